Context: an optimization exercise on an open-source flow, tuned for small area. The choices shown serve that exercise and are no tape-out recipe.
RTL that was checked went through simulation tests only; none was proved equivalent to the original.
Runs are listed by start time; runs that overlapped did not see each other's results, and the first one shown may already differ from the original design.
Some runs may be left out. An edit can pass the tests and still lose a function that they never use.
The RTL of runs 4 to 7 and 10 was laid out without a check of its function.

==> flow/design.v <==
module metronome_display(
    input wire clk,            
    input wire reset_n,        
    input wire key_inc_n,      
    input wire key_dec_n,      
    input wire key_mode_n,     
    input wire key_opt_n,      
    output wire beep_n,        
    output wire [3:0] led_n,   
    output wire [3:0] dig,     
    output wire [7:0] seg      
);
    wire [8:0] bpm;
    wire [1:0] beat_position;
    wire running;
    wire [1:0] time_sig;
    wire accent_enable;
    wire visual_only;
    wire [1:0] current_mode;
    wire show_mode;
    metronome metro (
        .clk(clk),
        .reset_n(reset_n),
        .key_inc_n(key_inc_n),
        .key_dec_n(key_dec_n),
        .key_mode_n(key_mode_n),
        .key_opt_n(key_opt_n),
        .beep_n(beep_n),
        .bpm_out(bpm),
        .beat_pos(beat_position),
        .running_out(running),
        .time_sig_out(time_sig),
        .accent_out(accent_enable),
        .visual_out(visual_only),
        .mode_out(current_mode),
        .show_mode_out(show_mode)
    );
    assign led_n[0] = ~(running && beat_position == 2'd0);
    assign led_n[1] = ~(running && beat_position == 2'd1);
    assign led_n[2] = ~(running && beat_position == 2'd2);
    assign led_n[3] = ~(running && beat_position == 2'd3);
    wire [8:0] display_val;
    assign display_val = show_mode ? {7'd0, current_mode} : bpm;
    seg7_display display (
        .clk(clk),
        .rst_n(reset_n),
        .display_value(display_val),
        .show_mode(show_mode),
        .mode_value(current_mode),
        .time_sig(time_sig),
        .accent(accent_enable),
        .visual(visual_only),
        .dig(dig),
        .seg(seg)
    );
endmodule
module metronome(
    input wire clk,
    input wire reset_n,
    input wire key_inc_n,
    input wire key_dec_n,
    input wire key_mode_n,
    input wire key_opt_n,
    output reg beep_n,
    output wire [8:0] bpm_out,
    output reg [1:0] beat_pos,
    output wire running_out,
    output wire [1:0] time_sig_out,
    output wire accent_out,
    output wire visual_out,
    output wire [1:0] mode_out,
    output wire show_mode_out
);
    parameter CLK_FREQ = 500000;       
    parameter MIN_BPM = 30;
    parameter MAX_BPM = 300;
    localparam MODE_RUN = 2'd0;
    localparam MODE_TIME_SIG = 2'd1;
    localparam MODE_ACCENT = 2'd2;
    localparam MODE_VISUAL = 2'd3;
    reg [1:0] current_mode;
    reg [8:0] bpm;
    reg running;
    reg [1:0] time_sig_sel;   
    reg accent_enable;
    reg visual_only;
    assign bpm_out = bpm;
    assign running_out = running;
    assign time_sig_out = time_sig_sel;
    assign accent_out = accent_enable;
    assign visual_out = visual_only;
    assign mode_out = current_mode;
    reg [26:0] mode_timer;
    reg show_mode;
    assign show_mode_out = show_mode;
    reg [31:0] tick_counter;
    reg [31:0] tick_threshold;
    reg [2:0] beats_per_measure;
    always @(*) begin
        case (time_sig_sel)
            2'b00: beats_per_measure = 3'd2;   
            2'b01: beats_per_measure = 3'd3;   
            2'b10: beats_per_measure = 3'd4;   
            2'b11: beats_per_measure = 3'd6;   
        endcase
    end
    reg [2:0] beat_count;
    reg [19:0] buzz_counter;
    reg buzz_active;
    reg accent_beat;
    reg [19:0] key_inc_db;
    reg [19:0] key_dec_db;
    reg [19:0] key_mode_db;
    reg [19:0] key_opt_db;
    reg key_mode_prev;
    reg key_opt_prev;
    wire key_mode_edge = key_mode_prev && !(|key_mode_db[19:10]);
    wire key_opt_edge = key_opt_prev && !(|key_opt_db[19:10]);
    reg [23:0] fast_inc_counter;
    reg fast_mode;
    reg [19:0] pulse_length;
    always @(posedge clk or negedge reset_n) begin
        if (!reset_n) begin
            bpm <= 9'd120;
            running <= 1'b1;
            current_mode <= MODE_RUN;
            time_sig_sel <= 2'b10;
            accent_enable <= 1'b1;
            visual_only <= 1'b0;
            tick_counter <= 0;
            tick_threshold <= CLK_FREQ * 60 / 120;
            beep_n <= 1;
            buzz_counter <= 0;
            buzz_active <= 0;
            beat_count <= 0;
            beat_pos <= 0;
            key_inc_db <= 20'hFFFFF;
            key_dec_db <= 20'hFFFFF;
            key_mode_db <= 20'hFFFFF;
            key_opt_db <= 20'hFFFFF;
            key_mode_prev <= 1;
            key_opt_prev <= 1;
            fast_mode <= 0;
            fast_inc_counter <= 0;
            show_mode <= 1'b0;
            mode_timer <= 27'd0;
            accent_beat <= 1'b0;
        end else begin
            key_inc_db <= {key_inc_db[18:0], key_inc_n};
            key_dec_db <= {key_dec_db[18:0], key_dec_n};
            key_mode_db <= {key_mode_db[18:0], key_mode_n};
            key_opt_db <= {key_opt_db[18:0], key_opt_n};
            key_mode_prev <= |key_mode_db[19:10];
            key_opt_prev <= |key_opt_db[19:10];
            if (key_mode_edge) begin
                if (current_mode == MODE_VISUAL)
                    current_mode <= MODE_RUN;
                else
                    current_mode <= current_mode + 1'b1;
                show_mode <= 1'b1;
                mode_timer <= CLK_FREQ * 2;
            end
            if (show_mode) begin
                if (mode_timer > 0)
                    mode_timer <= mode_timer - 1'b1;
                else
                    show_mode <= 1'b0;
            end
            if (key_opt_edge) begin
                case (current_mode)
                    MODE_RUN: begin
                        running <= ~running;
                        if (~running) begin
                            beat_count <= 0;
                            beat_pos <= 0;
                            tick_counter <= 0;
                        end
                    end
                    MODE_TIME_SIG: begin
                        time_sig_sel <= time_sig_sel + 1'b1;
                    end
                    MODE_ACCENT: begin
                        accent_enable <= ~accent_enable;
                    end
                    MODE_VISUAL: begin
                        visual_only <= ~visual_only;
                    end
                endcase
            end
            if (&key_inc_db == 0 || &key_dec_db == 0) begin
                fast_inc_counter <= fast_inc_counter + 1'b1;
                if (fast_inc_counter > CLK_FREQ * 5)  
                    fast_mode <= 1;
            end else begin
                fast_inc_counter <= 0;
                fast_mode <= 0;
            end
            if (&key_inc_db == 0 && bpm < MAX_BPM) begin
                if (fast_inc_counter == 0 || (fast_mode && (tick_counter[16:0] == 0)))
                    bpm <= (bpm < MAX_BPM - 5 && fast_mode) ? bpm + 5 : bpm + 1'b1;
            end
            if (&key_dec_db == 0 && bpm > MIN_BPM) begin
                if (fast_inc_counter == 0 || (fast_mode && (tick_counter[16:0] == 0)))
                    bpm <= (bpm > MIN_BPM + 5 && fast_mode) ? bpm - 5 : bpm - 1'b1;
            end
            tick_threshold <= CLK_FREQ * 60 / bpm;
            if (running) begin
                if (tick_counter >= tick_threshold) begin
                    tick_counter <= 0;
                    buzz_active <= 1;
                    buzz_counter <= 0;
                    accent_beat <= (beat_count == 0) && accent_enable;
                    beat_pos <= beat_count[1:0];
                    if (beat_count >= beats_per_measure - 1)
                        beat_count <= 0;
                    else
                        beat_count <= beat_count + 1'b1;
                end else begin
                    tick_counter <= tick_counter + 1'b1;
                end
            end
            if (buzz_active) begin
                pulse_length = accent_beat ? CLK_FREQ / 100 : CLK_FREQ / 200;
                if (buzz_counter < pulse_length) begin
                    beep_n <= visual_only ? 1'b1 : 1'b0;   
                    buzz_counter <= buzz_counter + 1'b1;
                end else begin
                    beep_n <= 1;
                    buzz_active <= 0;
                end
            end else begin
                beep_n <= 1;
            end
        end
    end
endmodule
module seg7_display (
    input wire clk,
    input wire rst_n,
    input wire [8:0] display_value,   
    input wire show_mode,             
    input wire [1:0] mode_value,      
    input wire [1:0] time_sig,        
    input wire accent,                
    input wire visual,                
    output reg [3:0] dig,
    output reg [7:0] seg
);
    wire [3:0] digit0, digit1, digit2, digit3;
    assign digit0 = display_value % 10;            
    assign digit1 = (display_value / 10) % 10;     
    assign digit2 = (display_value / 100) % 10;    
    assign digit3 = 4'd0;                          
    reg [9:0] refresh_counter;
    reg [1:0] digit_select;
    always @(posedge clk or negedge rst_n) begin
        if (!rst_n) begin
            refresh_counter <= 0;
            digit_select <= 0;
        end else begin
            refresh_counter <= refresh_counter + 1'b1;
            if (refresh_counter == 0) begin
                digit_select <= digit_select + 1'b1;
            end
        end
    end
    reg [3:0] current_digit;
    reg [7:0] mode_seg;
    always @(*) begin
        if (show_mode) begin
            case (mode_value)
                2'd0: begin  
                    case (digit_select)
                        2'b00: dig = 4'b1110;  
                        2'b01: dig = 4'b1101;  
                        2'b10: dig = 4'b1011;  
                        2'b11: dig = 4'b0111;  
                    endcase
                    current_digit = 4'd10;  
                    if (digit_select == 2'b11)
                        mode_seg = 8'b10001100;  
                    else
                        mode_seg = 8'b11111111;
                end
                2'd1: begin  
                    case (digit_select)
                        2'b00: dig = 4'b1110;  
                        2'b01: dig = 4'b1101;  
                        2'b10: dig = 4'b1011;  
                        2'b11: dig = 4'b0111;  
                    endcase
                    if (digit_select == 2'b11) begin
                        case (time_sig)
                            2'b00: current_digit = 4'd2;  
                            2'b01: current_digit = 4'd3;  
                            2'b10: current_digit = 4'd4;  
                            2'b11: current_digit = 4'd6;  
                        endcase
                    end else begin
                        current_digit = 4'd10;  
                    end
                    mode_seg = 8'b11111111;
                end
                2'd2: begin  
                    case (digit_select)
                        2'b00: dig = 4'b1110;  
                        2'b01: dig = 4'b1101;  
                        2'b10: dig = 4'b1011;  
                        2'b11: dig = 4'b0111;  
                    endcase
                    current_digit = 4'd10;
                    case (digit_select)
                        2'b11: mode_seg = 8'b10001000;  
                        2'b10: mode_seg = 8'b11111111;  
                        2'b01: mode_seg = 8'b11000000;  
                        2'b00: mode_seg = accent ? 8'b11001000 : 8'b10001110;  
                    endcase
                end
                2'd3: begin  
                    case (digit_select)
                        2'b00: dig = 4'b1110;  
                        2'b01: dig = 4'b1101;  
                        2'b10: dig = 4'b1011;  
                        2'b11: dig = 4'b0111;  
                    endcase
                    current_digit = 4'd10;
                    case (digit_select)
                        2'b11: mode_seg = 8'b11000001;  
                        2'b10: mode_seg = 8'b11111111;  
                        2'b01: mode_seg = 8'b11000000;  
                        2'b00: mode_seg = visual ? 8'b11001000 : 8'b10001110;  
                    endcase
                end
            endcase
        end else begin
            case (digit_select)
                2'b00: begin
                    dig = 4'b1110;
                    current_digit = digit0;
                end
                2'b01: begin
                    dig = 4'b1101;
                    current_digit = digit1;
                end
                2'b10: begin
                    dig = 4'b1011;
                    current_digit = digit2;
                end
                2'b11: begin
                    dig = 4'b0111;
                    current_digit = digit3;
                end
            endcase
            mode_seg = 8'b11111111;
        end
    end
    always @(*) begin
        if (show_mode && mode_seg != 8'b11111111) begin
            seg = mode_seg;
        end else begin
            case (current_digit)
                4'd0: seg = 8'b11000000;
                4'd1: seg = 8'b11111001;
                4'd2: seg = 8'b10100100;
                4'd3: seg = 8'b10110000;
                4'd4: seg = 8'b10011001;
                4'd5: seg = 8'b10010010;
                4'd6: seg = 8'b10000010;
                4'd7: seg = 8'b11111000;
                4'd8: seg = 8'b10000000;
                4'd9: seg = 8'b10010000;
                default: seg = 8'b11111111;  
            endcase
        end
    end
endmodule
==> flow/run.sh <==
#!/bin/bash
# synth_recipe.tcl (not shown) runs the flow's synth.tcl, then flattens the netlist and writes it again
# the make line also repeats each setting of config.mk as NAME=value (left out here)
make -C /OpenROAD-flow-scripts/flow DESIGN_CONFIG=/design/flow/config.mk WORK_HOME=/design/flow/orfs CLKGATE_MAP_FILE= SYNTH_SCRIPT=/design/flow/synth_recipe.tcl finish
==> flow/config.mk <==
export PLATFORM = sky130hd
export DESIGN_NAME = metronome_display
export DESIGN_NICKNAME = metronome_display
export VERILOG_FILES = /design/flow/design.v
export SDC_FILE = /design/flow/constraint.sdc
export NUM_CORES = 4
export LEC_CHECK = 0
export CAP_MARGIN = 20
export CORE_MARGIN = 2
export CORE_UTILIZATION = 40
export SLEW_MARGIN = 20
==> flow/constraint.sdc <==
create_clock -name core_clock -period 100.0 [get_ports {clk}]
set_input_delay 20.0000 -clock core_clock [delete_from_list [all_inputs] [get_ports {clk}]]
set_output_delay 20.0000 -clock core_clock [all_outputs]
set_load 0.01 [all_outputs]
==> summary.txt, run 1 <==
ys async rst share 1.00; I/O pin total 23; CTS resizes 0; relative slew slack 0.229; clock latency (worst-skew pair) between 0.6 and 0.7 ns; Final min period about 87 ns; synthesis-stage register bit count 255; DR pass1 iterations 5; Worst Path Max Fanout 36; Most common cell on crit path a21o_1; DR DRC count 0; postcts setup bufs 0; max_cap viols 0; critical path arrival slightly below 90 ns; # rows 110; CTS tree built; # hold bufs at CTS 0; GRT Util Overall 0.210; Synth Instances between 4000 and 5000; max-slew violations 0; max incr delay on CP 0.64 ns; Hold Path Class flop to flop; Post-synth EDFFs 0; top_reg_cell synth dfrtp_1; post-route ant nets 0; Sum Neg Setup Slack 0 ns; Die W slightly above 300 um; H-Tree Depth 1; setup ws final ~13 ns; Layout area overhead 6.84%; GR Overflow Total 0; area of the die ~0.093 sq mm; gpl congestion 0.909; final-report hold violation count 0; CTS clk-pin slew, worst paths approximately 0.070 ns; final setup vio count 0; RSZ-0062 raised after global routing false; mapped cell area ~0.036 sq mm; die height 305 um; cell area after layout ~0.039 sq mm; fmax about 0.012 GHz; Avg Inst Size Synth approximately 7.6 sq um; global-route wire length before repair 168 mm; ANT cells 0; worst slew pin tran between 1 and 1.5 ns; largest net degree at the start of global routing ~130; via total after detailed routing around 35000; CTS Sinks roughly 260; total number of yosys warnings 2; Place WS around 15 ns; post-layout net count 5050; Clock Skew 0.0368 ns; Initial Util 0.403; layout filler cell count 9088; DP Area ~0.038 sq mm; Core ar. 0.0899 sq mm; Clock Tree Buf Depth 3; root buffer cell clkbuf_16; vias in the first global route 32800; Worst Setup End Kind flop; fin crit share 0.866; TritonCTS Buffers 31; antenna violations before repair 0; register area share after synthesis 0.179; Synth cell types 148; Wirelength per Cell between 15 and 20 um; HPWL Detailed 76.9 mm; number of DRC markers in iteration 0 around 2900; layout cells sized above 1 0.0950; Via-to-Cell Ratio slightly below 6; status timing/DRC/antenna clean; Worst path slowest cell or2_1; Startpoint Class flop; PortBufs 21; Crit Path Class flop to flop; CP required around 100 ns; final WL between 100 and 150 mm
sequential cells by signal (all words and copies together), names as in the netlist, 2 cells and up:
signal / flops
metro.beat_pos: 2
metro.buzz_counter: 20
metro.fast_inc_counter: 24
metro.current_mode: 2
metro.time_sig_sel: 2
metro.key_opt_db: 20
display.refresh_counter: 10
metro.beat_count: 3
metro.bpm: 9
display.digit_select: 2
metro.tick_threshold: 32
metro.key_mode_db: 20
metro.key_dec_db: 20
metro.tick_counter: 32
metro.key_inc_db: 20
metro.mode_timer: 27
per-stage QoR:
step	utilization	hold slack, ns	cells
final	0.431	0.345	5912
after global routing	0.431	0.351	5912
after CTS	0.431	0.348	5912
after detailed placement	0.419	0.347	5854
after global placement	0.419	0.346	5854
after floorplan	-	0.345	4755
cell usage in the layout (no fill, tap or decap), drive strengths merged, types with 91 or more instances in the layout:
cell type | synthesis | final
nor2 | 436 | 436
nand2 | 401 | 401
a21oi | 354 | 354
o21ai | 346 | 346
ha | 333 | 333
inv | 220 | 223
nand3 | 194 | 194
xnor2 | 172 | 172
nor3 | 162 | 162
dfrtp | 158 | 158
a21o | 140 | 140
xor2 | 137 | 137
nand2b | 105 | 105
dfstp | 97 | 97
and3 | 91 | 91
per-layer routing:
layer	share of wire	vias up	track usage
li1	-	17700	-
met1	0.49	16500	0.302
met2	0.44	905	0.339
met3	0.048	132	0.0184
met4	0.021	0	0.0493
met5	0	-	0
cell families after synthesis:
group           share of synthesized area
compound gates                      0.280
xor+xnor                           0.0760
fa+ha+maj                           0.115
buf+inv                            0.0393
flops                               0.179
mux                                0.0384
other cells                      0.000207
simple gates                        0.271
critical path: cells and delay by family, from the launching register on:
kind | cells | cell delay, ns
xor+xnor | 1 | 0.15
compound gates | 193 | 42.67
simple gates | 124 | 24.41
flops | 1 | 0.53
mux | 6 | 1.87
buf+inv | 37 | 6.93
fa+ha+maj | 32 | 9.67
cell usage after synthesis, drive strengths merged, types with 57 or more instances:
cell type  count  share of area
a21oi        354          0.050
nor4          63          0.014
nand2b       105          0.018
dfstp         97          0.070
clkbuf        93         0.0096
dfrtp        158           0.11
xor2         137          0.033
a31oi         62          0.011
a21o         140          0.029
mux2          69          0.022
o211ai        57          0.012
nor3         162          0.024
nor2         436          0.046
o21ai        346          0.048
xnor2        172          0.042
or3           59          0.010
o31ai         64          0.015
ha           333           0.11
o21a          81          0.017
nand4         86          0.017
and3          91          0.016
nand3        194          0.028
nand2        401          0.042
inv          220          0.023
and2          73          0.013
mux2i         59          0.017
a211oi        60          0.013
path summary, 6_finish.rpt:
check,slack [ns],cells past startpoint,startpoint,to
hold / removal,0.34,0,metro.key_opt_db[1],metro.key_opt_db[2]
setup reg to reg,13.44,393,metro.bpm[1],metro.tick_threshold[0]
hold reg to reg,0.34,0,metro.key_opt_db[1],metro.key_opt_db[2]
max in group asynchronous,79.20,2,reset_n,metro.bpm[0]
setup / recovery,13.44,393,metro.bpm[1],metro.tick_threshold[0]
min in group asynchronous,19.54,1,reset_n,metro.visual_only
cell type report:
type / count / area, sq um / area share
sequential: 255 / 6500 / 0.168
clock buffer: 45 / 952 / 0.0246
inverter: 222 / 833 / 0.0215
timing repair buffer: 60 / 520 / 0.0134
clock inverter: 13 / 109 / 0.00281
multi-input combinational: 4141 / 28300 / 0.732
tap: 1176 / 1470 / 0.0380
Power of run 1 is not shown: default switching activity piles up to over one toggle a cycle in this logic, so the estimate is an artifact.
==> inputs of run 2 (changes only) <==
==> flow/design.v (replaced) <==
module metronome_display(
    input wire clk,
    input wire reset_n,
    input wire key_inc_n,
    input wire key_dec_n,
    input wire key_mode_n,
    input wire key_opt_n,
    output reg beep_n,
    output wire [3:0] led_n,
    output wire [3:0] dig,
    output reg [7:0] seg
);
    localparam [25:0] S_RST  = 26'h2363CF7;
    localparam [25:0] S_LOAD = 26'h2363C7F;
    localparam [23:0] FIC_F    = 24'hf5c025;   
    localparam [19:0] MT_START = 20'hd4cd1;    
    localparam [19:0] MT_END   = 20'hfffff;
    localparam [12:0] BZ_N     = 13'h020b;     
    localparam [12:0] BZ_A     = 13'h022b;     
    localparam [12:0] BZ_END   = 13'h0357;
    reg [8:0]  bpm;
    reg        running;
    reg [1:0]  mode;
    reg [1:0]  ts;
    reg        acc_en;
    reg        vis;
    reg        show_mode;
    reg [19:0] mt;               
    reg [19:0] tc;
    reg [25:0] s;                
    reg        d_nz, d_neg, d_5;  
    reg [2:0]  beat_count;
    reg [1:0]  beat_pos;
    reg [12:0] bz;               
    reg        bact;
    reg [4:0]  ki, kd;           
    reg [3:0]  mz, oz;           
    reg [3:0]  md, od;           
    reg [23:0] fic;              
    reg        fast;             
    reg [9:0]  rc;
    reg [1:0]  ds;
    integer i;
    wire inc_h = |ki;
    wire dec_h = |kd;
    wire any_h = inc_h | dec_h;
    wire mode_edge = (md == 4'd1);
    wire opt_edge  = (od == 4'd1);
    reg [4:0] ki_m1, kd_m1;
    reg [3:0] mz_p1, oz_p1, md_m1, od_m1;
    reg c0, c1, c2, c3, c4, c5;
    always @(*) begin
        c0 = 1'b1; c1 = 1'b1;
        for (i = 0; i < 5; i = i + 1) begin
            ki_m1[i] = ki[i] ^ c0; c0 = c0 & ~ki[i];
            kd_m1[i] = kd[i] ^ c1; c1 = c1 & ~kd[i];
        end
        c2 = 1'b1; c3 = 1'b1; c4 = 1'b1; c5 = 1'b1;
        for (i = 0; i < 4; i = i + 1) begin
            mz_p1[i] = mz[i] ^ c2; c2 = c2 & mz[i];
            oz_p1[i] = oz[i] ^ c3; c3 = c3 & oz[i];
            md_m1[i] = md[i] ^ c4; c4 = c4 & ~md[i];
            od_m1[i] = od[i] ^ c5; c5 = c5 & ~od[i];
        end
    end
    wire fic_low0 = ~|fic[22:0];
    wire fic_zero = fic_low0 & ~fic[23];
    wire fic_fb   = fic[23] ^ fic[22] ^ fic[21] ^ fic[16] ^ fic_low0;
    wire tcl0   = ~|tc[16:0];
    wire step   = fic_zero | (fast & tcl0);
    wire at_max = (bpm == 9'd300);
    wire at_min = (bpm == 9'd30);
    wire lt295  = ~(bpm[8] & bpm[5] & (bpm[3] | (bpm[2] & bpm[1] & bpm[0])));   
    wire gt35   = bpm[8] | bpm[7] | bpm[6] | (bpm[5] & (bpm[4] | bpm[3] | bpm[2]));   
    wire dec_ok = dec_h & ~at_min & step;
    wire inc_ok = inc_h & ~at_max & step;
    wire big    = fast & (dec_ok ? gt35 : lt295);
    wire [8:0] add = dec_ok ? {6'b111111, ~big, 2'b11} :
                     inc_ok ? {6'd0, big, 1'b0, 1'b1} : 9'd0;
    reg [8:0] bpm_n;
    reg cb;
    always @(*) begin
        cb = 1'b0;
        for (i = 0; i < 9; i = i + 1) begin
            bpm_n[i] = bpm[i] ^ add[i] ^ cb;
            cb = (bpm[i] & add[i]) | (cb & (bpm[i] ^ add[i]));
        end
    end
    wire restart = opt_edge & (mode == 2'd0) & ~running;
    wire beat    = running & ~s[25];
    wire load    = restart | beat;
    reg [19:0] u;         
    reg ct;
    always @(*) begin
        ct = 1'b1;
        for (i = 0; i < 20; i = i + 1) begin
            u[i] = tc[i] ^ ct; ct = ct & tc[i];
        end
    end
    reg [22:0] m;
    reg cm;
    reg [22:0] q4;
    always @(*) begin
        q4 = {1'b0, u, 2'b00} & {23{d_5}};
        cm = 1'b0;
        for (i = 0; i < 23; i = i + 1) begin
            m[i] = (i < 20 ? u[i] : 1'b0) ^ q4[i] ^ cm;
            cm = ((i < 20 ? u[i] : 1'b0) & q4[i]) | (cm & ((i < 20 ? u[i] : 1'b0) ^ q4[i]));
        end
    end
    reg [25:0] sa, mb, xs, xc, s_n;
    reg cs, xb;
    always @(*) begin
        sa = load ? S_LOAD : s;
        for (i = 0; i < 26; i = i + 1)
            mb[i] = ~load & d_nz & ((i < 23 ? m[i] : 1'b0) ^ d_neg);
        for (i = 0; i < 26; i = i + 1) begin
            xb = (i < 9) ? bpm[i] : 1'b0;
            xs[i] = sa[i] ^ mb[i] ^ xb;
            xc[i] = (sa[i] & mb[i]) | (xb & (sa[i] ^ mb[i]));
        end
        cs = ~load & d_nz & d_neg;
        for (i = 0; i < 26; i = i + 1) begin
            xb = (i > 0) ? xc[i-1] : 1'b0;
            s_n[i] = xs[i] ^ xb ^ cs;
            cs = (xs[i] & xb) | (cs & (xs[i] ^ xb));
        end
    end
    wire last_beat = (ts == 2'd0) ? (beat_count != 3'd0) :
                     (ts == 2'd1) ? beat_count[1] :
                     (ts == 2'd2) ? (beat_count[1] & beat_count[0]) | beat_count[2] :
                                    (beat_count[2] & beat_count[0]);
    wire [2:0] bc_inc = {beat_count[2] | (beat_count[1] & beat_count[0]),
                         beat_count[1] ^ beat_count[0], ~beat_count[0]};
    wire [19:0] mt_step = {mt[18:0], mt[19] ^ mt[16]};
    wire [12:0] bz_step = {bz[11:0], bz[12] ^ bz[3] ^ bz[2] ^ bz[0]};
    wire rc_low0 = ~|rc[8:0];
    wire rc_zero = rc_low0 & ~rc[9];
    wire [9:0]  rc_step = {rc[8:0], rc[9] ^ rc[6] ^ rc_low0};
    always @(posedge clk or negedge reset_n) begin
        if (!reset_n) begin
            bpm <= 9'd120;
            running <= 1'b1;
            mode <= 2'd0;
            ts <= 2'b10;
            acc_en <= 1'b1;
            vis <= 1'b0;
            show_mode <= 1'b0;
            tc <= 20'd0;
            s <= S_RST;
            d_nz <= 1'b0; d_neg <= 1'b0; d_5 <= 1'b0;
            beat_count <= 3'd0;
            beat_pos <= 2'd0;
            bact <= 1'b0;
            beep_n <= 1'b1;
            ki <= 5'd0; kd <= 5'd0;
            mz <= 4'd0; oz <= 4'd0;
            md <= 4'd0; od <= 4'd0;
            rc <= 10'd0;
            ds <= 2'd0;
        end else begin
            ki <= !key_inc_n ? 5'd20 : inc_h ? ki_m1 : 5'd0;
            kd <= !key_dec_n ? 5'd20 : dec_h ? kd_m1 : 5'd0;
            mz <= key_mode_n ? 4'd0 : (mz == 4'd10) ? mz : mz_p1;
            oz <= key_opt_n  ? 4'd0 : (oz == 4'd10) ? oz : oz_p1;
            md <= (!key_mode_n && mz == 4'd9) ? 4'd11 : (md != 4'd0) ? md_m1 : 4'd0;
            od <= (!key_opt_n  && oz == 4'd9) ? 4'd11 : (od != 4'd0) ? od_m1 : 4'd0;
            if (mode_edge) begin
                mode <= mode + 2'd1;
                show_mode <= 1'b1;
            end
            if (show_mode && mt == MT_END)
                show_mode <= 1'b0;
            if (opt_edge) begin
                case (mode)
                    2'd0: running <= ~running;
                    2'd1: ts <= ts + 2'd1;
                    2'd2: acc_en <= ~acc_en;
                    2'd3: vis <= ~vis;
                endcase
            end
            bpm <= bpm_n;
            d_nz <= dec_ok | inc_ok;
            d_neg <= dec_ok;
            d_5 <= big;
            s <= s_n;
            if (load)
                tc <= 20'd0;
            else if (running)
                tc <= u;
            if (restart) begin
                beat_count <= 3'd0;
                beat_pos <= 2'd0;
            end
            if (beat) begin
                beat_pos <= beat_count[1:0];
                beat_count <= last_beat ? 3'd0 : bc_inc;
            end
            if (bact && bz != BZ_END)
                beep_n <= vis;
            else
                beep_n <= 1'b1;
            if (beat)
                bact <= 1'b1;
            else if (bz == BZ_END)
                bact <= 1'b0;
            rc <= rc_step;
            if (rc_zero)
                ds <= ds + 2'd1;
        end
    end
    always @(posedge clk) begin
        fic  <= any_h ? {fic[22:0], fic_fb} : 24'd0;
        fast <= any_h & (fast | (fic == FIC_F));
        mt <= (mode_edge && !show_mode) ? MT_START : mt_step;
        bz <= beat ? ((beat_count == 3'd0 && acc_en) ? BZ_A : BZ_N) : bz_step;
    end
    assign led_n[0] = ~(running && beat_pos == 2'd0);
    assign led_n[1] = ~(running && beat_pos == 2'd1);
    assign led_n[2] = ~(running && beat_pos == 2'd2);
    assign led_n[3] = ~(running && beat_pos == 2'd3);
    assign dig = ~(4'b0001 << ds);
    function [3:0] add3;
        input [3:0] x;
        case (x)
            4'd5: add3 = 4'd8;
            4'd6: add3 = 4'd9;
            4'd7: add3 = 4'd10;
            4'd8: add3 = 4'd11;
            4'd9: add3 = 4'd12;
            default: add3 = x;
        endcase
    endfunction
    reg [20:0] dd;
    always @(*) begin
        dd = {12'd0, bpm};
        for (i = 0; i < 9; i = i + 1) begin
            dd[12:9]  = add3(dd[12:9]);
            dd[16:13] = add3(dd[16:13]);
            dd[20:17] = add3(dd[20:17]);
            dd = dd << 1;
        end
    end
    wire [3:0] d0 = dd[12:9];
    wire [3:0] d1 = dd[16:13];
    wire [3:0] d2 = dd[20:17];
    reg [3:0] cd;
    always @(*) begin
        case (ds)
            2'd0: cd = d0;
            2'd1: cd = d1;
            2'd2: cd = d2;
            default: cd = 4'd0;
        endcase
    end
    function [7:0] dec7;
        input [3:0] v;
        case (v)
            4'd0: dec7 = 8'b11000000;
            4'd1: dec7 = 8'b11111001;
            4'd2: dec7 = 8'b10100100;
            4'd3: dec7 = 8'b10110000;
            4'd4: dec7 = 8'b10011001;
            4'd5: dec7 = 8'b10010010;
            4'd6: dec7 = 8'b10000010;
            4'd7: dec7 = 8'b11111000;
            4'd8: dec7 = 8'b10000000;
            4'd9: dec7 = 8'b10010000;
            default: dec7 = 8'b11111111;
        endcase
    endfunction
    wire [3:0] tsd = (ts == 2'd0) ? 4'd2 : (ts == 2'd1) ? 4'd3 :
                     (ts == 2'd2) ? 4'd4 : 4'd6;
    always @(*) begin
        if (!show_mode)
            seg = dec7(cd);
        else case (mode)
            2'd0: seg = (ds == 2'd3) ? 8'b10001100 : 8'b11111111;
            2'd1: seg = (ds == 2'd3) ? dec7(tsd) : 8'b11111111;
            2'd2: seg = (ds == 2'd3) ? 8'b10001000 : (ds == 2'd2) ? 8'b11111111 :
                        (ds == 2'd1) ? 8'b11000000 : (acc_en ? 8'b11001000 : 8'b10001110);
            default: seg = (ds == 2'd3) ? 8'b11000001 : (ds == 2'd2) ? 8'b11111111 :
                        (ds == 2'd1) ? 8'b11000000 : (vis ? 8'b11001000 : 8'b10001110);
        endcase
    end
endmodule
==> summary.txt, run 2 <==
status timing/DRC/antenna clean (unchanged); CTS Sinks 169 (was 255); area of the die 0.0268 sq mm (was 0.0931 sq mm); Layout area overhead 10.6% (was 6.84%); number of flip-flops in the largest register 26; leading cell type in the layout, fill and taps excluded inv_1 (was nor2_1); GRT Util Overall 0.157 (was 0.210); I/O pin total 23 (unchanged); Synth Instances 1006 (was 4754); Clock Skew 0.0108 ns (was 0.0368 ns); max incr delay on CP 0.82 ns (was 0.64 ns); top_reg_cell synth dfrtp_1 (unchanged); Core ar. 0.0251 sq mm (was 0.0899 sq mm); Post-synth EDFFs 0 (unchanged); Worst Setup End Kind output port (was flop); CTS resizes 0 (unchanged); Via-to-Cell Ratio 5.07 (was 5.96); Hold Path Class flop to flop (unchanged); Worst path slowest cell dfrtp_1 (was or2_1); relative slew slack 0.415 (was 0.229); DR DRC count 0 (unchanged); TritonCTS Buffers 17 (was 31); Crit Path Class flop to output port (was flop to flop); HPWL Detailed 13.5 mm (was 76.9 mm); Startpoint Class flop (unchanged); top cell type's share of synthesized area 0.213 (was 0.115); die height 164 um (was 305 um); Wirelength per Cell 14.2 um (was 17.1 um); Initial Util 0.406 (was 0.403); Final min period 25.09 ns (was 86.56 ns); CP Cell Sequence and4bb_2 > a211oi_1 > a31oi_1 > nor3_2 > a22o_4 > mux2_4 > or3_4 > and2_4 > ha_1 > nor2b_1 > a221oi_1 > o31ai_1 > clkdlybuf4s50_1; max_cap viols 0 (unchanged); layout filler cell count 2358 (was 9088); most frequent cell after synthesis inv_1 (was nor2_1); via total after detailed routing 6862 (was 35200); Die W 164 um (was 305 um); CTS tree built (unchanged); Biggest register s; worst slew pin tran 0.877 ns (was 1.14 ns); vias in the first global route 6855 (was 32800); biggest regs s (26), fic (24) (was metro.tick_counter (32), metro.tick_threshold (32), metro.mode_timer (27)); mapped cell area 0.0102 sq mm (was 0.0363 sq mm); layout cells sized above 1 0.0929 (was 0.0950); CTS clk-pin slew, worst paths 0.07 ns (about the same); ys async rst share 0.657 (was 1.00); number of DRC markers in iteration 0 420 (was 2879); post-route ant nets 0 (unchanged); clock latency (worst-skew pair) 0.43 ns (was 0.61 ns); global-route wire length before repair 33.7 mm (was 168 mm); hold path depth 0 (unchanged); Hold Startpoint rc[4] (was metro.key_opt_db[1]); Worst Path Max Fanout 22 (was 36); DR pass1 iterations 4 (was 5); antenna violations before repair 0 (unchanged); Yosys top cell by area dfrtp_1 (was ha_1); post-layout net count 1151 (was 5050); final-report hold violation count 0 (unchanged); Hold Path End rc[5] (was metro.key_opt_db[2]); Sum Neg Setup Slack 0 ns (unchanged); register area share after synthesis 0.389 (was 0.179); worst r2r dst s[25] (was metro.tick_threshold[0]); Clock Tree Buf Depth 2 (was 3); fin crit share 0.251 (was 0.866); RSZ-0062 raised after global routing false (unchanged); Avg Inst Size Synth 10.1 sq um (was 7.63 sq um); # hold bufs at CTS 0 (unchanged); synthesis-stage register bit count 169 (was 255); root buffer cell clkbuf_16 (unchanged); fmax 0.0399 GHz (was 0.0116 GHz); postcts setup bufs 0 (unchanged); RR Startpoint tc[0] (was metro.bpm[1]); Worst R2R Path Depth 32 (was 393); ANT cells 0 (unchanged); final setup vio count 0 (unchanged); max-slew violations 0 (unchanged); largest net degree at the start of global routing 68 (was 131); critical path arrival 5.09 ns (was 87.06 ns); gpl congestion 0.849 (was 0.909); CP required 80.00 ns (was 100.49 ns); FF-to-FF setup slack 88.46 ns (was 13.44 ns); # rows 58 (was 110); PortBufs 21 (unchanged); final core utilization 0.450 (was 0.431); total number of yosys warnings 1 (was 2); H-Tree Depth 4 (was 1); top cells by area, synth dfrtp_1 (21%), dfxtp_1 (11%), fa_1 (11%) (was ha_1 (11%), dfrtp_1 (11%), dfstp_2 (7.0%)); final WL 19.3 mm (was 101 mm); Commonest cells post-synth inv_1 (105), dfrtp_1 (87), ha_1 (78) (was nor2_1 (429), nand2_1 (399), a21oi_1 (349)); Synth cell types 84 (was 148); GR Overflow Total 0 (unchanged); commonest cells after routing, fill and taps aside inv_1 (105), dfrtp_1 (87), ha_1 (78), nor2_1 (67), and2_1 (61) (was nor2_1 (429), nand2_1 (398), a21oi_1 (349), ha_1 (333), o21ai_0 (317))
[run 2: cell count changes after synthesis, sizes merged, moves of 88 or more]
cell	change
and3	-88
nand3	-174
ha	-255
xor2	-124
xnor2	-135
o21ai	-312
nor2	-369
nand2	-347
nor3	-148
a21o	-135
inv	-114
a21oi	-335
[run 2: layer usage]
layer  track usage  vias to the layer above  part of all wire
li1              -                     3397                 -
met4        0.0566                        0             0.017
met5             0                        -                 0
met2         0.248                       81              0.46
met1         0.218                     3357              0.50
met3        0.0265                       27             0.026
[run 2: critical path: cells and delay by family (launching register included)]
family,cells,cell delay (ns)
AO/OA/AOI/OAI,5,1.03
adder cells (fa/ha/maj),1,0.29
multiplexers,1,0.29
flip-flops,1,0.82
buffers and inverters,1,0.57
AND/OR/NAND/NOR,5,1.66
[run 2: cells by family after synthesis]
group           count (synthesis)  synth area share
other cells                     1          0.000367
buf+inv                       149            0.0576
simple gates                  339             0.184
xor+xnor                       50            0.0429
flops                         169             0.389
compound gates                154             0.109
fa+ha+maj                     136             0.208
mux                             8           0.00883
[run 2: area by class of cell]
class / instances / area [sq um] / area share
Timing Repair Buffer: 26 / 245 / 0.0217
Inverter: 108 / 407 / 0.0360
Sequential cell: 169 / 3970 / 0.352
Clock inverter: 14 / 161 / 0.0143
Tap cell: 330 / 413 / 0.0366
Multi-Input combinational cell: 688 / 5670 / 0.502
Clock buffer: 18 / 429 / 0.0380
[run 2: worst max path at each step]
stage | start | endpoint | slack [ns]
2_1_floorplan | bpm[6] | seg[3] | 76.66
3_3_place_gp | bpm[7] | seg[3] | 75.45
3_5_place_dp | bpm[7] | seg[3] | 75.40
4_1_cts | bpm[7] | seg[3] | 74.92
5_1_grt | bpm[7] | seg[3] | 74.62
6_report | bpm[7] | seg[3] | 74.91
[run 2: stage by stage]
step / std cells / area [sq um] / hold slack (ns) / worst slack (ns)
floorplan: 1006 / 10200 / 0.354 / 76.66
global placement: 1321 / 10700 / 0.364 / 75.45
detailed placement: 1321 / 10700 / 0.364 / 75.40
CTS: 1353 / 11300 / 0.380 / 74.92
global route: 1353 / 11300 / 0.396 / 74.62
finish: 1353 / 11300 / 0.378 / 74.91
Power of run 2 is not shown: the default activity estimate is doubtful for this run.
==> inputs of run 3 (changes only) <==
--- a/flow/design.v
+++ b/flow/design.v
@@ -19,5 +19,7 @@
     localparam [12:0] BZ_A     = 13'h022b;     
     localparam [12:0] BZ_END   = 13'h0357;
-    reg [8:0]  bpm;
+    reg [1:0]  bh;               
+    reg [3:0]  bt;               
+    reg [3:0]  bo;               
     reg        running;
     reg [1:0]  mode;
@@ -69,20 +71,42 @@
     wire tcl0   = ~|tc[16:0];
     wire step   = fic_zero | (fast & tcl0);
-    wire at_max = (bpm == 9'd300);
-    wire at_min = (bpm == 9'd30);
-    wire lt295  = ~(bpm[8] & bpm[5] & (bpm[3] | (bpm[2] & bpm[1] & bpm[0])));   
-    wire gt35   = bpm[8] | bpm[7] | bpm[6] | (bpm[5] & (bpm[4] | bpm[3] | bpm[2]));   
+    wire at_max = bh[1] & bh[0];
+    wire at_min = (bh == 2'd0) & (bt == 4'd3) & (bo == 4'd0);
+    wire o_ge5  = bo[3] | (bo[2] & (bo[1] | bo[0]));
+    wire lt295  = ~((bh == 2'd2) & (bt == 4'd9) & o_ge5);
+    wire gt35   = ~((bh == 2'd0) & (bt == 4'd3) & ~(bo[3] | (bo[2] & bo[1])));
     wire dec_ok = dec_h & ~at_min & step;
     wire inc_ok = inc_h & ~at_max & step;
     wire big    = fast & (dec_ok ? gt35 : lt295);
-    wire [8:0] add = dec_ok ? {6'b111111, ~big, 2'b11} :
-                     inc_ok ? {6'd0, big, 1'b0, 1'b1} : 9'd0;
-    reg [8:0] bpm_n;
-    reg cb;
+    reg [3:0] bo_n, bt_n;
+    reg [1:0] bh_n;
+    reg oc, tc_c;    
     always @(*) begin
-        cb = 1'b0;
-        for (i = 0; i < 9; i = i + 1) begin
-            bpm_n[i] = bpm[i] ^ add[i] ^ cb;
-            cb = (bpm[i] & add[i]) | (cb & (bpm[i] ^ add[i]));
+        bo_n = bo; bt_n = bt; bh_n = bh; oc = 1'b0; tc_c = 1'b0;
+        if (big) begin
+            bo_n = o_ge5 ? bo - 4'd5 : bo + 4'd5;
+            oc = dec_ok ? ~o_ge5 : o_ge5;
+        end else if (dec_ok) begin
+            bo_n = (bo == 4'd0) ? 4'd9 : bo - 4'd1;
+            oc = (bo == 4'd0);
+        end else begin
+            bo_n = (bo == 4'd9) ? 4'd0 : bo + 4'd1;
+            oc = (bo == 4'd9);
+        end
+        if (dec_ok) begin
+            if (oc) begin
+                bt_n = (bt == 4'd0) ? 4'd9 : bt - 4'd1;
+                tc_c = (bt == 4'd0);
+            end
+            if (tc_c) bh_n = bh - 2'd1;
+        end else begin
+            if (oc) begin
+                bt_n = (bt == 4'd9) ? 4'd0 : bt + 4'd1;
+                tc_c = (bt == 4'd9);
+            end
+            if (tc_c) bh_n = bh + 2'd1;
+        end
+        if (!(dec_ok | inc_ok)) begin
+            bo_n = bo; bt_n = bt; bh_n = bh;
         end
     end
@@ -98,33 +122,212 @@
         end
     end
-    reg [22:0] m;
-    reg cm;
-    reg [22:0] q4;
-    always @(*) begin
-        q4 = {1'b0, u, 2'b00} & {23{d_5}};
-        cm = 1'b0;
-        for (i = 0; i < 23; i = i + 1) begin
-            m[i] = (i < 20 ? u[i] : 1'b0) ^ q4[i] ^ cm;
-            cm = ((i < 20 ? u[i] : 1'b0) & q4[i]) | (cm & ((i < 20 ? u[i] : 1'b0) ^ q4[i]));
-        end
-    end
-    reg [25:0] sa, mb, xs, xc, s_n;
-    reg cs, xb;
-    always @(*) begin
-        sa = load ? S_LOAD : s;
-        for (i = 0; i < 26; i = i + 1)
-            mb[i] = ~load & d_nz & ((i < 23 ? m[i] : 1'b0) ^ d_neg);
-        for (i = 0; i < 26; i = i + 1) begin
-            xb = (i < 9) ? bpm[i] : 1'b0;
-            xs[i] = sa[i] ^ mb[i] ^ xb;
-            xc[i] = (sa[i] & mb[i]) | (xb & (sa[i] ^ mb[i]));
-        end
-        cs = ~load & d_nz & d_neg;
-        for (i = 0; i < 26; i = i + 1) begin
-            xb = (i > 0) ? xc[i-1] : 1'b0;
-            s_n[i] = xs[i] ^ xb ^ cs;
-            cs = (xs[i] & xb) | (cs & (xs[i] ^ xb));
-        end
-    end
+    wire nzg   = d_nz & ~load;
+    wire d5g   = d_5 & ~load;
+    wire cneg  = nzg & d_neg;
+    wire cneg5 = d5g & d_neg;
+    wire cneg1 = nzg & d_neg & ~d5g;
+    wire h6 = bh[1] ^ bh[0];
+    wire h7 = bh[1] & ~bh[0];
+    wire h8 = bh[1] & bh[0];
+    wire [25:0] sa = load ? S_LOAD : s;
+    wire [19:0] ra = {20{nzg}} & (u ^ {20{d_neg}});
+    wire [19:0] rb = {20{d5g}} & (u ^ {20{d_neg}});
+    wire [25:0] s_n;
+    wire ca0_s = sa[0] ^ ra[0] ^ cneg;
+    wire ca0_c = (sa[0] & ra[0]) | (cneg & (sa[0] ^ ra[0]));
+    wire ca1_s = bo[0] ^ ca0_s;
+    wire ca1_c = bo[0] & ca0_s;
+    assign s_n[0] = ca1_s;
+    wire ca2_s = sa[1] ^ ra[1] ^ bo[1];
+    wire ca2_c = (sa[1] & ra[1]) | (bo[1] & (sa[1] ^ ra[1]));
+    wire ca3_s = bt[0] ^ ca0_c ^ ca1_c;
+    wire ca3_c = (bt[0] & ca0_c) | (ca1_c & (bt[0] ^ ca0_c));
+    wire ca4_s = ca2_s ^ ca3_s;
+    wire ca4_c = ca2_s & ca3_s;
+    assign s_n[1] = ca4_s;
+    wire ca5_s = sa[2] ^ ra[2] ^ rb[0];
+    wire ca5_c = (sa[2] & ra[2]) | (rb[0] & (sa[2] ^ ra[2]));
+    wire ca6_s = cneg5 ^ bo[2] ^ bt[1];
+    wire ca6_c = (cneg5 & bo[2]) | (bt[1] & (cneg5 ^ bo[2]));
+    wire ca7_s = bh[0] ^ ca2_c ^ ca3_c;
+    wire ca7_c = (bh[0] & ca2_c) | (ca3_c & (bh[0] ^ ca2_c));
+    wire ca8_s = ca4_c ^ ca5_s ^ ca6_s;
+    wire ca8_c = (ca4_c & ca5_s) | (ca6_s & (ca4_c ^ ca5_s));
+    wire ca9_s = ca7_s ^ ca8_s;
+    wire ca9_c = ca7_s & ca8_s;
+    assign s_n[2] = ca9_s;
+    wire ca10_s = sa[3] ^ ra[3] ^ rb[1];
+    wire ca10_c = (sa[3] & ra[3]) | (rb[1] & (sa[3] ^ ra[3]));
+    wire ca11_s = bo[3] ^ bt[0] ^ bt[2];
+    wire ca11_c = (bo[3] & bt[0]) | (bt[2] & (bo[3] ^ bt[0]));
+    wire ca12_s = bh[1] ^ ca5_c ^ ca6_c;
+    wire ca12_c = (bh[1] & ca5_c) | (ca6_c & (bh[1] ^ ca5_c));
+    wire ca13_s = ca7_c ^ ca8_c ^ ca9_c;
+    wire ca13_c = (ca7_c & ca8_c) | (ca9_c & (ca7_c ^ ca8_c));
+    wire ca14_s = ca10_s ^ ca11_s ^ ca12_s;
+    wire ca14_c = (ca10_s & ca11_s) | (ca12_s & (ca10_s ^ ca11_s));
+    wire ca15_s = ca13_s ^ ca14_s;
+    wire ca15_c = ca13_s & ca14_s;
+    assign s_n[3] = ca15_s;
+    wire ca16_s = sa[4] ^ ra[4] ^ rb[2];
+    wire ca16_c = (sa[4] & ra[4]) | (rb[2] & (sa[4] ^ ra[4]));
+    wire ca17_s = bt[1] ^ bt[3] ^ ca10_c;
+    wire ca17_c = (bt[1] & bt[3]) | (ca10_c & (bt[1] ^ bt[3]));
+    wire ca18_s = ca11_c ^ ca12_c ^ ca13_c;
+    wire ca18_c = (ca11_c & ca12_c) | (ca13_c & (ca11_c ^ ca12_c));
+    wire ca19_s = ca14_c ^ ca15_c ^ ca16_s;
+    wire ca19_c = (ca14_c & ca15_c) | (ca16_s & (ca14_c ^ ca15_c));
+    wire ca20_s = ca17_s ^ ca18_s ^ ca19_s;
+    wire ca20_c = (ca17_s & ca18_s) | (ca19_s & (ca17_s ^ ca18_s));
+    assign s_n[4] = ca20_s;
+    wire ca21_s = sa[5] ^ ra[5] ^ rb[3];
+    wire ca21_c = (sa[5] & ra[5]) | (rb[3] & (sa[5] ^ ra[5]));
+    wire ca22_s = bh[0] ^ bt[2] ^ ca16_c;
+    wire ca22_c = (bh[0] & bt[2]) | (ca16_c & (bh[0] ^ bt[2]));
+    wire ca23_s = ca17_c ^ ca18_c ^ ca19_c;
+    wire ca23_c = (ca17_c & ca18_c) | (ca19_c & (ca17_c ^ ca18_c));
+    wire ca24_s = ca20_c ^ ca21_s ^ ca22_s;
+    wire ca24_c = (ca20_c & ca21_s) | (ca22_s & (ca20_c ^ ca21_s));
+    wire ca25_s = ca23_s ^ ca24_s;
+    wire ca25_c = ca23_s & ca24_s;
+    assign s_n[5] = ca25_s;
+    wire ca26_s = sa[6] ^ ra[6] ^ rb[4];
+    wire ca26_c = (sa[6] & ra[6]) | (rb[4] & (sa[6] ^ ra[6]));
+    wire ca27_s = h6 ^ bt[3] ^ ca21_c;
+    wire ca27_c = (h6 & bt[3]) | (ca21_c & (h6 ^ bt[3]));
+    wire ca28_s = ca22_c ^ ca23_c ^ ca24_c;
+    wire ca28_c = (ca22_c & ca23_c) | (ca24_c & (ca22_c ^ ca23_c));
+    wire ca29_s = ca25_c ^ ca26_s ^ ca27_s;
+    wire ca29_c = (ca25_c & ca26_s) | (ca27_s & (ca25_c ^ ca26_s));
+    wire ca30_s = ca28_s ^ ca29_s;
+    wire ca30_c = ca28_s & ca29_s;
+    assign s_n[6] = ca30_s;
+    wire ca31_s = sa[7] ^ ra[7] ^ rb[5];
+    wire ca31_c = (sa[7] & ra[7]) | (rb[5] & (sa[7] ^ ra[7]));
+    wire ca32_s = h7 ^ ca26_c ^ ca27_c;
+    wire ca32_c = (h7 & ca26_c) | (ca27_c & (h7 ^ ca26_c));
+    wire ca33_s = ca28_c ^ ca29_c ^ ca30_c;
+    wire ca33_c = (ca28_c & ca29_c) | (ca30_c & (ca28_c ^ ca29_c));
+    wire ca34_s = ca31_s ^ ca32_s ^ ca33_s;
+    wire ca34_c = (ca31_s & ca32_s) | (ca33_s & (ca31_s ^ ca32_s));
+    assign s_n[7] = ca34_s;
+    wire ca35_s = sa[8] ^ ra[8] ^ rb[6];
+    wire ca35_c = (sa[8] & ra[8]) | (rb[6] & (sa[8] ^ ra[8]));
+    wire ca36_s = h8 ^ ca31_c ^ ca32_c;
+    wire ca36_c = (h8 & ca31_c) | (ca32_c & (h8 ^ ca31_c));
+    wire ca37_s = ca33_c ^ ca34_c ^ ca35_s;
+    wire ca37_c = (ca33_c & ca34_c) | (ca35_s & (ca33_c ^ ca34_c));
+    wire ca38_s = ca36_s ^ ca37_s;
+    wire ca38_c = ca36_s & ca37_s;
+    assign s_n[8] = ca38_s;
+    wire ca39_s = sa[9] ^ ra[9] ^ rb[7];
+    wire ca39_c = (sa[9] & ra[9]) | (rb[7] & (sa[9] ^ ra[9]));
+    wire ca40_s = ca35_c ^ ca36_c ^ ca37_c;
+    wire ca40_c = (ca35_c & ca36_c) | (ca37_c & (ca35_c ^ ca36_c));
+    wire ca41_s = ca38_c ^ ca39_s ^ ca40_s;
+    wire ca41_c = (ca38_c & ca39_s) | (ca40_s & (ca38_c ^ ca39_s));
+    assign s_n[9] = ca41_s;
+    wire ca42_s = sa[10] ^ ra[10] ^ rb[8];
+    wire ca42_c = (sa[10] & ra[10]) | (rb[8] & (sa[10] ^ ra[10]));
+    wire ca43_s = ca39_c ^ ca40_c ^ ca41_c;
+    wire ca43_c = (ca39_c & ca40_c) | (ca41_c & (ca39_c ^ ca40_c));
+    wire ca44_s = ca42_s ^ ca43_s;
+    wire ca44_c = ca42_s & ca43_s;
+    assign s_n[10] = ca44_s;
+    wire ca45_s = sa[11] ^ ra[11] ^ rb[9];
+    wire ca45_c = (sa[11] & ra[11]) | (rb[9] & (sa[11] ^ ra[11]));
+    wire ca46_s = ca42_c ^ ca43_c ^ ca44_c;
+    wire ca46_c = (ca42_c & ca43_c) | (ca44_c & (ca42_c ^ ca43_c));
+    wire ca47_s = ca45_s ^ ca46_s;
+    wire ca47_c = ca45_s & ca46_s;
+    assign s_n[11] = ca47_s;
+    wire ca48_s = sa[12] ^ ra[12] ^ rb[10];
+    wire ca48_c = (sa[12] & ra[12]) | (rb[10] & (sa[12] ^ ra[12]));
+    wire ca49_s = ca45_c ^ ca46_c ^ ca47_c;
+    wire ca49_c = (ca45_c & ca46_c) | (ca47_c & (ca45_c ^ ca46_c));
+    wire ca50_s = ca48_s ^ ca49_s;
+    wire ca50_c = ca48_s & ca49_s;
+    assign s_n[12] = ca50_s;
+    wire ca51_s = sa[13] ^ ra[13] ^ rb[11];
+    wire ca51_c = (sa[13] & ra[13]) | (rb[11] & (sa[13] ^ ra[13]));
+    wire ca52_s = ca48_c ^ ca49_c ^ ca50_c;
+    wire ca52_c = (ca48_c & ca49_c) | (ca50_c & (ca48_c ^ ca49_c));
+    wire ca53_s = ca51_s ^ ca52_s;
+    wire ca53_c = ca51_s & ca52_s;
+    assign s_n[13] = ca53_s;
+    wire ca54_s = sa[14] ^ ra[14] ^ rb[12];
+    wire ca54_c = (sa[14] & ra[14]) | (rb[12] & (sa[14] ^ ra[14]));
+    wire ca55_s = ca51_c ^ ca52_c ^ ca53_c;
+    wire ca55_c = (ca51_c & ca52_c) | (ca53_c & (ca51_c ^ ca52_c));
+    wire ca56_s = ca54_s ^ ca55_s;
+    wire ca56_c = ca54_s & ca55_s;
+    assign s_n[14] = ca56_s;
+    wire ca57_s = sa[15] ^ ra[15] ^ rb[13];
+    wire ca57_c = (sa[15] & ra[15]) | (rb[13] & (sa[15] ^ ra[15]));
+    wire ca58_s = ca54_c ^ ca55_c ^ ca56_c;
+    wire ca58_c = (ca54_c & ca55_c) | (ca56_c & (ca54_c ^ ca55_c));
+    wire ca59_s = ca57_s ^ ca58_s;
+    wire ca59_c = ca57_s & ca58_s;
+    assign s_n[15] = ca59_s;
+    wire ca60_s = sa[16] ^ ra[16] ^ rb[14];
+    wire ca60_c = (sa[16] & ra[16]) | (rb[14] & (sa[16] ^ ra[16]));
+    wire ca61_s = ca57_c ^ ca58_c ^ ca59_c;
+    wire ca61_c = (ca57_c & ca58_c) | (ca59_c & (ca57_c ^ ca58_c));
+    wire ca62_s = ca60_s ^ ca61_s;
+    wire ca62_c = ca60_s & ca61_s;
+    assign s_n[16] = ca62_s;
+    wire ca63_s = sa[17] ^ ra[17] ^ rb[15];
+    wire ca63_c = (sa[17] & ra[17]) | (rb[15] & (sa[17] ^ ra[17]));
+    wire ca64_s = ca60_c ^ ca61_c ^ ca62_c;
+    wire ca64_c = (ca60_c & ca61_c) | (ca62_c & (ca60_c ^ ca61_c));
+    wire ca65_s = ca63_s ^ ca64_s;
+    wire ca65_c = ca63_s & ca64_s;
+    assign s_n[17] = ca65_s;
+    wire ca66_s = sa[18] ^ ra[18] ^ rb[16];
+    wire ca66_c = (sa[18] & ra[18]) | (rb[16] & (sa[18] ^ ra[18]));
+    wire ca67_s = ca63_c ^ ca64_c ^ ca65_c;
+    wire ca67_c = (ca63_c & ca64_c) | (ca65_c & (ca63_c ^ ca64_c));
+    wire ca68_s = ca66_s ^ ca67_s;
+    wire ca68_c = ca66_s & ca67_s;
+    assign s_n[18] = ca68_s;
+    wire ca69_s = sa[19] ^ ra[19] ^ rb[17];
+    wire ca69_c = (sa[19] & ra[19]) | (rb[17] & (sa[19] ^ ra[19]));
+    wire ca70_s = ca66_c ^ ca67_c ^ ca68_c;
+    wire ca70_c = (ca66_c & ca67_c) | (ca68_c & (ca66_c ^ ca67_c));
+    wire ca71_s = ca69_s ^ ca70_s;
+    wire ca71_c = ca69_s & ca70_s;
+    assign s_n[19] = ca71_s;
+    wire ca72_s = sa[20] ^ rb[18] ^ cneg;
+    wire ca72_c = (sa[20] & rb[18]) | (cneg & (sa[20] ^ rb[18]));
+    wire ca73_s = ca69_c ^ ca70_c ^ ca71_c;
+    wire ca73_c = (ca69_c & ca70_c) | (ca71_c & (ca69_c ^ ca70_c));
+    wire ca74_s = ca72_s ^ ca73_s;
+    wire ca74_c = ca72_s & ca73_s;
+    assign s_n[20] = ca74_s;
+    wire ca75_s = sa[21] ^ rb[19] ^ cneg;
+    wire ca75_c = (sa[21] & rb[19]) | (cneg & (sa[21] ^ rb[19]));
+    wire ca76_s = ca72_c ^ ca73_c ^ ca74_c;
+    wire ca76_c = (ca72_c & ca73_c) | (ca74_c & (ca72_c ^ ca73_c));
+    wire ca77_s = ca75_s ^ ca76_s;
+    wire ca77_c = ca75_s & ca76_s;
+    assign s_n[21] = ca77_s;
+    wire ca78_s = sa[22] ^ cneg1 ^ ca75_c;
+    wire ca78_c = (sa[22] & cneg1) | (ca75_c & (sa[22] ^ cneg1));
+    wire ca79_s = ca76_c ^ ca77_c ^ ca78_s;
+    wire ca79_c = (ca76_c & ca77_c) | (ca78_s & (ca76_c ^ ca77_c));
+    assign s_n[22] = ca79_s;
+    wire ca80_s = sa[23] ^ cneg ^ ca78_c;
+    wire ca80_c = (sa[23] & cneg) | (ca78_c & (sa[23] ^ cneg));
+    wire ca81_s = ca79_c ^ ca80_s;
+    wire ca81_c = ca79_c & ca80_s;
+    assign s_n[23] = ca81_s;
+    wire ca82_s = sa[24] ^ cneg ^ ca80_c;
+    wire ca82_c = (sa[24] & cneg) | (ca80_c & (sa[24] ^ cneg));
+    wire ca83_s = ca81_c ^ ca82_s;
+    wire ca83_c = ca81_c & ca82_s;
+    assign s_n[24] = ca83_s;
+    wire ca84_s = sa[25] ^ cneg ^ ca82_c;
+    wire ca85_s = ca83_c ^ ca84_s;
+    assign s_n[25] = ca85_s;
     wire last_beat = (ts == 2'd0) ? (beat_count != 3'd0) :
                      (ts == 2'd1) ? beat_count[1] :
@@ -140,5 +343,5 @@
     always @(posedge clk or negedge reset_n) begin
         if (!reset_n) begin
-            bpm <= 9'd120;
+            bh <= 2'd1; bt <= 4'd2; bo <= 4'd0;
             running <= 1'b1;
             mode <= 2'd0;
@@ -180,8 +383,8 @@
                 endcase
             end
-            bpm <= bpm_n;
+            bh <= bh_n; bt <= bt_n; bo <= bo_n;
             d_nz <= dec_ok | inc_ok;
             d_neg <= dec_ok;
-            d_5 <= big;
+            d_5 <= big & (dec_ok | inc_ok);
             s <= s_n;
             if (load)
@@ -221,28 +424,7 @@
     assign led_n[3] = ~(running && beat_pos == 2'd3);
     assign dig = ~(4'b0001 << ds);
-    function [3:0] add3;
-        input [3:0] x;
-        case (x)
-            4'd5: add3 = 4'd8;
-            4'd6: add3 = 4'd9;
-            4'd7: add3 = 4'd10;
-            4'd8: add3 = 4'd11;
-            4'd9: add3 = 4'd12;
-            default: add3 = x;
-        endcase
-    endfunction
-    reg [20:0] dd;
-    always @(*) begin
-        dd = {12'd0, bpm};
-        for (i = 0; i < 9; i = i + 1) begin
-            dd[12:9]  = add3(dd[12:9]);
-            dd[16:13] = add3(dd[16:13]);
-            dd[20:17] = add3(dd[20:17]);
-            dd = dd << 1;
-        end
-    end
-    wire [3:0] d0 = dd[12:9];
-    wire [3:0] d1 = dd[16:13];
-    wire [3:0] d2 = dd[20:17];
+    wire [3:0] d0 = bo;
+    wire [3:0] d1 = bt;
+    wire [3:0] d2 = {2'b00, bh};
     reg [3:0] cd;
     always @(*) begin
==> summary.txt, run 3 <==
synthesis-stage register bit count 170 (was 169); die height 162 um (was 164 um); # rows 57 (was 58); layout filler cell count 2339 (was 2358); DR DRC count 0 (unchanged); global-route wire length before repair 32.4 mm (was 33.7 mm); antenna violations before repair 0 (unchanged); I/O pin total 23 (unchanged); Worst path slowest cell a22oi_1 (was dfrtp_1); Commonest cells post-synth inv_1 (120), dfrtp_1 (90), ha_1 (84) (was inv_1 (105), dfrtp_1 (87), ha_1 (78)); metal3 WL 399 um (was 502 um); Worst Path Max Fanout 7 (was 22); Avg Inst Size Synth 10.3 sq um (was 10.1 sq um); fmax 0.0428 GHz (was 0.0399 GHz); # hold bufs at CTS 0 (unchanged); WP buf/inv 2 (was 1); HPWL Detailed 13.2 mm (was 13.5 mm); H-Tree Depth 4 (unchanged); max-slew violations 0 (unchanged); register area share after synthesis 0.401 (was 0.389); GRT Util Overall 0.153 (was 0.157); top cell type's share of synthesized area 0.226 (was 0.213); highest routed layer met4 (unchanged); Synth Instances 967 (was 1006); post-layout net count 1132 (was 1151); CTS resizes 0 (unchanged); largest net degree at the start of global routing 58 (was 68); RSZ-0062 raised after global routing false (unchanged); post-route ant nets 0 (unchanged); layout cells sized above 1 0.0949 (was 0.0929); worst slew pin tran 0.755 ns (was 0.877 ns); Routed met1 length 9.20 mm (was 9.57 mm); Sum Neg Setup Slack 0 ns (unchanged); final setup vio count 0 (unchanged); Sequential cell area 0.00399 sq mm (was 0.00397 sq mm); CTS Sinks 170 (was 169); CTS clk-pin slew, worst paths 0.08 ns (was 0.07 ns); Wirelength per Cell 14.0 um (was 14.2 um); PortBufs 21 (unchanged); Clock Tree Buf Depth 2 (unchanged); Biggest register s (unchanged); root buffer cell clkbuf_16 (unchanged); top_reg_cell synth dfrtp_1 (unchanged); fin crit share 0.234 (was 0.251); commonest cells after routing, fill and taps aside inv_1 (120), dfrtp_1 (90), ha_1 (84), nand2_1 (72), fa_1 (64) (was inv_1 (105), dfrtp_1 (87), ha_1 (78), nor2_1 (67), and2_1 (61)); final-report hold violation count 0 (unchanged); Layout area overhead 11.1% (was 10.6%); gpl congestion 0.841 (was 0.849); number of flip-flops in the largest register 26 (unchanged); number of DRC markers in iteration 0 315 (was 420); total number of yosys warnings 1 (unchanged); ys async rst share 0.659 (was 0.657); Die W 162 um (was 164 um); vias in the first global route 6570 (was 6855); worst r2r dst s[25] (unchanged); Hold Path End rc[8] (was rc[5]); Crit Path Class flop to output port (unchanged); CP Cell Sequence inv_1 > ha_1 > a22oi_1 > nor2_1 > o21ai_0 > nand2b_1 > a311oi_1 > a21oi_1 > clkdlybuf4s50_1 (was and4bb_2 > a211oi_1 > a31oi_1 > nor3_2 > a22o_4 > mux2_4 > or3_4 > and2_4 > ha_1 > nor2b_1 > a221oi_1 > o31ai_1 > clkdlybuf4s50_1); Post-synth EDFFs 0 (unchanged); RR Startpoint mode[0] (was tc[0]); Startpoint Class flop (unchanged); clock latency (worst-skew pair) 0.43 ns (about the same); FF-to-FF setup slack 80.56 ns (was 88.46 ns); max_cap viols 0 (unchanged); postcts setup bufs 0 (unchanged); Core ar. 0.0244 sq mm (was 0.0251 sq mm); CP required 80.00 ns (about the same); final WL 18.5 mm (was 19.3 mm); GR Overflow Total 0 (unchanged); critical path arrival 3.38 ns (was 5.09 ns); via total after detailed routing 6363 (was 6862); leading cell type in the layout, fill and taps excluded inv_1 (unchanged); final core utilization 0.453 (was 0.450); Synth cell types 64 (was 84); biggest regs s (26), fic (24) (unchanged); hold path depth 0 (unchanged); Worst Setup End Kind output port (unchanged); Hold Startpoint rc[7] (was rc[4]); ANT cells 0 (unchanged); CP delay by family, top compound AO/OA/AOI/OAI gates (was simple AND/OR/NAND/NOR gates); Final min period 23.38 ns (was 25.09 ns); relative slew slack 0.497 (was 0.415); CTS tree built (unchanged); Initial Util 0.408 (was 0.406); mapped cell area 0.00996 sq mm (was 0.0102 sq mm); detailed route wirelength on metal2 8.68 mm (was 8.86 mm); DR pass1 iterations 6 (was 4); Multi-input gate area 0.00537 sq mm (was 0.00567 sq mm); Clock Skew 0.0182 ns (was 0.0108 ns); most frequent cell after synthesis inv_1 (unchanged); Worst R2R Path Depth 94 (was 32); area of the die 0.0262 sq mm (was 0.0268 sq mm); Hold Path Class flop to flop (unchanged); Via-to-Cell Ratio 4.84 (was 5.07); status timing/DRC/antenna clean (unchanged); TritonCTS Buffers 17 (unchanged); top cells by area, synth dfrtp_1 (23%), fa_1 (13%), dfxtp_1 (12%) (was dfrtp_1 (21%), dfxtp_1 (11%), fa_1 (11%)); Yosys top cell by area dfrtp_1 (unchanged); max incr delay on CP 0.60 ns (was 0.82 ns)
==> run 3: per-stage QoR <==
stage	hold WS [ns]	cell area, sq um	worst slack, ns	std cells
2_1_floorplan	0.354	9960	77.88	967
6_report	0.376	11100	76.62	1315
3_3_place_gp	0.360	10500	77.25	1283
5_1_grt	0.393	11100	76.35	1315
3_5_place_dp	0.367	10500	77.11	1283
4_1_cts	0.379	11100	76.63	1315
==> run 3: kinds of logic after synthesis <==
group                    share of synthesized area
flip-flops                                   0.401
adder cells (fa/ha/maj)                      0.234
multiplexers                                0.0139
buffers and inverters                       0.0602
other                                     0.000377
AND/OR/NAND/NOR                              0.158
AO/OA/AOI/OAI                               0.0876
XOR/XNOR                                    0.0449
==> run 3: area by class of cell <==
cell class,instances,share of cell area
multi-input combinational,641,0.485
sequential,170,0.361
inverter,121,0.0415
clock buffer,17,0.0385
tap,324,0.0367
timing repair buffer,27,0.0229
clock inverter,15,0.0141
==> run 3: layer usage <==
metal,global-route usage,vias up
met5,0,-
met1,0.218,3103
met3,0.0283,14
met2,0.241,56
met4,0.0398,0
li1,-,3190
==> run 3: how the worst max path moves through the flow <==
stage / slack, ns / cells past startpoint / endpoint / from
2_1_floorplan: 77.88 / 10 / seg[3] / ds[1]
3_3_place_gp: 77.25 / 9 / seg[5] / ds[1]
3_5_place_dp: 77.11 / 9 / seg[5] / ds[1]
4_1_cts: 76.63 / 9 / seg[5] / ds[1]
5_1_grt: 76.35 / 11 / seg[6] / ds[1]
6_report: 76.62 / 9 / seg[5] / ds[1]
==> run 3: worst reg2reg max path, delay by kind of cell, from the launching register on <==
family / cells / cell delay, ns
fa+ha+maj: 47 / 14.63
flops: 1 / 0.40
buf+inv: 41 / 2.56
simple gates: 3 / 1.27
compound gates: 1 / 0.17
xor+xnor: 2 / 0.36
Power of run 3 is not shown: the default activity estimate is doubtful for this run.
==> inputs of run 4 (changes only) <==
--- a/flow/design.v
+++ b/flow/design.v
@@ -29,5 +29,6 @@
     reg        show_mode;
     reg [19:0] mt;               
-    reg [19:0] tc;
+    reg        fresh;            
+    reg [19:0] tc;               
     reg [25:0] s;                
     reg        d_nz, d_neg, d_5;  
@@ -44,6 +45,6 @@
     reg [1:0]  ds;
     integer i;
-    wire inc_h = |ki;
-    wire dec_h = |kd;
+    wire inc_h = |ki & ~fresh;
+    wire dec_h = |kd & ~fresh;
     wire any_h = inc_h | dec_h;
     wire mode_edge = (md == 4'd1);
@@ -112,5 +113,5 @@
     end
     wire restart = opt_edge & (mode == 2'd0) & ~running;
-    wire beat    = running & ~s[25];
+    wire beat    = running & ~s[25] & ~fresh;
     wire load    = restart | beat;
     reg [19:0] u;         
@@ -130,5 +131,5 @@
     wire h7 = bh[1] & ~bh[0];
     wire h8 = bh[1] & bh[0];
-    wire [25:0] sa = load ? S_LOAD : s;
+    wire [25:0] sa = fresh ? S_RST : load ? S_LOAD : s;
     wire [19:0] ra = {20{nzg}} & (u ^ {20{d_neg}});
     wire [19:0] rb = {20{d5g}} & (u ^ {20{d_neg}});
@@ -350,6 +351,5 @@
             vis <= 1'b0;
             show_mode <= 1'b0;
-            tc <= 20'd0;
-            s <= S_RST;
+            fresh <= 1'b1;
             d_nz <= 1'b0; d_neg <= 1'b0; d_5 <= 1'b0;
             beat_count <= 3'd0;
@@ -357,5 +357,4 @@
             bact <= 1'b0;
             beep_n <= 1'b1;
-            ki <= 5'd0; kd <= 5'd0;
             mz <= 4'd0; oz <= 4'd0;
             md <= 4'd0; od <= 4'd0;
@@ -363,6 +362,5 @@
             ds <= 2'd0;
         end else begin
-            ki <= !key_inc_n ? 5'd20 : inc_h ? ki_m1 : 5'd0;
-            kd <= !key_dec_n ? 5'd20 : dec_h ? kd_m1 : 5'd0;
+            fresh <= 1'b0;
             mz <= key_mode_n ? 4'd0 : (mz == 4'd10) ? mz : mz_p1;
             oz <= key_opt_n  ? 4'd0 : (oz == 4'd10) ? oz : oz_p1;
@@ -387,9 +385,4 @@
             d_neg <= dec_ok;
             d_5 <= big & (dec_ok | inc_ok);
-            s <= s_n;
-            if (load)
-                tc <= 20'd0;
-            else if (running)
-                tc <= u;
             if (restart) begin
                 beat_count <= 3'd0;
@@ -414,4 +407,11 @@
     end
     always @(posedge clk) begin
+        ki <= !key_inc_n ? 5'd20 : inc_h ? ki_m1 : 5'd0;
+        kd <= !key_dec_n ? 5'd20 : dec_h ? kd_m1 : 5'd0;
+        s <= s_n;
+        if (load | fresh)
+            tc <= {19'd0, fresh};
+        else if (running)
+            tc <= u;
         fic  <= any_h ? {fic[22:0], fic_fb} : 24'd0;
         fast <= any_h & (fast | (fic == FIC_F));
--- a/flow/config.mk
+++ b/flow/config.mk
@@ -8,4 +8,4 @@
 export CAP_MARGIN = 20
 export CORE_MARGIN = 2
-export CORE_UTILIZATION = 40
+export CORE_UTILIZATION = 70
 export SLEW_MARGIN = 20
==> summary.txt, run 4 <==
most frequent cell after synthesis inv_1 (unchanged); Via-to-Cell Ratio 5.67 (was 4.84); Crit Path Class flop to output port (unchanged); max-slew violations 0 (unchanged); RSZ-0062 raised after global routing false (unchanged); Biggest register s (unchanged); Die W 123 um (was 162 um); CTS Sinks 171 (was 170); Hold Startpoint rc[0] (was rc[7]); commonest cells after routing, fill and taps aside inv_1 (116), dfxtp_1 (113), nand2_1 (92), ha_1 (84), nor2_1 (80) (was inv_1 (120), dfrtp_1 (90), ha_1 (84), nand2_1 (72), fa_1 (64)); final WL 19.5 mm (was 18.5 mm); Synth Instances 999 (was 967); CTS clk-pin slew, worst paths 0.06 ns (was 0.08 ns); synthesis-stage register bit count 171 (was 170); total number of yosys warnings 1 (unchanged); Wirelength per Cell 16.3 um (was 14.0 um); worst slew pin tran 0.868 ns (was 0.755 ns); Sum Neg Setup Slack 0 ns (unchanged); top cell type's share of synthesized area 0.230 (was 0.226); biggest regs s (26), fic (24) (unchanged); Startpoint Class flop (unchanged); leading cell type in the layout, fill and taps excluded inv_1 (unchanged); TritonCTS Buffers 17 (unchanged); number of DRC markers in iteration 0 420 (was 315); Initial Util 0.714 (was 0.408); top cells by area, synth dfxtp_1 (23%), fa_1 (13%), dfrtp_1 (13%) (was dfrtp_1 (23%), fa_1 (13%), dfxtp_1 (12%)); root buffer cell clkbuf_16 (unchanged); number of flip-flops in the largest register 26 (unchanged); H-Tree Depth 4 (unchanged); die height 123 um (was 162 um); Worst Path Max Fanout 7 (unchanged); ys async rst share 0.333 (was 0.659); Yosys top cell by area dfxtp_1 (was dfrtp_1); Worst R2R Path Depth 93 (was 94); area of the die 0.0150 sq mm (was 0.0262 sq mm); gpl congestion 0.893 (was 0.841); vias in the first global route 7057 (was 6570); Post-synth EDFFs 1 (was 0); final setup vio count 0 (unchanged); DR DRC count 0 (unchanged); layout cells sized above 1 0.0716 (was 0.0949); max_cap viols 0 (unchanged); antenna violations before repair 0 (unchanged); Hold Path Class flop to flop (unchanged); final-report hold violation count 0 (unchanged); postcts setup bufs 0 (unchanged); # hold bufs at CTS 0 (unchanged); ANT cells 0 (unchanged); clock latency (worst-skew pair) 0.43 ns (about the same); Layout area overhead 8.71% (was 11.1%); post-layout net count 1161 (was 1132); status timing/DRC/antenna clean (unchanged); final core utilization 0.776 (was 0.453); # rows 43 (was 57); CTS resizes 0 (unchanged); hold path depth 0 (unchanged); Core ar. 0.0138 sq mm (was 0.0244 sq mm); critical path arrival 3.45 ns (was 3.38 ns); Hold Path End rc[1] (was rc[8]); Avg Inst Size Synth 9.84 sq um (was 10.3 sq um); largest net degree at the start of global routing 58 (unchanged); DR pass1 iterations 4 (was 6); GRT Util Overall 0.282 (was 0.153); CP required 80.00 ns (about the same); register area share after synthesis 0.379 (was 0.401); relative slew slack 0.421 (was 0.497); PortBufs 21 (unchanged); first element of the critical path ds[1] (unchanged); Worst Setup End Kind output port (unchanged); GR Overflow Total 0 (unchanged); Commonest cells post-synth inv_1 (116), dfxtp_1 (113), nand2_1 (92) (was inv_1 (120), dfrtp_1 (90), ha_1 (84)); RR Startpoint running (was mode[0]); Final min period 23.45 ns (was 23.38 ns); FF-to-FF setup slack 80.14 ns (was 80.56 ns); Clock Tree Buf Depth 2 (unchanged); post-route ant nets 0 (unchanged); Synth cell types 62 (was 64); Clock Skew 0.00944 ns (was 0.0182 ns); global-route wire length before repair 32.8 mm (was 32.4 mm); CTS tree built (unchanged); via total after detailed routing 6796 (was 6363); top_reg_cell synth dfxtp_1 (was dfrtp_1); mapped cell area 0.00983 sq mm (was 0.00996 sq mm); worst r2r dst s[25] (unchanged); fin crit share 0.234 (about the same); HPWL Detailed 14.0 mm (was 13.2 mm); fmax 0.0426 GHz (was 0.0428 GHz); I/O pin total 23 (unchanged)
## run 4: worst max-delay path by stage
stage | slack, ns | depth (start not counted) | endpoint
CTS | 76.57 | 10 | seg[4]
global route | 76.26 | 10 | seg[4]
global placement | 77.11 | 10 | seg[4]
finish | 76.55 | 10 | seg[4]
detailed placement | 77.04 | 10 | seg[4]
floorplan | 77.79 | 9 | seg[4]
## run 4: final cells by class
class | count | area [sq um]
Sequential cell | 171 | 3730
Timing Repair Buffer | 26 | 243
Inverter | 117 | 439
Clock buffer | 21 | 462
Tap cell | 180 | 225
Fill cell | 900 | 3090
Multi-Input combinational cell | 674 | 5510
Clock inverter | 10 | 81.3
## run 4: metal layers
metal / up-vias / wire length [um] / GRT usage
met3: 42 / 635 / 0.0520
met2: 125 / 10000 / 0.487
li1: 3268 / - / -
met5: - / 0 / 0
met4: 0 / 494 / 0.117
met1: 3361 / 8420 / 0.348
## run 4: critical path, stage by stage (launching register included)
cell	delay, ns
dfrtp_1	0.43
inv_1	0.13
ha_1	0.29
a222oi_1	0.63
nor2_1	0.16
ha_1	0.24
nand2_1	0.06
nand2_1	0.06
a221o_1	0.29
o21ai_0	0.16
clkdlybuf4s50_1	0.56
## run 4: kinds of logic (layout without fill, tap and decap cells)
kind of cell | Yosys count | count (layout) | synth area share
DFF | 171 | 171 | 0.379
other | 2 | 2 | 0.000764
muxes | 22 | 22 | 0.0229
buffers and inverters | 154 | 174 | 0.0607
xor gates and xnor gates | 52 | 52 | 0.0463
adders and majority gates | 148 | 148 | 0.237
and+or+nand+nor | 343 | 343 | 0.177
AOI/OAI and AO/OA | 107 | 107 | 0.0756
## run 4: metrics by stage
stage	instance area, sq um	setup WS, ns	instances	hold slack, ns
floorplan	9830	77.79	999	0.354
global placement	10100	77.11	1168	0.360
detailed placement	10100	77.04	1168	0.368
CTS	10700	76.57	1199	0.386
global route	10700	76.26	1199	0.399
finish	10700	76.55	1199	0.383
Power of run 4 is not shown: the default activity estimate is doubtful for this run.
==> inputs of run 5 (changes only) <==
--- a/flow/config.mk
+++ b/flow/config.mk
@@ -9,3 +9,5 @@
 export CORE_MARGIN = 2
 export CORE_UTILIZATION = 70
+export CTS_BUF_LIST = sky130_fd_sc_hd__clkbuf_8
+export CTS_CLUSTER_SIZE = 50
 export SLEW_MARGIN = 20
==> summary.txt, run 5 <==
status timing/DRC/antenna clean (unchanged); post-synthesis adder-cell area fraction 0.237 (unchanged); Post-synth EDFFs 1 (unchanged); # hold bufs at CTS 0 (unchanged); max incr delay on CP 0.62 ns (was 0.63 ns); post-layout net count 1161 (unchanged); TritonCTS Buffers 17 (unchanged); max_cap viols 0 (unchanged); Clock Tree Buf Depth 2 (unchanged); layout cells sized above 1 0.0716 (unchanged); commonest cells after routing, fill and taps aside inv_1 (119), dfxtp_1 (113), nand2_1 (92), ha_1 (84), nor2_1 (80) (was inv_1 (116), dfxtp_1 (113), nand2_1 (92), ha_1 (84), nor2_1 (80)); final core utilization 0.762 (was 0.776); GR Overflow Total 0 (unchanged); Die W 123 um (unchanged); number of flip-flops in the largest register 26 (unchanged); Post-Synth Simple-Gate Area 0.177 (unchanged); Yosys top cell by area dfxtp_1 (unchanged); top_reg_cell synth dfxtp_1 (unchanged); multiplexer share of the synthesized area 0.0229 (unchanged); final WL 19.1 mm (was 19.5 mm); CP required 80.00 ns (about the same); synthesis-stage register bit count 171 (unchanged); CTS resizes 0 (unchanged); gpl congestion 0.893 (unchanged); RSZ-0062 raised after global routing false (unchanged); non-filler cells, final 1199 (unchanged); ys async rst share 0.333 (unchanged); # rows 43 (unchanged); DR pass1 iterations 5 (was 4); compound-cell area share of the yosys netlist 0.0756 (unchanged); Worst path slowest cell a222oi_1 (unchanged); Startpoint Class flop (unchanged); fmax 0.0426 GHz (about the same); Clock Skew 0.0123 ns (was 0.00944 ns); mapped cell area 0.00983 sq mm (unchanged); biggest regs s (26), fic (24) (unchanged); HPWL Detailed 14.0 mm (unchanged); worst slew pin tran 0.830 ns (was 0.868 ns); final setup vio count 0 (unchanged); total number of yosys warnings 1 (unchanged); final-report hold violation count 0 (unchanged); most frequent cell after synthesis inv_1 (unchanged); CTS Sinks 171 (unchanged); Core ar. 0.0138 sq mm (unchanged); via total after detailed routing 6790 (was 6796); CTS tree built (unchanged); top cells by area, synth dfxtp_1 (23%), fa_1 (13%), dfrtp_1 (13%) (unchanged); Most Crowded Layer GR met2 (unchanged); clock latency (worst-skew pair) 0.46 ns (was 0.43 ns); fin crit share 0.235 (was 0.234); GRT Util Overall 0.278 (was 0.282); H-Tree Depth 4 (unchanged); Commonest cells post-synth inv_1 (116), dfxtp_1 (113), nand2_1 (92) (unchanged); top cell type's share of synthesized area 0.230 (unchanged); postcts setup bufs 0 (unchanged); ANT cells 0 (unchanged); met1 Usage GRT 0.342 (was 0.348); Worst Path Max Fanout 7 (unchanged); max-slew violations 0 (unchanged); PortBufs 21 (unchanged); Synth cell types 62 (unchanged); Final min period 23.45 ns (about the same); Biggest register s (unchanged); DR DRC count 0 (unchanged); Initial Util 0.714 (unchanged); relative slew slack 0.447 (was 0.421); Wirelength per Cell 15.9 um (was 16.3 um); Sum Neg Setup Slack 0 ns (unchanged); Post-Synth XOR/XNOR Area 0.0463 (unchanged); CTS clk-pin slew, worst paths 0.09 ns (was 0.06 ns); DP Cell Count 1168 (unchanged); M2 GR Usage 0.480 (was 0.487); Avg Inst Size Synth 9.84 sq um (unchanged); Layout area overhead 6.81% (was 8.71%); I/O pin total 23 (unchanged); root buffer cell clkbuf_8 (was clkbuf_16); global-route wire length before repair 32.5 mm (was 32.8 mm); register area share after synthesis 0.379 (unchanged); number of DRC markers in iteration 0 442 (was 420); critical path arrival 3.45 ns (about the same); vias in the first global route 7109 (was 7057); Crit Path Class flop to output port (unchanged); CP Cell Sequence inv_1 > ha_1 > a222oi_1 > nor2_1 > ha_1 > nand2_1 > nand2_1 > a221o_1 > o21ai_0 > clkdlybuf4s50_1 (unchanged); area of the die 0.0150 sq mm (unchanged); Synth Instances 999 (unchanged); Worst Setup End Kind output port (unchanged); GRT met3 Usage 0.0562 (was 0.0520); Via-to-Cell Ratio 5.66 (was 5.67); largest family of logic cells by synthesized area adder cells (unchanged); largest net degree at the start of global routing 58 (unchanged); Hold Path Class flop to flop (unchanged); die height 123 um (unchanged); antenna violations before repair 0 (unchanged); leading cell type in the layout, fill and taps excluded inv_1 (unchanged); post-route ant nets 0 (unchanged)
[run 5: cell counts after synthesis]
No cell type changed its count.
[run 5: critical path: cells and delay by family, from the launching register on]
family          cells  cell delay [ns]
simple gates        3             0.27
compound gates      3             1.08
fa+ha+maj           2             0.53
buf+inv             2             0.70
flops               1             0.43
[run 5: logic make-up (layout without fill, tap and decap cells)]
family | Yosys count | in the layout
compound gates | 107 | 107
fa+ha+maj | 148 | 148
simple gates | 343 | 343
flops | 171 | 171
other cells | 2 | 2
buf+inv | 154 | 174
mux | 22 | 22
xor+xnor | 52 | 52
[run 5: area by class of cell]
| type | count | area [sq um] |
|---|---|---|
| clock inverter | 14 | 123 |
| multi-input combinational | 674 | 5510 |
| clock buffer | 17 | 234 |
| fill | 928 | 3270 |
| tap | 180 | 225 |
| timing repair buffer | 26 | 243 |
| sequential | 171 | 3730 |
| inverter | 117 | 439 |
[run 5: per-stage QoR]
step	instance area (sq um)	setup slack, ns	hold WS [ns]
after floorplan	9830	77.79	0.354
after global placement	10100	77.11	0.360
after detailed placement	10100	77.04	0.368
after CTS	10500	76.53	0.391
after global routing	10500	76.20	0.405
final	10500	76.55	0.389
[run 5: layer usage]
| layer | vias to the layer above | part of all wire | wire length, um |
|---|---|---|---|
| met5 | - | 0 | 0 |
| met4 | 0 | 0.022 | 427 |
| met3 | 34 | 0.033 | 631 |
| met2 | 138 | 0.51 | 9840 |
| met1 | 3348 | 0.43 | 8220 |
| li1 | 3270 | - | - |
[run 5: worst paths after layout]
path | startpoint | endpoint | slack (ns) | cells past startpoint
worst min-delay path | rc[0] | rc[1] | 0.39 | 0
min in group asynchronous | reset_n | bact | 19.67 | 2
worst max register to register | running | s[25] | 80.20 | 93
worst max-delay path | ds[1] | seg[4] | 76.55 | 10
max in group asynchronous | reset_n | od[3] | 79.82 | 2
worst min register to register | rc[0] | rc[1] | 0.39 | 0
Power of run 5 is not shown: the default activity estimate is doubtful for this run.
==> inputs of run 6 (changes only) <==
--- a/flow/design.v
+++ b/flow/design.v
@@ -45,26 +45,39 @@
     reg [1:0]  ds;
     integer i;
-    wire inc_h = |ki & ~fresh;
-    wire dec_h = |kd & ~fresh;
+    wire inc_h = |ki;
+    wire dec_h = |kd;
     wire any_h = inc_h | dec_h;
-    wire mode_edge = (md == 4'd1);
-    wire opt_edge  = (od == 4'd1);
-    reg [4:0] ki_m1, kd_m1;
-    reg [3:0] mz_p1, oz_p1, md_m1, od_m1;
-    reg c0, c1, c2, c3, c4, c5;
-    always @(*) begin
-        c0 = 1'b1; c1 = 1'b1;
-        for (i = 0; i < 5; i = i + 1) begin
-            ki_m1[i] = ki[i] ^ c0; c0 = c0 & ~ki[i];
-            kd_m1[i] = kd[i] ^ c1; c1 = c1 & ~kd[i];
-        end
-        c2 = 1'b1; c3 = 1'b1; c4 = 1'b1; c5 = 1'b1;
-        for (i = 0; i < 4; i = i + 1) begin
-            mz_p1[i] = mz[i] ^ c2; c2 = c2 & mz[i];
-            oz_p1[i] = oz[i] ^ c3; c3 = c3 & oz[i];
-            md_m1[i] = md[i] ^ c4; c4 = c4 & ~md[i];
-            od_m1[i] = od[i] ^ c5; c5 = c5 & ~od[i];
-        end
-    end
+    wire mode_edge = ~md[3] & ~md[2] & ~md[1] & md[0];
+    wire opt_edge  = ~od[3] & ~od[2] & ~od[1] & od[0];
+    wire [4:0] ki_n;
+    assign ki_n[0] = (key_inc_n & ki[1] & ~ki[0]) | (key_inc_n & ki[2] & ~ki[0]) | (key_inc_n & ki[3] & ~ki[0]) | (key_inc_n & ki[4] & ~ki[0]);
+    assign ki_n[1] = (key_inc_n & ki[1] & ki[0]) | (key_inc_n & ki[2] & ~ki[1] & ~ki[0]) | (key_inc_n & ki[3] & ~ki[1] & ~ki[0]) | (key_inc_n & ki[4] & ~ki[1] & ~ki[0]);
+    assign ki_n[2] = (~key_inc_n) | (ki[2] & ki[0]) | (ki[3] & ~ki[2] & ~ki[1] & ~ki[0]) | (ki[4] & ~ki[2] & ~ki[1] & ~ki[0]) | (ki[2] & ki[1]);
+    assign ki_n[3] = (key_inc_n & ki[3] & ki[0]) | (key_inc_n & ki[4] & ~ki[2] & ~ki[1] & ~ki[0]) | (key_inc_n & ki[3] & ki[1]) | (key_inc_n & ki[3] & ki[2]);
+    assign ki_n[4] = (~key_inc_n) | (ki[4] & ki[0]) | (ki[4] & ki[1]) | (ki[4] & ki[2]);
+    wire [4:0] kd_n;
+    assign kd_n[0] = (key_dec_n & kd[1] & ~kd[0]) | (key_dec_n & kd[2] & ~kd[0]) | (key_dec_n & kd[3] & ~kd[0]) | (key_dec_n & kd[4] & ~kd[0]);
+    assign kd_n[1] = (key_dec_n & kd[1] & kd[0]) | (key_dec_n & kd[2] & ~kd[1] & ~kd[0]) | (key_dec_n & kd[3] & ~kd[1] & ~kd[0]) | (key_dec_n & kd[4] & ~kd[1] & ~kd[0]);
+    assign kd_n[2] = (~key_dec_n) | (kd[2] & kd[0]) | (kd[3] & ~kd[2] & ~kd[1] & ~kd[0]) | (kd[4] & ~kd[2] & ~kd[1] & ~kd[0]) | (kd[2] & kd[1]);
+    assign kd_n[3] = (key_dec_n & kd[3] & kd[0]) | (key_dec_n & kd[4] & ~kd[2] & ~kd[1] & ~kd[0]) | (key_dec_n & kd[3] & kd[1]) | (key_dec_n & kd[3] & kd[2]);
+    assign kd_n[4] = (~key_dec_n) | (kd[4] & kd[0]) | (kd[4] & kd[1]) | (kd[4] & kd[2]);
+    wire [3:0] mz_n, md_n;
+    assign mz_n[0] = (~key_mode_n & ~mz[1] & ~mz[0]) | (~key_mode_n & ~mz[3] & ~mz[0]);
+    assign mz_n[1] = (~key_mode_n & ~mz[1] & mz[0]) | (~key_mode_n & mz[1] & ~mz[0]);
+    assign mz_n[2] = (~key_mode_n & ~mz[2] & mz[1] & mz[0]) | (~key_mode_n & mz[2] & ~mz[1]) | (~key_mode_n & mz[2] & ~mz[0]);
+    assign mz_n[3] = (~key_mode_n & mz[3]) | (~key_mode_n & mz[2] & mz[1] & mz[0]);
+    assign md_n[0] = (md[1] & ~md[0]) | (md[2] & ~md[0]) | (md[3] & ~md[0]) | (~key_mode_n & mz[3] & mz[0]);
+    assign md_n[1] = (md[1] & md[0]) | (md[2] & ~md[1] & ~md[0]) | (md[3] & ~md[1] & ~md[0]) | (~key_mode_n & mz[3] & mz[0]);
+    assign md_n[2] = (~mz[3] & md[2] & md[0]) | (~mz[0] & md[2] & md[0]) | (~mz[0] & md[2] & md[1]) | (~mz[0] & md[3] & ~md[1] & ~md[0]) | (key_mode_n & md[2] & md[0]) | (key_mode_n & md[3] & ~md[1] & ~md[0]) | (~mz[3] & md[3] & ~md[1] & ~md[0]) | (key_mode_n & md[2] & md[1]) | (~mz[3] & md[2] & md[1]);
+    assign md_n[3] = (md[3] & md[0]) | (md[3] & md[1]) | (~key_mode_n & mz[3] & mz[0]);
+    wire [3:0] oz_n, od_n;
+    assign oz_n[0] = (~key_opt_n & ~oz[1] & ~oz[0]) | (~key_opt_n & ~oz[3] & ~oz[0]);
+    assign oz_n[1] = (~key_opt_n & ~oz[1] & oz[0]) | (~key_opt_n & oz[1] & ~oz[0]);
+    assign oz_n[2] = (~key_opt_n & ~oz[2] & oz[1] & oz[0]) | (~key_opt_n & oz[2] & ~oz[1]) | (~key_opt_n & oz[2] & ~oz[0]);
+    assign oz_n[3] = (~key_opt_n & oz[3]) | (~key_opt_n & oz[2] & oz[1] & oz[0]);
+    assign od_n[0] = (od[1] & ~od[0]) | (od[2] & ~od[0]) | (od[3] & ~od[0]) | (~key_opt_n & oz[3] & oz[0]);
+    assign od_n[1] = (od[1] & od[0]) | (od[2] & ~od[1] & ~od[0]) | (od[3] & ~od[1] & ~od[0]) | (~key_opt_n & oz[3] & oz[0]);
+    assign od_n[2] = (~oz[3] & od[2] & od[0]) | (~oz[0] & od[2] & od[0]) | (~oz[0] & od[2] & od[1]) | (~oz[0] & od[3] & ~od[1] & ~od[0]) | (key_opt_n & od[2] & od[0]) | (key_opt_n & od[3] & ~od[1] & ~od[0]) | (~oz[3] & od[3] & ~od[1] & ~od[0]) | (key_opt_n & od[2] & od[1]) | (~oz[3] & od[2] & od[1]);
+    assign od_n[3] = (od[3] & od[0]) | (od[3] & od[1]) | (~key_opt_n & oz[3] & oz[0]);
     wire fic_low0 = ~|fic[22:0];
     wire fic_zero = fic_low0 & ~fic[23];
@@ -80,36 +93,20 @@
     wire inc_ok = inc_h & ~at_max & step;
     wire big    = fast & (dec_ok ? gt35 : lt295);
-    reg [3:0] bo_n, bt_n;
-    reg [1:0] bh_n;
-    reg oc, tc_c;    
-    always @(*) begin
-        bo_n = bo; bt_n = bt; bh_n = bh; oc = 1'b0; tc_c = 1'b0;
-        if (big) begin
-            bo_n = o_ge5 ? bo - 4'd5 : bo + 4'd5;
-            oc = dec_ok ? ~o_ge5 : o_ge5;
-        end else if (dec_ok) begin
-            bo_n = (bo == 4'd0) ? 4'd9 : bo - 4'd1;
-            oc = (bo == 4'd0);
-        end else begin
-            bo_n = (bo == 4'd9) ? 4'd0 : bo + 4'd1;
-            oc = (bo == 4'd9);
-        end
-        if (dec_ok) begin
-            if (oc) begin
-                bt_n = (bt == 4'd0) ? 4'd9 : bt - 4'd1;
-                tc_c = (bt == 4'd0);
-            end
-            if (tc_c) bh_n = bh - 2'd1;
-        end else begin
-            if (oc) begin
-                bt_n = (bt == 4'd9) ? 4'd0 : bt + 4'd1;
-                tc_c = (bt == 4'd9);
-            end
-            if (tc_c) bh_n = bh + 2'd1;
-        end
-        if (!(dec_ok | inc_ok)) begin
-            bo_n = bo; bt_n = bt; bh_n = bh;
-        end
-    end
+    wire bcd_en = dec_ok | inc_ok;
+    wire [3:0] bo_n, bt_n;
+    wire [1:0] bh_n;
+    wire oc, tcy;
+    assign bo_n[0] = (~bcd_en & bo[0]) | (bcd_en & ~bo[0]);
+    assign bo_n[1] = (~bcd_en & bo[1]) | (~big & ~dec_ok & bo[1] & ~bo[0]) | (big & bo[2] & bo[1] & bo[0]) | (bcd_en & big & bo[3] & ~bo[0]) | (bcd_en & big & ~bo[3] & ~bo[2] & ~bo[1] & bo[0]) | (big & ~bo[2] & bo[1] & ~bo[0]) | (~big & dec_ok & bo[1] & bo[0]) | (bcd_en & dec_ok & bo[3] & ~bo[0]) | (bcd_en & ~big & dec_ok & bo[2] & ~bo[1] & ~bo[0]) | (bcd_en & ~big & ~dec_ok & ~bo[3] & ~bo[1] & bo[0]);
+    assign bo_n[2] = (~bcd_en & bo[2]) | (bcd_en & ~big & ~dec_ok & ~bo[2] & bo[1] & bo[0]) | (bcd_en & ~big & dec_ok & bo[3] & ~bo[0]) | (bcd_en & big & ~bo[2] & ~bo[1] & bo[0]) | (bcd_en & big & ~bo[3] & ~bo[2] & ~bo[0]) | (~big & ~dec_ok & bo[2] & ~bo[0]) | (~big & dec_ok & bo[2] & bo[1]) | (~big & bo[2] & ~bo[1] & bo[0]);
+    assign bo_n[3] = (~big & dec_ok & bo[3] & bo[0]) | (bcd_en & big & ~bo[2] & bo[1] & bo[0]) | (bcd_en & big & bo[2] & ~bo[1] & ~bo[0]) | (bcd_en & ~big & ~dec_ok & bo[2] & bo[1] & bo[0]) | (~bcd_en & bo[3]) | (~big & ~dec_ok & bo[3] & ~bo[0]) | (bcd_en & ~big & dec_ok & ~bo[3] & ~bo[2] & ~bo[1] & ~bo[0]);
+    assign oc = (bcd_en & big & ~dec_ok & bo[2] & bo[0]) | (bcd_en & big & ~dec_ok & bo[2] & bo[1]) | (bcd_en & big & ~dec_ok & bo[3]) | (bcd_en & ~dec_ok & bo[3] & bo[0]) | (bcd_en & dec_ok & ~bo[3] & ~bo[2] & ~bo[1] & ~bo[0]) | (bcd_en & big & dec_ok & ~bo[3] & ~bo[2]) | (bcd_en & big & dec_ok & ~bo[3] & ~bo[1] & ~bo[0]);
+    assign bt_n[0] = (~oc & bt[0]) | (oc & ~bt[0]);
+    assign bt_n[1] = (oc & ~dec_ok & ~bt[3] & ~bt[1] & bt[0]) | (~oc & bt[1]) | (~dec_ok & bt[1] & ~bt[0]) | (oc & dec_ok & bt[3] & ~bt[0]) | (dec_ok & bt[1] & bt[0]) | (oc & dec_ok & bt[2] & ~bt[1] & ~bt[0]);
+    assign bt_n[2] = (oc & ~dec_ok & ~bt[2] & bt[1] & bt[0]) | (~oc & bt[2]) | (oc & dec_ok & bt[3] & ~bt[0]) | (~dec_ok & bt[2] & ~bt[0]) | (dec_ok & bt[2] & bt[1]) | (bt[2] & ~bt[1] & bt[0]);
+    assign bt_n[3] = (oc & ~dec_ok & bt[2] & bt[1] & bt[0]) | (~oc & bt[3]) | (~dec_ok & bt[3] & ~bt[0]) | (oc & dec_ok & ~bt[3] & ~bt[2] & ~bt[1] & ~bt[0]) | (dec_ok & bt[3] & bt[0]);
+    assign tcy = (oc & dec_ok & ~bt[3] & ~bt[2] & ~bt[1] & ~bt[0]) | (oc & ~dec_ok & bt[3] & bt[0]);
+    assign bh_n[0] = (~tcy & bh[0]) | (tcy & ~bh[0]);
+    assign bh_n[1] = (~tcy & bh[1]) | (tcy & ~dec_ok & ~bh[1] & bh[0]) | (~dec_ok & bh[1] & ~bh[0]) | (tcy & dec_ok & ~bh[1] & ~bh[0]) | (dec_ok & bh[1] & bh[0]);
     wire restart = opt_edge & (mode == 2'd0) & ~running;
     wire beat    = running & ~s[25] & ~fresh;
@@ -118,5 +115,5 @@
     reg ct;
     always @(*) begin
-        ct = 1'b1;
+        ct = running;
         for (i = 0; i < 20; i = i + 1) begin
             u[i] = tc[i] ^ ct; ct = ct & tc[i];
@@ -357,4 +354,5 @@
             bact <= 1'b0;
             beep_n <= 1'b1;
+            ki <= 5'd0; kd <= 5'd0;
             mz <= 4'd0; oz <= 4'd0;
             md <= 4'd0; od <= 4'd0;
@@ -363,8 +361,7 @@
         end else begin
             fresh <= 1'b0;
-            mz <= key_mode_n ? 4'd0 : (mz == 4'd10) ? mz : mz_p1;
-            oz <= key_opt_n  ? 4'd0 : (oz == 4'd10) ? oz : oz_p1;
-            md <= (!key_mode_n && mz == 4'd9) ? 4'd11 : (md != 4'd0) ? md_m1 : 4'd0;
-            od <= (!key_opt_n  && oz == 4'd9) ? 4'd11 : (od != 4'd0) ? od_m1 : 4'd0;
+            ki <= ki_n; kd <= kd_n;
+            mz <= mz_n; oz <= oz_n;
+            md <= md_n; od <= od_n;
             if (mode_edge) begin
                 mode <= mode + 2'd1;
@@ -407,10 +404,8 @@
     end
     always @(posedge clk) begin
-        ki <= !key_inc_n ? 5'd20 : inc_h ? ki_m1 : 5'd0;
-        kd <= !key_dec_n ? 5'd20 : dec_h ? kd_m1 : 5'd0;
         s <= s_n;
         if (load | fresh)
             tc <= {19'd0, fresh};
-        else if (running)
+        else
             tc <= u;
         fic  <= any_h ? {fic[22:0], fic_fb} : 24'd0;
--- a/flow/config.mk
+++ b/flow/config.mk
@@ -9,5 +9,6 @@
 export CORE_MARGIN = 2
 export CORE_UTILIZATION = 70
-export CTS_BUF_LIST = sky130_fd_sc_hd__clkbuf_8
-export CTS_CLUSTER_SIZE = 50
+export CTS_BUF_LIST = sky130_fd_sc_hd__clkbuf_16
+export CTS_CLUSTER_DIAMETER = 300
+export CTS_CLUSTER_SIZE = 80
 export SLEW_MARGIN = 20
==> summary.txt, run 6 <==
Worst R2R Path Depth 93 (unchanged); mapped cell area 0.00943 sq mm (was 0.00983 sq mm); Synth cell types 66 (was 62); compound-cell area share of the yosys netlist 0.0811 (was 0.0756); Startpoint Class flop (unchanged); Core ar. 0.0132 sq mm (was 0.0138 sq mm); FF-to-FF setup slack 79.77 ns (was 80.20 ns); vias in the first global route 6920 (was 7109); HPWL Detailed 13.3 mm (was 14.0 mm); post-layout net count 1100 (was 1161); multiplexer share of the synthesized area 0.00770 (was 0.0229); PortBufs 21 (unchanged); Via-to-Cell Ratio 5.72 (was 5.66); worst r2r dst s[25] (unchanged); largest net degree at the start of global routing 68 (was 58); register area share after synthesis 0.400 (was 0.379); Hold Path Class flop to flop (unchanged); CTS clk-pin slew, worst paths 0.07 ns (was 0.09 ns); CTS Sinks 171 (unchanged); fmax 0.0429 GHz (was 0.0426 GHz); Clock Skew 0.0106 ns (was 0.0123 ns); relative slew slack 0.215 (was 0.447); crit path to seg[5] (was seg[4]); Yosys top cell by area dfxtp_1 (unchanged); most frequent cell after synthesis dfxtp_1 (was inv_1); Post-Synth Simple-Gate Area 0.189 (was 0.177); Sum Neg Setup Slack 0 ns (unchanged); global-route wire length before repair 32.3 mm (was 32.5 mm); gpl congestion 0.853 (was 0.893); max-slew violations 0 (unchanged); top cell type's share of synthesized area 0.221 (was 0.230); first element of the critical path ds[0] (was ds[1]); ys async rst share 0.392 (was 0.333); TritonCTS Buffers 17 (unchanged); GRT Util Overall 0.286 (was 0.278); ANT cells 0 (unchanged); Synth Instances 953 (was 999); Post-Synth XOR/XNOR Area 0.0455 (was 0.0463); RR Startpoint od[1] (was running); synthesis-stage register bit count 171 (unchanged); CTS tree built (unchanged); root buffer cell clkbuf_16 (was clkbuf_8); Wirelength per Cell 16.4 um (was 15.9 um); via total after detailed routing 6602 (was 6790); critical path arrival 3.33 ns (was 3.45 ns); largest family of logic cells by synthesized area adder cells (unchanged); number of flip-flops in the largest register 26 (unchanged); final-report hold violation count 0 (unchanged); final WL 18.9 mm (was 19.1 mm); GR Overflow Total 0 (unchanged); area of the die 0.0144 sq mm (was 0.0150 sq mm); total number of yosys warnings 1 (unchanged); top cells by area, synth dfxtp_1 (22%), dfrtp_1 (16%), fa_1 (13%) (was dfxtp_1 (23%), fa_1 (13%), dfrtp_1 (13%)); fin crit share 0.233 (was 0.235); Initial Util 0.715 (was 0.714); Biggest register s (unchanged); CP required 80.00 ns (about the same); top_reg_cell synth dfxtp_1 (unchanged); DR pass1 iterations 5 (unchanged); biggest regs s (26), fic (24) (unchanged); # rows 42 (was 43); Avg Inst Size Synth 9.89 sq um (was 9.84 sq um); Layout area overhead 9.62% (was 6.81%); layout cells sized above 1 0.0695 (was 0.0716); die height 120 um (was 123 um); final setup vio count 0 (unchanged); number of DRC markers in iteration 0 408 (was 442); antenna violations before repair 0 (unchanged); worst slew pin tran 1.16 ns (was 0.830 ns); Commonest cells post-synth dfxtp_1 (104), inv_1 (103), nand2_1 (89) (was inv_1 (116), dfxtp_1 (113), nand2_1 (92)); Clock Tree Buf Depth 2 (unchanged); status timing/DRC/antenna clean (unchanged); max_cap viols 0 (unchanged); post-synthesis adder-cell area fraction 0.221 (was 0.237); RSZ-0062 raised after global routing false (unchanged); I/O pin total 23 (unchanged); Crit Path Class flop to output port (unchanged); post-route ant nets 0 (unchanged); H-Tree Depth 4 (unchanged); Worst Path Max Fanout 6 (was 7); CTS resizes 0 (unchanged); Die W 120 um (was 123 um); Worst Setup End Kind output port (unchanged); Post-synth EDFFs 0 (was 1); Final min period 23.33 ns (was 23.45 ns); DR DRC count 0 (unchanged); clock latency (worst-skew pair) 0.44 ns (was 0.46 ns); postcts setup bufs 0 (unchanged); commonest cells after routing, fill and taps aside inv_1 (104), dfxtp_1 (104), nand2_1 (89), ha_1 (65), fa_1 (63) (was inv_1 (119), dfxtp_1 (113), nand2_1 (92), ha_1 (84), nor2_1 (80)); # hold bufs at CTS 0 (unchanged)
==> run 6: cell types whose count changed after synthesis, moves of 5 or more <==
| cell | before | now |
|---|---|---|
| inv_1 | 116 | 103 |
| nor4_1 | 7 | 12 |
| nor3_1 | 10 | 21 |
| mux2i_1 | 18 | 5 |
| dfxtp_1 | 113 | 104 |
| nor2_1 | 80 | 57 |
| a21boi_0 | 0 | 5 |
| o21ai_0 | 31 | 41 |
| dfrtp_1 | 50 | 60 |
| ha_1 | 84 | 65 |
| clkbuf_1 | 33 | 27 |
| and2_1 | 42 | 60 |
==> run 6: worst min path at each step <==
stage / startpoint / to / slack (ns) / depth (start not counted)
2_1_floorplan: rc[1] / rc[2] / 0.35 / 0
3_3_place_gp: rc[5] / rc[6] / 0.36 / 0
3_5_place_dp: rc[1] / rc[2] / 0.36 / 0
4_1_cts: rc[8] / rc[9] / 0.39 / 0
5_1_grt: rc[8] / rc[9] / 0.39 / 0
6_report: rc[4] / rc[5] / 0.38 / 0
==> run 6: critical path, stage by stage, from the launching register on <==
cell and delay, ns:
dfrtp_1 0.46, inv_1 0.12, ha_1 0.28, a222oi_1 0.47
or2_2 0.24, inv_1 0.07, ha_1 0.21, nor3_1 0.19
nor2_1 0.07, o21ai_0 0.18, o21ai_0 0.11, clkdlybuf4s50_1 0.50
==> run 6: logic make-up (layout without fill, tap and decap cells) <==
family	after synthesis	after routing
muxes	7	7
xor gates and xnor gates	49	49
AOI/OAI and AO/OA	117	117
adders and majority gates	129	129
and+or+nand+nor	344	344
other	2	2
DFF	171	171
buffers and inverters	134	160
==> run 6: metrics by stage <==
step | hold WS (ns) | setup WS [ns] | instance area (sq um) | utilization | std cells
after detailed placement | 0.364 | 77.12 | 9750 | 0.739 | 1123
after CTS | 0.385 | 76.68 | 10300 | 0.783 | 1155
after floorplan | 0.354 | 77.92 | 9430 | - | 953
after global placement | 0.362 | 77.22 | 9750 | 0.739 | 1123
final | 0.385 | 76.67 | 10300 | 0.783 | 1155
after global routing | 0.391 | 76.46 | 10300 | 0.783 | 1155
==> run 6: final cells by class <==
cell class / count / area, sq um
clock buffer: 17 / 425
timing repair buffer: 25 / 235
sequential: 171 / 3770
tap: 176 / 220
clock inverter: 15 / 153
inverter: 103 / 387
multi-input combinational: 648 / 5140
fill: 861 / 2860
==> run 6: routing by layer <==
metal  routed length (um)  GRT usage  vias up
met2                 9690      0.500      144
met1                 8120      0.352     3278
met4                  318      0.102        0
li1                     -          -     3145
met3                  809     0.0570       35
met5                    0          0        -
Power of run 6 is not shown: the default activity estimate is doubtful for this run.
==> inputs of run 7 (changes only) <==
--- a/flow/config.mk
+++ b/flow/config.mk
@@ -9,6 +9,6 @@
 export CORE_MARGIN = 2
 export CORE_UTILIZATION = 70
-export CTS_BUF_LIST = sky130_fd_sc_hd__clkbuf_16
-export CTS_CLUSTER_DIAMETER = 300
-export CTS_CLUSTER_SIZE = 80
+export CTS_BUF_LIST = sky130_fd_sc_hd__clkbuf_8
+export CTS_CLUSTER_DIAMETER = 200
+export CTS_CLUSTER_SIZE = 40
 export SLEW_MARGIN = 20
==> summary.txt, run 7 <==
largest net degree at the start of global routing 68 (unchanged); # rows 42 (unchanged); commonest cells after routing, fill and taps aside inv_1 (104), dfxtp_1 (104), nand2_1 (89), ha_1 (65), fa_1 (63) (unchanged); Avg Inst Size Synth 9.89 sq um (unchanged); FF-to-FF setup slack 80.04 ns (was 79.77 ns); Worst R2R Path Depth 93 (unchanged); fmax 0.0428 GHz (was 0.0429 GHz); ys async rst share 0.392 (unchanged); critical path arrival 3.38 ns (was 3.33 ns); synthesis-stage register bit count 171 (unchanged); postcts setup bufs 0 (unchanged); ANT cells 0 (unchanged); final WL 18.1 mm (was 18.9 mm); final-report hold violation count 0 (unchanged); DR DRC count 0 (unchanged); Worst Path Max Fanout 6 (unchanged); hold path depth 0 (unchanged); status timing/DRC/antenna clean (unchanged); # hold bufs at CTS 0 (unchanged); CTS clk-pin slew, worst paths 0.09 ns (was 0.07 ns); Place WS 77.12 ns (unchanged); top cell type's share of synthesized area 0.221 (unchanged); Sum Neg Setup Slack 0 ns (unchanged); biggest regs s (26), fic (24) (unchanged); relative slew slack 0.290 (was 0.215); number of DRC markers in iteration 0 399 (was 408); DP Area 0.00975 sq mm (unchanged); PortBufs 21 (unchanged); total number of yosys warnings 1 (unchanged); worst slew pin tran 1.05 ns (was 1.16 ns); register area share after synthesis 0.400 (unchanged); CTS tree built (unchanged); Core ar. 0.0132 sq mm (unchanged); RSZ-0062 raised after global routing false (unchanged); GR Overflow Total 0 (unchanged); layout filler cell count 887 (was 861); clock latency (worst-skew pair) 0.47 ns (was 0.44 ns); Biggest register s (unchanged); antenna violations before repair 0 (unchanged); Crit Path Class flop to output port (unchanged); most frequent cell after synthesis dfxtp_1 (unchanged); final setup vio count 0 (unchanged); Die W 120 um (unchanged); TritonCTS Buffers 17 (unchanged); Worst Setup End Kind output port (unchanged); top_reg_cell synth dfxtp_1 (unchanged); Via-to-Cell Ratio 5.65 (was 5.72); fin crit share 0.234 (was 0.233); area of the die 0.0144 sq mm (unchanged); vias in the first global route 6761 (was 6920); cell area after layout 0.0101 sq mm (was 0.0103 sq mm); Initial Util 0.715 (unchanged); CP required 80.00 ns (about the same); CP Cell Sequence inv_1 > ha_1 > a222oi_1 > or2_2 > inv_1 > ha_1 > nor3_1 > nor2_1 > o21ai_0 > o21ai_0 > clkdlybuf4s50_1 (unchanged); layout cells sized above 1 0.0695 (unchanged); setup ws final 76.62 ns (was 76.67 ns); mapped cell area 0.00943 sq mm (unchanged); root buffer cell clkbuf_8 (was clkbuf_16); CTS Sinks 171 (unchanged); max-slew violations 0 (unchanged); Commonest cells post-synth dfxtp_1 (104), inv_1 (103), nand2_1 (89) (unchanged); Synth cell types 66 (unchanged); max_cap viols 0 (unchanged); global-route wire length before repair 31.2 mm (was 32.3 mm); RR Startpoint fresh (was od[1]); Clock Skew 0.0154 ns (was 0.0106 ns); DP Cell Count 1123 (unchanged); Synth Instances 953 (unchanged); via total after detailed routing 6523 (was 6602); max incr delay on CP 0.50 ns (about the same); Wirelength per Cell 15.6 um (was 16.4 um); Hold Startpoint rc[2] (was rc[4]); Yosys top cell by area dfxtp_1 (unchanged); Worst path slowest cell clkdlybuf4s50_1 (unchanged); HPWL Detailed 13.3 mm (unchanged); GRT Util Overall 0.273 (was 0.286); worst r2r dst s[25] (unchanged); die height 120 um (unchanged); Startpoint Class flop (unchanged); Clock Tree Buf Depth 2 (unchanged); Post-synth EDFFs 0 (unchanged); Hold Path End rc[3] (was rc[5]); top cells by area, synth dfxtp_1 (22%), dfrtp_1 (16%), fa_1 (13%) (unchanged); Layout area overhead 7.59% (was 9.62%); post-layout net count 1100 (unchanged); Hold Path Class flop to flop (unchanged); number of flip-flops in the largest register 26 (unchanged); I/O pin total 23 (unchanged); gpl congestion 0.853 (unchanged); non-filler cells, final 1155 (unchanged); post-route ant nets 0 (unchanged); Final min period 23.38 ns (was 23.33 ns); DR pass1 iterations 6 (was 5); H-Tree Depth 4 (unchanged); CTS resizes 0 (unchanged)
run 7: cell counts after synthesis:
No cell type changed its count.
run 7: area by class of cell:
type,instances,area (sq um),area share
multi-input cells,648,5140,0.507
flip-flops and latches,171,3770,0.371
inverters,103,387,0.0381
repair buffers,25,235,0.0232
clock buffers,17,234,0.0231
well taps,176,220,0.0217
clock inverters,15,153,0.0151
run 7: through the flow:
step           hold slack [ns]  utilization
6_report                 0.390        0.769
4_1_cts                  0.392        0.769
5_1_grt                  0.398        0.769
3_3_place_gp             0.362        0.739
2_1_floorplan            0.354            -
3_5_place_dp             0.364        0.739
run 7: routing by layer:
metal	part of all wire	up-vias	track usage	wire length [um]
met3	0.041	36	0.0604	739
met1	0.45	3213	0.347	8140
met5	0	-	0	0
met2	0.49	134	0.467	8870
met4	0.018	0	0.0890	329
li1	-	3140	-	-
run 7: worst max-delay path by stage:
stage | start | endpoint | cells after the start
6_report | ds[1] | seg[5] | 11
5_1_grt | ds[1] | seg[3] | 13
3_3_place_gp | ds[0] | seg[3] | 13
2_1_floorplan | ds[0] | seg[3] | 12
4_1_cts | ds[0] | seg[3] | 13
3_5_place_dp | ds[1] | seg[3] | 13
run 7: worst max-delay path, delay by kind of cell (launching register included):
kind | cells | cell delay (ns)
compound gates | 3 | 0.77
simple gates | 3 | 0.51
fa+ha+maj | 2 | 0.48
flops | 1 | 0.46
buf+inv | 3 | 0.71
run 7: cell families (layout without fill, tap and decap cells):
family	count (synthesis)	in the layout	synth area share
fa+ha+maj	129	129	0.221
simple gates	344	344	0.189
compound gates	117	117	0.0811
flops	171	171	0.400
other cells	2	2	0.000797
xor+xnor	49	49	0.0455
mux	7	7	0.00770
buf+inv	134	160	0.0547
Power of run 7 is not shown: the default activity estimate is doubtful for this run.
==> inputs of run 8 (changes only) <==
--- a/flow/design.v
+++ b/flow/design.v
@@ -431,33 +431,21 @@
         endcase
     end
-    function [7:0] dec7;
-        input [3:0] v;
-        case (v)
-            4'd0: dec7 = 8'b11000000;
-            4'd1: dec7 = 8'b11111001;
-            4'd2: dec7 = 8'b10100100;
-            4'd3: dec7 = 8'b10110000;
-            4'd4: dec7 = 8'b10011001;
-            4'd5: dec7 = 8'b10010010;
-            4'd6: dec7 = 8'b10000010;
-            4'd7: dec7 = 8'b11111000;
-            4'd8: dec7 = 8'b10000000;
-            4'd9: dec7 = 8'b10010000;
-            default: dec7 = 8'b11111111;
-        endcase
-    endfunction
-    wire [3:0] tsd = (ts == 2'd0) ? 4'd2 : (ts == 2'd1) ? 4'd3 :
-                     (ts == 2'd2) ? 4'd4 : 4'd6;
-    always @(*) begin
-        if (!show_mode)
-            seg = dec7(cd);
-        else case (mode)
-            2'd0: seg = (ds == 2'd3) ? 8'b10001100 : 8'b11111111;
-            2'd1: seg = (ds == 2'd3) ? dec7(tsd) : 8'b11111111;
-            2'd2: seg = (ds == 2'd3) ? 8'b10001000 : (ds == 2'd2) ? 8'b11111111 :
-                        (ds == 2'd1) ? 8'b11000000 : (acc_en ? 8'b11001000 : 8'b10001110);
-            default: seg = (ds == 2'd3) ? 8'b11000001 : (ds == 2'd2) ? 8'b11111111 :
-                        (ds == 2'd1) ? 8'b11000000 : (vis ? 8'b11001000 : 8'b10001110);
-        endcase
-    end
+    wire [6:0] dn;
+    wire [7:0] sp;
+    assign dn[0] = (~cd[3] & ~cd[2] & ~cd[1] & cd[0]) | (cd[2] & ~cd[1] & ~cd[0]);
+    assign dn[1] = (cd[2] & ~cd[1] & cd[0]) | (cd[2] & cd[1] & ~cd[0]);
+    assign dn[2] = (~cd[2] & cd[1] & ~cd[0]);
+    assign dn[3] = (~cd[3] & ~cd[2] & ~cd[1] & cd[0]) | (cd[2] & ~cd[1] & ~cd[0]) | (cd[2] & cd[1] & cd[0]);
+    assign dn[4] = (cd[0]) | (cd[2] & ~cd[1]);
+    assign dn[5] = (~cd[3] & ~cd[2] & cd[0]) | (~cd[2] & cd[1]) | (cd[1] & cd[0]);
+    assign dn[6] = (~cd[3] & ~cd[2] & ~cd[1]) | (cd[2] & cd[1] & cd[0]);
+    assign sp[0] = (~mode[1] & ~ds[1]) | (ds[1] & ~ds[0]) | (mode[1] & mode[0] & ds[1]) | (mode[0] & ds[1] & ts[1] & ~ts[0]);
+    assign sp[1] = (~mode[1] & ~ds[1]) | (~mode[1] & mode[0] & ts[1] & ts[0]) | (~mode[0] & ~ds[0] & ~acc_en) | (ds[1] & ~ds[0]) | (mode[0] & ~ds[0] & ~vis);
+    assign sp[2] = (~mode[1] & ~mode[0]) | (~mode[1] & ~ds[1]) | (~mode[0] & ~ds[0] & ~acc_en) | (ds[1] & ~ds[0]) | (mode[0] & ~ds[0] & ~vis) | (~mode[1] & ~ts[1] & ~ts[0]);
+    assign sp[3] = (~mode[1] & ~ds[1]) | (~ds[0]) | (~mode[0] & ds[1]) | (~mode[1] & ts[1] & ~ts[0]);
+    assign sp[4] = (~mode[1] & ~ds[1]) | (ds[1] & ~ds[0]) | (~mode[1] & mode[0] & ~ts[1] & ts[0]) | (~mode[1] & mode[0] & ts[1] & ~ts[0]);
+    assign sp[5] = (~mode[1] & ~ds[1]) | (ds[1] & ~ds[0]) | (~mode[1] & mode[0] & ~ts[1]);
+    assign sp[6] = (~ds[1] & ds[0]) | (ds[1] & ~ds[0]) | (~mode[1] & ~ds[1]) | (mode[1] & mode[0] & vis) | (mode[1] & mode[0] & ds[0]) | (~mode[0] & ~ds[1] & acc_en);
+    assign sp[7] = 1'b1;
+    always @(*) seg = show_mode ? sp : {1'b1, dn};
 endmodule
--- a/flow/config.mk
+++ b/flow/config.mk
@@ -10,5 +10,3 @@
 export CORE_UTILIZATION = 70
 export CTS_BUF_LIST = sky130_fd_sc_hd__clkbuf_8
-export CTS_CLUSTER_DIAMETER = 200
-export CTS_CLUSTER_SIZE = 40
 export SLEW_MARGIN = 20
==> summary.txt, run 8 <==
PortBufs 21 (unchanged); layout filler cell count 846 (was 887); # hold bufs at CTS 0 (unchanged); top cells by area, synth dfxtp_1 (23%), dfrtp_1 (16%), fa_1 (14%) (was dfxtp_1 (22%), dfrtp_1 (16%), fa_1 (13%)); Hold Path End rc[8] (was rc[3]); CP required 80.00 ns (about the same); CTS clk-pin slew, worst paths 0.10 ns (was 0.09 ns); max incr delay on CP 0.86 ns (was 0.50 ns); vias in the first global route 6513 (was 6761); fmax 0.0425 GHz (was 0.0428 GHz); CTS resizes 0 (unchanged); max_cap viols 0 (unchanged); max-slew violations 0 (unchanged); relative slew slack 0.378 (was 0.290); biggest regs s (26), fic (24) (unchanged); DR pass1 iterations 6 (unchanged); ANT cells 0 (unchanged); Yosys top cell by area dfxtp_1 (unchanged); Die W 119 um (was 120 um); die height 119 um (was 120 um); antenna violations before repair 0 (unchanged); final setup vio count 0 (unchanged); gpl congestion 0.895 (was 0.853); Synth cell types 68 (was 66); Initial Util 0.724 (was 0.715); CP Cell Sequence inv_1 > ha_1 > a222oi_1 > nand2_1 > o21ai_0 > nand2_1 > a21oi_1 > nor2_1 > a31oi_1 > clkdlybuf4s50_1 (was inv_1 > ha_1 > a222oi_1 > or2_2 > inv_1 > ha_1 > nor3_1 > nor2_1 > o21ai_0 > o21ai_0 > clkdlybuf4s50_1); H-Tree Depth 4 (unchanged); number of flip-flops in the largest register 26 (unchanged); clock latency (worst-skew pair) 0.47 ns (about the same); worst slew pin tran 0.933 ns (was 1.05 ns); top_reg_cell synth dfxtp_1 (unchanged); CTS Sinks 171 (unchanged); critical path arrival 3.52 ns (was 3.38 ns); via total after detailed routing 6364 (was 6523); GRT Util Overall 0.273 (about the same); root buffer cell clkbuf_8 (unchanged); I/O pin total 23 (unchanged); ys async rst share 0.392 (unchanged); Via-to-Cell Ratio 5.68 (was 5.65); most frequent cell after synthesis dfxtp_1 (unchanged); Worst R2R Path Depth 93 (unchanged); layout cells sized above 1 0.0802 (was 0.0695); post-layout net count 1062 (was 1100); Core ar. 0.0128 sq mm (was 0.0132 sq mm); Commonest cells post-synth dfxtp_1 (104), inv_1 (101), nand2_1 (85) (was dfxtp_1 (104), inv_1 (103), nand2_1 (89)); Worst path slowest cell a222oi_1 (was clkdlybuf4s50_1); RSZ-0062 raised after global routing false (unchanged); Clock Tree Buf Depth 2 (unchanged); synthesis-stage register bit count 171 (unchanged); top cell type's share of synthesized area 0.225 (was 0.221); Crit Path Class flop to output port (unchanged); Biggest register s (unchanged); fin crit share 0.235 (was 0.234); Wirelength per Cell 15.9 um (was 15.6 um); CTS tree built (unchanged); final-report hold violation count 0 (unchanged); Worst Setup End Kind output port (unchanged); register area share after synthesis 0.407 (was 0.400); final core utilization 0.782 (was 0.769); # rows 41 (was 42); DP Area 0.00956 sq mm (was 0.00975 sq mm); global-route wire length before repair 30.8 mm (was 31.2 mm); TritonCTS Buffers 17 (unchanged); RR Startpoint fresh (unchanged); DR DRC count 0 (unchanged); postcts setup bufs 0 (unchanged); Avg Inst Size Synth 10.1 sq um (was 9.89 sq um); area of the die 0.0141 sq mm (was 0.0144 sq mm); HPWL Detailed 13.0 mm (was 13.3 mm); final WL 17.8 mm (was 18.1 mm); FF-to-FF setup slack 80.05 ns (was 80.04 ns); hold path depth 0 (unchanged); Most common cell on crit path nand2_1; leading cell type in the layout, fill and taps excluded dfxtp_1; mapped cell area 0.00925 sq mm (was 0.00943 sq mm); commonest cells after routing, fill and taps aside dfxtp_1 (104), inv_1 (101), nand2_1 (85), fa_1 (63), dfrtp_1 (60) (was inv_1 (104), dfxtp_1 (104), nand2_1 (89), ha_1 (65), fa_1 (63)); Worst Path Max Fanout 9 (was 6); Clock Skew 0.0157 ns (was 0.0154 ns); status timing/DRC/antenna clean (unchanged); cell area after layout 0.00998 sq mm (was 0.0101 sq mm); largest net degree at the start of global routing 68 (unchanged); GR Overflow Total 0 (unchanged); worst r2r dst s[25] (unchanged); Sum Neg Setup Slack 0 ns (unchanged); Final min period 23.52 ns (was 23.38 ns); Post-synth EDFFs 0 (unchanged); Synth Instances 920 (was 953); Hold Startpoint rc[7] (was rc[2]); number of DRC markers in iteration 0 485 (was 399); Hold Path Class flop to flop (unchanged); Startpoint Class flop (unchanged); post-route ant nets 0 (unchanged); Layout area overhead 7.97% (was 7.59%); total number of yosys warnings 1 (unchanged)
run 8: cell type report:
class                   instances  area, sq um  area share
clock buffers                  17          234      0.0234
flip-flops and latches        171         3770       0.377
inverters                     102          385      0.0386
clock inverters                15          168      0.0168
multi-input cells             615         4960       0.497
well taps                     172          215      0.0216
repair buffers                 28          255      0.0256
run 8: stage by stage:
| stage | hold WS, ns | cells | setup WS [ns] |
|---|---|---|---|
| 2_1_floorplan | 0.354 | 920 | 77.87 |
| 3_3_place_gp | 0.362 | 1086 | 77.20 |
| 3_5_place_dp | 0.370 | 1086 | 77.04 |
| 4_1_cts | 0.397 | 1118 | 76.50 |
| 5_1_grt | 0.405 | 1120 | 76.30 |
| 6_report | 0.394 | 1120 | 76.48 |
run 8: layer usage:
layer  GRT usage  routed length [um]  vias to the layer above
met5           0                   0                        -
met4      0.0885                 297                        0
met3      0.0589                 704                       32
met2       0.457                8870                      161
met1       0.355                7910                     3125
li1            -                   -                     3046
run 8: how the worst max path moves through the flow:
| stage | from | end | slack, ns | cells after the start |
|---|---|---|---|---|
| floorplan | ds[1] | seg[3] | 77.87 | 9 |
| global placement | ds[1] | seg[3] | 77.20 | 10 |
| detailed placement | ds[1] | seg[3] | 77.04 | 10 |
| CTS | ds[1] | seg[3] | 76.50 | 10 |
| global route | ds[1] | seg[3] | 76.30 | 10 |
| finish | ds[1] | seg[3] | 76.48 | 10 |
run 8: logic make-up (layout without fill, tap and decap cells):
kind of cell / after synthesis / in the layout / synth area share
adders and majority gates: 121 / 121 / 0.215
AOI/OAI and AO/OA: 116 / 116 / 0.0848
xor gates and xnor gates: 49 / 49 / 0.0464
and+or+nand+nor: 322 / 322 / 0.183
muxes: 5 / 5 / 0.00568
other: 2 / 2 / 0.000812
buffers and inverters: 134 / 162 / 0.0570
DFF: 171 / 171 / 0.407
run 8: critical path: cells and delay by family (launching register included):
family	cells	cell delay (ns)
AO/OA/AOI/OAI	4	1.33
buffers and inverters	2	0.69
flip-flops	1	0.51
adder cells (fa/ha/maj)	1	0.27
AND/OR/NAND/NOR	3	0.27
Power of run 8 is not shown: the default activity estimate is doubtful for this run.
==> inputs of run 9 (changes only) <==
==> flow/flow/run.sh (new file) <==
#!/bin/bash
# The standard layout, with the port buffers made from the smallest buffer cell.
set -euo pipefail
bash standard.sh BUFFER_PORTS_ARGS="-buffer_cell sky130_fd_sc_hd__buf_1" finish > standard.log 2>&1
==> flow/standard.sh (new file) <==
#!/bin/bash
# synth_recipe.tcl (not shown) runs the flow's synth.tcl, then flattens the netlist and writes it again
# the make line also repeats each setting of config.mk as NAME=value (left out here)
make -C /OpenROAD-flow-scripts/flow DESIGN_CONFIG=/design/flow/config.mk WORK_HOME=/design/flow/orfs CLKGATE_MAP_FILE= SYNTH_SCRIPT=/design/flow/synth_recipe.tcl "${@:-finish}"
removed: flow/run.sh
==> summary.txt, run 9 <==
global-route wire length before repair 31.1 mm (was 30.8 mm); biggest regs s (26), fic (24) (unchanged); Clock Tree Buf Depth 2 (unchanged); GR Overflow Total 0 (unchanged); Via-to-Cell Ratio 5.60 (was 5.68); status timing/DRC/antenna clean (unchanged); CP required 80.00 ns (about the same); Startpoint Class flop (unchanged); crit path to seg[3] (unchanged); Commonest cells post-synth dfxtp_1 (104), inv_1 (101), nand2_1 (85) (unchanged); PortBufs 21 (unchanged); total number of yosys warnings 1 (unchanged); ys async rst share 0.392 (unchanged); post-route ant nets 0 (unchanged); number of DRC markers in iteration 0 466 (was 485); DR pass1 iterations 5 (was 6); vias in the first global route 6421 (was 6513); clock latency (worst-skew pair) 0.48 ns (was 0.47 ns); die height 119 um (unchanged); CTS clk-pin slew, worst paths 0.09 ns (was 0.10 ns); synthesis-stage register bit count 171 (unchanged); Sum Neg Setup Slack 0 ns (unchanged); Yosys top cell by area dfxtp_1 (unchanged); Place WS 77.44 ns (was 77.04 ns); mapped cell area 0.00925 sq mm (unchanged); postcts setup bufs 0 (unchanged); setup ws final 76.86 ns (was 76.48 ns); via total after detailed routing 6246 (was 6364); Hold Path Class flop to flop (unchanged); RR Startpoint fresh (unchanged); top_reg_cell synth dfxtp_1 (unchanged); register area share after synthesis 0.407 (unchanged); max incr delay on CP 0.83 ns (was 0.86 ns); Avg Inst Size Synth 10.1 sq um (unchanged); Worst Setup End Kind output port (unchanged); relative slew slack 0.250 (was 0.378); antenna violations before repair 0 (unchanged); DR DRC count 0 (unchanged); CTS Sinks 171 (unchanged); final setup vio count 0 (unchanged); DP Area 0.00942 sq mm (was 0.00956 sq mm); layout cells sized above 1 0.0773 (was 0.0802); Post-synth EDFFs 0 (unchanged); Worst path slowest cell a222oi_1 (unchanged); HPWL Detailed 13.4 mm (was 13.0 mm); H-Tree Depth 4 (unchanged); final WL 18.0 mm (was 17.8 mm); max-slew violations 0 (unchanged); final-report hold violation count 0 (unchanged); leading cell type in the layout, fill and taps excluded dfxtp_1 (unchanged); cell area after layout 0.00987 sq mm (was 0.00998 sq mm); Initial Util 0.724 (unchanged); Die W 119 um (unchanged); worst r2r dst s[25] (unchanged); # rows 41 (unchanged); final core utilization 0.772 (was 0.782); layout filler cell count 875 (was 846); largest net degree at the start of global routing 68 (unchanged); Clock Skew 0.0101 ns (was 0.0157 ns); TritonCTS Buffers 17 (unchanged); Final min period 23.14 ns (was 23.52 ns); Synth Instances 920 (unchanged); ANT cells 0 (unchanged); RSZ-0062 raised after global routing false (unchanged); hold path depth 0 (unchanged); fmax 0.0432 GHz (was 0.0425 GHz); # hold bufs at CTS 0 (unchanged); CP Cell Sequence inv_1 > ha_1 > a222oi_1 > nand2_1 > o21ai_0 > nand2_1 > a21oi_1 > nor2_1 > a31oi_1 > buf_1 (was inv_1 > ha_1 > a222oi_1 > nand2_1 > o21ai_0 > nand2_1 > a21oi_1 > nor2_1 > a31oi_1 > clkdlybuf4s50_1); Worst Path Max Fanout 9 (unchanged); top cells by area, synth dfxtp_1 (23%), dfrtp_1 (16%), fa_1 (14%) (unchanged); Wirelength per Cell 16.1 um (was 15.9 um); number of flip-flops in the largest register 26 (unchanged); Core ar. 0.0128 sq mm (unchanged); fin crit share 0.231 (was 0.235); I/O pin total 23 (unchanged); CTS tree built (unchanged); root buffer cell clkbuf_8 (unchanged); Most common cell on crit path nand2_1 (unchanged); area of the die 0.0141 sq mm (unchanged); first element of the critical path ds[1] (unchanged); commonest cells after routing, fill and taps aside dfxtp_1 (104), inv_1 (101), nand2_1 (85), fa_1 (63), dfrtp_1 (60) (unchanged); CTS resizes 0 (unchanged); Biggest register s (unchanged); worst slew pin tran 1.11 ns (was 0.933 ns); post-layout net count 1058 (was 1062); most frequent cell after synthesis dfxtp_1 (unchanged); Layout area overhead 6.70% (was 7.97%); Crit Path Class flop to output port (unchanged); GRT Util Overall 0.277 (was 0.273); critical path arrival 3.14 ns (was 3.52 ns); FF-to-FF setup slack 80.06 ns (was 80.05 ns); Worst R2R Path Depth 93 (unchanged); top cell type's share of synthesized area 0.225 (unchanged); Synth cell types 68 (unchanged); max_cap viols 0 (unchanged); gpl congestion 0.889 (was 0.895)
run 9: cell counts after synthesis:
No cell type changed its count.
run 9: cells by family after synthesis:
family,Yosys count,share of synthesized area
mux,5,0.00568
flops,171,0.407
simple gates,322,0.183
buf+inv,134,0.0570
fa+ha+maj,121,0.215
xor+xnor,49,0.0464
compound gates,116,0.0848
other cells,2,0.000812
run 9: per-stage QoR:
stage / std cells / hold WS [ns]
2_1_floorplan: 920 / 0.354
3_3_place_gp: 1084 / 0.359
3_5_place_dp: 1084 / 0.366
4_1_cts: 1116 / 0.395
5_1_grt: 1116 / 0.401
6_report: 1116 / 0.392
run 9: worst max-delay path: cells and delay by family (launching register included):
kind                       cells  cell delay [ns]
DFF                            1             0.51
buffers and inverters          2             0.31
adders and majority gates      1             0.26
AOI/OAI and AO/OA              4             1.32
and+or+nand+nor                3             0.27
run 9: layout make-up:
type	count	area, sq um	share of cell area
well taps	172	215	0.0218
repair buffers	24	103	0.0104
inverters	102	385	0.0391
multi-input cells	615	4960	0.503
clock buffers	17	234	0.0237
clock inverters	15	200	0.0203
flip-flops and latches	171	3770	0.382
run 9: worst min-delay path by stage:
stage           from  slack, ns    end
4_1_cts        rc[1]       0.40  rc[2]
6_report       rc[7]       0.39  rc[8]
2_1_floorplan  rc[1]       0.35  rc[2]
3_5_place_dp   rc[2]       0.37  rc[3]
5_1_grt        rc[4]       0.40  rc[5]
3_3_place_gp   rc[4]       0.36  rc[5]
run 9: layer usage:
metal,GRT usage,part of all wire,wire length (um)
met1,0.359,0.45,8030
met2,0.474,0.51,9170
met3,0.0522,0.028,505
met4,0.0833,0.016,291
met5,0,0,0
Power of run 9 is not shown: the default activity estimate is doubtful for this run.
==> inputs of run 10 (changes only) <==
--- a/flow/design.v
+++ b/flow/design.v
@@ -48,36 +48,22 @@
     wire dec_h = |kd;
     wire any_h = inc_h | dec_h;
-    wire mode_edge = ~md[3] & ~md[2] & ~md[1] & md[0];
-    wire opt_edge  = ~od[3] & ~od[2] & ~od[1] & od[0];
-    wire [4:0] ki_n;
-    assign ki_n[0] = (key_inc_n & ki[1] & ~ki[0]) | (key_inc_n & ki[2] & ~ki[0]) | (key_inc_n & ki[3] & ~ki[0]) | (key_inc_n & ki[4] & ~ki[0]);
-    assign ki_n[1] = (key_inc_n & ki[1] & ki[0]) | (key_inc_n & ki[2] & ~ki[1] & ~ki[0]) | (key_inc_n & ki[3] & ~ki[1] & ~ki[0]) | (key_inc_n & ki[4] & ~ki[1] & ~ki[0]);
-    assign ki_n[2] = (~key_inc_n) | (ki[2] & ki[0]) | (ki[3] & ~ki[2] & ~ki[1] & ~ki[0]) | (ki[4] & ~ki[2] & ~ki[1] & ~ki[0]) | (ki[2] & ki[1]);
-    assign ki_n[3] = (key_inc_n & ki[3] & ki[0]) | (key_inc_n & ki[4] & ~ki[2] & ~ki[1] & ~ki[0]) | (key_inc_n & ki[3] & ki[1]) | (key_inc_n & ki[3] & ki[2]);
-    assign ki_n[4] = (~key_inc_n) | (ki[4] & ki[0]) | (ki[4] & ki[1]) | (ki[4] & ki[2]);
-    wire [4:0] kd_n;
-    assign kd_n[0] = (key_dec_n & kd[1] & ~kd[0]) | (key_dec_n & kd[2] & ~kd[0]) | (key_dec_n & kd[3] & ~kd[0]) | (key_dec_n & kd[4] & ~kd[0]);
-    assign kd_n[1] = (key_dec_n & kd[1] & kd[0]) | (key_dec_n & kd[2] & ~kd[1] & ~kd[0]) | (key_dec_n & kd[3] & ~kd[1] & ~kd[0]) | (key_dec_n & kd[4] & ~kd[1] & ~kd[0]);
-    assign kd_n[2] = (~key_dec_n) | (kd[2] & kd[0]) | (kd[3] & ~kd[2] & ~kd[1] & ~kd[0]) | (kd[4] & ~kd[2] & ~kd[1] & ~kd[0]) | (kd[2] & kd[1]);
-    assign kd_n[3] = (key_dec_n & kd[3] & kd[0]) | (key_dec_n & kd[4] & ~kd[2] & ~kd[1] & ~kd[0]) | (key_dec_n & kd[3] & kd[1]) | (key_dec_n & kd[3] & kd[2]);
-    assign kd_n[4] = (~key_dec_n) | (kd[4] & kd[0]) | (kd[4] & kd[1]) | (kd[4] & kd[2]);
-    wire [3:0] mz_n, md_n;
-    assign mz_n[0] = (~key_mode_n & ~mz[1] & ~mz[0]) | (~key_mode_n & ~mz[3] & ~mz[0]);
-    assign mz_n[1] = (~key_mode_n & ~mz[1] & mz[0]) | (~key_mode_n & mz[1] & ~mz[0]);
-    assign mz_n[2] = (~key_mode_n & ~mz[2] & mz[1] & mz[0]) | (~key_mode_n & mz[2] & ~mz[1]) | (~key_mode_n & mz[2] & ~mz[0]);
-    assign mz_n[3] = (~key_mode_n & mz[3]) | (~key_mode_n & mz[2] & mz[1] & mz[0]);
-    assign md_n[0] = (md[1] & ~md[0]) | (md[2] & ~md[0]) | (md[3] & ~md[0]) | (~key_mode_n & mz[3] & mz[0]);
-    assign md_n[1] = (md[1] & md[0]) | (md[2] & ~md[1] & ~md[0]) | (md[3] & ~md[1] & ~md[0]) | (~key_mode_n & mz[3] & mz[0]);
-    assign md_n[2] = (~mz[3] & md[2] & md[0]) | (~mz[0] & md[2] & md[0]) | (~mz[0] & md[2] & md[1]) | (~mz[0] & md[3] & ~md[1] & ~md[0]) | (key_mode_n & md[2] & md[0]) | (key_mode_n & md[3] & ~md[1] & ~md[0]) | (~mz[3] & md[3] & ~md[1] & ~md[0]) | (key_mode_n & md[2] & md[1]) | (~mz[3] & md[2] & md[1]);
-    assign md_n[3] = (md[3] & md[0]) | (md[3] & md[1]) | (~key_mode_n & mz[3] & mz[0]);
-    wire [3:0] oz_n, od_n;
-    assign oz_n[0] = (~key_opt_n & ~oz[1] & ~oz[0]) | (~key_opt_n & ~oz[3] & ~oz[0]);
-    assign oz_n[1] = (~key_opt_n & ~oz[1] & oz[0]) | (~key_opt_n & oz[1] & ~oz[0]);
-    assign oz_n[2] = (~key_opt_n & ~oz[2] & oz[1] & oz[0]) | (~key_opt_n & oz[2] & ~oz[1]) | (~key_opt_n & oz[2] & ~oz[0]);
-    assign oz_n[3] = (~key_opt_n & oz[3]) | (~key_opt_n & oz[2] & oz[1] & oz[0]);
-    assign od_n[0] = (od[1] & ~od[0]) | (od[2] & ~od[0]) | (od[3] & ~od[0]) | (~key_opt_n & oz[3] & oz[0]);
-    assign od_n[1] = (od[1] & od[0]) | (od[2] & ~od[1] & ~od[0]) | (od[3] & ~od[1] & ~od[0]) | (~key_opt_n & oz[3] & oz[0]);
-    assign od_n[2] = (~oz[3] & od[2] & od[0]) | (~oz[0] & od[2] & od[0]) | (~oz[0] & od[2] & od[1]) | (~oz[0] & od[3] & ~od[1] & ~od[0]) | (key_opt_n & od[2] & od[0]) | (key_opt_n & od[3] & ~od[1] & ~od[0]) | (~oz[3] & od[3] & ~od[1] & ~od[0]) | (key_opt_n & od[2] & od[1]) | (~oz[3] & od[2] & od[1]);
-    assign od_n[3] = (od[3] & od[0]) | (od[3] & od[1]) | (~key_opt_n & oz[3] & oz[0]);
+    wire mode_edge = (md == 4'b1000);
+    wire opt_edge  = (od == 4'b1000);
+    function kf_fb;
+        input [4:0] q;
+        kf_fb = (q[3] & ~q[0] & ~q[4]) | (q[0] & q[4]);
+    endfunction
+    function m_fb;
+        input [3:0] q;
+        m_fb = (~q[3] & (q[1] ^ q[2])) | (q[1] & q[2] & q[3]);
+    endfunction
+    wire [4:0] ki_n = key_inc_n ? {ki[3:0], kf_fb(ki)} : 5'b00001;
+    wire [4:0] kd_n = key_dec_n ? {kd[3:0], kf_fb(kd)} : 5'b00001;
+    wire [3:0] mz_n = key_mode_n ? 4'b1110 : {mz[2:0], m_fb(mz)};
+    wire [3:0] oz_n = key_opt_n  ? 4'b1110 : {oz[2:0], m_fb(oz)};
+    wire m_ev = ~key_mode_n & (mz == 4'b1100);
+    wire o_ev = ~key_opt_n  & (oz == 4'b1100);
+    wire [3:0] md_n = m_ev ? 4'b1110 : {md[2:0], m_fb(md)};
+    wire [3:0] od_n = o_ev ? 4'b1110 : {od[2:0], m_fb(od)};
     wire fic_low0 = ~|fic[22:0];
     wire fic_zero = fic_low0 & ~fic[23];
@@ -355,5 +341,5 @@
             beep_n <= 1'b1;
             ki <= 5'd0; kd <= 5'd0;
-            mz <= 4'd0; oz <= 4'd0;
+            mz <= 4'b1110; oz <= 4'b1110;
             md <= 4'd0; od <= 4'd0;
             rc <= 10'd0;
==> summary.txt, run 10 <==
status timing/DRC/antenna clean (unchanged); final setup vio count 0 (unchanged); CTS clk-pin slew, worst paths 0.09 ns (about the same); fin crit share 0.229 (was 0.231); Startpoint Class flop (unchanged); global-route wire length before repair 29.7 mm (was 31.1 mm); CP required 80.00 ns (about the same); biggest regs s (26), fic (24) (unchanged); layout cells sized above 1 0.0904 (was 0.0773); max_cap viols 0 (unchanged); postcts setup bufs 0 (unchanged); register area share after synthesis 0.414 (was 0.407); largest family of logic cells by synthesized area adder cells (unchanged); worst slew pin tran 0.981 ns (was 1.11 ns); Sum Neg Setup Slack 0 ns (unchanged); Post-Synth XOR/XNOR Area 0.0442 (was 0.0464); RSZ-0062 raised after global routing false (unchanged); Worst Setup End Kind output port (unchanged); area of the die 0.0139 sq mm (was 0.0141 sq mm); total number of yosys warnings 1 (unchanged); Initial Util 0.719 (was 0.724); multiplexer share of the synthesized area 0.00810 (was 0.00568); leading cell type in the layout, fill and taps excluded dfxtp_1 (unchanged); root buffer cell clkbuf_8 (unchanged); Via-to-Cell Ratio 5.57 (was 5.60); final-report hold violation count 0 (unchanged); Hold Path Class flop to flop (unchanged); Yosys top cell by area dfxtp_1 (unchanged); Post-Synth Simple-Gate Area 0.193 (was 0.183); HPWL Detailed 13.0 mm (was 13.4 mm); ys async rst share 0.392 (unchanged); Clock Tree Buf Depth 2 (unchanged); Biggest register s (unchanged); compound-cell area share of the yosys netlist 0.0630 (was 0.0848); max-slew violations 0 (unchanged); GR Overflow Total 0 (unchanged); Post-synth EDFFs 0 (unchanged); CTS Sinks 171 (unchanged); top cell type's share of synthesized area 0.229 (was 0.225); GRT Util Overall 0.265 (was 0.277); gpl congestion 0.971 (was 0.889); DP Area 0.00933 sq mm (was 0.00942 sq mm); top_reg_cell synth dfxtp_1 (unchanged); # rows 41 (unchanged); commonest cells after routing, fill and taps aside dfxtp_1 (104), inv_1 (102), nand2_1 (86), fa_1 (63), ha_1 (62) (was dfxtp_1 (104), inv_1 (101), nand2_1 (85), fa_1 (63), dfrtp_1 (60)); PortBufs 21 (unchanged); Worst Path Max Fanout 8 (was 9); number of flip-flops in the largest register 26 (unchanged); H-Tree Depth 4 (unchanged); Synth Instances 899 (was 920); vias in the first global route 6265 (was 6421); Die W 118 um (was 119 um); Clock Skew 0.0147 ns (was 0.0101 ns); synthesis-stage register bit count 171 (unchanged); DR pass1 iterations 6 (was 5); Final min period 22.86 ns (was 23.14 ns); top cells by area, synth dfxtp_1 (23%), dfrtp_1 (15%), fa_1 (14%) (was dfxtp_1 (23%), dfrtp_1 (16%), fa_1 (14%)); DR DRC count 0 (unchanged); cell area after layout 0.00969 sq mm (was 0.00987 sq mm); Synth cell types 58 (was 68); Layout area overhead 6.32% (was 6.70%); I/O pin total 23 (unchanged); clock latency (worst-skew pair) 0.46 ns (was 0.48 ns); via total after detailed routing 6134 (was 6246); Core ar. 0.0127 sq mm (was 0.0128 sq mm); mapped cell area 0.00911 sq mm (was 0.00925 sq mm); Crit Path Class flop to output port (unchanged); fmax 0.0437 GHz (was 0.0432 GHz); final WL 17.1 mm (was 18.0 mm); largest net degree at the start of global routing 68 (unchanged); CTS resizes 0 (unchanged); post-layout net count 1047 (was 1058); TritonCTS Buffers 17 (unchanged); CTS tree built (unchanged); number of DRC markers in iteration 0 501 (was 466); Avg Inst Size Synth 10.1 sq um (about the same); most frequent cell after synthesis dfxtp_1 (unchanged); post-route ant nets 0 (unchanged); critical path arrival 2.86 ns (was 3.14 ns); # hold bufs at CTS 0 (unchanged); post-synthesis adder-cell area fraction 0.224 (was 0.215); Commonest cells post-synth dfxtp_1 (104), inv_1 (100), nand2_1 (86) (was dfxtp_1 (104), inv_1 (101), nand2_1 (85)); die height 118 um (was 119 um); Wirelength per Cell 15.6 um (was 16.1 um); ANT cells 0 (unchanged); antenna violations before repair 0 (unchanged); relative slew slack 0.337 (was 0.250)
run 10: cell count changes after synthesis, sizes merged, moves of 4 or more:
cell	previous run	this run
a21boi	5	0
nor2	57	51
nor2b	15	38
dfstp	7	13
a21oi	24	19
buf	9	1
and2	60	54
or2	12	24
o21ai	32	24
dfrtp	60	54
nand2b	12	7
a31oi	12	3
ha	58	62
o22ai	0	4
run 10: stage by stage:
step                      hold WS [ns]  instances  utilization  worst slack (ns)
after floorplan                  0.354        899            -             78.08
after global placement           0.361       1069        0.736             77.82
after detailed placement         0.361       1069        0.736             77.64
after CTS                        0.386       1101        0.764             77.13
after global routing             0.405       1101        0.764             76.88
final                            0.385       1101        0.764             77.14
run 10: final timing paths:
check	startpoint	endpoint	slack (ns)	depth (start not counted)
setup / recovery	ds[0]	seg[4]	77.14	6
hold / removal	rc[7]	rc[8]	0.38	0
setup reg to reg	od[1]	s[25]	80.53	94
hold reg to reg	rc[7]	rc[8]	0.38	0
max in group asynchronous	reset_n	d_neg	79.75	2
min in group asynchronous	reset_n	ki[1]	19.72	2
run 10: critical path, stage by stage, from the launching register on:
cell	delay [ns]
dfrtp_1	0.50
inv_1	0.11
ha_1	0.28
a222oi_1	0.84
o21ai_0	0.27
a22o_1	0.29
buf_1	0.12
run 10: cell type report:
| cell class | instances | area, sq um |
|---|---|---|
| multi-input cells | 601 | 4860 |
| flip-flops and latches | 171 | 3770 |
| fillers | 862 | 2980 |
| inverters | 100 | 375 |
| clock buffers | 17 | 234 |
| well taps | 172 | 215 |
| clock inverters | 15 | 119 |
| repair buffers | 25 | 110 |
run 10: per-layer routing:
layer | up-vias | GRT usage | routed length [um]
met1 | 3043 | 0.357 | 7650
met3 | 19 | 0.0601 | 802
li1 | 2940 | - | -
met4 | 0 | 0.0587 | 163
met2 | 132 | 0.442 | 8520
met5 | - | 0 | 0
run 10: cell families (layout without fill, tap and decap cells):
logic type | count (synthesis) | count (layout)
mux | 7 | 7
fa+ha+maj | 125 | 125
flops | 171 | 171
other cells | 2 | 2
buf+inv | 127 | 157
simple gates | 335 | 335
xor+xnor | 46 | 46
compound gates | 86 | 86
Power of run 10 is not shown: the default activity estimate is doubtful for this run.
==> inputs of run 11 (changes only) <==
==> flow/design.v (replaced) <==
module metronome_display(
    input wire clk,
    input wire reset_n,
    input wire key_inc_n,
    input wire key_dec_n,
    input wire key_mode_n,
    input wire key_opt_n,
    output reg beep_n,
    output wire [3:0] led_n,
    output wire [3:0] dig,
    output reg [7:0] seg
);
    localparam [25:0] S_RST  = 26'h2363CF7;
    localparam [25:0] S_LOAD = 26'h2363C7F;
    localparam [23:0] FIC_F    = 24'hf5c025;   
    localparam [19:0] MT_START = 20'hd4cd1;    
    localparam [19:0] MT_END   = 20'hfffff;
    localparam [12:0] BZ_N     = 13'h020b;     
    localparam [12:0] BZ_A     = 13'h022b;     
    localparam [12:0] BZ_END   = 13'h0357;
    localparam [23:0] FIC_M    = 24'hffd772;
    localparam [19:0] MT_M     = 20'hffffe;
    localparam [12:0] BZ_M     = 13'h1fed;
    reg [1:0]  bh;               
    reg [3:0]  bt;               
    reg        bq;               
    reg [2:0]  br;               
    reg        running;
    reg [1:0]  mode;
    reg [1:0]  ts;
    reg        acc_en;
    reg        vis;
    reg        show_mode;
    reg [19:0] mt;               
    reg        fresh;            
    reg [19:0] tc;               
    reg [25:0] s;                
    reg        d_nz, d_neg, d_5;  
    reg [2:0]  beat_count;
    reg [1:0]  beat_pos;
    reg [12:0] bz;               
    reg        bact;
    reg [4:0]  ki, kd;           
    reg [3:0]  mz, oz;           
    reg [3:0]  md, od;           
    reg [23:0] fic;              
    reg        fast;             
    reg [9:0]  rc;
    reg [1:0]  ds;
    integer i;
    wire inc_h = |ki;
    wire dec_h = |kd;
    wire any_h = inc_h | dec_h;
    wire mode_edge = (md == 4'b1000);
    wire opt_edge  = (od == 4'b1000);
    function kf_fb;
        input [4:0] q;
        kf_fb = (q[3] & ~q[0] & ~q[4]) | (q[0] & q[4]);
    endfunction
    function m_fb;
        input [3:0] q;
        m_fb = (~q[3] & (q[1] ^ q[2])) | (q[1] & q[2] & q[3]);
    endfunction
    wire [4:0] ki_n = key_inc_n ? {ki[3:0], kf_fb(ki)} : 5'b00001;
    wire [4:0] kd_n = key_dec_n ? {kd[3:0], kf_fb(kd)} : 5'b00001;
    wire [3:0] mz_n = key_mode_n ? 4'b1110 : {mz[2:0], m_fb(mz)};
    wire [3:0] oz_n = key_opt_n  ? 4'b1110 : {oz[2:0], m_fb(oz)};
    wire m_ev = ~key_mode_n & (mz == 4'b1100);
    wire o_ev = ~key_opt_n  & (oz == 4'b1100);
    wire [3:0] md_n = m_ev ? 4'b1110 : {md[2:0], m_fb(md)};
    wire [3:0] od_n = o_ev ? 4'b1110 : {od[2:0], m_fb(od)};
    wire fic_low0 = ~|fic[22:0];
    wire fic_zero = fic_low0 & ~fic[23];
    wire fic_fb   = fic[23] ^ fic[22] ^ fic[21] ^ fic[16] ^ fic_low0;
    wire tcl0   = ~|tc[16:0];
    wire step   = fic_zero | (fast & tcl0);
    wire at_max = bh[1] & bh[0];
    wire at_min = (bh == 2'd0) & (bt == 4'd3) & ~bq & (br == 3'd0);
    wire lt295  = ~((bh == 2'd2) & (bt == 4'd9) & bq);
    wire gt35   = ~((bh == 2'd0) & (bt == 4'd3) & (~bq | (br == 3'd0)));
    wire dec_ok = dec_h & ~at_min & step;
    wire inc_ok = inc_h & ~at_max & step;
    wire big    = fast & (dec_ok ? gt35 : lt295);
    wire bcd_en = dec_ok | inc_ok;
    wire bq_n, oc, tcy;
    wire [2:0] br_n;
    wire [3:0] bt_n;
    wire [1:0] bh_n;
    wire [3:0] d0;       
    assign bq_n = (~bcd_en & bq) | (bcd_en & ~dec_ok & ~bq & br[2]) | (bcd_en & big & ~bq) | (~big & ~dec_ok & bq & ~br[2]) | (bcd_en & dec_ok & ~bq & ~br[2] & ~br[1] & ~br[0]) | (~big & bq & br[0]) | (~big & bq & br[1]) | (~big & dec_ok & bq & br[2]);
    assign br_n[0] = (~bcd_en & br[0]) | (bcd_en & ~big & ~dec_ok & ~br[2] & ~br[0]) | (big & br[0]) | (bcd_en & ~big & br[1] & ~br[0]) | (bcd_en & ~big & dec_ok & br[2]);
    assign br_n[1] = (~bcd_en & br[1]) | (bcd_en & ~big & ~dec_ok & ~br[1] & br[0]) | (~dec_ok & br[1] & ~br[0]) | (big & br[1]) | (dec_ok & br[1] & br[0]) | (bcd_en & ~big & dec_ok & br[2]);
    assign br_n[2] = (bcd_en & ~big & ~dec_ok & br[1] & br[0]) | (big & br[2]) | (~bcd_en & br[2]) | (bcd_en & ~big & dec_ok & ~br[2] & ~br[1] & ~br[0]);
    assign oc = (bcd_en & big & ~dec_ok & bq) | (bcd_en & ~dec_ok & bq & br[2]) | (bcd_en & dec_ok & ~bq & ~br[2] & ~br[1] & ~br[0]) | (bcd_en & big & dec_ok & ~bq);
    assign bt_n[0] = (~oc & bt[0]) | (oc & ~bt[0]);
    assign bt_n[1] = (oc & ~dec_ok & ~bt[3] & ~bt[1] & bt[0]) | (~oc & bt[1]) | (~dec_ok & bt[1] & ~bt[0]) | (oc & dec_ok & bt[3] & ~bt[0]) | (dec_ok & bt[1] & bt[0]) | (oc & dec_ok & bt[2] & ~bt[1] & ~bt[0]);
    assign bt_n[2] = (oc & ~dec_ok & ~bt[2] & bt[1] & bt[0]) | (~oc & bt[2]) | (oc & dec_ok & bt[3] & ~bt[0]) | (~dec_ok & bt[2] & ~bt[1]) | (bt[2] & bt[1] & ~bt[0]) | (dec_ok & bt[2] & bt[0]);
    assign bt_n[3] = (oc & ~dec_ok & bt[2] & bt[1] & bt[0]) | (~oc & bt[3]) | (~dec_ok & bt[3] & ~bt[0]) | (oc & dec_ok & ~bt[3] & ~bt[2] & ~bt[1] & ~bt[0]) | (dec_ok & bt[3] & bt[0]);
    assign tcy = (oc & dec_ok & ~bt[3] & ~bt[2] & ~bt[1] & ~bt[0]) | (oc & ~dec_ok & bt[3] & bt[0]);
    assign bh_n[0] = (~tcy & bh[0]) | (tcy & ~bh[0]);
    assign bh_n[1] = (~tcy & bh[1]) | (tcy & ~dec_ok & ~bh[1] & bh[0]) | (~dec_ok & bh[1] & ~bh[0]) | (tcy & dec_ok & ~bh[1] & ~bh[0]) | (dec_ok & bh[1] & bh[0]);
    assign d0[0] = (~bq & br[0]) | (bq & ~br[0]);
    assign d0[1] = (br[1] & ~br[0]) | (bq & ~br[1] & br[0]) | (~bq & br[1]);
    assign d0[2] = (~bq & br[2]) | (bq & ~br[2] & ~br[0]) | (bq & ~br[1] & br[0]);
    assign d0[3] = (bq & br[1] & br[0]) | (bq & br[2]);
    wire restart = opt_edge & (mode == 2'd0) & ~running;
    wire beat    = running & ~s[25] & ~fresh;
    wire load    = restart | beat;
    reg [19:0] u;         
    reg ct;
    always @(*) begin
        ct = running;
        for (i = 0; i < 20; i = i + 1) begin
            u[i] = tc[i] ^ ct; ct = ct & tc[i];
        end
    end
    wire nzg   = d_nz & ~load;
    wire d5g   = d_5 & ~load;
    wire cneg  = nzg & d_neg;
    wire cneg5 = d5g & d_neg;
    wire cneg1 = nzg & d_neg & ~d5g;
    wire h6 = bh[1] ^ bh[0];
    wire h7 = bh[1] & ~bh[0];
    wire h8 = bh[1] & bh[0];
    wire [25:0] sa = fresh ? S_RST : load ? S_LOAD : s;
    wire [19:0] ra = {20{nzg}} & (u ^ {20{d_neg}});
    wire [19:0] rb = {20{d5g}} & (u ^ {20{d_neg}});
    wire [25:0] s_n;
    wire ca0_s = sa[0] ^ ra[0] ^ cneg;
    wire ca0_c = (sa[0] & ra[0]) | (cneg & (sa[0] ^ ra[0]));
    wire ca1_s = br[0] ^ bq ^ ca0_s;
    wire ca1_c = (br[0] & bq) | (ca0_s & (br[0] ^ bq));
    assign s_n[0] = ca1_s;
    wire ca2_s = sa[1] ^ ra[1] ^ br[1];
    wire ca2_c = (sa[1] & ra[1]) | (br[1] & (sa[1] ^ ra[1]));
    wire ca3_s = bt[0] ^ ca0_c ^ ca1_c;
    wire ca3_c = (bt[0] & ca0_c) | (ca1_c & (bt[0] ^ ca0_c));
    wire ca4_s = ca2_s ^ ca3_s;
    wire ca4_c = ca2_s & ca3_s;
    assign s_n[1] = ca4_s;
    wire ca5_s = sa[2] ^ ra[2] ^ rb[0];
    wire ca5_c = (sa[2] & ra[2]) | (rb[0] & (sa[2] ^ ra[2]));
    wire ca6_s = cneg5 ^ br[2] ^ bq;
    wire ca6_c = (cneg5 & br[2]) | (bq & (cneg5 ^ br[2]));
    wire ca7_s = bt[1] ^ bh[0] ^ ca2_c;
    wire ca7_c = (bt[1] & bh[0]) | (ca2_c & (bt[1] ^ bh[0]));
    wire ca8_s = ca3_c ^ ca4_c ^ ca5_s;
    wire ca8_c = (ca3_c & ca4_c) | (ca5_s & (ca3_c ^ ca4_c));
    wire ca9_s = ca6_s ^ ca7_s ^ ca8_s;
    wire ca9_c = (ca6_s & ca7_s) | (ca8_s & (ca6_s ^ ca7_s));
    assign s_n[2] = ca9_s;
    wire ca10_s = sa[3] ^ ra[3] ^ rb[1];
    wire ca10_c = (sa[3] & ra[3]) | (rb[1] & (sa[3] ^ ra[3]));
    wire ca11_s = bt[0] ^ bt[2] ^ bh[1];
    wire ca11_c = (bt[0] & bt[2]) | (bh[1] & (bt[0] ^ bt[2]));
    wire ca12_s = ca5_c ^ ca6_c ^ ca7_c;
    wire ca12_c = (ca5_c & ca6_c) | (ca7_c & (ca5_c ^ ca6_c));
    wire ca13_s = ca8_c ^ ca9_c ^ ca10_s;
    wire ca13_c = (ca8_c & ca9_c) | (ca10_s & (ca8_c ^ ca9_c));
    wire ca14_s = ca11_s ^ ca12_s ^ ca13_s;
    wire ca14_c = (ca11_s & ca12_s) | (ca13_s & (ca11_s ^ ca12_s));
    assign s_n[3] = ca14_s;
    wire ca15_s = sa[4] ^ ra[4] ^ rb[2];
    wire ca15_c = (sa[4] & ra[4]) | (rb[2] & (sa[4] ^ ra[4]));
    wire ca16_s = bt[1] ^ bt[3] ^ ca10_c;
    wire ca16_c = (bt[1] & bt[3]) | (ca10_c & (bt[1] ^ bt[3]));
    wire ca17_s = ca11_c ^ ca12_c ^ ca13_c;
    wire ca17_c = (ca11_c & ca12_c) | (ca13_c & (ca11_c ^ ca12_c));
    wire ca18_s = ca14_c ^ ca15_s ^ ca16_s;
    wire ca18_c = (ca14_c & ca15_s) | (ca16_s & (ca14_c ^ ca15_s));
    wire ca19_s = ca17_s ^ ca18_s;
    wire ca19_c = ca17_s & ca18_s;
    assign s_n[4] = ca19_s;
    wire ca20_s = sa[5] ^ ra[5] ^ rb[3];
    wire ca20_c = (sa[5] & ra[5]) | (rb[3] & (sa[5] ^ ra[5]));
    wire ca21_s = bh[0] ^ bt[2] ^ ca15_c;
    wire ca21_c = (bh[0] & bt[2]) | (ca15_c & (bh[0] ^ bt[2]));
    wire ca22_s = ca16_c ^ ca17_c ^ ca18_c;
    wire ca22_c = (ca16_c & ca17_c) | (ca18_c & (ca16_c ^ ca17_c));
    wire ca23_s = ca19_c ^ ca20_s ^ ca21_s;
    wire ca23_c = (ca19_c & ca20_s) | (ca21_s & (ca19_c ^ ca20_s));
    wire ca24_s = ca22_s ^ ca23_s;
    wire ca24_c = ca22_s & ca23_s;
    assign s_n[5] = ca24_s;
    wire ca25_s = sa[6] ^ ra[6] ^ rb[4];
    wire ca25_c = (sa[6] & ra[6]) | (rb[4] & (sa[6] ^ ra[6]));
    wire ca26_s = h6 ^ bt[3] ^ ca20_c;
    wire ca26_c = (h6 & bt[3]) | (ca20_c & (h6 ^ bt[3]));
    wire ca27_s = ca21_c ^ ca22_c ^ ca23_c;
    wire ca27_c = (ca21_c & ca22_c) | (ca23_c & (ca21_c ^ ca22_c));
    wire ca28_s = ca24_c ^ ca25_s ^ ca26_s;
    wire ca28_c = (ca24_c & ca25_s) | (ca26_s & (ca24_c ^ ca25_s));
    wire ca29_s = ca27_s ^ ca28_s;
    wire ca29_c = ca27_s & ca28_s;
    assign s_n[6] = ca29_s;
    wire ca30_s = sa[7] ^ ra[7] ^ rb[5];
    wire ca30_c = (sa[7] & ra[7]) | (rb[5] & (sa[7] ^ ra[7]));
    wire ca31_s = h7 ^ ca25_c ^ ca26_c;
    wire ca31_c = (h7 & ca25_c) | (ca26_c & (h7 ^ ca25_c));
    wire ca32_s = ca27_c ^ ca28_c ^ ca29_c;
    wire ca32_c = (ca27_c & ca28_c) | (ca29_c & (ca27_c ^ ca28_c));
    wire ca33_s = ca30_s ^ ca31_s ^ ca32_s;
    wire ca33_c = (ca30_s & ca31_s) | (ca32_s & (ca30_s ^ ca31_s));
    assign s_n[7] = ca33_s;
    wire ca34_s = sa[8] ^ ra[8] ^ rb[6];
    wire ca34_c = (sa[8] & ra[8]) | (rb[6] & (sa[8] ^ ra[8]));
    wire ca35_s = h8 ^ ca30_c ^ ca31_c;
    wire ca35_c = (h8 & ca30_c) | (ca31_c & (h8 ^ ca30_c));
    wire ca36_s = ca32_c ^ ca33_c ^ ca34_s;
    wire ca36_c = (ca32_c & ca33_c) | (ca34_s & (ca32_c ^ ca33_c));
    wire ca37_s = ca35_s ^ ca36_s;
    wire ca37_c = ca35_s & ca36_s;
    assign s_n[8] = ca37_s;
    wire ca38_s = sa[9] ^ ra[9] ^ rb[7];
    wire ca38_c = (sa[9] & ra[9]) | (rb[7] & (sa[9] ^ ra[9]));
    wire ca39_s = ca34_c ^ ca35_c ^ ca36_c;
    wire ca39_c = (ca34_c & ca35_c) | (ca36_c & (ca34_c ^ ca35_c));
    wire ca40_s = ca37_c ^ ca38_s ^ ca39_s;
    wire ca40_c = (ca37_c & ca38_s) | (ca39_s & (ca37_c ^ ca38_s));
    assign s_n[9] = ca40_s;
    wire ca41_s = sa[10] ^ ra[10] ^ rb[8];
    wire ca41_c = (sa[10] & ra[10]) | (rb[8] & (sa[10] ^ ra[10]));
    wire ca42_s = ca38_c ^ ca39_c ^ ca40_c;
    wire ca42_c = (ca38_c & ca39_c) | (ca40_c & (ca38_c ^ ca39_c));
    wire ca43_s = ca41_s ^ ca42_s;
    wire ca43_c = ca41_s & ca42_s;
    assign s_n[10] = ca43_s;
    wire ca44_s = sa[11] ^ ra[11] ^ rb[9];
    wire ca44_c = (sa[11] & ra[11]) | (rb[9] & (sa[11] ^ ra[11]));
    wire ca45_s = ca41_c ^ ca42_c ^ ca43_c;
    wire ca45_c = (ca41_c & ca42_c) | (ca43_c & (ca41_c ^ ca42_c));
    wire ca46_s = ca44_s ^ ca45_s;
    wire ca46_c = ca44_s & ca45_s;
    assign s_n[11] = ca46_s;
    wire ca47_s = sa[12] ^ ra[12] ^ rb[10];
    wire ca47_c = (sa[12] & ra[12]) | (rb[10] & (sa[12] ^ ra[12]));
    wire ca48_s = ca44_c ^ ca45_c ^ ca46_c;
    wire ca48_c = (ca44_c & ca45_c) | (ca46_c & (ca44_c ^ ca45_c));
    wire ca49_s = ca47_s ^ ca48_s;
    wire ca49_c = ca47_s & ca48_s;
    assign s_n[12] = ca49_s;
    wire ca50_s = sa[13] ^ ra[13] ^ rb[11];
    wire ca50_c = (sa[13] & ra[13]) | (rb[11] & (sa[13] ^ ra[13]));
    wire ca51_s = ca47_c ^ ca48_c ^ ca49_c;
    wire ca51_c = (ca47_c & ca48_c) | (ca49_c & (ca47_c ^ ca48_c));
    wire ca52_s = ca50_s ^ ca51_s;
    wire ca52_c = ca50_s & ca51_s;
    assign s_n[13] = ca52_s;
    wire ca53_s = sa[14] ^ ra[14] ^ rb[12];
    wire ca53_c = (sa[14] & ra[14]) | (rb[12] & (sa[14] ^ ra[14]));
    wire ca54_s = ca50_c ^ ca51_c ^ ca52_c;
    wire ca54_c = (ca50_c & ca51_c) | (ca52_c & (ca50_c ^ ca51_c));
    wire ca55_s = ca53_s ^ ca54_s;
    wire ca55_c = ca53_s & ca54_s;
    assign s_n[14] = ca55_s;
    wire ca56_s = sa[15] ^ ra[15] ^ rb[13];
    wire ca56_c = (sa[15] & ra[15]) | (rb[13] & (sa[15] ^ ra[15]));
    wire ca57_s = ca53_c ^ ca54_c ^ ca55_c;
    wire ca57_c = (ca53_c & ca54_c) | (ca55_c & (ca53_c ^ ca54_c));
    wire ca58_s = ca56_s ^ ca57_s;
    wire ca58_c = ca56_s & ca57_s;
    assign s_n[15] = ca58_s;
    wire ca59_s = sa[16] ^ ra[16] ^ rb[14];
    wire ca59_c = (sa[16] & ra[16]) | (rb[14] & (sa[16] ^ ra[16]));
    wire ca60_s = ca56_c ^ ca57_c ^ ca58_c;
    wire ca60_c = (ca56_c & ca57_c) | (ca58_c & (ca56_c ^ ca57_c));
    wire ca61_s = ca59_s ^ ca60_s;
    wire ca61_c = ca59_s & ca60_s;
    assign s_n[16] = ca61_s;
    wire ca62_s = sa[17] ^ ra[17] ^ rb[15];
    wire ca62_c = (sa[17] & ra[17]) | (rb[15] & (sa[17] ^ ra[17]));
    wire ca63_s = ca59_c ^ ca60_c ^ ca61_c;
    wire ca63_c = (ca59_c & ca60_c) | (ca61_c & (ca59_c ^ ca60_c));
    wire ca64_s = ca62_s ^ ca63_s;
    wire ca64_c = ca62_s & ca63_s;
    assign s_n[17] = ca64_s;
    wire ca65_s = sa[18] ^ ra[18] ^ rb[16];
    wire ca65_c = (sa[18] & ra[18]) | (rb[16] & (sa[18] ^ ra[18]));
    wire ca66_s = ca62_c ^ ca63_c ^ ca64_c;
    wire ca66_c = (ca62_c & ca63_c) | (ca64_c & (ca62_c ^ ca63_c));
    wire ca67_s = ca65_s ^ ca66_s;
    wire ca67_c = ca65_s & ca66_s;
    assign s_n[18] = ca67_s;
    wire ca68_s = sa[19] ^ ra[19] ^ rb[17];
    wire ca68_c = (sa[19] & ra[19]) | (rb[17] & (sa[19] ^ ra[19]));
    wire ca69_s = ca65_c ^ ca66_c ^ ca67_c;
    wire ca69_c = (ca65_c & ca66_c) | (ca67_c & (ca65_c ^ ca66_c));
    wire ca70_s = ca68_s ^ ca69_s;
    wire ca70_c = ca68_s & ca69_s;
    assign s_n[19] = ca70_s;
    wire ca71_s = sa[20] ^ rb[18] ^ cneg;
    wire ca71_c = (sa[20] & rb[18]) | (cneg & (sa[20] ^ rb[18]));
    wire ca72_s = ca68_c ^ ca69_c ^ ca70_c;
    wire ca72_c = (ca68_c & ca69_c) | (ca70_c & (ca68_c ^ ca69_c));
    wire ca73_s = ca71_s ^ ca72_s;
    wire ca73_c = ca71_s & ca72_s;
    assign s_n[20] = ca73_s;
    wire ca74_s = sa[21] ^ rb[19] ^ cneg;
    wire ca74_c = (sa[21] & rb[19]) | (cneg & (sa[21] ^ rb[19]));
    wire ca75_s = ca71_c ^ ca72_c ^ ca73_c;
    wire ca75_c = (ca71_c & ca72_c) | (ca73_c & (ca71_c ^ ca72_c));
    wire ca76_s = ca74_s ^ ca75_s;
    wire ca76_c = ca74_s & ca75_s;
    assign s_n[21] = ca76_s;
    wire ca77_s = sa[22] ^ cneg1 ^ ca74_c;
    wire ca77_c = (sa[22] & cneg1) | (ca74_c & (sa[22] ^ cneg1));
    wire ca78_s = ca75_c ^ ca76_c ^ ca77_s;
    wire ca78_c = (ca75_c & ca76_c) | (ca77_s & (ca75_c ^ ca76_c));
    assign s_n[22] = ca78_s;
    wire ca79_s = sa[23] ^ cneg ^ ca77_c;
    wire ca79_c = (sa[23] & cneg) | (ca77_c & (sa[23] ^ cneg));
    wire ca80_s = ca78_c ^ ca79_s;
    wire ca80_c = ca78_c & ca79_s;
    assign s_n[23] = ca80_s;
    wire ca81_s = sa[24] ^ cneg ^ ca79_c;
    wire ca81_c = (sa[24] & cneg) | (ca79_c & (sa[24] ^ cneg));
    wire ca82_s = ca80_c ^ ca81_s;
    wire ca82_c = ca80_c & ca81_s;
    assign s_n[24] = ca82_s;
    wire ca83_s = sa[25] ^ cneg ^ ca81_c;
    wire ca84_s = ca82_c ^ ca83_s;
    assign s_n[25] = ca84_s;
    wire last_beat = (ts == 2'd0) ? (beat_count != 3'd0) :
                     (ts == 2'd1) ? beat_count[1] :
                     (ts == 2'd2) ? (beat_count[1] & beat_count[0]) | beat_count[2] :
                                    (beat_count[2] & beat_count[0]);
    wire [2:0] bc_inc = {beat_count[2] | (beat_count[1] & beat_count[0]),
                         beat_count[1] ^ beat_count[0], ~beat_count[0]};
    wire [19:0] mt_step = {mt[18:0], mt[19] ^ mt[16]};
    wire [12:0] bz_step = {bz[11:0], bz[12] ^ bz[3] ^ bz[2] ^ bz[0]};
    wire rc_low0 = ~|rc[8:0];
    wire rc_zero = rc_low0 & ~rc[9];
    wire [9:0]  rc_step = {rc[8:0], rc[9] ^ rc[6] ^ rc_low0};
    always @(posedge clk or negedge reset_n) begin
        if (!reset_n) begin
            bh <= 2'd1; bt <= 4'd2; bq <= 1'b0; br <= 3'd0;
            running <= 1'b1;
            mode <= 2'd0;
            ts <= 2'b10;
            acc_en <= 1'b1;
            vis <= 1'b0;
            show_mode <= 1'b0;
            fresh <= 1'b1;
            d_nz <= 1'b0; d_neg <= 1'b0; d_5 <= 1'b0;
            beat_count <= 3'd0;
            beat_pos <= 2'd0;
            bact <= 1'b0;
            beep_n <= 1'b1;
            ki <= 5'd0; kd <= 5'd0;
            mz <= 4'b1110; oz <= 4'b1110;
            md <= 4'd0; od <= 4'd0;
            rc <= 10'd0;
            ds <= 2'd0;
        end else begin
            fresh <= 1'b0;
            ki <= ki_n; kd <= kd_n;
            mz <= mz_n; oz <= oz_n;
            md <= md_n; od <= od_n;
            if (mode_edge) begin
                mode <= mode + 2'd1;
                show_mode <= 1'b1;
            end
            if (show_mode && (mt & MT_M) == (MT_END & MT_M))
                show_mode <= 1'b0;
            if (opt_edge) begin
                case (mode)
                    2'd0: running <= ~running;
                    2'd1: ts <= ts + 2'd1;
                    2'd2: acc_en <= ~acc_en;
                    2'd3: vis <= ~vis;
                endcase
            end
            bh <= bh_n; bt <= bt_n; bq <= bq_n; br <= br_n;
            d_nz <= dec_ok | inc_ok;
            d_neg <= dec_ok;
            d_5 <= big & (dec_ok | inc_ok);
            if (restart) begin
                beat_count <= 3'd0;
                beat_pos <= 2'd0;
            end
            if (beat) begin
                beat_pos <= beat_count[1:0];
                beat_count <= last_beat ? 3'd0 : bc_inc;
            end
            if (bact && (bz & BZ_M) != (BZ_END & BZ_M))
                beep_n <= vis;
            else
                beep_n <= 1'b1;
            if (beat)
                bact <= 1'b1;
            else if ((bz & BZ_M) == (BZ_END & BZ_M))
                bact <= 1'b0;
            rc <= rc_step;
            if (rc_zero)
                ds <= ds + 2'd1;
        end
    end
    always @(posedge clk) begin
        s <= s_n;
        if (load | fresh)
            tc <= {19'd0, fresh};
        else
            tc <= u;
        fic  <= any_h ? {fic[22:0], fic_fb} : 24'd0;
        fast <= any_h & (fast | ((fic & FIC_M) == (FIC_F & FIC_M)));
        mt <= (mode_edge && !show_mode) ? MT_START : mt_step;
        bz <= beat ? ((beat_count == 3'd0 && acc_en) ? BZ_A : BZ_N) : bz_step;
    end
    assign led_n[0] = ~(running && beat_pos == 2'd0);
    assign led_n[1] = ~(running && beat_pos == 2'd1);
    assign led_n[2] = ~(running && beat_pos == 2'd2);
    assign led_n[3] = ~(running && beat_pos == 2'd3);
    assign dig = ~(4'b0001 << ds);
    wire [3:0] d1 = bt;
    wire [3:0] d2 = {2'b00, bh};
    reg [3:0] cd;
    always @(*) begin
        case (ds)
            2'd0: cd = d0;
            2'd1: cd = d1;
            2'd2: cd = d2;
            default: cd = 4'd0;
        endcase
    end
    wire [6:0] dn;
    wire [7:0] sp;
    assign dn[0] = (~cd[3] & ~cd[2] & ~cd[1] & cd[0]) | (cd[2] & ~cd[1] & ~cd[0]);
    assign dn[1] = (cd[2] & ~cd[1] & cd[0]) | (cd[2] & cd[1] & ~cd[0]);
    assign dn[2] = (~cd[2] & cd[1] & ~cd[0]);
    assign dn[3] = (~cd[3] & ~cd[2] & ~cd[1] & cd[0]) | (cd[2] & ~cd[1] & ~cd[0]) | (cd[2] & cd[1] & cd[0]);
    assign dn[4] = (cd[0]) | (cd[2] & ~cd[1]);
    assign dn[5] = (~cd[3] & ~cd[2] & cd[0]) | (~cd[2] & cd[1]) | (cd[1] & cd[0]);
    assign dn[6] = (~cd[3] & ~cd[2] & ~cd[1]) | (cd[2] & cd[1] & cd[0]);
    assign sp[0] = (~mode[1] & ~ds[1]) | (ds[1] & ~ds[0]) | (mode[1] & mode[0] & ds[1]) | (mode[0] & ds[1] & ts[1] & ~ts[0]);
    assign sp[1] = (~mode[1] & ~ds[1]) | (~mode[1] & mode[0] & ts[1] & ts[0]) | (~mode[0] & ~ds[0] & ~acc_en) | (ds[1] & ~ds[0]) | (mode[0] & ~ds[0] & ~vis);
    assign sp[2] = (~mode[1] & ~mode[0]) | (~mode[1] & ~ds[1]) | (~mode[0] & ~ds[0] & ~acc_en) | (ds[1] & ~ds[0]) | (mode[0] & ~ds[0] & ~vis) | (~mode[1] & ~ts[1] & ~ts[0]);
    assign sp[3] = (~mode[1] & ~ds[1]) | (~ds[0]) | (~mode[0] & ds[1]) | (~mode[1] & ts[1] & ~ts[0]);
    assign sp[4] = (~mode[1] & ~ds[1]) | (ds[1] & ~ds[0]) | (~mode[1] & mode[0] & ~ts[1] & ts[0]) | (~mode[1] & mode[0] & ts[1] & ~ts[0]);
    assign sp[5] = (~mode[1] & ~ds[1]) | (ds[1] & ~ds[0]) | (~mode[1] & mode[0] & ~ts[1]);
    assign sp[6] = (~ds[1] & ds[0]) | (ds[1] & ~ds[0]) | (~mode[1] & ~ds[1]) | (mode[1] & mode[0] & vis) | (mode[1] & mode[0] & ds[0]) | (~mode[0] & ~ds[1] & acc_en);
    assign sp[7] = 1'b1;
    always @(*) seg = show_mode ? sp : {1'b1, dn};
endmodule
==> flow/flow/run.sh (replaced) <==
#!/bin/bash
# The standard layout, with two changes:
#  - the combinational logic of the standard synthesis is re-mapped for area by
#    yosys/ABC (flow/remap.ys, flow/remap.abc); flip-flops, adders and tie cells are
#    left untouched, so the registers keep their names and cells;
#  - the port buffers are made from the smallest buffer cell.
set -euo pipefail
ARGS=(BUFFER_PORTS_ARGS="-buffer_cell sky130_fd_sc_hd__buf_1")
bash standard.sh "${ARGS[@]}" synth > standard_synth.log 2>&1
R=orfs/results/${FLOW_PLATFORM}/metronome_display/base
cp $R/1_2_yosys.v $R/1_2_yosys_standard.v
LIB=$FLOW_HOME/platforms/${FLOW_PLATFORM}/lib/sky130_fd_sc_hd__tt_025C_1v80.lib
sed -e "s#@LIB@#$LIB#g" -e "s#@IN@#$R/1_2_yosys_standard.v#" -e "s#@OUT@#$R/1_2_yosys.v#" \
    -e "s#@ABC@#$PWD/flow/remap.abc#" -e "s#@STAT@#$PWD/remap_stat.txt#" flow/remap.ys > remap.ys
YOSYS=yosys
if [[ -x $FLOW_HOME/../tools/install/yosys/bin/yosys ]]; then YOSYS=$FLOW_HOME/../tools/install/yosys/bin/yosys; fi
$YOSYS -s remap.ys > yosys_remap.log 2>&1
bash standard.sh "${ARGS[@]}" finish > standard_finish.log 2>&1
==> flow/flow/remap.abc (new file) <==
strash
&get -n
&st
&syn2
&dch -f
&nf -R 1000
&put
topo
==> flow/flow/remap.ys (new file) <==
# Re-map the combinational logic of the standard synthesis for area. Flip-flops, full
# and half adders and tie cells are kept as they are (blackboxes), so every register
# keeps its name and cell.
read_liberty -ignore_miss_func @LIB@
read_verilog @IN@
hierarchy -top metronome_display
setattr -mod -set blackbox 1 sky130_fd_sc_hd__df* sky130_fd_sc_hd__fa_* sky130_fd_sc_hd__ha_* sky130_fd_sc_hd__conb_*
flatten
opt_clean -purge
abc -liberty @LIB@ -dont_use sky130_fd_sc_hd__lpflow_bleeder_1 -dont_use sky130_fd_sc_hd__lpflow_clkbufkapwr_1 -dont_use sky130_fd_sc_hd__lpflow_clkbufkapwr_16 -dont_use sky130_fd_sc_hd__lpflow_clkbufkapwr_2 -dont_use sky130_fd_sc_hd__lpflow_clkbufkapwr_4 -dont_use sky130_fd_sc_hd__lpflow_clkbufkapwr_8 -dont_use sky130_fd_sc_hd__lpflow_clkinvkapwr_1 -dont_use sky130_fd_sc_hd__lpflow_clkinvkapwr_16 -dont_use sky130_fd_sc_hd__lpflow_clkinvkapwr_2 -dont_use sky130_fd_sc_hd__lpflow_clkinvkapwr_4 -dont_use sky130_fd_sc_hd__lpflow_clkinvkapwr_8 -dont_use sky130_fd_sc_hd__lpflow_decapkapwr_12 -dont_use sky130_fd_sc_hd__lpflow_decapkapwr_3 -dont_use sky130_fd_sc_hd__lpflow_decapkapwr_4 -dont_use sky130_fd_sc_hd__lpflow_decapkapwr_6 -dont_use sky130_fd_sc_hd__lpflow_decapkapwr_8 -dont_use sky130_fd_sc_hd__lpflow_inputiso0n_1 -dont_use sky130_fd_sc_hd__lpflow_inputiso0p_1 -dont_use sky130_fd_sc_hd__lpflow_inputiso1n_1 -dont_use sky130_fd_sc_hd__lpflow_inputiso1p_1 -dont_use sky130_fd_sc_hd__lpflow_inputisolatch_1 -dont_use sky130_fd_sc_hd__lpflow_isobufsrc_1 -dont_use sky130_fd_sc_hd__lpflow_isobufsrc_16 -dont_use sky130_fd_sc_hd__lpflow_isobufsrc_2 -dont_use sky130_fd_sc_hd__lpflow_isobufsrc_4 -dont_use sky130_fd_sc_hd__lpflow_isobufsrc_8 -dont_use sky130_fd_sc_hd__lpflow_isobufsrckapwr_16 -dont_use sky130_fd_sc_hd__lpflow_lsbuf_lh_hl_isowell_tap_1 -dont_use sky130_fd_sc_hd__lpflow_lsbuf_lh_hl_isowell_tap_2 -dont_use sky130_fd_sc_hd__lpflow_lsbuf_lh_hl_isowell_tap_4 -dont_use sky130_fd_sc_hd__lpflow_lsbuf_lh_isowell_4 -dont_use sky130_fd_sc_hd__lpflow_lsbuf_lh_isowell_tap_1 -dont_use sky130_fd_sc_hd__lpflow_lsbuf_lh_isowell_tap_2 -dont_use sky130_fd_sc_hd__lpflow_lsbuf_lh_isowell_tap_4 -dont_use sky130_fd_sc_hd__probe_p_8 -dont_use sky130_fd_sc_hd__probec_p_8  -script @ABC@
read_liberty -lib -ignore_redef @LIB@
opt_clean -purge
splitnets
hilomap -singleton -hicell sky130_fd_sc_hd__conb_1 HI -locell sky130_fd_sc_hd__conb_1 LO
insbuf -buf sky130_fd_sc_hd__buf_4 A X
opt_clean -purge
check -assert
tee -o @STAT@ stat -liberty @LIB@
write_verilog -noattr -nohex -nodec @OUT@
==> summary.txt, run 11 <==
Initial Util 0.711 (was 0.719); largest net degree at the start of global routing 68 (unchanged); DR pass1 iterations 5 (was 6); CTS tree built (unchanged); # hold bufs at CTS 0 (unchanged); Startpoint Class flop (unchanged); TritonCTS Buffers 17 (unchanged); # rows 41 (unchanged); final WL 16.5 mm (was 17.1 mm); DR DRC count 0 (unchanged); Final min period 23.14 ns (was 22.86 ns); Most common cell on crit path nand2_1; Sum Neg Setup Slack 0 ns (unchanged); root buffer cell clkbuf_8 (unchanged); final-report hold violation count 0 (unchanged); max incr delay on CP 0.47 ns (was 0.84 ns); DP Cell Count 1043 (was 1069); HPWL Detailed 12.2 mm (was 13.0 mm); max_cap viols 0 (unchanged); die height 117 um (was 118 um); Die W 117 um (was 118 um); leading cell type in the layout, fill and taps excluded dfxtp_1 (unchanged); H-Tree Depth 4 (unchanged); post-layout net count 1021 (was 1047); critical path arrival 3.14 ns (was 2.86 ns); number of flip-flops in the largest register 26 (unchanged); final core utilization 0.761 (was 0.764); PortBufs 21 (unchanged); global-route wire length before repair 28.3 mm (was 29.7 mm); gpl congestion 0.857 (was 0.971); Core ar. 0.0125 sq mm (was 0.0127 sq mm); Biggest register s (unchanged); GR Overflow Total 0 (unchanged); Avg Inst Size Synth 10.4 sq um (was 10.1 sq um); total number of yosys warnings 1 (unchanged); Crit Path Class flop to output port (unchanged); fmax 0.0432 GHz (was 0.0437 GHz); Synth Instances 860 (was 899); final setup vio count 0 (unchanged); CTS clk-pin slew, worst paths 0.08 ns (was 0.09 ns); CTS resizes 0 (unchanged); layout cells sized above 1 0.0532 (was 0.0904); CP Cell Sequence clkinv_1 > nand2_1 > nand2_1 > a22o_1 > a22oi_1 > o21ai_0 > a21oi_1 > nor2_1 > a211oi_1 > o32a_1 > buf_1 (was inv_1 > ha_1 > a222oi_1 > o21ai_0 > a22o_1 > buf_1); postcts setup bufs 0 (unchanged); ANT cells 0 (unchanged); mapped cell area 0.00890 sq mm (was 0.00911 sq mm); Via-to-Cell Ratio 5.44 (was 5.57); CTS Sinks 171 (unchanged); Worst Setup End Kind output port (unchanged); GRT Util Overall 0.270 (was 0.265); I/O pin total 23 (unchanged); commonest cells after routing, fill and taps aside dfxtp_1 (104), clkinv_1 (103), nand2_1 (77), and2_0 (66), fa_1 (64) (was dfxtp_1 (104), inv_1 (102), nand2_1 (86), fa_1 (63), ha_1 (62)); antenna violations before repair 0 (unchanged); worst slew pin tran 1.18 ns (was 0.981 ns); post-route ant nets 0 (unchanged); CP required 80.00 ns (about the same); Wirelength per Cell 15.3 um (was 15.6 um); area of the die 0.0136 sq mm (was 0.0139 sq mm); relative slew slack 0.202 (was 0.337); Clock Tree Buf Depth 2 (unchanged); biggest regs s (26), fic (24) (unchanged); layout filler cell count 904 (was 862); Worst Path Max Fanout 7 (was 8); clock latency (worst-skew pair) 0.47 ns (was 0.46 ns); Layout area overhead 7.00% (was 6.32%); Worst path slowest cell dfrtp_1 (was a222oi_1); setup ws final 76.86 ns (was 77.14 ns); non-filler cells, final 1075 (was 1101); Clock Skew 0.0101 ns (was 0.0147 ns); via total after detailed routing 5847 (was 6134); max-slew violations 0 (unchanged); vias in the first global route 6058 (was 6265); Hold Path Class flop to flop (unchanged); status timing/DRC/antenna clean (unchanged); RSZ-0062 raised after global routing false (unchanged); fin crit share 0.231 (was 0.229); number of DRC markers in iteration 0 399 (was 501); Place WS 77.40 ns (was 77.64 ns)
==> run 11: per-stage QoR <==
stage | instance area [sq um] | hold WS [ns]
CTS | 9520 | 0.383
global route | 9520 | 0.394
detailed placement | 9120 | 0.368
finish | 9520 | 0.380
floorplan | 8900 | 0.354
global placement | 9120 | 0.365
==> run 11: worst max-delay path, delay by kind of cell (launching register included) <==
| family | cells | cell delay, ns |
|---|---|---|
| flip-flops | 1 | 0.47 |
| AO/OA/AOI/OAI | 6 | 1.60 |
| buffers and inverters | 2 | 0.35 |
| AND/OR/NAND/NOR | 3 | 0.25 |
==> run 11: final cells by class <==
type,count,area (sq um),area share
clock inverters,14,155,0.0163
flip-flops and latches,171,3770,0.396
clock buffers,18,248,0.0260
multi-input cells,570,4620,0.485
repair buffers,27,125,0.0131
inverters,103,387,0.0406
well taps,172,215,0.0226
==> run 11: routing by layer <==
| metal | part of all wire | track usage | wire length (um) |
|---|---|---|---|
| met1 | 0.45 | 0.356 | 7460 |
| met5 | 0 | 0 | 0 |
| met2 | 0.49 | 0.449 | 8040 |
| met4 | 0.020 | 0.0996 | 333 |
| met3 | 0.038 | 0.0503 | 627 |
==> run 11: worst paths after layout <==
| check | from | to | slack (ns) | depth (start not counted) |
|---|---|---|---|---|
| setup / recovery | br[1] | seg[3] | 76.86 | 11 |
| hold / removal | rc[4] | rc[5] | 0.38 | 0 |
| setup reg to reg | od[1] | s[25] | 79.42 | 93 |
| hold reg to reg | rc[4] | rc[5] | 0.38 | 0 |
| max in group asynchronous | reset_n | kd[2] | 79.73 | 2 |
| min in group asynchronous | reset_n | oz[0] | 19.70 | 2 |
Power of run 11 is not shown: the default activity estimate is doubtful for this run.
==> inputs of run 12 (changes only) <==
--- a/flow/flow/run.sh
+++ b/flow/flow/run.sh
@@ -4,7 +4,10 @@
 #    yosys/ABC (flow/remap.ys, flow/remap.abc); flip-flops, adders and tie cells are
 #    left untouched, so the registers keep their names and cells;
-#  - the port buffers are made from the smallest buffer cell.
+#  - the port buffers are made from the smallest buffer cell;
+#  - clock tree synthesis runs with its standard arguments plus -dont_use_dummy_load
+#    (no dummy load cells for balancing).
 set -euo pipefail
-ARGS=(BUFFER_PORTS_ARGS="-buffer_cell sky130_fd_sc_hd__buf_1")
+ARGS=(BUFFER_PORTS_ARGS="-buffer_cell sky130_fd_sc_hd__buf_1"
+      CTS_ARGS="-sink_clustering_enable -repair_clock_nets -buf_list sky130_fd_sc_hd__clkbuf_8 -dont_use_dummy_load")
 bash standard.sh "${ARGS[@]}" synth > standard_synth.log 2>&1
 R=orfs/results/${FLOW_PLATFORM}/metronome_display/base
==> summary.txt, run 12 <==
status timing/DRC/antenna clean (unchanged); CTS tree built (unchanged); RSZ-0062 raised after global routing false (unchanged); vias in the first global route 5977 (was 6058); critical path arrival 3.10 ns (was 3.14 ns); Startpoint Class flop (unchanged); fmax 0.0433 GHz (was 0.0432 GHz); worst slew pin tran 1.04 ns (was 1.18 ns); number of flip-flops in the largest register 26 (unchanged); Synth Instances 860 (unchanged); HPWL Detailed 12.2 mm (unchanged); TritonCTS Buffers 17 (unchanged); biggest regs s (26), fic (24) (unchanged); largest net degree at the start of global routing 68 (unchanged); antenna violations before repair 0 (unchanged); Clock Tree Buf Depth 2 (unchanged); Hold Path Class flop to flop (unchanged); final WL 16.2 mm (was 16.5 mm); CP required 80.00 ns (about the same); Worst Path Max Fanout 7 (unchanged); Avg Inst Size Synth 10.4 sq um (unchanged); Final min period 23.10 ns (was 23.14 ns); die height 117 um (unchanged); non-filler cells, final 1060 (was 1075); Worst Setup End Kind output port (unchanged); PortBufs 21 (unchanged); root buffer cell clkbuf_8 (unchanged); Clock Skew 0.0222 ns (was 0.0101 ns); Sequential cell area 0.00377 sq mm (unchanged); max_cap viols 0 (unchanged); I/O pin total 23 (unchanged); max-slew violations 0 (unchanged); Biggest register s (unchanged); commonest cells after routing, fill and taps aside dfxtp_1 (104), clkinv_1 (103), nand2_1 (77), and2_0 (66), fa_1 (64) (unchanged); relative slew slack 0.299 (was 0.202); Sum Neg Setup Slack 0 ns (unchanged); Wirelength per Cell 15.3 um (about the same); layout filler cell count 919 (was 904); number of DRC markers in iteration 0 316 (was 399); Crit Path Class flop to output port (unchanged); clock latency (worst-skew pair) 0.46 ns (was 0.47 ns); post-route ant nets 0 (unchanged); GRT Util Overall 0.266 (was 0.270); gpl congestion 0.857 (unchanged); ANT cells 0 (unchanged); DP Cell Count 1043 (unchanged); GR Overflow Total 0 (unchanged); CTS resizes 0 (unchanged); postcts setup bufs 0 (unchanged); fin crit share 0.231 (about the same); Initial Util 0.711 (unchanged); CTS Sinks 171 (unchanged); global-route wire length before repair 27.8 mm (was 28.3 mm); DR pass1 iterations 5 (unchanged); post-layout net count 1021 (unchanged); DP Area 0.00912 sq mm (unchanged); final-report hold violation count 0 (unchanged); final setup vio count 0 (unchanged); leading cell type in the layout, fill and taps excluded dfxtp_1 (unchanged); area of the die 0.0136 sq mm (unchanged); cell area after layout 0.00936 sq mm (was 0.00952 sq mm); final hold slack 0.379 ns (was 0.380 ns); Layout area overhead 5.10% (was 7.00%); DR DRC count 0 (unchanged); mapped cell area 0.00890 sq mm (unchanged); Via-to-Cell Ratio 5.46 (was 5.44); layout cells sized above 1 0.0417 (was 0.0532); Die W 117 um (unchanged); CTS clk-pin slew, worst paths 0.07 ns (was 0.08 ns); # rows 41 (unchanged); # hold bufs at CTS 0 (unchanged); Multi-input gate area 0.00462 sq mm (unchanged); total number of yosys warnings 1 (unchanged); via total after detailed routing 5788 (was 5847); H-Tree Depth 4 (unchanged); Core ar. 0.0125 sq mm (unchanged)
-- run 12: changes by cell type in the layout (fill, tap and decap cells not counted), sizes merged --
| cell | delta |
|---|---|
| clkinv | -3 |
| clkbuf | -1 |
| bufinv | -3 |
| clkinvlp | -1 |
| inv | -7 |
-- run 12: layer usage --
layer	share of wire	up-vias	global-route usage	routed length (um)
met5	0	-	0	0
met3	0.037	26	0.0576	597
met4	0.016	0	0.0847	261
met2	0.49	123	0.442	7980
met1	0.45	2816	0.351	7360
li1	-	2823	-	-
-- run 12: final timing paths --
kind                              start     end  slack [ns]  cells past startpoint
worst min-delay path              rc[4]   rc[5]        0.38                      0
worst max register to register    od[1]   s[25]       79.50                     93
min in group asynchronous       reset_n   oz[0]       19.70                      2
max in group asynchronous       reset_n      bq       79.72                      2
worst max-delay path              br[1]  seg[0]       76.90                     12
worst min register to register    rc[4]   rc[5]        0.38                      0
-- run 12: layout make-up --
type                            count  share of cell area
Tap cell                          172              0.0230
Inverter                          103              0.0413
Clock buffer                       17              0.0250
Timing Repair Buffer               27              0.0134
Sequential cell                   171               0.404
Multi-Input combinational cell    570               0.494
-- run 12: through the flow --
step                      setup WS [ns]  utilization
after floorplan                   77.79            -
after global placement            77.42        0.729
after detailed placement          77.40        0.729
after CTS                         76.89        0.747
after global routing              76.48        0.747
final                             76.90        0.747
-- run 12: critical path, stage by stage, from the launching register on --
cell      delay, ns
dfrtp_1        0.47
clkinv_1       0.20
nand2_1        0.12
nand2_1        0.06
a22o_1         0.25
a22oi_1        0.42
o21ai_0        0.18
a21oi_1        0.25
nor2_1         0.07
a211oi_1       0.26
nor2_1         0.07
a21oi_1        0.14
buf_1          0.17
Power of run 12 is not shown: the default activity estimate is doubtful for this run.
==> inputs of run 13 (changes only) <==
--- a/flow/flow/run.sh
+++ b/flow/flow/run.sh
@@ -1,4 +1,4 @@
 #!/bin/bash
-# The standard layout, with two changes:
+# The standard layout, with three changes:
 #  - the combinational logic of the standard synthesis is re-mapped for area by
 #    yosys/ABC (flow/remap.ys, flow/remap.abc); flip-flops, adders and tie cells are
==> summary.txt, run 13 <==
detailed route wirelength on metal2 7.98 mm (unchanged); CP Cell Sequence clkinv_1 > nand2_1 > nand2_1 > a22o_1 > a22oi_1 > o21ai_0 > a21oi_1 > nor2_1 > a211oi_1 > nor2_1 > a21oi_1 > buf_1 (unchanged); CTS tree built (unchanged); DP Cell Count 1043 (unchanged); Layout area overhead 5.10% (unchanged); final WL 16.2 mm (unchanged); final hold slack 0.379 ns (unchanged); commonest cells after routing, fill and taps aside dfxtp_1 (104), clkinv_1 (103), nand2_1 (77), and2_0 (66), fa_1 (64) (unchanged); worst r2r dst s[25] (unchanged); highest routed layer met4 (unchanged); CTS Sinks 171 (unchanged); max_cap viols 0 (unchanged); Hold Startpoint rc[4] (unchanged); area of the die 0.0136 sq mm (unchanged); first element of the critical path br[1] (unchanged); DR pass1 iterations 5 (unchanged); clock latency (worst-skew pair) 0.46 ns (about the same); critical path arrival 3.10 ns (about the same); max-slew violations 0 (unchanged); HPWL Detailed 12.2 mm (unchanged); CP required 80.00 ns (about the same); Die W 117 um (unchanged); Avg Inst Size Synth 10.4 sq um (unchanged); Clock Tree Buf Depth 2 (unchanged); number of DRC markers in iteration 0 316 (unchanged); antenna violations before repair 0 (unchanged); PortBufs 21 (unchanged); Hold Path Class flop to flop (unchanged); leading cell type in the layout, fill and taps excluded dfxtp_1 (unchanged); Routed met1 length 7.36 mm (unchanged); Synth Instances 860 (unchanged); GRT Util Overall 0.266 (unchanged); Clock Skew 0.0222 ns (unchanged); Crit Path Class flop to output port (unchanged); Worst Setup End Kind output port (unchanged); GR Overflow Total 0 (unchanged); I/O pin total 23 (unchanged); Wirelength per Cell 15.3 um (unchanged); via total after detailed routing 5788 (unchanged); max incr delay on CP 0.47 ns (about the same); worst slew pin tran 1.04 ns (unchanged); final-report hold violation count 0 (unchanged); FF-to-FF setup slack 79.50 ns (about the same); number of flip-flops in the largest register 26 (unchanged); post-route ant nets 0 (unchanged); mapped cell area 0.00890 sq mm (unchanged); RSZ-0062 raised after global routing false (unchanged); Startpoint Class flop (unchanged); global-route wire length before repair 27.8 mm (unchanged); root buffer cell clkbuf_8 (unchanged); largest net degree at the start of global routing 68 (unchanged); layout cells sized above 1 0.0417 (unchanged); Core ar. 0.0125 sq mm (unchanged); Biggest register s (unchanged); ANT cells 0 (unchanged); setup ws final 76.90 ns (unchanged); gpl congestion 0.857 (unchanged); Worst R2R Path Depth 93 (unchanged); Initial Util 0.711 (unchanged); CTS resizes 0 (unchanged); Final min period 23.10 ns (unchanged); status timing/DRC/antenna clean (unchanged); non-filler cells, final 1060 (unchanged); TritonCTS Buffers 17 (unchanged); hold path depth 0 (unchanged); vias in the first global route 5977 (unchanged); relative slew slack 0.299 (unchanged); Worst Path Max Fanout 7 (unchanged); fmax 0.0433 GHz (unchanged); final setup vio count 0 (unchanged); die height 117 um (unchanged); RR Startpoint od[1] (unchanged); Worst path slowest cell dfrtp_1 (unchanged); # hold bufs at CTS 0 (unchanged); metal3 WL 597 um (unchanged); layout filler cell count 919 (unchanged); biggest regs s (26), fic (24) (unchanged); postcts setup bufs 0 (unchanged); post-layout net count 1021 (unchanged); crit path to seg[0] (unchanged); CTS clk-pin slew, worst paths 0.07 ns (about the same); Place WS 77.40 ns (unchanged); total number of yosys warnings 1 (unchanged); DR DRC count 0 (unchanged); Via-to-Cell Ratio 5.46 (unchanged); Sum Neg Setup Slack 0 ns (unchanged); fin crit share 0.231 (unchanged); # rows 41 (unchanged); H-Tree Depth 4 (unchanged)
[run 13: worst min path at each step]
stage / slack [ns] / end
2_1_floorplan: 0.35 / rc[6]
3_3_place_gp: 0.37 / rc[1]
3_5_place_dp: 0.37 / rc[6]
4_1_cts: 0.38 / rc[5]
5_1_grt: 0.39 / rc[4]
6_report: 0.38 / rc[5]
[run 13: through the flow]
step,utilization,area (sq um)
after floorplan,-,8900
after detailed placement,0.729,9120
final,0.747,9360
after global routing,0.747,9360
after global placement,0.729,9120
after CTS,0.747,9360
[run 13: cell type report]
class / count / area [sq um] / area share
Sequential cell: 171 / 3770 / 0.404
Inverter: 103 / 387 / 0.0413
Clock buffer: 17 / 234 / 0.0250
Tap cell: 172 / 215 / 0.0230
Timing Repair Buffer: 27 / 125 / 0.0134
Multi-Input combinational cell: 570 / 4620 / 0.494
[run 13: worst max-delay path: cells and delay by family (launching register included)]
kind | cells | cell delay (ns)
buffers and inverters | 2 | 0.37
and+or+nand+nor | 4 | 0.32
AOI/OAI and AO/OA | 6 | 1.50
DFF | 1 | 0.47
[run 13: routing by layer]
metal  vias up  GRT usage
met5         -          0
met4         0     0.0847
met3        26     0.0576
met2       123      0.442
met1      2816      0.351
li1       2823          -
Power of run 13 is not shown: the default activity estimate is doubtful for this run.
==> inputs of run 14 (changes only) <==
--- a/flow/config.mk
+++ b/flow/config.mk
@@ -6,7 +6,7 @@
 export NUM_CORES = 4
 export LEC_CHECK = 0
-export CAP_MARGIN = 20
+export CAP_MARGIN = 0
 export CORE_MARGIN = 2
 export CORE_UTILIZATION = 70
 export CTS_BUF_LIST = sky130_fd_sc_hd__clkbuf_8
-export SLEW_MARGIN = 20
+export SLEW_MARGIN = 0
==> summary.txt, run 14 <==
status timing/DRC/antenna clean (unchanged); leading cell type in the layout, fill and taps excluded dfxtp_1 (unchanged); antenna violations before repair 0 (unchanged); RR Startpoint od[1] (unchanged); GRT Util Overall 0.266 (unchanged); layout filler cell count 919 (unchanged); number of DRC markers in iteration 0 316 (unchanged); setup ws final 76.90 ns (unchanged); Biggest register s (unchanged); Hold Path Class flop to flop (unchanged); Startpoint Class flop (unchanged); clock latency (worst-skew pair) 0.46 ns (about the same); # rows 41 (unchanged); final WL 16.2 mm (unchanged); layout cells sized above 1 0.0417 (unchanged); fmax 0.0433 GHz (unchanged); # hold bufs at CTS 0 (unchanged); I/O pin total 23 (unchanged); via total after detailed routing 5788 (unchanged); vias in the first global route 5977 (unchanged); ANT cells 0 (unchanged); mapped cell area 0.00890 sq mm (unchanged); DR DRC count 0 (unchanged); post-layout net count 1021 (unchanged); area of the die 0.0136 sq mm (unchanged); relative slew slack 0.299 (unchanged); CP required 80.00 ns (about the same); biggest regs s (26), fic (24) (unchanged); Clock Tree Buf Depth 2 (unchanged); Wirelength per Cell 15.3 um (unchanged); PortBufs 21 (unchanged); GR Overflow Total 0 (unchanged); CTS Sinks 171 (unchanged); worst slew pin tran 1.04 ns (unchanged); Via-to-Cell Ratio 5.46 (unchanged); max-slew violations 0 (unchanged); first element of the critical path br[1] (unchanged); H-Tree Depth 4 (unchanged); total number of yosys warnings 1 (unchanged); CTS tree built (unchanged); Initial Util 0.711 (unchanged); Avg Inst Size Synth 10.4 sq um (unchanged); die height 117 um (unchanged); Sum Neg Setup Slack 0 ns (unchanged); postcts setup bufs 0 (unchanged); final core utilization 0.747 (unchanged); HPWL Detailed 12.2 mm (unchanged); DP Cell Count 1043 (unchanged); max_cap viols 0 (unchanged); Synth Instances 860 (unchanged); post-route ant nets 0 (unchanged); root buffer cell clkbuf_8 (unchanged); largest net degree at the start of global routing 68 (unchanged); TritonCTS Buffers 17 (unchanged); CTS resizes 0 (unchanged); Place WS 77.40 ns (unchanged); Clock Skew 0.0222 ns (unchanged); Core ar. 0.0125 sq mm (unchanged); Hold Startpoint rc[4] (unchanged); gpl congestion 0.857 (unchanged); global-route wire length before repair 27.8 mm (unchanged); Die W 117 um (unchanged); Final min period 23.10 ns (unchanged); critical path arrival 3.10 ns (about the same); final setup vio count 0 (unchanged); RSZ-0062 raised after global routing false (unchanged); commonest cells after routing, fill and taps aside dfxtp_1 (104), clkinv_1 (103), nand2_1 (77), and2_0 (66), fa_1 (64) (unchanged); CTS clk-pin slew, worst paths 0.07 ns (about the same); DR pass1 iterations 5 (unchanged); Layout area overhead 5.10% (unchanged); Crit Path Class flop to output port (unchanged); non-filler cells, final 1060 (unchanged); Worst Setup End Kind output port (unchanged); fin crit share 0.231 (unchanged); number of flip-flops in the largest register 26 (unchanged); final-report hold violation count 0 (unchanged); Worst Path Max Fanout 7 (unchanged)
[run 14: worst paths after layout]
check	endpoint	cells after the start	slack [ns]
max reg2reg	s[25]	93	79.50
min	rc[5]	0	0.38
min in group asynchronous	oz[0]	2	19.70
max in group asynchronous	bq	2	79.72
min reg2reg	rc[5]	0	0.38
max	seg[0]	12	76.90
[run 14: through the flow]
stage	instance area, sq um	hold slack [ns]
3_3_place_gp	9120	0.365
6_report	9360	0.379
5_1_grt	9360	0.392
3_5_place_dp	9120	0.368
4_1_cts	9360	0.382
2_1_floorplan	8900	0.354
[run 14: cell type report]
type	count	area, sq um	share of cell area
Timing Repair Buffer	27	125	0.0134
Sequential cell	171	3770	0.404
Multi-Input combinational cell	570	4620	0.494
Inverter	103	387	0.0413
Tap cell	172	215	0.0230
Clock buffer	17	234	0.0250
[run 14: per-layer routing]
layer,wire length [um],vias to the layer above,GRT usage
li1,-,2823,-
met1,7360,2816,0.351
met2,7980,123,0.442
met3,597,26,0.0576
met4,261,0,0.0847
met5,0,-,0
[run 14: worst max-delay path, cell delays in order, from the launching register on]
cell and delay [ns]:
dfrtp_1 0.47, clkinv_1 0.20, nand2_1 0.12, nand2_1 0.06, a22o_1 0.25, a22oi_1 0.42, o21ai_0 0.18, a21oi_1 0.25
nor2_1 0.07, a211oi_1 0.26, nor2_1 0.07, a21oi_1 0.14, buf_1 0.17
Power of run 14 is not shown: the default activity estimate is doubtful for this run.
==> inputs of run 15 (changes only) <==
--- a/flow/config.mk
+++ b/flow/config.mk
@@ -6,7 +6,8 @@
 export NUM_CORES = 4
 export LEC_CHECK = 0
-export CAP_MARGIN = 0
+export CAP_MARGIN = 20
 export CORE_MARGIN = 2
 export CORE_UTILIZATION = 70
 export CTS_BUF_LIST = sky130_fd_sc_hd__clkbuf_8
-export SLEW_MARGIN = 0
+export GPL_TIMING_DRIVEN = 0
+export SLEW_MARGIN = 20
==> summary.txt, run 15 <==
CP Cell Sequence clkinv_1 > nand2_1 > nand2_1 > a22o_1 > a22oi_1 > o21ai_0 > a21oi_1 > nor2_1 > a211oi_1 > nor2_1 > a21oi_1 > buf_4 > buf_1 (was clkinv_1 > nand2_1 > nand2_1 > a22o_1 > a22oi_1 > o21ai_0 > a21oi_1 > nor2_1 > a211oi_1 > nor2_1 > a21oi_1 > buf_1); CTS tree built (unchanged); RR Startpoint mode[0] (was od[1]); layout cells sized above 1 0.0588 (was 0.0417); max_cap viols 0 (unchanged); Worst path slowest cell dfrtp_1 (unchanged); DR DRC count 0 (unchanged); first element of the critical path br[1] (unchanged); Crit Path Class flop to output port (unchanged); antenna violations before repair 0 (unchanged); largest net degree at the start of global routing 29 (was 68); DR pass1 iterations 5 (unchanged); I/O pin total 23 (unchanged); FF-to-FF setup slack 79.06 ns (was 79.50 ns); WP buf/inv 3 (was 2); Synth Instances 860 (unchanged); worst slew pin tran 1.04 ns (about the same); final setup vio count 0 (unchanged); fmax 0.0429 GHz (was 0.0433 GHz); TritonCTS Buffers 17 (unchanged); CTS resizes 0 (unchanged); HPWL Detailed 11.8 mm (was 12.2 mm); global-route wire length before repair 26.9 mm (was 27.8 mm); Worst R2R Path Depth 96 (was 93); Core ar. 0.0125 sq mm (unchanged); post-route ant nets 0 (unchanged); critical path arrival 3.29 ns (was 3.10 ns); # hold bufs at CTS 0 (unchanged); commonest cells after routing, fill and taps aside dfxtp_1 (104), clkinv_1 (103), nand2_1 (77), and2_0 (66), fa_1 (64) (unchanged); Startpoint Class flop (unchanged); highest routed layer met4 (unchanged); post-layout net count 1035 (was 1021); GR Overflow Total 0 (unchanged); fin crit share 0.233 (was 0.231); Routed met1 length 7.26 mm (was 7.36 mm); layout filler cell count 946 (was 919); metal3 WL 502 um (was 597 um); ANT cells 0 (unchanged); Layout area overhead 6.78% (was 5.10%); Clock Skew 0.0214 ns (was 0.0222 ns); GRT Util Overall 0.253 (was 0.266); Clock Tree Buf Depth 2 (unchanged); H-Tree Depth 4 (unchanged); number of DRC markers in iteration 0 340 (was 316); final-report hold violation count 0 (unchanged); worst r2r dst s[25] (unchanged); crit path to seg[0] (unchanged); total number of yosys warnings 1 (unchanged); PortBufs 21 (unchanged); via total after detailed routing 5819 (was 5788); Hold Path Class flop to flop (unchanged); Avg Inst Size Synth 10.4 sq um (unchanged); CP delay by family, top compound AO/OA/AOI/OAI gates (unchanged); Levels on crit path 13 (was 12); mapped cell area 0.00890 sq mm (unchanged); number of flip-flops in the largest register 26 (unchanged); root buffer cell clkbuf_8 (unchanged); Via-to-Cell Ratio 5.42 (was 5.46); max incr delay on CP 0.48 ns (was 0.47 ns); postcts setup bufs 0 (unchanged); # rows 41 (unchanged); clock latency (worst-skew pair) 0.45 ns (was 0.46 ns); vias in the first global route 5903 (was 5977); Die W 117 um (unchanged); RSZ-0062 raised after global routing false (unchanged); CTS clk-pin slew, worst paths 0.08 ns (was 0.07 ns); leading cell type in the layout, fill and taps excluded dfxtp_1 (unchanged); relative slew slack 0.299 (about the same); area of the die 0.0136 sq mm (unchanged); Worst Path Max Fanout 7 (unchanged); Wirelength per Cell 14.4 um (was 15.3 um); Initial Util 0.711 (unchanged); detailed route wirelength on metal2 7.54 mm (was 7.98 mm); CTS Sinks 171 (unchanged); die height 117 um (unchanged); Worst Setup End Kind output port (unchanged); Sum Neg Setup Slack 0 ns (unchanged); max-slew violations 0 (unchanged); Biggest register s (unchanged); Final min period 23.29 ns (was 23.10 ns); status timing/DRC/antenna clean (unchanged); CP required 80.00 ns (about the same); final WL 15.5 mm (was 16.2 mm); gpl congestion 0.900 (was 0.857); biggest regs s (26), fic (24) (unchanged)
run 15: how the worst min path moves through the flow:
| stage | start | endpoint | cells after the start |
|---|---|---|---|
| floorplan | rc[5] | rc[6] | 0 |
| global placement | rc[3] | rc[4] | 0 |
| detailed placement | rc[8] | rc[9] | 0 |
| CTS | rc[8] | rc[9] | 0 |
| global route | rc[8] | rc[9] | 0 |
| finish | rc[8] | rc[9] | 0 |
run 15: final cells by class:
type | instances | area, sq um | area share
Clock buffer | 17 | 234 | 0.0246
Buffer | 16 | 120 | 0.0126
Sequential cell | 171 | 3780 | 0.397
Multi-Input combinational cell | 570 | 4620 | 0.486
Inverter | 103 | 387 | 0.0407
Timing Repair Buffer | 25 | 150 | 0.0158
Tap cell | 172 | 215 | 0.0226
run 15: layer usage:
metal  track usage  up-vias
met2         0.420      106
met3        0.0602       25
met5             0        -
met1         0.339     2832
met4        0.0651        0
li1              -     2856
run 15: stage by stage:
stage	setup slack [ns]	cells	cell area, sq um	utilization	hold WS [ns]
floorplan	77.79	860	8900	-	0.354
global placement	76.67	1053	9200	0.735	0.363
detailed placement	77.21	1056	9260	0.740	0.363
CTS	76.72	1073	9500	0.759	0.381
global route	76.39	1074	9500	0.759	0.397
finish	76.71	1074	9500	0.759	0.379
Power of run 15 is not shown: the default activity estimate is doubtful for this run.
==> inputs of run 16 (changes only) <==
==> flow/flow/run.sh (replaced) <==
#!/bin/bash
# The standard layout, with three changes:
#  - the combinational logic of the standard synthesis, its adder cells included, is
#    re-mapped for area by yosys/ABC (flow/remap.ys, flow/remap.abc, flow/soft.v);
#    flip-flops and tie cells are left untouched, so the registers keep their names
#    and cells;
#  - the port buffers are made from the smallest buffer cell;
#  - clock tree synthesis runs with its standard arguments plus -dont_use_dummy_load
#    (no dummy load cells for balancing).
set -euo pipefail
ARGS=(BUFFER_PORTS_ARGS="-buffer_cell sky130_fd_sc_hd__buf_1"
      CTS_ARGS="-sink_clustering_enable -repair_clock_nets -buf_list sky130_fd_sc_hd__clkbuf_8 -dont_use_dummy_load")
bash standard.sh "${ARGS[@]}" synth > standard_synth.log 2>&1
R=orfs/results/${FLOW_PLATFORM}/metronome_display/base
cp $R/1_2_yosys.v $R/1_2_yosys_standard.v
sed -e 's/^\( *\)sky130_fd_sc_hd__fa_1 /\1fa_soft /' $R/1_2_yosys_standard.v > remap_in.v
LIB=$FLOW_HOME/platforms/${FLOW_PLATFORM}/lib/sky130_fd_sc_hd__tt_025C_1v80.lib
sed -e "s#@LIB@#$LIB#g" -e "s#@IN@#$PWD/remap_in.v#" -e "s#@SOFT@#$PWD/flow/soft.v#" -e "s#@OUT@#$R/1_2_yosys.v#" \
    -e "s#@ABC@#$PWD/flow/remap.abc#" -e "s#@STAT@#$PWD/remap_stat.txt#" flow/remap.ys > remap.ys
YOSYS=yosys
if [[ -x $FLOW_HOME/../tools/install/yosys/bin/yosys ]]; then YOSYS=$FLOW_HOME/../tools/install/yosys/bin/yosys; fi
$YOSYS -s remap.ys > yosys_remap.log 2>&1
sed -e "s#@LIB@#$LIB#g" -e "s#@STD@#$R/1_2_yosys_standard.v#" -e "s#@OUT@#$R/1_2_yosys.v#" flow/equiv.ys > equiv.ys
$YOSYS -s equiv.ys > yosys_equiv.log 2>&1
bash standard.sh "${ARGS[@]}" finish > standard_finish.log 2>&1
==> flow/flow/equiv.ys (new file) <==
# Prove that the re-mapped netlist does what the standard synthesis's netlist does
# (registers paired by name).
read_liberty -ignore_miss_func @LIB@
read_verilog @STD@
rename metronome_display gold
read_verilog @OUT@
rename metronome_display gate
hierarchy -check
flatten gold gate
opt_clean
async2sync
equiv_make gold gate equiv
hierarchy -top equiv
equiv_simple -undef
equiv_induct -undef
equiv_status -assert
--- a/flow/flow/remap.ys
+++ b/flow/flow/remap.ys
@@ -1,9 +1,11 @@
-# Re-map the combinational logic of the standard synthesis for area. Flip-flops, full
-# and half adders and tie cells are kept as they are (blackboxes), so every register
-# keeps its name and cell.
+# Re-map the combinational logic of the standard synthesis for area. Flip-flops and
+# tie cells are kept as they are (blackboxes), so every register keeps its name and
+# cell; everything else, the adder cells included (the input netlist has its full adders renamed
+# to fa_soft, flow/soft.v), becomes plain logic for ABC.
 read_liberty -ignore_miss_func @LIB@
+read_verilog @SOFT@
 read_verilog @IN@
 hierarchy -top metronome_display
-setattr -mod -set blackbox 1 sky130_fd_sc_hd__df* sky130_fd_sc_hd__fa_* sky130_fd_sc_hd__ha_* sky130_fd_sc_hd__conb_*
+setattr -mod -set blackbox 1 sky130_fd_sc_hd__df* sky130_fd_sc_hd__conb_*
 flatten
 opt_clean -purge
==> flow/flow/soft.v (new file) <==
// Full adder as plain logic, so that ABC may restructure the adders of the
// standard synthesis together with the logic around them.
module fa_soft(input A, input B, input CIN, output COUT, output SUM);
  assign SUM = A ^ B ^ CIN;
  assign COUT = (A & B) | (CIN & (A ^ B));
endmodule
--- a/flow/config.mk
+++ b/flow/config.mk
@@ -10,4 +10,3 @@
 export CORE_UTILIZATION = 70
 export CTS_BUF_LIST = sky130_fd_sc_hd__clkbuf_8
-export GPL_TIMING_DRIVEN = 0
 export SLEW_MARGIN = 20
==> summary.txt, run 16 <==
Fail Step netlist read-in after synthesis (1_synth); error msg [ERROR STA-0171] /design/flow/orfs/results/sky130hd/metronome_display/base/1_2_yosys.v line 4478, syntax error; total number of yosys warnings 1 (unchanged); status aborted with a tool error (was timing/DRC/antenna clean)
==> inputs of run 17 (changes only) <==
--- a/flow/flow/run.sh
+++ b/flow/flow/run.sh
@@ -1,8 +1,9 @@
 #!/bin/bash
 # The standard layout, with three changes:
-#  - the combinational logic of the standard synthesis, its adder cells included, is
-#    re-mapped for area by yosys/ABC (flow/remap.ys, flow/remap.abc, flow/soft.v);
-#    flip-flops and tie cells are left untouched, so the registers keep their names
-#    and cells;
+#  - the combinational logic of the standard synthesis, its half adders included, is
+#    re-mapped for area by yosys/ABC (flow/remap.ys, flow/remap.abc); flip-flops, full
+#    adders and tie cells are left untouched, so the registers keep their names and
+#    cells; yosys then proves the new netlist equivalent to the standard one
+#    (flow/equiv.ys);
 #  - the port buffers are made from the smallest buffer cell;
 #  - clock tree synthesis runs with its standard arguments plus -dont_use_dummy_load
@@ -14,7 +15,6 @@
 R=orfs/results/${FLOW_PLATFORM}/metronome_display/base
 cp $R/1_2_yosys.v $R/1_2_yosys_standard.v
-sed -e 's/^\( *\)sky130_fd_sc_hd__fa_1 /\1fa_soft /' $R/1_2_yosys_standard.v > remap_in.v
 LIB=$FLOW_HOME/platforms/${FLOW_PLATFORM}/lib/sky130_fd_sc_hd__tt_025C_1v80.lib
-sed -e "s#@LIB@#$LIB#g" -e "s#@IN@#$PWD/remap_in.v#" -e "s#@SOFT@#$PWD/flow/soft.v#" -e "s#@OUT@#$R/1_2_yosys.v#" \
+sed -e "s#@LIB@#$LIB#g" -e "s#@IN@#$R/1_2_yosys_standard.v#" -e "s#@OUT@#$R/1_2_yosys.v#" \
     -e "s#@ABC@#$PWD/flow/remap.abc#" -e "s#@STAT@#$PWD/remap_stat.txt#" flow/remap.ys > remap.ys
 YOSYS=yosys
==> flow/flow/remap.ys (replaced) <==
# Re-map the combinational logic of the standard synthesis for area. Flip-flops, full
# adders and tie cells are kept as they are (blackboxes), so every register keeps its
# name and cell; everything else, the half adders included, becomes plain logic for ABC.
read_liberty -ignore_miss_func @LIB@
read_verilog @IN@
hierarchy -top metronome_display
setattr -mod -set blackbox 1 sky130_fd_sc_hd__df* sky130_fd_sc_hd__fa_* sky130_fd_sc_hd__conb_*
flatten
techmap
opt_clean -purge
abc -liberty @LIB@ -dont_use sky130_fd_sc_hd__lpflow_bleeder_1 -dont_use sky130_fd_sc_hd__lpflow_clkbufkapwr_1 -dont_use sky130_fd_sc_hd__lpflow_clkbufkapwr_16 -dont_use sky130_fd_sc_hd__lpflow_clkbufkapwr_2 -dont_use sky130_fd_sc_hd__lpflow_clkbufkapwr_4 -dont_use sky130_fd_sc_hd__lpflow_clkbufkapwr_8 -dont_use sky130_fd_sc_hd__lpflow_clkinvkapwr_1 -dont_use sky130_fd_sc_hd__lpflow_clkinvkapwr_16 -dont_use sky130_fd_sc_hd__lpflow_clkinvkapwr_2 -dont_use sky130_fd_sc_hd__lpflow_clkinvkapwr_4 -dont_use sky130_fd_sc_hd__lpflow_clkinvkapwr_8 -dont_use sky130_fd_sc_hd__lpflow_decapkapwr_12 -dont_use sky130_fd_sc_hd__lpflow_decapkapwr_3 -dont_use sky130_fd_sc_hd__lpflow_decapkapwr_4 -dont_use sky130_fd_sc_hd__lpflow_decapkapwr_6 -dont_use sky130_fd_sc_hd__lpflow_decapkapwr_8 -dont_use sky130_fd_sc_hd__lpflow_inputiso0n_1 -dont_use sky130_fd_sc_hd__lpflow_inputiso0p_1 -dont_use sky130_fd_sc_hd__lpflow_inputiso1n_1 -dont_use sky130_fd_sc_hd__lpflow_inputiso1p_1 -dont_use sky130_fd_sc_hd__lpflow_inputisolatch_1 -dont_use sky130_fd_sc_hd__lpflow_isobufsrc_1 -dont_use sky130_fd_sc_hd__lpflow_isobufsrc_16 -dont_use sky130_fd_sc_hd__lpflow_isobufsrc_2 -dont_use sky130_fd_sc_hd__lpflow_isobufsrc_4 -dont_use sky130_fd_sc_hd__lpflow_isobufsrc_8 -dont_use sky130_fd_sc_hd__lpflow_isobufsrckapwr_16 -dont_use sky130_fd_sc_hd__lpflow_lsbuf_lh_hl_isowell_tap_1 -dont_use sky130_fd_sc_hd__lpflow_lsbuf_lh_hl_isowell_tap_2 -dont_use sky130_fd_sc_hd__lpflow_lsbuf_lh_hl_isowell_tap_4 -dont_use sky130_fd_sc_hd__lpflow_lsbuf_lh_isowell_4 -dont_use sky130_fd_sc_hd__lpflow_lsbuf_lh_isowell_tap_1 -dont_use sky130_fd_sc_hd__lpflow_lsbuf_lh_isowell_tap_2 -dont_use sky130_fd_sc_hd__lpflow_lsbuf_lh_isowell_tap_4 -dont_use sky130_fd_sc_hd__probe_p_8 -dont_use sky130_fd_sc_hd__probec_p_8  -script @ABC@
read_liberty -lib -ignore_redef @LIB@
opt_clean -purge
splitnets
hilomap -singleton -hicell sky130_fd_sc_hd__conb_1 HI -locell sky130_fd_sc_hd__conb_1 LO
insbuf -buf sky130_fd_sc_hd__buf_4 A X
opt_clean -purge
check -assert
select -assert-none t:$*
tee -o @STAT@ stat -liberty @LIB@
write_verilog -noattr -nohex -nodec @OUT@
removed: flow/flow/soft.v
==> summary.txt, run 17 <==
fin crit share 0.229; number of DRC markers in iteration 0 330; Worst Setup End Kind output port; Most common cell on crit path clkinv_1; GR Overflow Total 0; DR pass1 iterations 5; commonest cells after routing, fill and taps aside dfxtp_1 (104), nand2_1 (83), nor2_1 (76), fa_1 (64); critical path arrival about 2.9 ns; Sum Neg Setup Slack 0 ns; layout cells sized above 1 0.0440; Avg Inst Size Synth roughly 10 sq um; total number of yosys warnings 1 (unchanged); Layout area overhead 5.16%; post-layout net count around 960; status timing/DRC/antenna clean (was aborted with a tool error); Wirelength per Cell between 15 and 20 um; fmax 0.0437 GHz; CTS clk-pin slew, worst paths ~0.08 ns; H-Tree Depth 4; biggest regs s (26), fic (24); CTS resizes 0; number of flip-flops in the largest register 26; Final min period 22.91 ns; die height 115 um; max incr delay on CP 0.50 ns; max_cap viols 0; HPWL Detailed around 12 mm; Core ar. ~0.012 sq mm; I/O pin total 23; final-report hold violation count 0; RR Startpoint od[3]; relative slew slack 0.268; RSZ-0062 raised after global routing false; clock latency (worst-skew pair) 0.46 ns; postcts setup bufs 0; CP Cell Sequence clkinv_1 > nor2_1 > clkinv_1 > o221ai_1 > mux2_1 > a31oi_1 > o21ai_0 > o31a_1 > buf_1; gpl congestion ~0.85; layout filler cell count 860; Worst R2R Path Depth 64; antenna violations before repair 0; largest net degree at the start of global routing just under 70; final setup vio count 0; TritonCTS Buffers 17; Worst path slowest cell dfrtp_1; crit path to seg[3]; Die W roughly 110 um; worst slew pin tran 1.10 ns; Hold Path Class flop to flop; DR DRC count 0; vias in the first global route around 6200; final WL about 16 mm; CTS Sinks roughly 170; Startpoint Class flop; Initial Util 0.717; Worst Path Max Fanout 9; root buffer cell clkbuf_8; worst r2r dst s[25]; Synth Instances 858; # hold bufs at CTS 0; CP required around 80 ns; Clock Skew roughly 0.026 ns; Via-to-Cell Ratio ~5.7; GRT Util Overall 0.267; mapped cell area ~0.0086 sq mm; Clock Tree Buf Depth 2; global-route wire length before repair 27.8 mm; area of the die 0.0132 sq mm; via total after detailed routing approximately 5900; first element of the critical path ds[1]; Biggest register s; PortBufs 21; Crit Path Class flop to output port; # rows 40; leading cell type in the layout, fill and taps excluded dfxtp_1; FF-to-FF setup slack 80.28 ns; ANT cells 0; CTS tree built; post-route ant nets 0; max-slew violations 0
[run 17: worst min path at each step]
stage	start	to	slack [ns]	cells after the start
3_5_place_dp	rc[7]	rc[8]	0.36	0
2_1_floorplan	rc[7]	rc[8]	0.35	0
6_report	rc[8]	rc[9]	0.38	0
4_1_cts	rc[8]	rc[9]	0.38	0
5_1_grt	rc[8]	rc[9]	0.40	0
3_3_place_gp	rc[5]	rc[6]	0.36	0
[run 17: metal layers]
| layer | track usage | vias to the layer above | wire length, um |
|---|---|---|---|
| li1 | - | 2839 | - |
| met1 | 0.344 | 2890 | 7050 |
| met2 | 0.449 | 112 | 7910 |
| met3 | 0.0606 | 35 | 465 |
| met4 | 0.0900 | 0 | 325 |
| met5 | 0 | - | 0 |
[run 17: stage by stage]
stage / hold WS (ns) / std cells / setup WS [ns] / utilization / cell area [sq um]
after detailed placement: 0.361 / 1016 / 77.61 / 0.734 / 8810
after global placement: 0.364 / 1016 / 77.69 / 0.734 / 8810
after CTS: 0.383 / 1033 / 77.10 / 0.753 / 9040
after global routing: 0.398 / 1034 / 76.86 / 0.754 / 9060
after floorplan: 0.354 / 858 / 77.91 / - / 8620
final: 0.382 / 1034 / 77.09 / 0.754 / 9060
[run 17: cell type report]
cell class | instances | area [sq um] | area share
Timing Repair Buffer | 28 | 140 | 0.0155
Tap cell | 147 | 184 | 0.0203
Sequential cell | 171 | 3770 | 0.417
Clock buffer | 17 | 234 | 0.0258
Multi-Input combinational cell | 617 | 4520 | 0.499
Inverter | 54 | 203 | 0.0224
[run 17: worst max-delay path: cells and delay by family (launching register included)]
family	cells	cell delay, ns
buffers and inverters	3	0.43
flip-flops	1	0.50
multiplexers	1	0.38
AO/OA/AOI/OAI	4	0.95
AND/OR/NAND/NOR	1	0.20
Power of run 17 is not shown: the default activity estimate is doubtful for this run.
==> inputs of run 18 (changes only) <==
--- a/flow/flow/run.sh
+++ b/flow/flow/run.sh
@@ -2,5 +2,5 @@
 # The standard layout, with three changes:
 #  - the combinational logic of the standard synthesis, its half adders included, is
-#    re-mapped for area by yosys/ABC (flow/remap.ys, flow/remap.abc); flip-flops, full
+#    re-mapped for area by yosys/ABC (flow/remap.ys with the best of flow/remapN.abc); flip-flops, full
 #    adders and tie cells are left untouched, so the registers keep their names and
 #    cells; yosys then proves the new netlist equivalent to the standard one
@@ -16,9 +16,20 @@
 cp $R/1_2_yosys.v $R/1_2_yosys_standard.v
 LIB=$FLOW_HOME/platforms/${FLOW_PLATFORM}/lib/sky130_fd_sc_hd__tt_025C_1v80.lib
-sed -e "s#@LIB@#$LIB#g" -e "s#@IN@#$R/1_2_yosys_standard.v#" -e "s#@OUT@#$R/1_2_yosys.v#" \
-    -e "s#@ABC@#$PWD/flow/remap.abc#" -e "s#@STAT@#$PWD/remap_stat.txt#" flow/remap.ys > remap.ys
 YOSYS=yosys
 if [[ -x $FLOW_HOME/../tools/install/yosys/bin/yosys ]]; then YOSYS=$FLOW_HOME/../tools/install/yosys/bin/yosys; fi
-$YOSYS -s remap.ys > yosys_remap.log 2>&1
+# try a few ABC scripts (flow/remapN.abc) and keep the netlist with the least cell area
+best=""; best_area=""
+for n in 1 2 3 4; do
+  sed -e "s#@LIB@#$LIB#g" -e "s#@IN@#$R/1_2_yosys_standard.v#" -e "s#@OUT@#$PWD/remap_$n.v#" \
+      -e "s#@ABC@#$PWD/flow/remap$n.abc#" -e "s#@STAT@#$PWD/remap_stat_$n.txt#" flow/remap.ys > remap_$n.ys
+  if $YOSYS -s remap_$n.ys > yosys_remap_$n.log 2>&1; then
+    area=$(awk '/Chip area/ {print $NF}' remap_stat_$n.txt)
+    if [[ -z "$best" ]] || awk -v a="$area" -v b="$best_area" 'BEGIN {exit !(a < b)}'; then
+      best=$n; best_area=$area
+    fi
+  fi
+done
+echo "re-mapped netlist: script $best, area $best_area" > remap_choice.txt
+cp remap_$best.v $R/1_2_yosys.v
 sed -e "s#@LIB@#$LIB#g" -e "s#@STD@#$R/1_2_yosys_standard.v#" -e "s#@OUT@#$R/1_2_yosys.v#" flow/equiv.ys > equiv.ys
 $YOSYS -s equiv.ys > yosys_equiv.log 2>&1
==> flow/flow/remap1.abc (new file) <==
strash
&get -n
&st
&syn2
&dch -f
&nf -R 1000
&put
topo
==> flow/flow/remap2.abc (new file) <==
strash
&get -n
&st
&dch -f
&nf -R 1000
&put
topo
==> flow/flow/remap3.abc (new file) <==
strash
dc2
&get -n
&st
&dch -f
&nf -R 1000 -p
&put
topo
==> flow/flow/remap4.abc (new file) <==
strash
&get -n
&st
&syn2
&synch2
&dch -f
&nf -R 1000
&st
&syn2
&dch -f
&nf -R 1000
&put
topo
removed: flow/flow/remap.abc
==> summary.txt, run 18 <==
Synth Instances 840 (was 858); final-report hold violation count 0 (unchanged); final setup vio count 0 (unchanged); Core ar. 0.0120 sq mm (about the same); CTS Sinks 171 (unchanged); post-layout net count 941 (was 959); fin crit share 0.229 (about the same); CP delay by family, top compound AO/OA/AOI/OAI gates (unchanged); WP buf/inv 3 (unchanged); DR pass1 iterations 5 (unchanged); status timing/DRC/antenna clean (unchanged); die height 115 um (about the same); TritonCTS Buffers 17 (unchanged); Worst Setup End Kind output port (unchanged); GRT Util Overall 0.260 (was 0.267); global-route wire length before repair 26.8 mm (was 27.8 mm); final hold slack 0.381 ns (was 0.382 ns); Final min period 22.87 ns (was 22.91 ns); post-route ant nets 0 (unchanged); max_cap viols 0 (unchanged); Wirelength per Cell 14.9 um (was 15.2 um); fmax 0.0437 GHz (about the same); Worst Path Max Fanout 11 (was 9); ANT cells 0 (unchanged); Avg Inst Size Synth 10.2 sq um (was 10.0 sq um); Sum Neg Setup Slack 0 ns (unchanged); Biggest register s (unchanged); Most common cell on crit path a21oi_1 (was clkinv_1); number of flip-flops in the largest register 26 (unchanged); DR DRC count 0 (unchanged); number of DRC markers in iteration 0 445 (was 330); Startpoint Class flop (unchanged); max-slew violations 0 (unchanged); Die W 115 um (about the same); Via-to-Cell Ratio 5.65 (was 5.68); H-Tree Depth 4 (unchanged); CTS tree built (unchanged); # hold bufs at CTS 0 (unchanged); max incr delay on CP 0.56 ns (was 0.50 ns); CP Cell Sequence clkinv_1 > a21oi_1 > a21oi_1 > o21bai_1 > nand2_1 > a211oi_1 > clkinv_1 > a21oi_1 > nor2_1 > a22oi_1 > buf_1 (was clkinv_1 > nor2_1 > clkinv_1 > o221ai_1 > mux2_1 > a31oi_1 > o21ai_0 > o31a_1 > buf_1); antenna violations before repair 0 (unchanged); largest net degree at the start of global routing 68 (unchanged); mapped cell area 0.00855 sq mm (was 0.00862 sq mm); Layout area overhead 5.20% (was 5.16%); leading cell type in the layout, fill and taps excluded dfxtp_1 (unchanged); relative slew slack 0.286 (was 0.268); Hold Path Class flop to flop (unchanged); vias in the first global route 5795 (was 6157); layout cells sized above 1 0.0472 (was 0.0440); CTS resizes 0 (unchanged); root buffer cell clkbuf_8 (unchanged); CP required 80.00 ns (about the same); # rows 40 (unchanged); CTS clk-pin slew, worst paths 0.08 ns (about the same); GR Overflow Total 0 (unchanged); final core utilization 0.752 (was 0.754); Crit Path Class flop to output port (unchanged); critical path arrival 2.87 ns (was 2.91 ns); setup ws final 77.13 ns (was 77.09 ns); Clock Tree Buf Depth 2 (unchanged); RSZ-0062 raised after global routing false (unchanged); Place WS 77.62 ns (was 77.61 ns); layout filler cell count 868 (was 860); I/O pin total 23 (unchanged); PortBufs 21 (unchanged); Worst path slowest cell dfrtp_1 (unchanged); clock latency (worst-skew pair) 0.45 ns (was 0.46 ns); via total after detailed routing 5743 (was 5876); postcts setup bufs 0 (unchanged); Clock Skew 0.0257 ns (was 0.0260 ns); total number of yosys warnings 1 (unchanged); biggest regs s (26), fic (24) (unchanged); commonest cells after routing, fill and taps aside dfxtp_1 (104), nand2_1 (77), nor2_1 (70), fa_1 (64), nor2b_1 (59) (was dfxtp_1 (104), nand2_1 (83), nor2_1 (76), fa_1 (64)); Initial Util 0.715 (was 0.717); HPWL Detailed 11.3 mm (was 11.7 mm); area of the die 0.0131 sq mm (was 0.0132 sq mm); worst slew pin tran 1.07 ns (was 1.10 ns); gpl congestion 0.944 (was 0.846); final WL 15.2 mm (was 15.8 mm)
[run 18: path summary, 6_finish.rpt]
path / from / end / slack, ns / depth (start not counted)
max in group asynchronous: reset_n / mode[1] / 79.72 / 2
hold / removal: rc[2] / rc[3] / 0.38 / 0
setup / recovery: br[0] / seg[3] / 77.13 / 11
setup reg to reg: running / s[25] / 80.88 / 62
hold reg to reg: rc[2] / rc[3] / 0.38 / 0
min in group asynchronous: reset_n / ki[2] / 19.71 / 2
[run 18: per-layer routing]
metal	wire, um	vias to the layer above	GRT usage	part of all wire
met5	0	-	0	0
met4	309	0	0.0919	0.020
met3	649	31	0.0598	0.043
met2	7240	136	0.408	0.48
met1	6960	2770	0.358	0.46
li1	-	2806	-	-
[run 18: area by class of cell]
class	instances	area, sq um	share of cell area
clock buffers	17	234	0.0260
inverters	48	180	0.0200
multi-input cells	605	4490	0.499
flip-flops and latches	171	3770	0.420
well taps	147	184	0.0205
repair buffers	28	133	0.0148
[run 18: per-stage QoR]
step,instance area (sq um),cells
after floorplan,8550,840
after global placement,8750,999
after detailed placement,8750,999
after CTS,8980,1016
after global routing,8990,1016
final,8990,1016
[run 18: worst register-to-register path, delay by kind of cell, from the launching register on]
kind,cells,cell delay (ns)
XOR/XNOR,3,0.44
adder cells (fa/ha/maj),28,12.48
buffers and inverters,10,0.91
flip-flops,1,0.69
AND/OR/NAND/NOR,21,4.45
Power of run 18 is not shown: the default activity estimate is doubtful for this run.
==> inputs of run 19 (changes only) <==
--- a/flow/flow/run.sh
+++ b/flow/flow/run.sh
@@ -20,5 +20,5 @@
 # try a few ABC scripts (flow/remapN.abc) and keep the netlist with the least cell area
 best=""; best_area=""
-for n in 1 2 3 4; do
+for n in 1 2 3 4 5 6; do
   sed -e "s#@LIB@#$LIB#g" -e "s#@IN@#$R/1_2_yosys_standard.v#" -e "s#@OUT@#$PWD/remap_$n.v#" \
       -e "s#@ABC@#$PWD/flow/remap$n.abc#" -e "s#@STAT@#$PWD/remap_stat_$n.txt#" flow/remap.ys > remap_$n.ys
==> flow/flow/remap5.abc (new file) <==
strash
dc2
&get -n
&deepsyn -T 120
&dch -f
&nf -R 1000 -p
&put
topo
==> flow/flow/remap6.abc (new file) <==
strash
&get -n
&deepsyn -T 120
&dch -f
&nf -R 1000
&put
topo
==> summary.txt, run 19 <==
CTS tree built (unchanged); antenna violations before repair 0 (unchanged); Worst R2R Path Depth 62 (unchanged); root buffer cell clkbuf_8 (unchanged); post-layout net count 940 (was 941); CTS clk-pin slew, worst paths 0.07 ns (was 0.08 ns); max_cap viols 0 (unchanged); number of DRC markers in iteration 0 399 (was 445); critical path arrival 2.60 ns (was 2.87 ns); clock latency (worst-skew pair) 0.45 ns (about the same); mapped cell area 0.00844 sq mm (was 0.00855 sq mm); fin crit share 0.226 (was 0.229); worst slew pin tran 0.979 ns (was 1.07 ns); # hold bufs at CTS 0 (unchanged); Worst Setup End Kind output port (unchanged); RR Startpoint fresh (was running); postcts setup bufs 0 (unchanged); CTS resizes 0 (unchanged); I/O pin total 23 (unchanged); final setup vio count 0 (unchanged); global-route wire length before repair 26.6 mm (was 26.8 mm); Via-to-Cell Ratio 5.69 (was 5.65); via total after detailed routing 5778 (was 5743); layout cells sized above 1 0.0438 (was 0.0472); relative slew slack 0.347 (was 0.286); Biggest register s (unchanged); Clock Skew 0.0224 ns (was 0.0257 ns); Sum Neg Setup Slack 0 ns (unchanged); gpl congestion 0.859 (was 0.944); DR pass1 iterations 6 (was 5); DR DRC count 0 (unchanged); Die W 114 um (was 115 um); post-route ant nets 0 (unchanged); max-slew violations 0 (unchanged); Clock Tree Buf Depth 2 (unchanged); area of the die 0.0130 sq mm (was 0.0131 sq mm); hold path depth 0 (unchanged); Startpoint Class flop (unchanged); Avg Inst Size Synth 10.0 sq um (was 10.2 sq um); status timing/DRC/antenna clean (unchanged); FF-to-FF setup slack 80.54 ns (was 80.88 ns); vias in the first global route 5798 (was 5795); Hold Path Class flop to flop (unchanged); Crit Path Class flop to output port (unchanged); HPWL Detailed 11.4 mm (was 11.3 mm); Hold Startpoint rc[2] (unchanged); ANT cells 0 (unchanged); CP required 80.00 ns (about the same); TritonCTS Buffers 17 (unchanged); final WL 15.4 mm (was 15.2 mm); Hold Path End rc[3] (unchanged); number of flip-flops in the largest register 26 (unchanged); Synth Instances 841 (was 840); Worst Path Max Fanout 13 (was 11); RSZ-0062 raised after global routing false (unchanged); total number of yosys warnings 1 (unchanged); Core ar. 0.0119 sq mm (was 0.0120 sq mm); worst r2r dst s[25] (unchanged); die height 114 um (was 115 um); commonest cells after routing, fill and taps aside dfxtp_1 (104), nor2_1 (82), nand2_1 (72), fa_1 (64), dfrtp_1 (54) (was dfxtp_1 (104), nand2_1 (77), nor2_1 (70), fa_1 (64), nor2b_1 (59)); CTS Sinks 171 (unchanged); GRT Util Overall 0.262 (was 0.260); biggest regs s (26), fic (24) (unchanged); H-Tree Depth 4 (unchanged); PortBufs 21 (unchanged); Final min period 22.60 ns (was 22.87 ns); Initial Util 0.709 (was 0.715); leading cell type in the layout, fill and taps excluded dfxtp_1 (unchanged); Wirelength per Cell 15.2 um (was 14.9 um); # rows 40 (unchanged); fmax 0.0443 GHz (was 0.0437 GHz); GR Overflow Total 0 (unchanged); Layout area overhead 5.05% (was 5.20%); layout filler cell count 864 (was 868); largest net degree at the start of global routing 68 (unchanged); final-report hold violation count 0 (unchanged)
==> run 19: worst max-delay path, cell delays in order, from the launching register on <==
cell      delay [ns]
dfrtp_1         0.62
nand3_1         0.20
nand2_1         0.10
o21ai_0         0.10
o31ai_1         0.35
o21ai_0         0.19
o21ai_0         0.18
a21boi_0        0.25
buf_1           0.19
==> run 19: layout make-up <==
class	count	area, sq um	area share
well taps	147	184	0.0207
clock buffers	17	234	0.0264
flip-flops and latches	171	3770	0.426
inverters	51	191	0.0216
multi-input cells	603	4370	0.492
repair buffers	26	118	0.0133
==> run 19: metrics by stage <==
stage                     cells   util  hold WS, ns  worst slack (ns)  area (sq um)
final                      1015  0.745        0.384             77.40          8870
after global routing       1015  0.745        0.397             77.24          8870
after CTS                  1015  0.745        0.387             77.46          8870
after detailed placement    998  0.725        0.362             77.95          8630
after global placement      998  0.725        0.362             78.10          8630
after floorplan             841      -        0.354             78.29          8440
==> run 19: routing by layer <==
layer,part of all wire,track usage,up-vias
li1,-,-,2804
met1,0.44,0.340,2750
met2,0.49,0.434,174
met3,0.047,0.0627,50
met4,0.026,0.0927,0
met5,0,0,-
==> run 19: worst max path at each step <==
stage / from / endpoint / slack, ns / cells after the start
finish: bq / seg[0] / 77.40 / 8
global route: bq / seg[0] / 77.24 / 8
CTS: bq / seg[0] / 77.46 / 8
detailed placement: bq / seg[0] / 77.95 / 8
global placement: bq / seg[0] / 78.10 / 8
floorplan: bq / seg[0] / 78.29 / 8
Power of run 19 is not shown: the default activity estimate is doubtful for this run.

-- separate check: timing with driven ports --
No port has a modelled driver above. Below, the same layouts with a new extraction and two added sets of constraints.
Step 1 (the two cells are an assumption about what drives the block):
set clk [get_ports {clk}]
set_driving_cell -lib_cell sky130_fd_sc_hd__clkbuf_16 $clk
set_driving_cell -lib_cell sky130_fd_sc_hd__buf_2 [delete_from_list [all_inputs] $clk]
Step 2 moves the port delays by t, midway between the first and last clock arrival at a register: inputs arrive t later, outputs are due t later. That takes back most of the time a late clock gives input paths.
Three values: ideal, step 1, step 2; two values: the first two.
run | t (ns) | slack for setup (ns) | pins driven straight from the clock port
run 1 | 0.644 | 13.436 / 13.436 / 13.436 | 1
run 2 | 0.476 | 74.909 / 74.861 / 75.338 | 1
run 3 | 0.470 | 76.622 / 76.573 / 77.043 | 1
run 4 | 0.472 | 76.550 / 76.504 / 76.976 | 1
run 5 | 0.492 | 76.550 / 76.510 / 77.002 | 1
run 6 | 0.473 | 76.673 / 76.634 / 77.107 | 1
run 7 | 0.498 | 76.617 / 76.583 / 77.081 | 1
run 8 | 0.501 | 76.480 / 76.441 / 76.942 | 1
run 9 | 0.511 | 76.862 / 76.822 / 77.333 | 1
run 10 | 0.487 | 77.136 / 77.099 / 77.586 | 1
run 11 | 0.504 | 76.864 / 76.826 / 77.329 | 1
run 12 | 0.489 | 76.901 / 76.861 / 77.350 | 1
run 13 | 0.489 | 76.901 / 76.861 / 77.350 | 1
run 14 | 0.489 | 76.901 / 76.861 / 77.350 | 1
run 15 | 0.478 | 76.713 / 76.677 / 77.155 | 1
run 17 | 0.478 | 77.092 / 77.057 / 77.535 | 1
run 18 | 0.479 | 77.134 / 77.095 / 77.574 | 1
run 19 | 0.472 | 77.401 / 77.365 / 77.836 | 1
After both steps setup and hold are still met in every run listed.
